From an optimization exercise on the open Yosys and OpenROAD flow, aimed at small area, a short achievable clock period and few clock cycles per item; shortcuts taken in it are not production practice.
In this exercise RTL edits were held to simulation tests only and were not proved equivalent to the original.
Order is by start time. A run may have started before the one above it ended, and the first run may already hold edits.
The series may have gaps, and a smaller design here may also do less where the tests do not look.

==> design/flow/design.v <==
package BasicTypes;
parameter BYTE_WIDTH = 8;
typedef logic signed [7:0]  int8_t;
typedef logic signed [15:0] int16_t;
typedef logic signed [31:0] int32_t;
typedef logic signed [63:0] int64_t;
typedef logic [7:0]  uint8_t;
typedef logic [15:0] uint16_t;
typedef logic [31:0] uint32_t;
typedef logic [63:0] uint64_t;
typedef struct packed {
    logic sign;
    logic [7:0] exponent;
    logic [22:0] fraction;
} fp32_t;
endpackage
package RvTypes;
parameter REG_ADDR_WIDTH = 5;
parameter CSR_ADDR_WIDTH = 12;
parameter FRM_RNE = 3'b000;  
parameter FRM_RTZ = 3'b001;  
parameter FRM_RDN = 3'b010;  
parameter FRM_RUP = 3'b011;  
parameter FRM_RMM = 3'b100;  
parameter FRM_DYN = 3'b111;  
parameter EXCEPTION_CODE_INSN_ADDR_MISALIGNED  = 4'h0;
parameter EXCEPTION_CODE_INSN_ACCESS_FAULT     = 4'h1;
parameter EXCEPTION_CODE_ILLEGAL_INSN          = 4'h2;
parameter EXCEPTION_CODE_BREAKPOINT            = 4'h3;
parameter EXCEPTION_CODE_LOAD_ADDR_MISALIGNED  = 4'h4;
parameter EXCEPTION_CODE_LOAD_ACCESS_FAULT     = 4'h5;
parameter EXCEPTION_CODE_STORE_ADDR_MISALIGNED = 4'h6;
parameter EXCEPTION_CODE_STORE_ACCESS_FAULT    = 4'h7;
parameter EXCEPTION_CODE_ECALL_FROM_U          = 4'h8;
parameter EXCEPTION_CODE_ECALL_FROM_S          = 4'h9;
parameter EXCEPTION_CODE_ECALL_FROM_M          = 4'hb;
parameter EXCEPTION_CODE_INSN_PAGE_FAULT       = 4'hc;
parameter EXCEPTION_CODE_LOAD_PAGE_FAULT       = 4'hd;
parameter EXCEPTION_CODE_STORE_PAGE_FAULT      = 4'hf;
parameter INTERRUPT_CODE_U_SOFTWARE = 4'h0;
parameter INTERRUPT_CODE_S_SOFTWARE = 4'h1;
parameter INTERRUPT_CODE_M_SOFTWARE = 4'h3;
parameter INTERRUPT_CODE_U_TIMER    = 4'h4;
parameter INTERRUPT_CODE_S_TIMER    = 4'h5;
parameter INTERRUPT_CODE_M_TIMER    = 4'h7;
parameter INTERRUPT_CODE_U_EXTERNAL = 4'h8;
parameter INTERRUPT_CODE_S_EXTERNAL = 4'h9;
parameter INTERRUPT_CODE_M_EXTERNAL = 4'hb;
typedef enum logic [1:0]
{
    MemoryAccessType_Instruction  = 2'h0,
    MemoryAccessType_Load         = 2'h2,
    MemoryAccessType_Store        = 2'h3
} MemoryAccessType;
typedef enum logic [1:0]
{
    Priv_User         = 2'b00,
    Priv_Supervisor   = 2'b01,
    Priv_Machine      = 2'b11
} Priv;
typedef logic [REG_ADDR_WIDTH-1:0] reg_addr_t;
typedef logic [CSR_ADDR_WIDTH-1:0] csr_addr_t;
typedef struct packed {
    logic NV;    
    logic DZ;    
    logic OF;    
    logic UF;    
    logic NX;    
} fflags_t;
endpackage
package Rv32Types;
parameter XLEN = 32;
parameter XLEN_LOG2 = 5;
parameter WORD_WIDTH = XLEN;
parameter WORD_SIZE = WORD_WIDTH / 8;
parameter VADDR_WIDTH = 32;
parameter PADDR_WIDTH = 34;
parameter PAGE_OFFSET_WIDTH = 12;
parameter VIRTUAL_PAGE_NUMBER_WIDTH = VADDR_WIDTH - PAGE_OFFSET_WIDTH;
parameter PHYSICAL_PAGE_NUMBER_WIDTH = PADDR_WIDTH - PAGE_OFFSET_WIDTH;
parameter PAGE_TABLE_ENTRY_SIZE = 4;
parameter PAGE_TABLE_ENTRY_WIDTH = PAGE_TABLE_ENTRY_SIZE * 8;
typedef logic signed    [XLEN-1:0] word_t;
typedef logic [VADDR_WIDTH-1:0] vaddr_t;
typedef logic [PADDR_WIDTH-1:0] paddr_t;
typedef struct packed
{
    logic [ 9:0] VPN1;
    logic [ 9:0] VPN0;
} virtual_page_number_t;
typedef struct packed
{
    logic [11:0] PPN1;
    logic [ 9:0] PPN0;
} physical_page_number_t;
typedef struct packed
{
    logic [ 9:0] VPN1;
    logic [ 9:0] VPN0;
    logic [11:0] OFFSET;
} vaddr_sv32_t;
typedef struct packed
{
    logic [11:0] PPN1;
    logic [ 9:0] PPN0;
    logic [11:0] OFFSET;
} paddr_sv32_t;
typedef struct packed
{
    logic [11:0] PPN1;
    logic [ 9:0] PPN0;
    logic [ 1:0] RESERVED;
    logic D;  
    logic A;  
    logic G;  
    logic U;  
    logic X;  
    logic W;  
    logic R;  
    logic V;  
} PageTableEntry;
typedef enum logic
{
    AddressTranslationMode_Bare = 1'h0,
    AddressTranslationMode_Sv32 = 1'h1
} AddressTranslationMode;
typedef enum logic [1:0]
{
    TrapVectorMode_Direct   = 2'b00,
    TrapVectorMode_Vectored = 2'b01
} TrapVectorMode;
parameter CSR_ADDR_USTATUS  = 12'h000;
parameter CSR_ADDR_UIE      = 12'h004;
parameter CSR_ADDR_UTVEC    = 12'h005;
parameter CSR_ADDR_FFLAGS   = 12'h001;
parameter CSR_ADDR_FRM      = 12'h002;
parameter CSR_ADDR_FCSR     = 12'h003;
parameter CSR_ADDR_USCRATCH = 12'h040;
parameter CSR_ADDR_UEPC     = 12'h041;
parameter CSR_ADDR_UCAUSE   = 12'h042;
parameter CSR_ADDR_UTVAL    = 12'h043;
parameter CSR_ADDR_UIP      = 12'h044;
parameter CSR_ADDR_SSTATUS      = 12'h100;
parameter CSR_ADDR_SEDELEG      = 12'h102;
parameter CSR_ADDR_SIDELEG      = 12'h103;
parameter CSR_ADDR_SIE          = 12'h104;
parameter CSR_ADDR_STVEC        = 12'h105;
parameter CSR_ADDR_SCOUNTEREN   = 12'h106;  
parameter CSR_ADDR_SSCRATCH = 12'h140;
parameter CSR_ADDR_SEPC     = 12'h141;
parameter CSR_ADDR_SCAUSE   = 12'h142;
parameter CSR_ADDR_STVAL    = 12'h143;
parameter CSR_ADDR_SIP      = 12'h144;
parameter CSR_ADDR_SATP     = 12'h180;
parameter CSR_ADDR_MSTATUS      = 12'h300;
parameter CSR_ADDR_MISA         = 12'h301;
parameter CSR_ADDR_MEDELEG      = 12'h302;
parameter CSR_ADDR_MIDELEG      = 12'h303;
parameter CSR_ADDR_MIE          = 12'h304;
parameter CSR_ADDR_MTVEC        = 12'h305;
parameter CSR_ADDR_MCOUNTEREN   = 12'h306;  
parameter CSR_ADDR_MSCRATCH = 12'h340;
parameter CSR_ADDR_MEPC     = 12'h341;
parameter CSR_ADDR_MCAUSE   = 12'h342;
parameter CSR_ADDR_MTVAL    = 12'h343;
parameter CSR_ADDR_MIP      = 12'h344;
parameter CSR_ADDR_CYCLE    = 12'hc00;
parameter CSR_ADDR_TIME     = 12'hc01;
parameter CSR_ADDR_INSTRET  = 12'hc02;
parameter CSR_ADDR_CYCLEH   = 12'hc80;
parameter CSR_ADDR_TIMEH    = 12'hc81;
parameter CSR_ADDR_INSTRETH = 12'hc82;
parameter CSR_ADDR_MVENDORID    = 12'hf11;
parameter CSR_ADDR_MARCHID      = 12'hf12;
parameter CSR_ADDR_MIMPID       = 12'hf13;
parameter CSR_ADDR_MHARTID      = 12'hf14;
typedef struct packed {
    logic SD;
    logic [7:0] RESERVED1;
    logic TSR;
    logic TW;
    logic TVM;
    logic MXR;
    logic SUM;
    logic MPRV;
    logic [1:0] XS;
    logic [1:0] FS;
    logic [1:0] MPP;
    logic [1:0] RESERVED2;
    logic SPP;
    logic MPIE;
    logic RESERVED3;
    logic SPIE;
    logic UPIE;
    logic MIE;
    logic RESERVED4;
    logic SIE;
    logic UIE;
} csr_xstatus_t;
typedef struct packed {
    logic [XLEN-1:2] BASE;
    TrapVectorMode MODE;
} csr_xtvec_t;
typedef struct packed {
    logic MEIP;
    logic RESERVED0;
    logic SEIP;
    logic UEIP;
    logic MTIP;
    logic RESERVED1;
    logic STIP;
    logic UTIP;
    logic MSIP;
    logic RESERVED2;
    logic SSIP;
    logic USIP;
} csr_xip_t;
typedef struct packed {
    logic MEIE;
    logic RESERVED0;
    logic SEIE;
    logic UEIE;
    logic MTIE;
    logic RESERVED1;
    logic STIE;
    logic UTIE;
    logic MSIE;
    logic RESERVED2;
    logic SSIE;
    logic USIE;
} csr_xie_t;
typedef struct packed {
    AddressTranslationMode MODE;
    logic [8:0] ASID;
    logic [21:0] PPN;
} csr_satp_t;
endpackage
package OpTypes;
typedef enum logic [3:0]
{
    AluCommand_Add      = 4'b0000,
    AluCommand_Sub      = 4'b1000,
    AluCommand_Sll      = 4'b0001,
    AluCommand_Slt      = 4'b0010,
    AluCommand_Sltu     = 4'b0011,
    AluCommand_Xor      = 4'b0100,
    AluCommand_Srl      = 4'b0101,
    AluCommand_Sra      = 4'b1101,
    AluCommand_Or       = 4'b0110,
    AluCommand_And      = 4'b0111,
    AluCommand_Clear1   = 4'b1001,  
    AluCommand_Clear2   = 4'b1010   
} AluCommand;
typedef enum logic [1:0]
{
    AluSrcType1_Zero    = 2'h0,
    AluSrcType1_Reg     = 2'h1,
    AluSrcType1_Pc      = 2'h2,
    AluSrcType1_Csr     = 2'h3
} AluSrcType1;
typedef enum logic [1:0]
{
    AluSrcType2_Zero    = 2'h0,
    AluSrcType2_Reg     = 2'h1,
    AluSrcType2_Imm     = 2'h2,
    AluSrcType2_Csr     = 2'h3
} AluSrcType2;
typedef enum logic [3:0]
{
    BranchType_Equal                = 4'b0000,
    BranchType_NotEqual             = 4'b0001,
    BranchType_LessThan             = 4'b0100,
    BranchType_GreaterEqual         = 4'b0101,
    BranchType_UnsignedLessThan     = 4'b0110,
    BranchType_UnsignedGreaterEqual = 4'b0111,
    BranchType_Always               = 4'b1111
} BranchType;
typedef enum logic [1:0]
{
    FenceType_None   = 2'b00,
    FenceType_Normal = 2'b01,  
    FenceType_I      = 2'b10,  
    FenceType_Vma    = 2'b11   
} FenceType;
typedef enum logic [2:0]
{
    ExecuteUnitType_None         = 3'h0,
    ExecuteUnitType_FpConverter  = 3'h1,
    ExecuteUnitType_Fp32         = 3'h2,
    ExecuteUnitType_Fp64         = 3'h3,
    ExecuteUnitType_LoadStore    = 3'h4,
    ExecuteUnitType_MulDiv       = 3'h5,
    ExecuteUnitType_Branch       = 3'h6
} ExecuteUnitType;
typedef enum logic [2:0]
{
    FpSubUnitType_Move         = 3'h0,
    FpSubUnitType_Classifier   = 3'h1,
    FpSubUnitType_Sign         = 3'h2,
    FpSubUnitType_Comparator   = 3'h3,
    FpSubUnitType_Converter    = 3'h4,
    FpSubUnitType_MulAdd       = 3'h5,
    FpSubUnitType_Div          = 3'h6,
    FpSubUnitType_Sqrt         = 3'h7
} FpSubUnitType;
typedef enum logic [3:0]
{
    FpComparatorCommand_Eq    = 4'h1,
    FpComparatorCommand_Lt    = 4'h2,
    FpComparatorCommand_Le    = 4'h3,
    FpComparatorCommand_Min   = 4'h4,
    FpComparatorCommand_Max   = 4'h5
} FpComparatorCommand;
typedef enum logic [3:0]
{
    FpSignUnitCommand_Sgnj  = 4'h1,
    FpSignUnitCommand_Sgnjn = 4'h2,
    FpSignUnitCommand_Sgnjx = 4'h3
} FpSignUnitCommand;
typedef enum logic [4:0]
{
    FpConverterCommand_W_S  = 5'h00,
    FpConverterCommand_WU_S = 5'h01,
    FpConverterCommand_L_S  = 5'h02,
    FpConverterCommand_LU_S = 5'h03,
    FpConverterCommand_W_D  = 5'h04,
    FpConverterCommand_WU_D = 5'h05,
    FpConverterCommand_L_D  = 5'h06,
    FpConverterCommand_LU_D = 5'h07,
    FpConverterCommand_S_W  = 5'h08,
    FpConverterCommand_S_WU = 5'h09,
    FpConverterCommand_S_L  = 5'h0a,
    FpConverterCommand_S_LU = 5'h0b,
    FpConverterCommand_D_W  = 5'h0c,
    FpConverterCommand_D_WU = 5'h0d,
    FpConverterCommand_D_L  = 5'h0e,
    FpConverterCommand_D_LU = 5'h0f,
    FpConverterCommand_S_D  = 5'h10,
    FpConverterCommand_D_S  = 5'h11
} FpConverterCommand;
typedef enum logic [3:0]
{
    FpMulAddCommand_FMADD   = 4'h0,
    FpMulAddCommand_FMSUB   = 4'h1,
    FpMulAddCommand_FNMSUB  = 4'h2,
    FpMulAddCommand_FNMADD  = 4'h3,
    FpMulAddCommand_FADD    = 4'h4,
    FpMulAddCommand_FSUB    = 4'h5,
    FpMulAddCommand_FMUL    = 4'h6
} FpMulAddCommand;
typedef union packed
{
    FpComparatorCommand cmp;
    FpSignUnitCommand sign;
    FpMulAddCommand mulAdd;
} FpCommandUnion;
typedef struct packed
{
    FpSubUnitType unit;
    FpCommandUnion command;
} FpCommand;
endpackage
import BasicTypes::*;
import RvTypes::*;
import Rv32Types::*;
module FpRounder #(
    parameter EXPONENT_WIDTH = 8,
    parameter FRACTION_WIDTH = 23,
    parameter WIDTH = 1 + EXPONENT_WIDTH + FRACTION_WIDTH
)(
    output logic [EXPONENT_WIDTH-1:0] roundedExponent,
    output logic [FRACTION_WIDTH-1:0] roundedFraction,
    output logic inexact,
    input logic [2:0] roundingMode,
    input logic sign,
    input logic [EXPONENT_WIDTH-1:0] exponent,
    input logic [FRACTION_WIDTH-1:0] fraction,
    input logic g,
    input logic r,
    input logic s
);
    logic [FRACTION_WIDTH:0] extendedFraction;
    logic ulp;
    always_comb begin
        extendedFraction = {1'b1, fraction};
        ulp = fraction[0];
    end
    logic increment;
    always_comb begin
        unique case (roundingMode)
        FRM_RNE: begin
            if ({g, r, s} == 3'b100) begin
                increment = ulp ? 1 : 0;
            end
            else if (({g, r, s} == 3'b101 || {g, r, s} == 3'b110 || {g, r, s} == 3'b111)) begin
                increment = 1;
            end
            else begin
                increment = 0;
            end
        end
        FRM_RTZ: increment = (sign == '1 && {g, r, s} != 3'b000) ? 1 : 0;
        FRM_RDN: increment = 0;
        FRM_RUP: increment = {g, r, s} != 3'b000 ? 1 : 0;
        FRM_RMM: increment = ({g, r, s} == 3'b100 || {g, r, s} == 3'b101 || {g, r, s} == 3'b110 || {g, r, s} == 3'b111) ? 1 : 0;
        default: increment = '0;
        endcase
    end
    logic [FRACTION_WIDTH:0] incrementdFraction;
    always_comb begin
        incrementdFraction = extendedFraction + 1;
    end
    always_comb begin
        if (increment && !incrementdFraction[FRACTION_WIDTH]) begin
            roundedExponent = exponent + 1;
            roundedFraction = incrementdFraction[FRACTION_WIDTH:1];
        end
        else if (increment && incrementdFraction[FRACTION_WIDTH]) begin
            roundedExponent = exponent;
            roundedFraction = incrementdFraction[FRACTION_WIDTH-1:0];
        end
        else begin
            roundedExponent = exponent;
            roundedFraction = fraction;
        end
        inexact = g | r | s;
    end
endmodule
import BasicTypes::*;
import RvTypes::*;
import Rv32Types::*;
import OpTypes::*;
module FpClassifier #(
    parameter EXPONENT_WIDTH = 8,
    parameter FRACTION_WIDTH = 23,
    parameter WIDTH = 1 + EXPONENT_WIDTH + FRACTION_WIDTH
)(
    output Rv32Types::word_t intResult,
    input logic [WIDTH-1:0] fpSrc,
    input logic clk,
    input logic rst
);
    localparam FP_CLASS_NEG_INF          = 32'h0001;
    localparam FP_CLASS_NEG_NORMAL       = 32'h0002;
    localparam FP_CLASS_NEG_SUBNORMAL    = 32'h0004;
    localparam FP_CLASS_NEG_ZERO         = 32'h0008;
    localparam FP_CLASS_POS_ZERO         = 32'h0010;
    localparam FP_CLASS_POS_SUBNORMAL    = 32'h0020;
    localparam FP_CLASS_POS_NORMAL       = 32'h0040;
    localparam FP_CLASS_POS_INF          = 32'h0080;
    localparam FP_CLASS_SIGNALING_NAN    = 32'h0100;
    localparam FP_CLASS_QUIET_NAN        = 32'h0200;
    localparam EXPONENT_MAX = (1 << EXPONENT_WIDTH) - 2;
    logic sign;
    logic [EXPONENT_WIDTH-1:0] exponent;
    logic [FRACTION_WIDTH-1:0] fraction;
    always_comb begin
        sign = fpSrc[WIDTH-1];
        exponent = fpSrc[WIDTH-2:FRACTION_WIDTH];
        fraction = fpSrc[FRACTION_WIDTH-1:0];
    end
    always_comb begin
        if (sign == 1 && exponent == '1 && fraction == '0) begin
            intResult =  FP_CLASS_NEG_INF;
        end
        else if (sign == 1 && 1 <= exponent && exponent <= EXPONENT_MAX) begin
            intResult =  FP_CLASS_NEG_NORMAL;
        end
        else if (sign == 1 && exponent == '0 && fraction != '0) begin
            intResult =  FP_CLASS_NEG_SUBNORMAL;
        end
        else if (sign == 1 && exponent == '0 && fraction == '0) begin
            intResult =  FP_CLASS_NEG_ZERO;
        end
        else if (sign == 0 && exponent == '0 && fraction == '0) begin
            intResult =  FP_CLASS_POS_ZERO;
        end
        else if (sign == 0 && exponent == '0 && fraction != '0) begin
            intResult =  FP_CLASS_POS_SUBNORMAL;
        end
        else if (sign == 0 && 1 <= exponent && exponent <= EXPONENT_MAX) begin
            intResult =  FP_CLASS_POS_NORMAL;
        end
        else if (sign == 0 && exponent == '1 && fraction == '0) begin        
            intResult =  FP_CLASS_POS_INF;
        end
        else if (exponent == '1 && fraction != '0 && fraction[FRACTION_WIDTH-1] == 0) begin
            intResult =  FP_CLASS_SIGNALING_NAN;
        end
        else if (exponent == '1 && fraction != '0 && fraction[FRACTION_WIDTH-1] == 1) begin
            intResult =  FP_CLASS_QUIET_NAN;
        end
        else begin
            intResult =  '0;
        end
    end
endmodule
import BasicTypes::*;
import RvTypes::*;
import Rv32Types::*;
import OpTypes::*;
module FpSignUnit #(
    parameter WIDTH = 32
)(
    output logic [WIDTH-1:0] fpResult,
    input OpTypes::FpSignUnitCommand command,
    input logic [WIDTH-1:0] fpSrc1,
    input logic [WIDTH-1:0] fpSrc2,
    input logic clk,
    input logic rst
);
    always_comb begin
        unique case (command)
        FpSignUnitCommand_Sgnj:     fpResult = {fpSrc2[WIDTH-1], fpSrc1[WIDTH-2:0]};
        FpSignUnitCommand_Sgnjn:    fpResult = {~fpSrc2[WIDTH-1], fpSrc1[WIDTH-2:0]};
        FpSignUnitCommand_Sgnjx:    fpResult = {fpSrc1[WIDTH-1] ^ fpSrc2[WIDTH-1], fpSrc1[WIDTH-2:0]};
        default:                    fpResult = '0;
        endcase
    end
endmodule
import BasicTypes::*;
import RvTypes::*;
import Rv32Types::*;
import OpTypes::*;
module FpComparator #(
    parameter EXPONENT_WIDTH = 8,
    parameter FRACTION_WIDTH = 23,
    parameter WIDTH = 1 + EXPONENT_WIDTH + FRACTION_WIDTH
)(
    output Rv32Types::word_t intResult,
    output logic unsigned [WIDTH-1:0] fpResult,
    output RvTypes::fflags_t flags,
    input OpTypes::FpComparatorCommand command,
    input logic unsigned [WIDTH-1:0] fpSrc1,
    input logic unsigned [WIDTH-1:0] fpSrc2,
    input logic clk,
    input logic rst
);
    typedef enum logic [1:0]
    {
        FpResultType_Src1           = 2'h0,
        FpResultType_Src2           = 2'h1,
        FpResultType_QuietNan       = 2'h2,
        FpResultType_SignalingNan   = 2'h3
    } FpResultType;
    typedef logic unsigned [EXPONENT_WIDTH-1:0] exponent_t;
    typedef logic unsigned [FRACTION_WIDTH-1:0] fraction_t;
    function automatic logic unsigned [WIDTH-1:0] GetCanonicalQuietNan();
        logic unsigned [WIDTH-1:0] value;
        value[WIDTH-1] = '0;
        value[WIDTH-2:FRACTION_WIDTH-1] = '1;
        value[FRACTION_WIDTH-2:0] = '0;
        GetCanonicalQuietNan = value;
    endfunction
    function automatic logic unsigned [WIDTH-1:0] GetCanonicalSignalingNan();
        logic unsigned [WIDTH-1:0] value;
        value[WIDTH-1] = '0;
        value[WIDTH-2:FRACTION_WIDTH] = '1;
        value[FRACTION_WIDTH-1:1] = '0;
        value[0] = '1;
        GetCanonicalSignalingNan = value;
    endfunction
    logic sign1;
    logic sign2;
    exponent_t exponent1;
    exponent_t exponent2;
    fraction_t fraction1;
    fraction_t fraction2;
    always_comb begin
        sign1 = fpSrc1[WIDTH-1];
        sign2 = fpSrc2[WIDTH-1];
        exponent1 = fpSrc1[WIDTH-2:FRACTION_WIDTH];
        exponent2 = fpSrc2[WIDTH-2:FRACTION_WIDTH];
        fraction1 = fpSrc1[FRACTION_WIDTH-1:0];
        fraction2 = fpSrc2[FRACTION_WIDTH-1:0];
    end
    logic is_zero1;
    logic is_zero2;
    logic is_nan1;
    logic is_nan2;
    logic is_signaling_nan1;
    logic is_signaling_nan2;
    always_comb begin
        is_zero1 = exponent1 == '0 && fraction1 != '0;
        is_zero2 = exponent2 == '0 && fraction2 != '0;
        is_nan1 = exponent1 == '1 && fraction1 != '0;
        is_nan2 = exponent2 == '1 && fraction2 != '0;
        is_signaling_nan1 = is_nan1 && fraction1[FRACTION_WIDTH-1] == '0;
        is_signaling_nan2 = is_nan2 && fraction2[FRACTION_WIDTH-1] == '0;
    end
    logic sign_eq;
    logic sign_lt;
    logic sign_le;
    always_comb begin
        sign_eq = sign1 == sign2;
        sign_lt = sign1 == 1 && sign2 == 0;
        sign_le = sign_eq && sign_lt;
    end
    logic exponent_eq;
    logic exponent_lt;
    logic exponent_le;
    always_comb begin
        exponent_eq = exponent1 == exponent2;
        exponent_lt = exponent1 < exponent2;
        exponent_le = exponent1 <= exponent2;
    end
    logic fraction_eq;
    logic fraction_lt;
    logic fraction_le;
    always_comb begin
        fraction_eq = fraction1 == fraction2;
        fraction_lt = fraction1 < fraction2;
        fraction_le = fraction1 <= fraction2;
    end
    logic eq;
    logic lt;
    logic le;
    always_comb begin
        eq = (sign_eq & exponent_eq & fraction_eq) | (is_zero1 & is_zero2);
        lt = sign_lt |
            (sign_eq & !sign1 & exponent_lt) |
            (sign_eq & sign1 & !exponent_le) |
            (sign_eq & exponent_eq & !sign1 & fraction_lt) |
            (sign_eq & exponent_eq & sign1 & !fraction_le);
        le = eq | lt;
    end
    FpResultType fp_result_type;
    always_comb begin
        if (is_zero1 && is_zero2) begin
            fp_result_type = (!sign1 && sign2) ? FpResultType_Src1 : FpResultType_Src2;
        end
        else if (is_nan1 && is_nan2) begin
            fp_result_type = (is_signaling_nan1 || is_signaling_nan2) ? FpResultType_SignalingNan : FpResultType_QuietNan;
        end
        else if (!is_nan1 && is_nan2) begin
            fp_result_type = FpResultType_Src1;
        end
        else if (is_nan1 && !is_nan2) begin
            fp_result_type = FpResultType_Src2;
        end
        else begin
            unique case (command)
            FpComparatorCommand_Max: fp_result_type = lt ? FpResultType_Src2 : FpResultType_Src1;
            FpComparatorCommand_Min: fp_result_type = lt ? FpResultType_Src1 : FpResultType_Src2;
            default:                 fp_result_type = FpResultType_Src1;
            endcase
        end
    end
    always_comb begin
        if (is_nan1 || is_nan2) begin
            intResult = 0;
        end
        else begin
            unique case (command)
            FpComparatorCommand_Eq: intResult = eq ? 1 : 0;
            FpComparatorCommand_Lt: intResult = lt ? 1 : 0;
            FpComparatorCommand_Le: intResult = le ? 1 : 0;
            default:                intResult = 0;
            endcase
        end
        unique case (fp_result_type)
        FpResultType_Src1:          fpResult = fpSrc1;
        FpResultType_Src2:          fpResult = fpSrc2;
        FpResultType_QuietNan:      fpResult = GetCanonicalQuietNan();
        FpResultType_SignalingNan:  fpResult = GetCanonicalSignalingNan();
        default:                    fpResult = '0;
        endcase
        if ((command == FpComparatorCommand_Lt || command == FpComparatorCommand_Le)) begin
            flags.NV = is_nan1 || is_nan2;
            flags.DZ = 0;
            flags.OF = 0;
            flags.UF = 0;
            flags.NX = 0;
        end
        else begin
            flags.NV = is_signaling_nan1 || is_signaling_nan2;
            flags.DZ = 0;
            flags.OF = 0;
            flags.UF = 0;
            flags.NX = 0;
        end
    end
endmodule
import BasicTypes::*;
import RvTypes::*;
import Rv32Types::*;
import OpTypes::*;
module FpMul #(
    parameter EXPONENT_WIDTH = 8,
    parameter FRACTION_WIDTH = 23,
    parameter WIDTH = 1 + EXPONENT_WIDTH + FRACTION_WIDTH
)(
    output logic [WIDTH-1:0] result,
    output RvTypes::fflags_t flags,
    input logic [2:0] roundingMode,
    input logic [WIDTH-1:0] src1,
    input logic [WIDTH-1:0] src2
);
    localparam EXPONENT_MAX = (1 << EXPONENT_WIDTH) - 2;
    typedef enum logic [1:0]
    {
        ResultType_Production = 2'h0,
        ResultType_Zero       = 2'h1,
        ResultType_Inf        = 2'h2,
        ResultType_Nan        = 2'h3
    } ResultType;
    logic sign1;
    logic sign2;
    logic [EXPONENT_WIDTH-1:0] exponent1;
    logic [EXPONENT_WIDTH-1:0] exponent2;
    logic [FRACTION_WIDTH-1:0] fraction1;
    logic [FRACTION_WIDTH-1:0] fraction2;
    always_comb begin
        sign1 = src1[WIDTH-1];
        sign2 = src2[WIDTH-1];
        exponent1 = src1[WIDTH-2:FRACTION_WIDTH];
        exponent2 = src2[WIDTH-2:FRACTION_WIDTH];
        fraction1 = src1[FRACTION_WIDTH-1:0];
        fraction2 = src2[FRACTION_WIDTH-1:0];
    end
    logic is_zero1;
    logic is_zero2;
    logic is_inf1;
    logic is_inf2;
    logic is_nan1;
    logic is_nan2;
    always_comb begin
        is_zero1 = exponent1 == '0;
        is_zero2 = exponent2 == '0;
        is_nan1 = exponent1 == '1 && fraction1 != '0;
        is_nan2 = exponent2 == '1 && fraction2 != '0;
        is_inf1 = exponent1 == '1 && fraction1 == '0;
        is_inf2 = exponent2 == '1 && fraction2 == '0;
    end
    logic signed [EXPONENT_WIDTH+1:0] exponent1_extended;
    logic signed [EXPONENT_WIDTH+1:0] exponent2_extended;
    logic [FRACTION_WIDTH:0] fraction1_extended;
    logic [FRACTION_WIDTH:0] fraction2_extended;
    always_comb begin
        exponent1_extended = {2'h0, exponent1};
        exponent2_extended = {2'h0, exponent2};
        fraction1_extended = {1'h1, fraction1};
        fraction2_extended = {1'h1, fraction2};
    end
    logic sign;
    logic signed [EXPONENT_WIDTH+1:0] exponent_sum;
    logic [FRACTION_WIDTH*2+1:0] fraction_prod;
    always_comb begin
        sign = sign1 ^ sign2;
        exponent_sum = exponent1_extended + exponent2_extended - EXPONENT_MAX / 2;
        fraction_prod = fraction1_extended * fraction2_extended;
    end
    logic signed [EXPONENT_WIDTH+1:0] exponent_normalized;
    logic [FRACTION_WIDTH*2:0] fraction_normalized;
    always_comb begin
        if (fraction_prod[FRACTION_WIDTH*2+1]) begin
            exponent_normalized = exponent_sum + 1;
            fraction_normalized = fraction_prod[FRACTION_WIDTH*2+1:1];
        end
        else begin
            exponent_normalized = exponent_sum;
            fraction_normalized = fraction_prod[FRACTION_WIDTH*2:0];
        end
    end
    logic inexact;
    logic signed [EXPONENT_WIDTH+1:0] exponent_rounded;
    logic [FRACTION_WIDTH-1:0] fraction_rounded;
    FpRounder #(
        .EXPONENT_WIDTH(EXPONENT_WIDTH + 2),
        .FRACTION_WIDTH(FRACTION_WIDTH)
    ) rounder (
        .inexact(inexact),
        .roundedExponent(exponent_rounded),
        .roundedFraction(fraction_rounded),
        .roundingMode(roundingMode),
        .sign(sign),
        .exponent(exponent_normalized),
        .fraction(fraction_normalized[FRACTION_WIDTH*2-1:FRACTION_WIDTH]),
        .g(fraction_normalized[FRACTION_WIDTH-1]),
        .r(fraction_normalized[FRACTION_WIDTH-2]),
        .s(|fraction_normalized[FRACTION_WIDTH-3:0]));
    logic overflow;
    logic underflow;
    always_comb begin
        overflow = exponent_rounded > EXPONENT_MAX;
        underflow = exponent_rounded <= 0;
    end
    ResultType result_type;
    always_comb begin
        if (is_nan1 || is_nan2 || (is_zero1 && is_inf2) || (is_zero2 && is_inf1)) begin
            result_type = ResultType_Nan;
        end
        else if (is_inf1 || is_inf2) begin
            result_type = ResultType_Inf;
        end
        else if (is_zero1 || is_zero2) begin
            result_type = ResultType_Zero;
        end
        else begin
            result_type = ResultType_Production;
        end
    end
    always_comb begin
        unique case (result_type)
        ResultType_Production: begin
            result[WIDTH-1] = sign;
            result[WIDTH-2:FRACTION_WIDTH] = exponent_rounded[EXPONENT_WIDTH-1:0];
            result[FRACTION_WIDTH-1:0] = fraction_rounded;
        end
        ResultType_Zero: begin
            result[WIDTH-1] = sign;
            result[WIDTH-2:0] = '0;
        end
        ResultType_Inf: begin
            result[WIDTH-1] = sign;
            result[WIDTH-2:FRACTION_WIDTH] = '1;
            result[FRACTION_WIDTH-1:0] = '0;
        end
        ResultType_Nan: begin
            result[WIDTH-1] = '0;
            result[WIDTH-2:FRACTION_WIDTH] = '1;
            result[FRACTION_WIDTH-1:1] = '0;
            result[0] = '1;
        end
        default: begin
            result = '0;
        end
        endcase
        flags.NV = result_type == ResultType_Nan;
        flags.DZ = 0;
        flags.OF = overflow;
        flags.UF = underflow;
        flags.NX = inexact;
    end
endmodule
module FpAdd #(
    parameter EXPONENT_WIDTH = 8,
    parameter FRACTION_WIDTH = 23,
    parameter WIDTH = 1 + EXPONENT_WIDTH + FRACTION_WIDTH
)(
    output logic [WIDTH-1:0] result,
    output RvTypes::fflags_t flags,
    input logic [2:0] roundingMode,
    input logic minus1,
    input logic minus2,
    input logic [WIDTH-1:0] src1,
    input logic [WIDTH-1:0] src2
);
    localparam EXPONENT_MAX = (1 << EXPONENT_WIDTH) - 2;
    typedef enum logic [1:0]
    {
        ResultType_Sum  = 2'h0,
        ResultType_Zero = 2'h1,
        ResultType_Inf  = 2'h2,
        ResultType_Nan  = 2'h3
    } ResultType;
    logic sign1;
    logic sign2;
    logic [EXPONENT_WIDTH-1:0] exponent1;
    logic [EXPONENT_WIDTH-1:0] exponent2;
    logic [FRACTION_WIDTH-1:0] fraction1;
    logic [FRACTION_WIDTH-1:0] fraction2;
    always_comb begin
        sign1 = src1[WIDTH-1] ^ minus1;
        sign2 = src2[WIDTH-1] ^ minus2;
        exponent1 = src1[WIDTH-2:FRACTION_WIDTH];
        exponent2 = src2[WIDTH-2:FRACTION_WIDTH];
        fraction1 = src1[FRACTION_WIDTH-1:0];
        fraction2 = src2[FRACTION_WIDTH-1:0];
    end
    logic is_zero1;
    logic is_zero2;
    logic is_inf1;
    logic is_inf2;
    logic is_nan1;
    logic is_nan2;
    always_comb begin
        is_zero1 = exponent1 == '0;
        is_zero2 = exponent2 == '0;
        is_nan1 = exponent1 == '1 && fraction1 != '0;
        is_nan2 = exponent2 == '1 && fraction2 != '0;
        is_inf1 = exponent1 == '1 && fraction1 == '0;
        is_inf2 = exponent2 == '1 && fraction2 == '0;
    end
    logic ge;  
    logic sign_large;
    logic sign_small;
    logic [EXPONENT_WIDTH-1:0] exponent_large;
    logic [EXPONENT_WIDTH-1:0] exponent_small;
    logic [FRACTION_WIDTH-1:0] fraction_large;
    logic [FRACTION_WIDTH-1:0] fraction_small;
    always_comb begin
        ge = (exponent1 > exponent2) ||
            (exponent1 == exponent2 && fraction1 >= fraction2);
        sign_large = ge ? sign1 : sign2;
        sign_small = ge ? sign2 : sign1;
        exponent_large = ge ? exponent1 : exponent2;
        exponent_small = ge ? exponent2 : exponent1;
        fraction_large = ge ? fraction1 : fraction2;
        fraction_small = ge ? fraction2 : fraction1;
    end
    logic [FRACTION_WIDTH*2+3:0] fraction_large_extended;
    logic [FRACTION_WIDTH*2+3:0] fraction_small_extended;
    always_comb begin
        fraction_large_extended[FRACTION_WIDTH*2+3] = 1'b0;
        fraction_large_extended[FRACTION_WIDTH*2+2] = 1'b1;
        fraction_large_extended[FRACTION_WIDTH*2+1:FRACTION_WIDTH+2] = fraction_large;
        fraction_large_extended[FRACTION_WIDTH+1:0] = '0;
        fraction_small_extended[FRACTION_WIDTH*2+3] = 1'b0;
        fraction_small_extended[FRACTION_WIDTH*2+2] = 1'b1;
        fraction_small_extended[FRACTION_WIDTH*2+1:FRACTION_WIDTH+2] = fraction_small;
        fraction_small_extended[FRACTION_WIDTH+1:0] = '0;
    end
    logic [EXPONENT_WIDTH-1:0] shamt;
    logic [FRACTION_WIDTH*2+3:0] fraction_small_shifted;
    always_comb begin
        shamt = exponent_large - exponent_small;
        fraction_small_shifted = fraction_small_extended >> shamt;
    end
    logic minus;
    logic [FRACTION_WIDTH*2+3:0] fraction_added;
    always_comb begin
        minus = sign_large != sign_small;
        fraction_added = fraction_large_extended +
            (minus ? -fraction_small_shifted : fraction_small_shifted);
    end
    function automatic logic [EXPONENT_WIDTH+1:0] GetNumberOfLeadingZero(logic [FRACTION_WIDTH*2+3:0] value);
        GetNumberOfLeadingZero = '0;
        for (int i = 0; i <= FRACTION_WIDTH*2+3; i++) begin
            if (value[i] == 1'b1) begin
                /*verilator lint_off WIDTH*/
                GetNumberOfLeadingZero = FRACTION_WIDTH*2+3 - i;
            end
        end
    endfunction
    logic [EXPONENT_WIDTH+1:0] shamt_normalize;
    logic signed [EXPONENT_WIDTH+1:0] exponent_normalized;
    logic [FRACTION_WIDTH*2+3:0] fraction_normalized;
    always_comb begin
        shamt_normalize = GetNumberOfLeadingZero(fraction_added);
        exponent_normalized = {2'h0, exponent_large} + 1 - shamt_normalize;
        fraction_normalized = fraction_added << shamt_normalize;
    end
    logic inexact;
    logic [EXPONENT_WIDTH+1:0] exponent_rounded;
    logic [FRACTION_WIDTH-1:0] fraction_rounded;
    FpRounder #(
        .EXPONENT_WIDTH(EXPONENT_WIDTH),
        .FRACTION_WIDTH(FRACTION_WIDTH)
    ) rounder (
        .inexact(inexact),
        .roundedExponent(exponent_rounded),
        .roundedFraction(fraction_rounded),
        .roundingMode(roundingMode),
        .sign(sign_large),
        .exponent(exponent_normalized[EXPONENT_WIDTH-1:0]),
        .fraction(fraction_normalized[FRACTION_WIDTH*2+2:FRACTION_WIDTH+3]),
        .g(fraction_normalized[FRACTION_WIDTH+2]),
        .r(fraction_normalized[FRACTION_WIDTH+1]),
        .s(|fraction_normalized[FRACTION_WIDTH:0]));
    logic overflow;
    logic underflow;
    always_comb begin
        overflow = exponent_rounded > EXPONENT_MAX;
        underflow = exponent_rounded <= 0;
    end
    ResultType result_type;
    always_comb begin
        if (is_nan1 || is_nan2) begin
            result_type = ResultType_Nan;
        end
        else if (is_inf1 && is_inf2 && sign1 != sign2) begin
            result_type = ResultType_Nan;
        end
        else if (is_inf1 || is_inf2) begin
            result_type = ResultType_Inf;
        end
        else if (is_zero1 && is_zero2) begin
            result_type = ResultType_Zero;
        end
        else begin
            result_type = ResultType_Sum;
        end
    end
    always_comb begin
        unique case (result_type)
        ResultType_Sum: begin
            result[WIDTH-1] = sign_large;
            result[WIDTH-2:FRACTION_WIDTH] = exponent_rounded[EXPONENT_WIDTH-1:0];
            result[FRACTION_WIDTH-1:0] = fraction_rounded;
        end
        ResultType_Zero: begin
            result = '0;
        end
        ResultType_Inf: begin
            result[WIDTH-1] = sign_large;
            result[WIDTH-2:FRACTION_WIDTH] = '1;
            result[FRACTION_WIDTH-1:0] = '0;
        end
        ResultType_Nan: begin
            result[WIDTH-1] = '0;
            result[WIDTH-2:FRACTION_WIDTH-1] = '1;
            result[FRACTION_WIDTH-2:0] = '0;
        end
        default: begin
            result = '0;
        end
        endcase
        flags.NV = result_type == ResultType_Nan;
        flags.DZ = 0;
        flags.OF = (result_type != ResultType_Nan) && overflow;
        flags.UF = (result_type != ResultType_Nan) && underflow;
        flags.NX = (result_type != ResultType_Nan) && inexact;
    end
endmodule
module FpMulAdd #(
    parameter EXPONENT_WIDTH = 8,
    parameter FRACTION_WIDTH = 23,
    parameter WIDTH = 1 + EXPONENT_WIDTH + FRACTION_WIDTH
)(
    output logic [WIDTH-1:0] fpResult,
    output RvTypes::fflags_t flags,
    input logic [2:0] roundingMode,
    input OpTypes::FpMulAddCommand command,
    input logic [WIDTH-1:0] fpSrc1,
    input logic [WIDTH-1:0] fpSrc2,
    input logic [WIDTH-1:0] fpSrc3,
    input logic clk,
    input logic rst
);
    logic [WIDTH-1:0] resultMul;
    RvTypes::fflags_t flagsMul;
    FpMul #(
        .EXPONENT_WIDTH(EXPONENT_WIDTH),
        .FRACTION_WIDTH(FRACTION_WIDTH)
    ) fpMul (
        .result(resultMul),
        .flags(flagsMul),
        .roundingMode(roundingMode),
        .src1(fpSrc1),
        .src2(fpSrc2));
    logic [WIDTH-1:0] resultAdd;
    RvTypes::fflags_t flagsAdd;
    logic useSrc3;
    logic minus1;
    logic minus2;
    FpAdd #(
        .EXPONENT_WIDTH(EXPONENT_WIDTH),
        .FRACTION_WIDTH(FRACTION_WIDTH)
    ) fpAdd (
        .result(resultAdd),
        .flags(flagsAdd),
        .roundingMode(roundingMode),
        .minus1(minus1),
        .minus2(minus2),
        .src1(useSrc3 ? resultMul : fpSrc1),
        .src2(useSrc3 ? fpSrc3 : fpSrc2));
    always_comb begin
        fpResult = (command == FpMulAddCommand_FMUL) ? resultMul : resultAdd;
        flags    = (command == FpMulAddCommand_FMUL) ? flagsMul : flagsAdd;
        useSrc3  = (command == FpMulAddCommand_FMADD || command == FpMulAddCommand_FMSUB || command == FpMulAddCommand_FNMADD || command == FpMulAddCommand_FNMSUB);
        minus1   = (command == FpMulAddCommand_FNMADD || command == FpMulAddCommand_FNMSUB);
        minus2   = (command == FpMulAddCommand_FSUB || command == FpMulAddCommand_FMSUB || command == FpMulAddCommand_FNMADD);
    end
endmodule
import BasicTypes::*;
import RvTypes::*;
import Rv32Types::*;
module FpDivUnit #(
    parameter EXPONENT_WIDTH = 8,
    parameter FRACTION_WIDTH = 23,
    parameter WIDTH = 1 + EXPONENT_WIDTH + FRACTION_WIDTH
)(
    output logic [WIDTH-1:0] fpResult,
    output RvTypes::fflags_t flags,
    input logic [2:0] roundingMode,
    input logic [WIDTH-1:0] fpSrc1,
    input logic [WIDTH-1:0] fpSrc2,
    input logic clk,
    input logic rst
);
    localparam EXPONENT_MAX = (1 << EXPONENT_WIDTH) - 2;
    typedef enum logic [1:0]
    {
        ResultType_Quotient = 2'h0,
        ResultType_Zero     = 2'h1,
        ResultType_Inf      = 2'h2,
        ResultType_Nan      = 2'h3
    } ResultType;
    logic sign1;
    logic sign2;
    logic [EXPONENT_WIDTH-1:0] exponent1;
    logic [EXPONENT_WIDTH-1:0] exponent2;
    logic [FRACTION_WIDTH-1:0] fraction1;
    logic [FRACTION_WIDTH-1:0] fraction2;
    always_comb begin
        sign1 = fpSrc1[WIDTH-1];
        sign2 = fpSrc2[WIDTH-1];
        exponent1 = fpSrc1[WIDTH-2:FRACTION_WIDTH];
        exponent2 = fpSrc2[WIDTH-2:FRACTION_WIDTH];
        fraction1 = fpSrc1[FRACTION_WIDTH-1:0];
        fraction2 = fpSrc2[FRACTION_WIDTH-1:0];
    end
    logic is_zero1;
    logic is_zero2;
    logic is_inf1;
    logic is_inf2;
    logic is_nan1;
    logic is_nan2;
    always_comb begin
        is_zero1 = exponent1 == '0;
        is_zero2 = exponent2 == '0;
        is_nan1 = exponent1 == '1 && fraction1 != '0;
        is_nan2 = exponent2 == '1 && fraction2 != '0;
        is_inf1 = exponent1 == '1 && fraction1 == '0;
        is_inf2 = exponent2 == '1 && fraction2 == '0;
    end
    logic signed [EXPONENT_WIDTH+1:0] exponent1_extended;
    logic signed [EXPONENT_WIDTH+1:0] exponent2_extended;
    logic [FRACTION_WIDTH*2+3:0] fraction1_extended;
    logic [FRACTION_WIDTH*2+3:0] fraction2_extended;
    always_comb begin
        exponent1_extended = {2'h0, exponent1};
        exponent2_extended = {2'h0, exponent2};
        fraction1_extended[FRACTION_WIDTH*2+3] = 1'b0;
        fraction1_extended[FRACTION_WIDTH*2+2] = 1'b1;
        fraction1_extended[FRACTION_WIDTH*2+1:FRACTION_WIDTH+2] = fraction1;
        fraction1_extended[FRACTION_WIDTH+1:0] = '0;
        fraction2_extended[FRACTION_WIDTH*2+3:FRACTION_WIDTH+1] = '0;
        fraction2_extended[FRACTION_WIDTH] = 1'b1;
        fraction2_extended[FRACTION_WIDTH-1:0] = fraction2;
    end
    logic sign;
    logic signed [EXPONENT_WIDTH+1:0] exponent_sum;
    logic [FRACTION_WIDTH*2+3:0] fraction_quotient;
    logic [FRACTION_WIDTH*2+3:0] fraction_remnant;
    always_comb begin
        sign = sign1 ^ sign2;
        exponent_sum = exponent1_extended - exponent2_extended + (EXPONENT_MAX / 2);
        fraction_quotient = fraction1_extended / fraction2_extended;
        fraction_remnant = fraction1_extended % fraction2_extended;
    end
    logic signed [EXPONENT_WIDTH+1:0] exponent_normalized;
    logic [FRACTION_WIDTH+3:0] fraction_normalized;
    always_comb begin
        if (~fraction_quotient[FRACTION_WIDTH+2]) begin
            exponent_normalized = exponent_sum - 1;
            fraction_normalized = {fraction_quotient[FRACTION_WIDTH+1:0], fraction_remnant == '0 ? 2'b00 : 2'b11};
        end
        else begin
            exponent_normalized = exponent_sum;
            fraction_normalized = {fraction_quotient[FRACTION_WIDTH+2:0], fraction_remnant == '0 ? 1'b0 : 1'b1};
        end
    end
    logic inexact;
    logic signed [EXPONENT_WIDTH+1:0] exponent_rounded;
    logic [FRACTION_WIDTH-1:0] fraction_rounded;
    FpRounder #(
        .EXPONENT_WIDTH(EXPONENT_WIDTH + 2),
        .FRACTION_WIDTH(FRACTION_WIDTH)
    ) rounder (
        .inexact(inexact),
        .roundedExponent(exponent_rounded),
        .roundedFraction(fraction_rounded),
        .roundingMode(roundingMode),
        .sign(sign),
        .exponent(exponent_normalized),
        .fraction(fraction_normalized[FRACTION_WIDTH+2:3]),
        .g(fraction_normalized[2]),
        .r(fraction_normalized[1]),
        .s(fraction_normalized[0]));
    logic overflow;
    logic underflow;
    always_comb begin
        overflow = exponent_rounded > EXPONENT_MAX;
        underflow = exponent_rounded <= 0;
    end
    ResultType result_type;
    always_comb begin
        if (is_nan1 || is_nan2 || (is_zero1 && is_zero2) || (is_inf1 && is_inf2)) begin
            result_type = ResultType_Nan;
        end
        else if (is_inf1 || is_zero2) begin
            result_type = ResultType_Inf;
        end
        else if (is_zero1 || is_inf2) begin
            result_type = ResultType_Zero;
        end
        else begin
            result_type = ResultType_Quotient;
        end
    end
    always_comb begin
        unique case (result_type)
        ResultType_Quotient: begin
            fpResult[WIDTH-1] = sign;
            fpResult[WIDTH-2:FRACTION_WIDTH] = exponent_rounded[EXPONENT_WIDTH-1:0];
            fpResult[FRACTION_WIDTH-1:0] = fraction_rounded;
        end
        ResultType_Zero: begin
            fpResult[WIDTH-1] = sign;
            fpResult[WIDTH-2:0] = '0;
        end
        ResultType_Inf: begin
            fpResult[WIDTH-1] = sign;
            fpResult[WIDTH-2:FRACTION_WIDTH] = '1;
            fpResult[FRACTION_WIDTH-1:0] = '0;
        end
        ResultType_Nan: begin
            fpResult[WIDTH-1] = '0;
            fpResult[WIDTH-2:FRACTION_WIDTH-1] = '1;
            fpResult[FRACTION_WIDTH-2:0] = '0;
        end
        default: begin
            fpResult = '0;
        end
        endcase
        flags.NV = result_type == ResultType_Nan;
        flags.DZ = 0;
        flags.OF = overflow;
        flags.UF = underflow;
        flags.NX = inexact;
    end
endmodule
import BasicTypes::*;
import RvTypes::*;
import Rv32Types::*;
module SqrtUnit #(
    parameter WIDTH = 16
)(
    output logic [WIDTH-1:0] sqrt,
    output logic [WIDTH-1:0] remnant,
    output logic done,
    input logic enable,
    input logic [WIDTH*2-1:0] src,
    input logic flush,
    input logic clk,
    input logic rst
);
    typedef logic [$clog2(WIDTH):0] _counter_t;
    _counter_t reg_counter;
    logic [WIDTH*2-1:0] reg_shifted_src;
    logic [WIDTH-1:0] reg_sqrt;
    logic [WIDTH-1:0] reg_remnant;
    logic [WIDTH+1:0] sub_src1;
    logic [WIDTH+1:0] sub_src2;
    logic [WIDTH+1:0] sub_result;
    logic sub_result_sign;
    always_comb begin
        sub_src1 = {reg_remnant, (reg_counter == _counter_t'(WIDTH)) ? src[WIDTH*2-1:WIDTH*2-2] : reg_shifted_src[WIDTH*2-1:WIDTH*2-2]};
        sub_src2 = {reg_sqrt, 2'b01};
        sub_result = sub_src1 - sub_src2;
        sub_result_sign = sub_result[WIDTH+1];
    end
    _counter_t next_counter;
    logic [WIDTH*2-1:0] next_shifted_src;
    logic [WIDTH-1:0] next_sqrt;
    logic [WIDTH-1:0] next_remnant;
    always_comb begin
        if (!enable || flush || reg_counter == '0) begin
            next_counter = _counter_t'(WIDTH);
            next_shifted_src = '0;
            next_sqrt = '0;
            next_remnant = '0;
        end
        else begin
            next_counter = reg_counter - 1;
            next_shifted_src = (reg_counter == _counter_t'(WIDTH)) ? src << 2 : reg_shifted_src << 2;
            next_sqrt = {reg_sqrt[WIDTH-2:0], ~sub_result_sign};
            next_remnant = sub_result_sign ? sub_src1[WIDTH-1:0] : sub_result[WIDTH-1:0];
        end
    end
    always_comb begin
        sqrt = reg_sqrt;
        remnant = reg_remnant;
        done = reg_counter == '0;
    end
    always_ff @(posedge clk) begin
        if (rst) begin
            reg_counter <= _counter_t'(WIDTH);
            reg_shifted_src <= '0;
            reg_sqrt <= '0;
            reg_remnant <= '0;
        end
        else begin
            reg_counter <= next_counter;
            reg_shifted_src <= next_shifted_src;
            reg_sqrt <= next_sqrt;
            reg_remnant <= next_remnant;
        end
    end
endmodule
import BasicTypes::*;
import RvTypes::*;
import Rv32Types::*;
module FpSqrtUnit #(
    parameter EXPONENT_WIDTH = 8,
    parameter FRACTION_WIDTH = 23,
    parameter WIDTH = 1 + EXPONENT_WIDTH + FRACTION_WIDTH
)(
    output logic [WIDTH-1:0] fpResult,
    output RvTypes::fflags_t flags,
    output logic done,
    input logic enable,
    input logic flush,
    input logic [2:0] roundingMode,
    input logic [WIDTH-1:0] fpSrc,
    input logic clk,
    input logic rst
);
    localparam EXPONENT_MAX = (1 << EXPONENT_WIDTH) - 2;
    typedef enum logic [1:0]
    {
        ResultType_Sqrt = 2'h0,
        ResultType_Zero = 2'h1,
        ResultType_Inf  = 2'h2,
        ResultType_Nan  = 2'h3
    } ResultType;
    logic sign;
    logic [EXPONENT_WIDTH-1:0] exponent;
    logic [FRACTION_WIDTH-1:0] fraction;
    always_comb begin
        sign = fpSrc[WIDTH-1];
        exponent = fpSrc[WIDTH-2:FRACTION_WIDTH];
        fraction = fpSrc[FRACTION_WIDTH-1:0];
    end
    logic is_zero;
    logic is_inf;
    logic is_nan;
    always_comb begin
        is_zero = exponent == '0;
        is_nan = exponent == '1 && fraction != '0;
        is_inf = exponent == '1 && fraction == '0;
    end
    logic [EXPONENT_WIDTH:0] exponent_unbiased;
    logic [EXPONENT_WIDTH:0] exponent_normalized;
    logic [FRACTION_WIDTH*2+5:0] fraction_normalized;
    always_comb begin
        exponent_unbiased = {1'b0, exponent} - EXPONENT_MAX / 2;
        exponent_normalized[EXPONENT_WIDTH:1] = exponent_unbiased[EXPONENT_WIDTH:1];
        exponent_normalized[0] = 1'b0;
        if (exponent_unbiased[0]) begin
            fraction_normalized[FRACTION_WIDTH*2+5] = 1'b1;
            fraction_normalized[FRACTION_WIDTH*2+4:FRACTION_WIDTH+5] = fraction;
            fraction_normalized[FRACTION_WIDTH  +4:0] = '0;
        end
        else begin
            fraction_normalized[FRACTION_WIDTH*2+5] = 1'b0;
            fraction_normalized[FRACTION_WIDTH*2+4] = 1'b1;
            fraction_normalized[FRACTION_WIDTH*2+3:FRACTION_WIDTH+4] = fraction;
            fraction_normalized[FRACTION_WIDTH  +3:0] = '0;
        end
    end
    logic [EXPONENT_WIDTH-1:0] exponent_sqrt;
    logic [FRACTION_WIDTH+2:0] fraction_sqrt;
    logic [FRACTION_WIDTH+2:0] remnant;
    SqrtUnit #(
        .WIDTH(FRACTION_WIDTH+3)
    ) sqrtUnit (
        .sqrt(fraction_sqrt),
        .remnant(remnant),
        .done(done),
        .enable(enable),
        .flush(flush),
        .src(fraction_normalized),
        .clk(clk),
        .rst(rst));
    always_comb begin
        exponent_sqrt = exponent_normalized[EXPONENT_WIDTH:1] + EXPONENT_MAX / 2;
    end
    logic inexact;
    logic [EXPONENT_WIDTH-1:0] exponent_rounded;
    logic [FRACTION_WIDTH-1:0] fraction_rounded;
    FpRounder #(
        .EXPONENT_WIDTH(EXPONENT_WIDTH),
        .FRACTION_WIDTH(FRACTION_WIDTH)
    ) rounder (
        .inexact(inexact),
        .roundedExponent(exponent_rounded),
        .roundedFraction(fraction_rounded),
        .roundingMode(roundingMode),
        .sign(sign),
        .exponent(exponent_sqrt),
        .fraction(fraction_sqrt[FRACTION_WIDTH+1:2]),
        .g(fraction_sqrt[1]),
        .r(fraction_sqrt[0]),
        .s(|remnant));
    ResultType result_type;
    always_comb begin
        if (is_nan || sign) begin
            result_type = ResultType_Nan;
        end
        else if (is_inf) begin
            result_type = ResultType_Inf;
        end
        else if (is_zero) begin
            result_type = ResultType_Zero;
        end
        else begin
            result_type = ResultType_Sqrt;
        end
    end
    always_comb begin
        unique case (result_type)
        ResultType_Sqrt: begin
            fpResult[WIDTH-1] = 0;
            fpResult[WIDTH-2:FRACTION_WIDTH] = exponent_rounded;
            fpResult[FRACTION_WIDTH-1:0] = fraction_rounded;
        end
        ResultType_Zero: begin
            fpResult = '0;
        end
        ResultType_Inf: begin
            fpResult[WIDTH-1] = 0;
            fpResult[WIDTH-2:FRACTION_WIDTH] = '1;
            fpResult[FRACTION_WIDTH-1:0] = '0;
        end
        ResultType_Nan: begin
            fpResult[WIDTH-1] = '0;
            fpResult[WIDTH-2:FRACTION_WIDTH-1] = '1;
            fpResult[FRACTION_WIDTH-2:0] = '0;
        end
        default: begin
            fpResult = '0;
        end
        endcase
        flags.NV = result_type == ResultType_Nan;
        flags.DZ = 0;
        flags.OF = 0;
        flags.UF = 0;
        flags.NX = result_type == ResultType_Sqrt && inexact;
    end
endmodule
import BasicTypes::*;
import RvTypes::*;
import Rv32Types::*;
import OpTypes::*;
module FpUnit #(
    parameter EXPONENT_WIDTH = 8,
    parameter FRACTION_WIDTH = 23,
    parameter FP_WIDTH = 1 + EXPONENT_WIDTH + FRACTION_WIDTH
)(
    output Rv32Types::word_t intResult,
    output logic [FP_WIDTH-1:0] fpResult,
    output logic writeFlags,
    output RvTypes::fflags_t writeFlagsValue,
    output logic done,
    input logic enable,
    input logic flush,
    input OpTypes::FpSubUnitType unit,
    input OpTypes::FpCommandUnion command,
    input logic [2:0] roundingMode,
    input Rv32Types::word_t intSrc1,
    input Rv32Types::word_t intSrc2,
    input logic [FP_WIDTH-1:0] fpSrc1,
    input logic [FP_WIDTH-1:0] fpSrc2,
    input logic [FP_WIDTH-1:0] fpSrc3,
    input logic clk,
    input logic rst
);
    BasicTypes::uint32_t fpResultClass;
    FpClassifier #(
        .EXPONENT_WIDTH(EXPONENT_WIDTH),
        .FRACTION_WIDTH(FRACTION_WIDTH)
    ) fpClassifier(
        .intResult(fpResultClass),
        .fpSrc(fpSrc1),
        .clk(clk),
        .rst(rst));
    logic [FP_WIDTH-1:0] fpResultSign;
    FpSignUnit #(
        .WIDTH(FP_WIDTH)
    ) fpSignUnit (
        .fpResult(fpResultSign),
        .command(command.sign),
        .fpSrc1(fpSrc1),
        .fpSrc2(fpSrc2),
        .clk(clk),
        .rst(rst));
    BasicTypes::uint32_t intResultCmp;
    logic [FP_WIDTH-1:0] fpResultCmp;
    RvTypes::fflags_t flagsCmp;
    FpComparator #(
        .EXPONENT_WIDTH(EXPONENT_WIDTH),
        .FRACTION_WIDTH(FRACTION_WIDTH)
    ) fpComparator (
        .intResult(intResultCmp),
        .fpResult(fpResultCmp),
        .flags(flagsCmp),
        .command(command.cmp),
        .fpSrc1(fpSrc1),
        .fpSrc2(fpSrc2),
        .clk(clk),
        .rst(rst));
    logic [FP_WIDTH-1:0] fpResultMulAdd;
    RvTypes::fflags_t flagsMulAdd;
    FpMulAdd #(
        .EXPONENT_WIDTH(EXPONENT_WIDTH),
        .FRACTION_WIDTH(FRACTION_WIDTH)
    ) fpMulAdd (
        .fpResult(fpResultMulAdd),
        .flags(flagsMulAdd),
        .command(command.mulAdd),
        .roundingMode(roundingMode),
        .fpSrc1(fpSrc1),
        .fpSrc2(fpSrc2),
        .fpSrc3(fpSrc3),
        .clk(clk),
        .rst(rst));
    logic [FP_WIDTH-1:0] fpResultDiv;
    RvTypes::fflags_t flagsDiv;
    FpDivUnit #(
        .EXPONENT_WIDTH(EXPONENT_WIDTH),
        .FRACTION_WIDTH(FRACTION_WIDTH)
    ) fpDivUnit (
        .fpResult(fpResultDiv),
        .flags(flagsDiv),
        .roundingMode(roundingMode),
        .fpSrc1(fpSrc1),
        .fpSrc2(fpSrc2),
        .clk(clk),
        .rst(rst));
    logic [FP_WIDTH-1:0] fpResultSqrt;
    RvTypes::fflags_t flagsSqrt;
    logic doneSqrt;
    FpSqrtUnit #(
        .EXPONENT_WIDTH(EXPONENT_WIDTH),
        .FRACTION_WIDTH(FRACTION_WIDTH)
    ) fpSqrtUnit (
        .fpResult(fpResultSqrt),
        .flags(flagsSqrt),
        .done(doneSqrt),
        .enable(enable && unit == FpSubUnitType_Sqrt),
        .flush(flush),
        .roundingMode(roundingMode),
        .fpSrc(fpSrc1),
        .clk(clk),
        .rst(rst));
    always_comb begin
        unique case (unit)
        FpSubUnitType_Move: begin
            intResult = fpSrc1[31:0];  
            fpResult = '0;
            fpResult[31:0] = intSrc1;  
            done = '1;
            writeFlags = '0;
            writeFlagsValue = '0;
        end
        FpSubUnitType_Classifier: begin
            intResult = fpResultClass;
            fpResult = '0;
            done = '1;
            writeFlags = '0;
            writeFlagsValue = '0;
        end
        FpSubUnitType_Sign: begin
            intResult = '0;
            fpResult = fpResultSign;
            done = '1;
            writeFlags = '0;
            writeFlagsValue = '0;
        end
        FpSubUnitType_Comparator: begin
            intResult = intResultCmp;
            fpResult = fpResultCmp;
            done = '1;
            writeFlags = '1;
            writeFlagsValue = flagsCmp;
        end
        FpSubUnitType_MulAdd: begin
            intResult = '0;
            fpResult = fpResultMulAdd;
            done = '1;
            writeFlags = '1;
            writeFlagsValue = flagsMulAdd;
        end
        FpSubUnitType_Div: begin
            intResult = '0;
            fpResult = fpResultDiv;
            done = '1;
            writeFlags = '1;
            writeFlagsValue = flagsDiv;
        end
        FpSubUnitType_Sqrt: begin
            intResult = '0;
            fpResult = fpResultSqrt;
            done = doneSqrt;
            writeFlags = '1;
            writeFlagsValue = flagsSqrt;
        end
        default: begin
            intResult = '0;
            fpResult = '0;
            done = '0;
            writeFlags = '0;
            writeFlagsValue = '0;
        end
        endcase
    end
endmodule
import BasicTypes::*;
import RvTypes::*;
import Rv32Types::*;
import OpTypes::*;
module Fp32Unit (
    output logic [31:0] intResult,
    output logic [31:0] fpResult,
    output logic writeFlags,
    output logic [4:0] writeFlagsValue,
    output logic done,
    input logic enable,
    input logic flush,
    input logic [2:0] unit,
    input logic [3:0] command,
    input logic [2:0] roundingMode,
    input logic [31:0] intSrc1,
    input logic [31:0] intSrc2,
    input logic [31:0] fpSrc1,
    input logic [31:0] fpSrc2,
    input logic [31:0] fpSrc3,
    input logic clk,
    input logic rst
);
    FpUnit #(
        .EXPONENT_WIDTH(8),
        .FRACTION_WIDTH(23)
    ) body (
        .intResult(intResult),
        .fpResult(fpResult),
        .writeFlags(writeFlags),
        .writeFlagsValue(writeFlagsValue),
        .done(done),
        .enable(enable),
        .flush(flush),
        .unit(OpTypes::FpSubUnitType'(unit)),
        .command(OpTypes::FpCommandUnion'(command)),
        .roundingMode(roundingMode),
        .intSrc1(intSrc1),
        .intSrc2(intSrc2),
        .fpSrc1(fpSrc1),
        .fpSrc2(fpSrc2),
        .fpSrc3(fpSrc3),
        .clk(clk),
        .rst(rst));
endmodule
==> design/flow/run.sh <==
#!/bin/bash
# synth_recipe.tcl (not shown) runs the flow's synth.tcl, then flattens the netlist and writes it again
# the make line also repeats each setting of config.mk as NAME=value (left out here)
make -C /OpenROAD-flow-scripts/flow DESIGN_CONFIG=/design/flow/config.mk WORK_HOME=/design/flow/orfs CLKGATE_MAP_FILE= SYNTH_SCRIPT=/design/flow/synth_recipe.tcl finish
==> design/flow/config.mk <==
export PLATFORM = sky130hd
export DESIGN_NAME = Fp32Unit
export DESIGN_NICKNAME = Fp32Unit
export VERILOG_FILES = /design/flow/design.v
export SDC_FILE = /design/flow/constraint.sdc
export NUM_CORES = 4
export LEC_CHECK = 0
export ABC_CLOCK_PERIOD_IN_PS = 80000
export CAP_MARGIN = 20
export CORE_MARGIN = 2
export CORE_UTILIZATION = 40
export SETUP_SLACK_MARGIN = 5
export SLEW_MARGIN = 20
==> design/flow/constraint.sdc <==
create_clock -name core_clock -period 240.0 [get_ports {clk}]
set_input_delay 48.0000 -clock core_clock [delete_from_list [all_inputs] [get_ports {clk}]]
set_output_delay 48.0000 -clock core_clock [all_outputs]
set_load 0.01 [all_outputs]
==> flow_metrics.env, run 1 <==
export IMPL_status="no timing/DRC/antenna violations"
export IMPL_tritoncts_num_buffers=9
export IMPL_port_buffers=211
export IMPL_synth_net_count=14771
export IMPL_worstReg2RegStart="body.fpSqrtUnit.sqrtUnit.reg_counter[0]$_SDFF_PP0_"
export IMPL_worst_path_dominant_cell_family="compound AO/OA/AOI/OAI gates"
export IMPL_worst_r2r_cell_count=36
export IMPL_grt_pass1_vias=92396
export IMPL_regToRegSetupSlack_ps=232560
export IMPL_synth_seq_cells=81
export IMPL_yosys_cell_types_count=171
export IMPL_seqCellArea_um2=1622
export IMPL_critical_path_cell_count=688
export IMPL_start_kind="primary input"
export IMPL_min_delay_start="body.fpSqrtUnit.sqrtUnit.reg_counter[0]$_SDFF_PP0_"
export IMPL_synth_adder_area_share_pct=22.63
export IMPL_pre_cts_ws_ps=1727
export IMPL_critPathArrivalTime_ps=178580
export IMPL_setup_viol=0
export IMPL_h_tree_depth=3
export IMPL_cts_tree="yes"
export IMPL_regToRegEndpoint="body.fpSqrtUnit.sqrtUnit.reg_remnant[16]$_SDFF_PP0_"
export IMPL_layout_min_cycle_time_ps=226580
export IMPL_synth_compound_gate_area_share_pct=29.09
export IMPL_post_synth_top_area_cell="ha_1"
export IMPL_initial_core_util_pct=40.11
export IMPL_drv_max_cap_violation_count=0
export IMPL_hold_depth=1
export IMPL_route_detailed_drc=0
export IMPL_n_fill_cell=24253
export IMPL_ys_warn_count=13
export IMPL_critical_path_buf_inv_count=36
export IMPL_antenna_found_initial=17
export IMPL_finalMaxSlewViolations=0
export IMPL_total_routed_length_um=368000
export IMPL_boundaryPins=245
export IMPL_yosys_top_cells_area="ha_1 12%, fa_1 10%, a21oi_1 6.2%"
export IMPL_synth_edf_count=0
export IMPL_multiInputGateArea_um2=85950
export IMPL_synthFlopType="dfxtp_1"
export IMPL_cts_num_sinks=81
export IMPL_ctsRootBufferMaster="clkbuf_16"
export IMPL_post_synth_mux_area_share_pct=4.439
export IMPL_yosys_area_share_xor_xnor_pct=8.902
export IMPL_clockBufferDepth=2
export IMPL_synthesis_area_per_instance_um2=7.042
export IMPL_hold_end="body.fpSqrtUnit.sqrtUnit.reg_counter[0]$_SDFF_PP0_"
export IMPL_tightest_slew_ps=1254
export IMPL_route_antenna_remaining_nets=0
export IMPL_crit_path_frequent_cell="o21a_1"
export IMPL_core_rowCount=177
export IMPL_grt_remaining_overflow=0
export IMPL_die_w_um=486.2
export IMPL_crit_slowest_cell="o21ai_1"
export IMPL_tns_ps=0
export IMPL_gr_usage_all_layers_pct=29.60
export IMPL_criticalPathCategory="in -> out"
export IMPL_route_detailed_vias_per_inst=6.182
export IMPL_final_layout_size_suffix_gt1_share_pct=7.293
export IMPL_synth_simple_gate_area_share_pct=26.35
export IMPL_drtIter0Drc=10012
export IMPL_setup_crit_start="fpSrc2[17]"
export IMPL_max_slew_margin_rel_pct=15.32
export IMPL_synth_largest_type_area_fraction_pct=12.13
export IMPL_final_critical_path_setup_slack_ps=13420
export IMPL_number_of_vias_after_detailed_routing=99959
export IMPL_grt_pass1_wl_um=558300
export IMPL_cts_hold_fix_buffers=0
export IMPL_yosysSeqAreaShare_pct=1.743
export IMPL_syn_instance_count=13208
export IMPL_rsz0062_at_grt="false"
export IMPL_synth_async_reset_ratio_pct=0
export IMPL_cts_reportedPaths_clkPinSlew_ps=60
export IMPL_place_detailed_hpwl_um=280100
export IMPL_netlist_area_um2=93010
export IMPL_num_nets_final=14681
export IMPL_endpoint_kind="output pin"
export IMPL_final_hold_violation_count=0
export IMPL_critPathRequiredTime_ps=192000
export IMPL_drt_wirelength_per_cell_um=22.76
export IMPL_combinational_family_with_the_most_area_after_synthesis="compound AO/OA/AOI/OAI gates"
export IMPL_cpPeakStageDelay_ps=720
export IMPL_floorplan_die_height_um=486.2
export IMPL_core_region_area_um2=231900
export IMPL_skew_pair_late_insertion_delay_ps=340
export IMPL_timing_critical_path_fanout_max=49
export IMPL_hold_path_class="reg -> reg"
export IMPL_grt_start_max_net_pins=65
export IMPL_die_area_um2=236400
export IMPL_finalWeightedCongestion=1.011
export IMPL_crit_end="fpResult[2]"
export IMPL_timing_fmax_mhz=4.413
export IMPL_synthToLayoutAreaGrowth_pct=6.850
export IMPL_drt_pass1_iterations=9
export IMPL_worst_clock_skew_ps=8.148
export IMPL_final_min_period_over_clock_period_pct=94.41
[final cells by class]
cell class | count | share of cell area (%)
antenna | 4 | 0.01007
clock buffer | 9 | 0.2266
clock inverter | 7 | 0.1020
inverter | 879 | 3.326
multi-input combinational | 11640 | 86.49
sequential | 81 | 1.632
tap | 3043 | 3.831
timing repair buffer | 507 | 4.383
[metrics by stage]
step                      hold slack, ps  util (%)  instance area [um2]  instances
after CTS                          441.1     42.33                98150      16098
after global placement             428.0     42.10                97610      16071
final                              439.6     42.86                99380      16170
after detailed placement           429.7     42.10                97620      16072
after floorplan                    412.8         -                93010      13208
after global routing               481.4     42.86                99370      16167
[placed cells by master, fill, tap and decap left out, types with 120 or more instances in the layout]
master / synthesis / layout
or2_2: 131 / 131
nand2_1: 1150 / 1144
clkdlybuf4s50_1: 0 / 182
a21o_1: 503 / 502
a31oi_1: 121 / 120
xor2_1: 292 / 290
buf_4: 78 / 274
ha_1: 902 / 898
o21ai_0: 613 / 594
xnor2_1: 619 / 613
nor3_1: 379 / 372
and3_1: 123 / 120
mux2i_1: 273 / 271
nand2b_1: 201 / 200
fa_1: 487 / 487
nand3_1: 324 / 323
inv_1: 873 / 849
o21bai_1: 130 / 130
nand4_1: 176 / 176
nor2_1: 1390 / 1376
a21oi_1: 1156 / 1140
and2_1: 323 / 323
o21a_1: 236 / 234
[metal layers]
metal  up-vias  share of wire [%]  track usage, %
met1     47391                 44           41.02
met2      4145                 43           46.32
met5         -              0.025               0
met3       734                8.6           4.361
met4        14                4.3           10.77
li1      47675                  -               -
[synthesized netlist by cell type (all sizes together), types with 38 or more instances]
library cell,count
a221oi,51
buf,227
nand2b,201
o22ai,61
a31oi,122
or2,154
xnor2,625
nor3,400
fa,487
a21o,506
a211o,42
and4,53
a2111oi,47
o31ai,91
clkbuf,383
and3,125
o221ai,38
o21bai,131
o21ai,714
a41oi,45
nand2,1162
mux2,96
nor2b,97
o21a,238
dfxtp,81
or4,52
nor2,1401
nand4,182
ha,902
nand3,331
a21oi,1170
or3,109
nor4,127
inv,876
and2,330
o211ai,96
a211oi,121
a21boi,48
a311oi,40
nand3b,41
xor2,296
mux2i,276
[flip-flops by register name (all words and copies together), names as in the netlist]
name / flops
body.fpSqrtUnit.sqrtUnit.reg_remnant: 26
body.fpSqrtUnit.sqrtUnit.reg_sqrt: 26
body.fpSqrtUnit.sqrtUnit.reg_counter: 6
body.fpSqrtUnit.sqrtUnit.reg_shifted_src: 23
[cell families after synthesis]
logic type / Yosys count
AO/OA/AOI/OAI: 4019
XOR/XNOR: 927
adder cells (fa/ha/maj): 1390
buffers and inverters: 1494
flip-flops: 81
multiplexers: 384
other: 1
AND/OR/NAND/NOR: 4912
[what timing repair did]
action                                  in CTS  in global routing
endpoints found under the hold margin        0                  0
buffers inserted                             9                 62
endpoints found under the setup margin      34                 34
resized for setup                           25                171
pin swaps                                    5                 27
gates cloned                                 1                  6
Testbench counts, summed over its fixed seeds: cycles 27,678, ops 12,000.
Power of run 1 is not shown: the default activity estimate is doubtful for this run.
==> inputs of run 2 (changes only) <==
--- a/design/flow/design.v
+++ b/design/flow/design.v
@@ -363,6 +363,43 @@
 import BasicTypes::*;
 import RvTypes::*;
 import Rv32Types::*;
+module RcAdd #(
+    parameter W = 8
+)(
+    output logic [W-1:0] s,
+    output logic co,
+    input logic [W-1:0] a,
+    input logic [W-1:0] b,
+    input logic ci
+);
+    logic [W:0] c;
+    always_comb begin
+        c[0] = ci;
+        for (int i = 0; i < W; i++) begin
+            s[i] = a[i] ^ b[i] ^ c[i];
+            c[i+1] = (a[i] & b[i]) | (a[i] & c[i]) | (b[i] & c[i]);
+        end
+        co = c[W];
+    end
+endmodule
+module RcInc #(
+    parameter W = 8
+)(
+    output logic [W-1:0] s,
+    output logic co,
+    input logic [W-1:0] a,
+    input logic ci
+);
+    logic [W:0] c;
+    always_comb begin
+        c[0] = ci;
+        for (int i = 0; i < W; i++) begin
+            s[i] = a[i] ^ c[i];
+            c[i+1] = a[i] & c[i];
+        end
+        co = c[W];
+    end
+endmodule
 module FpRounder #(
     parameter EXPONENT_WIDTH = 8,
     parameter FRACTION_WIDTH = 23,
@@ -379,51 +416,33 @@
     input logic r,
     input logic s
 );
-    logic [FRACTION_WIDTH:0] extendedFraction;
-    logic ulp;
-    always_comb begin
-        extendedFraction = {1'b1, fraction};
-        ulp = fraction[0];
-    end
     logic increment;
     always_comb begin
         unique case (roundingMode)
-        FRM_RNE: begin
-            if ({g, r, s} == 3'b100) begin
-                increment = ulp ? 1 : 0;
-            end
-            else if (({g, r, s} == 3'b101 || {g, r, s} == 3'b110 || {g, r, s} == 3'b111)) begin
-                increment = 1;
-            end
-            else begin
-                increment = 0;
-            end
-        end
-        FRM_RTZ: increment = (sign == '1 && {g, r, s} != 3'b000) ? 1 : 0;
-        FRM_RDN: increment = 0;
-        FRM_RUP: increment = {g, r, s} != 3'b000 ? 1 : 0;
-        FRM_RMM: increment = ({g, r, s} == 3'b100 || {g, r, s} == 3'b101 || {g, r, s} == 3'b110 || {g, r, s} == 3'b111) ? 1 : 0;
-        default: increment = '0;
+        FRM_RNE: increment = g & (r | s | fraction[0]);
+        FRM_RTZ: increment = sign & (g | r | s);
+        FRM_RDN: increment = 1'b0;
+        FRM_RUP: increment = g | r | s;
+        FRM_RMM: increment = g;
+        default: increment = 1'b0;
         endcase
+        inexact = g | r | s;
     end
-    logic [FRACTION_WIDTH:0] incrementdFraction;
-    always_comb begin
-        incrementdFraction = extendedFraction + 1;
-    end
+    logic [FRACTION_WIDTH-1:0] fractionPlusOne;
+    logic fractionCarry;
+    RcInc #(.W(FRACTION_WIDTH)) fractionInc (
+        .s(fractionPlusOne),
+        .co(fractionCarry),
+        .a(fraction),
+        .ci(1'b1));
+    logic exponentCarry;
+    RcInc #(.W(EXPONENT_WIDTH)) exponentInc (
+        .s(roundedExponent),
+        .co(exponentCarry),
+        .a(exponent),
+        .ci(increment & fractionCarry));
     always_comb begin
-        if (increment && !incrementdFraction[FRACTION_WIDTH]) begin
-            roundedExponent = exponent + 1;
-            roundedFraction = incrementdFraction[FRACTION_WIDTH:1];
-        end
-        else if (increment && incrementdFraction[FRACTION_WIDTH]) begin
-            roundedExponent = exponent;
-            roundedFraction = incrementdFraction[FRACTION_WIDTH-1:0];
-        end
-        else begin
-            roundedExponent = exponent;
-            roundedFraction = fraction;
-        end
-        inexact = g | r | s;
+        roundedFraction = increment ? fractionPlusOne : fraction;
     end
 endmodule
 import BasicTypes::*;
@@ -685,46 +704,57 @@
 import RvTypes::*;
 import Rv32Types::*;
 import OpTypes::*;
-module FpMul #(
-    parameter EXPONENT_WIDTH = 8,
-    parameter FRACTION_WIDTH = 23,
-    parameter WIDTH = 1 + EXPONENT_WIDTH + FRACTION_WIDTH
-)(
-    output logic [WIDTH-1:0] result,
+module MulArray24 (
+    output logic [47:0] p,
+    input logic [23:0] a,
+    input logic [23:0] b
+);
+    logic [23:0] s [0:23];
+    logic [23:0] c [0:23];
+    logic [23:0] cc;
+    always_comb begin
+        for (int j = 0; j < 24; j++) begin
+            s[0][j] = a[j] & b[0];
+            c[0][j] = 1'b0;
+        end
+        p[0] = s[0][0];
+        for (int i = 1; i < 24; i++) begin
+            for (int j = 0; j < 24; j++) begin
+                logic x, y, z;
+                x = a[j] & b[i];
+                y = (j == 23) ? 1'b0 : s[i-1][j+1];
+                z = c[i-1][j];
+                s[i][j] = x ^ y ^ z;
+                c[i][j] = (x & y) | (x & z) | (y & z);
+            end
+            p[i] = s[i][0];
+        end
+        cc[0] = 1'b0;
+        for (int j = 0; j < 23; j++) begin
+            p[24+j] = s[23][j+1] ^ c[23][j] ^ cc[j];
+            cc[j+1] = (s[23][j+1] & c[23][j]) | (s[23][j+1] & cc[j]) | (c[23][j] & cc[j]);
+        end
+        p[47] = c[23][23] ^ cc[23];
+    end
+endmodule
+module FpMul (
+    output logic [31:0] result,
     output RvTypes::fflags_t flags,
     input logic [2:0] roundingMode,
-    input logic [WIDTH-1:0] src1,
-    input logic [WIDTH-1:0] src2
+    input logic [31:0] src1,
+    input logic [31:0] src2
 );
-    localparam EXPONENT_MAX = (1 << EXPONENT_WIDTH) - 2;
-    typedef enum logic [1:0]
-    {
-        ResultType_Production = 2'h0,
-        ResultType_Zero       = 2'h1,
-        ResultType_Inf        = 2'h2,
-        ResultType_Nan        = 2'h3
-    } ResultType;
-    logic sign1;
-    logic sign2;
-    logic [EXPONENT_WIDTH-1:0] exponent1;
-    logic [EXPONENT_WIDTH-1:0] exponent2;
-    logic [FRACTION_WIDTH-1:0] fraction1;
-    logic [FRACTION_WIDTH-1:0] fraction2;
-    always_comb begin
-        sign1 = src1[WIDTH-1];
-        sign2 = src2[WIDTH-1];
-        exponent1 = src1[WIDTH-2:FRACTION_WIDTH];
-        exponent2 = src2[WIDTH-2:FRACTION_WIDTH];
-        fraction1 = src1[FRACTION_WIDTH-1:0];
-        fraction2 = src2[FRACTION_WIDTH-1:0];
-    end
-    logic is_zero1;
-    logic is_zero2;
-    logic is_inf1;
-    logic is_inf2;
-    logic is_nan1;
-    logic is_nan2;
-    always_comb begin
+    logic sign1, sign2;
+    logic [7:0] exponent1, exponent2;
+    logic [22:0] fraction1, fraction2;
+    logic is_zero1, is_zero2, is_inf1, is_inf2, is_nan1, is_nan2;
+    always_comb begin
+        sign1 = src1[31];
+        sign2 = src2[31];
+        exponent1 = src1[30:23];
+        exponent2 = src2[30:23];
+        fraction1 = src1[22:0];
+        fraction2 = src2[22:0];
         is_zero1 = exponent1 == '0;
         is_zero2 = exponent2 == '0;
         is_nan1 = exponent1 == '1 && fraction1 != '0;
@@ -732,149 +762,101 @@
         is_inf1 = exponent1 == '1 && fraction1 == '0;
         is_inf2 = exponent2 == '1 && fraction2 == '0;
     end
-    logic signed [EXPONENT_WIDTH+1:0] exponent1_extended;
-    logic signed [EXPONENT_WIDTH+1:0] exponent2_extended;
-    logic [FRACTION_WIDTH:0] fraction1_extended;
-    logic [FRACTION_WIDTH:0] fraction2_extended;
-    always_comb begin
-        exponent1_extended = {2'h0, exponent1};
-        exponent2_extended = {2'h0, exponent2};
-        fraction1_extended = {1'h1, fraction1};
-        fraction2_extended = {1'h1, fraction2};
-    end
-    logic sign;
-    logic signed [EXPONENT_WIDTH+1:0] exponent_sum;
-    logic [FRACTION_WIDTH*2+1:0] fraction_prod;
-    always_comb begin
-        sign = sign1 ^ sign2;
-        exponent_sum = exponent1_extended + exponent2_extended - EXPONENT_MAX / 2;
-        fraction_prod = fraction1_extended * fraction2_extended;
-    end
-    logic signed [EXPONENT_WIDTH+1:0] exponent_normalized;
-    logic [FRACTION_WIDTH*2:0] fraction_normalized;
-    always_comb begin
-        if (fraction_prod[FRACTION_WIDTH*2+1]) begin
-            exponent_normalized = exponent_sum + 1;
-            fraction_normalized = fraction_prod[FRACTION_WIDTH*2+1:1];
+    logic [47:0] prod;
+    MulArray24 mulArray (
+        .p(prod),
+        .a({1'b1, fraction1}),
+        .b({1'b1, fraction2}));
+    logic [8:0] exponentPair;
+    logic [9:0] exponentNormalized;
+    logic unusedCarry1, unusedCarry2;
+    RcAdd #(.W(8)) exponentAdd (
+        .s(exponentPair[7:0]),
+        .co(exponentPair[8]),
+        .a(exponent1),
+        .b(exponent2),
+        .ci(1'b0));
+    RcAdd #(.W(10)) exponentBias (
+        .s(exponentNormalized),
+        .co(unusedCarry1),
+        .a({1'b0, exponentPair}),
+        .b(10'h381),
+        .ci(prod[47]));
+    logic [22:0] fraction;
+    logic g, r, s;
+    always_comb begin
+        if (prod[47]) begin
+            fraction = prod[46:24];
+            g = prod[23];
+            r = prod[22];
+            s = |prod[21:1];
         end
         else begin
-            exponent_normalized = exponent_sum;
-            fraction_normalized = fraction_prod[FRACTION_WIDTH*2:0];
+            fraction = prod[45:23];
+            g = prod[22];
+            r = prod[21];
+            s = |prod[20:0];
         end
     end
     logic inexact;
-    logic signed [EXPONENT_WIDTH+1:0] exponent_rounded;
-    logic [FRACTION_WIDTH-1:0] fraction_rounded;
+    logic [9:0] exponentRounded;
+    logic [22:0] fractionRounded;
     FpRounder #(
-        .EXPONENT_WIDTH(EXPONENT_WIDTH + 2),
-        .FRACTION_WIDTH(FRACTION_WIDTH)
+        .EXPONENT_WIDTH(10),
+        .FRACTION_WIDTH(23)
     ) rounder (
         .inexact(inexact),
-        .roundedExponent(exponent_rounded),
-        .roundedFraction(fraction_rounded),
+        .roundedExponent(exponentRounded),
+        .roundedFraction(fractionRounded),
         .roundingMode(roundingMode),
-        .sign(sign),
-        .exponent(exponent_normalized),
-        .fraction(fraction_normalized[FRACTION_WIDTH*2-1:FRACTION_WIDTH]),
-        .g(fraction_normalized[FRACTION_WIDTH-1]),
-        .r(fraction_normalized[FRACTION_WIDTH-2]),
-        .s(|fraction_normalized[FRACTION_WIDTH-3:0]));
-    logic overflow;
-    logic underflow;
-    always_comb begin
-        overflow = exponent_rounded > EXPONENT_MAX;
-        underflow = exponent_rounded <= 0;
-    end
-    ResultType result_type;
-    always_comb begin
-        if (is_nan1 || is_nan2 || (is_zero1 && is_inf2) || (is_zero2 && is_inf1)) begin
-            result_type = ResultType_Nan;
+        .sign(sign1 ^ sign2),
+        .exponent(exponentNormalized),
+        .fraction(fraction),
+        .g(g),
+        .r(r),
+        .s(s));
+    logic overflow, underflow, isNan;
+    always_comb begin
+        overflow = !exponentRounded[9] && (exponentRounded[8] || exponentRounded[7:0] == 8'hff);
+        underflow = exponentRounded[9] || exponentRounded == '0;
+        isNan = is_nan1 || is_nan2 || (is_zero1 && is_inf2) || (is_zero2 && is_inf1);
+        if (isNan) begin
+            result = 32'h7f800001;
         end
         else if (is_inf1 || is_inf2) begin
-            result_type = ResultType_Inf;
+            result = {sign1 ^ sign2, 8'hff, 23'h0};
         end
         else if (is_zero1 || is_zero2) begin
-            result_type = ResultType_Zero;
+            result = {sign1 ^ sign2, 31'h0};
         end
         else begin
-            result_type = ResultType_Production;
-        end
-    end
-    always_comb begin
-        unique case (result_type)
-        ResultType_Production: begin
-            result[WIDTH-1] = sign;
-            result[WIDTH-2:FRACTION_WIDTH] = exponent_rounded[EXPONENT_WIDTH-1:0];
-            result[FRACTION_WIDTH-1:0] = fraction_rounded;
-        end
-        ResultType_Zero: begin
-            result[WIDTH-1] = sign;
-            result[WIDTH-2:0] = '0;
-        end
-        ResultType_Inf: begin
-            result[WIDTH-1] = sign;
-            result[WIDTH-2:FRACTION_WIDTH] = '1;
-            result[FRACTION_WIDTH-1:0] = '0;
-        end
-        ResultType_Nan: begin
-            result[WIDTH-1] = '0;
-            result[WIDTH-2:FRACTION_WIDTH] = '1;
-            result[FRACTION_WIDTH-1:1] = '0;
-            result[0] = '1;
+            result = {sign1 ^ sign2, exponentRounded[7:0], fractionRounded};
         end
-        default: begin
-            result = '0;
-        end
-        endcase
-        flags.NV = result_type == ResultType_Nan;
-        flags.DZ = 0;
+        flags.NV = isNan;
+        flags.DZ = 1'b0;
         flags.OF = overflow;
         flags.UF = underflow;
         flags.NX = inexact;
     end
 endmodule
-module FpAdd #(
-    parameter EXPONENT_WIDTH = 8,
-    parameter FRACTION_WIDTH = 23,
-    parameter WIDTH = 1 + EXPONENT_WIDTH + FRACTION_WIDTH
-)(
-    output logic [WIDTH-1:0] result,
+module FpAdd (
+    output logic [31:0] result,
     output RvTypes::fflags_t flags,
     input logic [2:0] roundingMode,
-    input logic minus1,
-    input logic minus2,
-    input logic [WIDTH-1:0] src1,
-    input logic [WIDTH-1:0] src2
+    input logic [31:0] src1,
+    input logic [31:0] src2
 );
-    localparam EXPONENT_MAX = (1 << EXPONENT_WIDTH) - 2;
-    typedef enum logic [1:0]
-    {
-        ResultType_Sum  = 2'h0,
-        ResultType_Zero = 2'h1,
-        ResultType_Inf  = 2'h2,
-        ResultType_Nan  = 2'h3
-    } ResultType;
-    logic sign1;
-    logic sign2;
-    logic [EXPONENT_WIDTH-1:0] exponent1;
-    logic [EXPONENT_WIDTH-1:0] exponent2;
-    logic [FRACTION_WIDTH-1:0] fraction1;
-    logic [FRACTION_WIDTH-1:0] fraction2;
-    always_comb begin
-        sign1 = src1[WIDTH-1] ^ minus1;
-        sign2 = src2[WIDTH-1] ^ minus2;
-        exponent1 = src1[WIDTH-2:FRACTION_WIDTH];
-        exponent2 = src2[WIDTH-2:FRACTION_WIDTH];
-        fraction1 = src1[FRACTION_WIDTH-1:0];
-        fraction2 = src2[FRACTION_WIDTH-1:0];
-    end
-    logic is_zero1;
-    logic is_zero2;
-    logic is_inf1;
-    logic is_inf2;
-    logic is_nan1;
-    logic is_nan2;
-    always_comb begin
+    logic sign1, sign2;
+    logic [7:0] exponent1, exponent2;
+    logic [22:0] fraction1, fraction2;
+    logic is_zero1, is_zero2, is_inf1, is_inf2, is_nan1, is_nan2;
+    always_comb begin
+        sign1 = src1[31];
+        sign2 = src2[31];
+        exponent1 = src1[30:23];
+        exponent2 = src2[30:23];
+        fraction1 = src1[22:0];
+        fraction2 = src2[22:0];
         is_zero1 = exponent1 == '0;
         is_zero2 = exponent2 == '0;
         is_nan1 = exponent1 == '1 && fraction1 != '0;
@@ -882,16 +864,18 @@
         is_inf1 = exponent1 == '1 && fraction1 == '0;
         is_inf2 = exponent2 == '1 && fraction2 == '0;
     end
-    logic ge;  
-    logic sign_large;
-    logic sign_small;
-    logic [EXPONENT_WIDTH-1:0] exponent_large;
-    logic [EXPONENT_WIDTH-1:0] exponent_small;
-    logic [FRACTION_WIDTH-1:0] fraction_large;
-    logic [FRACTION_WIDTH-1:0] fraction_small;
+    logic ge;
+    logic [30:0] unusedDiff;
+    RcAdd #(.W(31)) magnitudeCompare (
+        .s(unusedDiff),
+        .co(ge),
+        .a(src1[30:0]),
+        .b(~src2[30:0]),
+        .ci(1'b1));
+    logic sign_large, sign_small;
+    logic [7:0] exponent_large, exponent_small;
+    logic [22:0] fraction_large, fraction_small;
     always_comb begin
-        ge = (exponent1 > exponent2) ||
-            (exponent1 == exponent2 && fraction1 >= fraction2);
         sign_large = ge ? sign1 : sign2;
         sign_small = ge ? sign2 : sign1;
         exponent_large = ge ? exponent1 : exponent2;
@@ -899,118 +883,105 @@
         fraction_large = ge ? fraction1 : fraction2;
         fraction_small = ge ? fraction2 : fraction1;
     end
-    logic [FRACTION_WIDTH*2+3:0] fraction_large_extended;
-    logic [FRACTION_WIDTH*2+3:0] fraction_small_extended;
-    always_comb begin
-        fraction_large_extended[FRACTION_WIDTH*2+3] = 1'b0;
-        fraction_large_extended[FRACTION_WIDTH*2+2] = 1'b1;
-        fraction_large_extended[FRACTION_WIDTH*2+1:FRACTION_WIDTH+2] = fraction_large;
-        fraction_large_extended[FRACTION_WIDTH+1:0] = '0;
-        fraction_small_extended[FRACTION_WIDTH*2+3] = 1'b0;
-        fraction_small_extended[FRACTION_WIDTH*2+2] = 1'b1;
-        fraction_small_extended[FRACTION_WIDTH*2+1:FRACTION_WIDTH+2] = fraction_small;
-        fraction_small_extended[FRACTION_WIDTH+1:0] = '0;
-    end
-    logic [EXPONENT_WIDTH-1:0] shamt;
-    logic [FRACTION_WIDTH*2+3:0] fraction_small_shifted;
-    always_comb begin
-        shamt = exponent_large - exponent_small;
-        fraction_small_shifted = fraction_small_extended >> shamt;
-    end
+    logic [7:0] shamt;
+    logic unusedCarry1;
+    RcAdd #(.W(8)) shamtSub (
+        .s(shamt),
+        .co(unusedCarry1),
+        .a(exponent_large),
+        .b(~exponent_small),
+        .ci(1'b1));
+    logic [23:0] mantissa_small;
+    logic [27:0] shifted_small;
+    logic sticky_small;
+    logic [28:0] window_large;
+    logic [28:0] window_small;
     logic minus;
-    logic [FRACTION_WIDTH*2+3:0] fraction_added;
     always_comb begin
-        minus = sign_large != sign_small;
-        fraction_added = fraction_large_extended +
-            (minus ? -fraction_small_shifted : fraction_small_shifted);
-    end
-    function automatic logic [EXPONENT_WIDTH+1:0] GetNumberOfLeadingZero(logic [FRACTION_WIDTH*2+3:0] value);
-        GetNumberOfLeadingZero = '0;
-        for (int i = 0; i <= FRACTION_WIDTH*2+3; i++) begin
-            if (value[i] == 1'b1) begin
-                /*verilator lint_off WIDTH*/
-                GetNumberOfLeadingZero = FRACTION_WIDTH*2+3 - i;
-            end
+        mantissa_small = {1'b1, fraction_small};
+        shifted_small = (|shamt[7:5]) ? 28'h0 : ({1'b0, mantissa_small, 3'b000} >> shamt[4:0]);
+        sticky_small = 1'b0;
+        for (int i = 0; i < 24; i++) begin
+            sticky_small = sticky_small | (mantissa_small[i] && shamt >= i + 4 && shamt <= i + 25);
         end
-    endfunction
-    logic [EXPONENT_WIDTH+1:0] shamt_normalize;
-    logic signed [EXPONENT_WIDTH+1:0] exponent_normalized;
-    logic [FRACTION_WIDTH*2+3:0] fraction_normalized;
-    always_comb begin
-        shamt_normalize = GetNumberOfLeadingZero(fraction_added);
-        exponent_normalized = {2'h0, exponent_large} + 1 - shamt_normalize;
-        fraction_normalized = fraction_added << shamt_normalize;
+        window_large = {2'b01, fraction_large, 4'b0000};
+        window_small = {shifted_small, sticky_small};
+        minus = sign_large != sign_small;
     end
+    logic [28:0] sum;
+    logic unusedCarry2;
+    RcAdd #(.W(29)) fractionAdd (
+        .s(sum),
+        .co(unusedCarry2),
+        .a(window_large),
+        .b(window_small ^ {29{minus}}),
+        .ci(minus));
+    logic [28:0] v1, v2, v3, v4, normalized;
+    logic [4:0] lzc;
+    logic isZeroSum;
+    always_comb begin
+        lzc[4] = ~|sum[28:13];
+        v1 = lzc[4] ? {sum[12:0], 16'h0} : sum;
+        lzc[3] = ~|v1[28:21];
+        v2 = lzc[3] ? {v1[20:0], 8'h0} : v1;
+        lzc[2] = ~|v2[28:25];
+        v3 = lzc[2] ? {v2[24:0], 4'h0} : v2;
+        lzc[1] = ~|v3[28:27];
+        v4 = lzc[1] ? {v3[26:0], 2'h0} : v3;
+        lzc[0] = ~v4[28];
+        normalized = lzc[0] ? {v4[27:0], 1'b0} : v4;
+        isZeroSum = ~normalized[28];
+    end
+    logic [7:0] exponentPlusOne, exponentNormalized;
+    logic unusedCarry3, unusedCarry4;
+    RcInc #(.W(8)) exponentInc (
+        .s(exponentPlusOne),
+        .co(unusedCarry3),
+        .a(exponent_large),
+        .ci(1'b1));
+    RcAdd #(.W(8)) exponentSub (
+        .s(exponentNormalized),
+        .co(unusedCarry4),
+        .a(exponentPlusOne),
+        .b(~{3'b000, isZeroSum ? 5'h0 : lzc}),
+        .ci(1'b1));
     logic inexact;
-    logic [EXPONENT_WIDTH+1:0] exponent_rounded;
-    logic [FRACTION_WIDTH-1:0] fraction_rounded;
+    logic [7:0] exponentRounded;
+    logic [22:0] fractionRounded;
     FpRounder #(
-        .EXPONENT_WIDTH(EXPONENT_WIDTH),
-        .FRACTION_WIDTH(FRACTION_WIDTH)
+        .EXPONENT_WIDTH(8),
+        .FRACTION_WIDTH(23)
     ) rounder (
         .inexact(inexact),
-        .roundedExponent(exponent_rounded),
-        .roundedFraction(fraction_rounded),
+        .roundedExponent(exponentRounded),
+        .roundedFraction(fractionRounded),
         .roundingMode(roundingMode),
         .sign(sign_large),
-        .exponent(exponent_normalized[EXPONENT_WIDTH-1:0]),
-        .fraction(fraction_normalized[FRACTION_WIDTH*2+2:FRACTION_WIDTH+3]),
-        .g(fraction_normalized[FRACTION_WIDTH+2]),
-        .r(fraction_normalized[FRACTION_WIDTH+1]),
-        .s(|fraction_normalized[FRACTION_WIDTH:0]));
-    logic overflow;
-    logic underflow;
-    always_comb begin
-        overflow = exponent_rounded > EXPONENT_MAX;
-        underflow = exponent_rounded <= 0;
-    end
-    ResultType result_type;
-    always_comb begin
-        if (is_nan1 || is_nan2) begin
-            result_type = ResultType_Nan;
-        end
-        else if (is_inf1 && is_inf2 && sign1 != sign2) begin
-            result_type = ResultType_Nan;
+        .exponent(exponentNormalized),
+        .fraction(normalized[27:5]),
+        .g(normalized[4]),
+        .r(normalized[3]),
+        .s(|normalized[2:0]));
+    logic isNan;
+    always_comb begin
+        isNan = is_nan1 || is_nan2 || (is_inf1 && is_inf2 && sign1 != sign2);
+        if (isNan) begin
+            result = 32'h7fc00000;
         end
         else if (is_inf1 || is_inf2) begin
-            result_type = ResultType_Inf;
+            result = {sign_large, 8'hff, 23'h0};
         end
         else if (is_zero1 && is_zero2) begin
-            result_type = ResultType_Zero;
-        end
-        else begin
-            result_type = ResultType_Sum;
-        end
-    end
-    always_comb begin
-        unique case (result_type)
-        ResultType_Sum: begin
-            result[WIDTH-1] = sign_large;
-            result[WIDTH-2:FRACTION_WIDTH] = exponent_rounded[EXPONENT_WIDTH-1:0];
-            result[FRACTION_WIDTH-1:0] = fraction_rounded;
-        end
-        ResultType_Zero: begin
             result = '0;
         end
-        ResultType_Inf: begin
-            result[WIDTH-1] = sign_large;
-            result[WIDTH-2:FRACTION_WIDTH] = '1;
-            result[FRACTION_WIDTH-1:0] = '0;
-        end
-        ResultType_Nan: begin
-            result[WIDTH-1] = '0;
-            result[WIDTH-2:FRACTION_WIDTH-1] = '1;
-            result[FRACTION_WIDTH-2:0] = '0;
-        end
-        default: begin
-            result = '0;
+        else begin
+            result = {sign_large, exponentRounded, fractionRounded};
         end
-        endcase
-        flags.NV = result_type == ResultType_Nan;
-        flags.DZ = 0;
-        flags.OF = (result_type != ResultType_Nan) && overflow;
-        flags.UF = (result_type != ResultType_Nan) && underflow;
-        flags.NX = (result_type != ResultType_Nan) && inexact;
+        flags.NV = isNan;
+        flags.DZ = 1'b0;
+        flags.OF = !isNan && exponentRounded == 8'hff;
+        flags.UF = !isNan && exponentRounded == 8'h00;
+        flags.NX = !isNan && inexact;
     end
 endmodule
 module FpMulAdd #(
@@ -1028,58 +999,84 @@
     input logic clk,
     input logic rst
 );
-    logic [WIDTH-1:0] resultMul;
+    logic [31:0] resultMul;
     RvTypes::fflags_t flagsMul;
-    FpMul #(
-        .EXPONENT_WIDTH(EXPONENT_WIDTH),
-        .FRACTION_WIDTH(FRACTION_WIDTH)
-    ) fpMul (
+    FpMul fpMul (
         .result(resultMul),
         .flags(flagsMul),
         .roundingMode(roundingMode),
         .src1(fpSrc1),
         .src2(fpSrc2));
-    logic [WIDTH-1:0] resultAdd;
-    RvTypes::fflags_t flagsAdd;
-    logic useSrc3;
-    logic minus1;
-    logic minus2;
-    FpAdd #(
-        .EXPONENT_WIDTH(EXPONENT_WIDTH),
-        .FRACTION_WIDTH(FRACTION_WIDTH)
-    ) fpAdd (
-        .result(resultAdd),
-        .flags(flagsAdd),
-        .roundingMode(roundingMode),
-        .minus1(minus1),
-        .minus2(minus2),
-        .src1(useSrc3 ? resultMul : fpSrc1),
-        .src2(useSrc3 ? fpSrc3 : fpSrc2));
+    logic isMul, useSrc3, minus1, minus2;
     always_comb begin
-        fpResult = (command == FpMulAddCommand_FMUL) ? resultMul : resultAdd;
-        flags    = (command == FpMulAddCommand_FMUL) ? flagsMul : flagsAdd;
+        isMul    = (command == FpMulAddCommand_FMUL);
         useSrc3  = (command == FpMulAddCommand_FMADD || command == FpMulAddCommand_FMSUB || command == FpMulAddCommand_FNMADD || command == FpMulAddCommand_FNMSUB);
         minus1   = (command == FpMulAddCommand_FNMADD || command == FpMulAddCommand_FNMSUB);
         minus2   = (command == FpMulAddCommand_FSUB || command == FpMulAddCommand_FMSUB || command == FpMulAddCommand_FNMADD);
     end
+    logic [31:0] regSrc1, regSrc2;
+    RvTypes::fflags_t regFlagsMul;
+    logic regIsMul;
+    logic [2:0] regRoundingMode;
+    always_ff @(posedge clk) begin
+        regSrc1 <= (useSrc3 || isMul) ? {resultMul[31] ^ minus1, resultMul[30:0]} : fpSrc1;
+        regSrc2 <= useSrc3 ? {fpSrc3[31] ^ minus2, fpSrc3[30:0]} : {fpSrc2[31] ^ minus2, fpSrc2[30:0]};
+        regFlagsMul <= flagsMul;
+        regIsMul <= isMul;
+        regRoundingMode <= roundingMode;
+    end
+    logic [31:0] resultAdd;
+    RvTypes::fflags_t flagsAdd;
+    FpAdd fpAdd (
+        .result(resultAdd),
+        .flags(flagsAdd),
+        .roundingMode(regRoundingMode),
+        .src1(regSrc1),
+        .src2(regSrc2));
+    always_comb begin
+        fpResult = regIsMul ? regSrc1 : resultAdd;
+        flags    = regIsMul ? regFlagsMul : flagsAdd;
+    end
 endmodule
 import BasicTypes::*;
 import RvTypes::*;
 import Rv32Types::*;
+module DivStep (
+    output logic [23:0] remainderNext,
+    output logic quotientBit,
+    input logic [23:0] remainder,
+    input logic dividendBit,
+    input logic [23:0] divisor
+);
+    logic [24:0] diff;
+    logic noBorrow;
+    RcAdd #(.W(25)) sub (
+        .s(diff),
+        .co(noBorrow),
+        .a({remainder, dividendBit}),
+        .b({1'b1, ~divisor}),
+        .ci(1'b1));
+    always_comb begin
+        quotientBit = noBorrow;
+        remainderNext = noBorrow ? diff[23:0] : {remainder[22:0], dividendBit};
+    end
+endmodule
 module FpDivUnit #(
     parameter EXPONENT_WIDTH = 8,
     parameter FRACTION_WIDTH = 23,
-    parameter WIDTH = 1 + EXPONENT_WIDTH + FRACTION_WIDTH
+    parameter WIDTH = 1 + EXPONENT_WIDTH + FRACTION_WIDTH,
+    parameter STEPS = 8,
+    parameter LAST_STEPS = 2
 )(
     output logic [WIDTH-1:0] fpResult,
     output RvTypes::fflags_t flags,
+    input logic first,
     input logic [2:0] roundingMode,
     input logic [WIDTH-1:0] fpSrc1,
     input logic [WIDTH-1:0] fpSrc2,
     input logic clk,
     input logic rst
 );
-    localparam EXPONENT_MAX = (1 << EXPONENT_WIDTH) - 2;
     typedef enum logic [1:0]
     {
         ResultType_Quotient = 2'h0,
@@ -1087,27 +1084,17 @@
         ResultType_Inf      = 2'h2,
         ResultType_Nan      = 2'h3
     } ResultType;
-    logic sign1;
-    logic sign2;
-    logic [EXPONENT_WIDTH-1:0] exponent1;
-    logic [EXPONENT_WIDTH-1:0] exponent2;
-    logic [FRACTION_WIDTH-1:0] fraction1;
-    logic [FRACTION_WIDTH-1:0] fraction2;
-    always_comb begin
-        sign1 = fpSrc1[WIDTH-1];
-        sign2 = fpSrc2[WIDTH-1];
-        exponent1 = fpSrc1[WIDTH-2:FRACTION_WIDTH];
-        exponent2 = fpSrc2[WIDTH-2:FRACTION_WIDTH];
-        fraction1 = fpSrc1[FRACTION_WIDTH-1:0];
-        fraction2 = fpSrc2[FRACTION_WIDTH-1:0];
-    end
-    logic is_zero1;
-    logic is_zero2;
-    logic is_inf1;
-    logic is_inf2;
-    logic is_nan1;
-    logic is_nan2;
-    always_comb begin
+    logic sign1, sign2;
+    logic [7:0] exponent1, exponent2;
+    logic [22:0] fraction1, fraction2;
+    logic is_zero1, is_zero2, is_inf1, is_inf2, is_nan1, is_nan2;
+    always_comb begin
+        sign1 = fpSrc1[31];
+        sign2 = fpSrc2[31];
+        exponent1 = fpSrc1[30:23];
+        exponent2 = fpSrc2[30:23];
+        fraction1 = fpSrc1[22:0];
+        fraction2 = fpSrc2[22:0];
         is_zero1 = exponent1 == '0;
         is_zero2 = exponent2 == '0;
         is_nan1 = exponent1 == '1 && fraction1 != '0;
@@ -1115,66 +1102,6 @@
         is_inf1 = exponent1 == '1 && fraction1 == '0;
         is_inf2 = exponent2 == '1 && fraction2 == '0;
     end
-    logic signed [EXPONENT_WIDTH+1:0] exponent1_extended;
-    logic signed [EXPONENT_WIDTH+1:0] exponent2_extended;
-    logic [FRACTION_WIDTH*2+3:0] fraction1_extended;
-    logic [FRACTION_WIDTH*2+3:0] fraction2_extended;
-    always_comb begin
-        exponent1_extended = {2'h0, exponent1};
-        exponent2_extended = {2'h0, exponent2};
-        fraction1_extended[FRACTION_WIDTH*2+3] = 1'b0;
-        fraction1_extended[FRACTION_WIDTH*2+2] = 1'b1;
-        fraction1_extended[FRACTION_WIDTH*2+1:FRACTION_WIDTH+2] = fraction1;
-        fraction1_extended[FRACTION_WIDTH+1:0] = '0;
-        fraction2_extended[FRACTION_WIDTH*2+3:FRACTION_WIDTH+1] = '0;
-        fraction2_extended[FRACTION_WIDTH] = 1'b1;
-        fraction2_extended[FRACTION_WIDTH-1:0] = fraction2;
-    end
-    logic sign;
-    logic signed [EXPONENT_WIDTH+1:0] exponent_sum;
-    logic [FRACTION_WIDTH*2+3:0] fraction_quotient;
-    logic [FRACTION_WIDTH*2+3:0] fraction_remnant;
-    always_comb begin
-        sign = sign1 ^ sign2;
-        exponent_sum = exponent1_extended - exponent2_extended + (EXPONENT_MAX / 2);
-        fraction_quotient = fraction1_extended / fraction2_extended;
-        fraction_remnant = fraction1_extended % fraction2_extended;
-    end
-    logic signed [EXPONENT_WIDTH+1:0] exponent_normalized;
-    logic [FRACTION_WIDTH+3:0] fraction_normalized;
-    always_comb begin
-        if (~fraction_quotient[FRACTION_WIDTH+2]) begin
-            exponent_normalized = exponent_sum - 1;
-            fraction_normalized = {fraction_quotient[FRACTION_WIDTH+1:0], fraction_remnant == '0 ? 2'b00 : 2'b11};
-        end
-        else begin
-            exponent_normalized = exponent_sum;
-            fraction_normalized = {fraction_quotient[FRACTION_WIDTH+2:0], fraction_remnant == '0 ? 1'b0 : 1'b1};
-        end
-    end
-    logic inexact;
-    logic signed [EXPONENT_WIDTH+1:0] exponent_rounded;
-    logic [FRACTION_WIDTH-1:0] fraction_rounded;
-    FpRounder #(
-        .EXPONENT_WIDTH(EXPONENT_WIDTH + 2),
-        .FRACTION_WIDTH(FRACTION_WIDTH)
-    ) rounder (
-        .inexact(inexact),
-        .roundedExponent(exponent_rounded),
-        .roundedFraction(fraction_rounded),
-        .roundingMode(roundingMode),
-        .sign(sign),
-        .exponent(exponent_normalized),
-        .fraction(fraction_normalized[FRACTION_WIDTH+2:3]),
-        .g(fraction_normalized[2]),
-        .r(fraction_normalized[1]),
-        .s(fraction_normalized[0]));
-    logic overflow;
-    logic underflow;
-    always_comb begin
-        overflow = exponent_rounded > EXPONENT_MAX;
-        underflow = exponent_rounded <= 0;
-    end
     ResultType result_type;
     always_comb begin
         if (is_nan1 || is_nan2 || (is_zero1 && is_zero2) || (is_inf1 && is_inf2)) begin
@@ -1190,105 +1117,106 @@
             result_type = ResultType_Quotient;
         end
     end
-    always_comb begin
-        unique case (result_type)
-        ResultType_Quotient: begin
-            fpResult[WIDTH-1] = sign;
-            fpResult[WIDTH-2:FRACTION_WIDTH] = exponent_rounded[EXPONENT_WIDTH-1:0];
-            fpResult[FRACTION_WIDTH-1:0] = fraction_rounded;
-        end
-        ResultType_Zero: begin
-            fpResult[WIDTH-1] = sign;
-            fpResult[WIDTH-2:0] = '0;
-        end
-        ResultType_Inf: begin
-            fpResult[WIDTH-1] = sign;
-            fpResult[WIDTH-2:FRACTION_WIDTH] = '1;
-            fpResult[FRACTION_WIDTH-1:0] = '0;
-        end
-        ResultType_Nan: begin
-            fpResult[WIDTH-1] = '0;
-            fpResult[WIDTH-2:FRACTION_WIDTH-1] = '1;
-            fpResult[FRACTION_WIDTH-2:0] = '0;
-        end
-        default: begin
-            fpResult = '0;
-        end
-        endcase
-        flags.NV = result_type == ResultType_Nan;
-        flags.DZ = 0;
-        flags.OF = overflow;
-        flags.UF = underflow;
-        flags.NX = inexact;
-    end
-endmodule
-import BasicTypes::*;
-import RvTypes::*;
-import Rv32Types::*;
-module SqrtUnit #(
-    parameter WIDTH = 16
-)(
-    output logic [WIDTH-1:0] sqrt,
-    output logic [WIDTH-1:0] remnant,
-    output logic done,
-    input logic enable,
-    input logic [WIDTH*2-1:0] src,
-    input logic flush,
-    input logic clk,
-    input logic rst
-);
-    typedef logic [$clog2(WIDTH):0] _counter_t;
-    _counter_t reg_counter;
-    logic [WIDTH*2-1:0] reg_shifted_src;
-    logic [WIDTH-1:0] reg_sqrt;
-    logic [WIDTH-1:0] reg_remnant;
-    logic [WIDTH+1:0] sub_src1;
-    logic [WIDTH+1:0] sub_src2;
-    logic [WIDTH+1:0] sub_result;
-    logic sub_result_sign;
-    always_comb begin
-        sub_src1 = {reg_remnant, (reg_counter == _counter_t'(WIDTH)) ? src[WIDTH*2-1:WIDTH*2-2] : reg_shifted_src[WIDTH*2-1:WIDTH*2-2]};
-        sub_src2 = {reg_sqrt, 2'b01};
-        sub_result = sub_src1 - sub_src2;
-        sub_result_sign = sub_result[WIDTH+1];
-    end
-    _counter_t next_counter;
-    logic [WIDTH*2-1:0] next_shifted_src;
-    logic [WIDTH-1:0] next_sqrt;
-    logic [WIDTH-1:0] next_remnant;
-    always_comb begin
-        if (!enable || flush || reg_counter == '0) begin
-            next_counter = _counter_t'(WIDTH);
-            next_shifted_src = '0;
-            next_sqrt = '0;
-            next_remnant = '0;
-        end
-        else begin
-            next_counter = reg_counter - 1;
-            next_shifted_src = (reg_counter == _counter_t'(WIDTH)) ? src << 2 : reg_shifted_src << 2;
-            next_sqrt = {reg_sqrt[WIDTH-2:0], ~sub_result_sign};
-            next_remnant = sub_result_sign ? sub_src1[WIDTH-1:0] : sub_result[WIDTH-1:0];
+    logic [9:0] exponentSum;
+    logic unusedCarry1;
+    RcAdd #(.W(10)) exponentSub (
+        .s(exponentSum),
+        .co(unusedCarry1),
+        .a({2'b00, exponent1}),
+        .b(~{2'b00, exponent2}),
+        .ci(1'b1));
+    ResultType regType;
+    logic regSign;
+    logic [9:0] regExponent;
+    logic [2:0] regRoundingMode;
+    logic [23:0] regDivisor;
+    logic [23:0] regRemainder;
+    logic [25:0] regQuotient;
+    logic regDividendBit;
+    logic [23:0] stepRemainder [0:STEPS];
+    logic [25:0] stepQuotient [0:STEPS];
+    always_comb begin
+        stepRemainder[0] = regRemainder;
+        stepQuotient[0] = regQuotient;
+    end
+    for (genvar i = 0; i < STEPS; i++) begin : step
+        logic quotientBit;
+        DivStep divStep (
+            .remainderNext(stepRemainder[i+1]),
+            .quotientBit(quotientBit),
+            .remainder(stepRemainder[i]),
+            .dividendBit((i == 0) ? regDividendBit : 1'b0),
+            .divisor(regDivisor));
+        always_comb begin
+            stepQuotient[i+1] = {stepQuotient[i][24:0], quotientBit};
         end
     end
-    always_comb begin
-        sqrt = reg_sqrt;
-        remnant = reg_remnant;
-        done = reg_counter == '0;
-    end
     always_ff @(posedge clk) begin
-        if (rst) begin
-            reg_counter <= _counter_t'(WIDTH);
-            reg_shifted_src <= '0;
-            reg_sqrt <= '0;
-            reg_remnant <= '0;
+        regType <= result_type;
+        regSign <= sign1 ^ sign2;
+        regExponent <= exponentSum + 10'd127;
+        regRoundingMode <= roundingMode;
+        regDivisor <= {1'b1, fraction2};
+        regDividendBit <= first ? fraction1[0] : 1'b0;
+        regRemainder <= first ? {2'b01, fraction1[22:1]} : stepRemainder[STEPS];
+        regQuotient <= stepQuotient[STEPS];
+    end
+    logic [25:0] quotient;
+    logic sticky;
+    logic [9:0] exponentMinusOne;
+    logic [9:0] exponentNormalized;
+    logic [22:0] fraction;
+    logic g, r, s;
+    always_comb begin
+        quotient = stepQuotient[LAST_STEPS];
+        sticky = |stepRemainder[LAST_STEPS];
+        exponentMinusOne = regExponent - 10'd1;
+        if (quotient[25]) begin
+            exponentNormalized = regExponent;
+            fraction = quotient[24:2];
+            g = quotient[1];
+            r = quotient[0];
+            s = sticky;
         end
         else begin
-            reg_counter <= next_counter;
-            reg_shifted_src <= next_shifted_src;
-            reg_sqrt <= next_sqrt;
-            reg_remnant <= next_remnant;
+            exponentNormalized = exponentMinusOne;
+            fraction = quotient[23:1];
+            g = quotient[0];
+            r = sticky;
+            s = sticky;
         end
     end
+    logic inexact;
+    logic [9:0] exponentRounded;
+    logic [22:0] fractionRounded;
+    FpRounder #(
+        .EXPONENT_WIDTH(10),
+        .FRACTION_WIDTH(23)
+    ) rounder (
+        .inexact(inexact),
+        .roundedExponent(exponentRounded),
+        .roundedFraction(fractionRounded),
+        .roundingMode(regRoundingMode),
+        .sign(regSign),
+        .exponent(exponentNormalized),
+        .fraction(fraction),
+        .g(g),
+        .r(r),
+        .s(s));
+    always_comb begin
+        unique case (regType)
+        ResultType_Quotient: fpResult = {regSign, exponentRounded[7:0], fractionRounded};
+        ResultType_Zero:     fpResult = {regSign, 31'h0};
+        ResultType_Inf:      fpResult = {regSign, 8'hff, 23'h0};
+        ResultType_Nan:      fpResult = 32'h7fc00000;
+        default:             fpResult = '0;
+        endcase
+        flags.NV = regType == ResultType_Nan;
+        flags.DZ = 1'b0;
+        flags.OF = !exponentRounded[9] && (exponentRounded[8] || exponentRounded[7:0] == 8'hff);
+        flags.UF = exponentRounded[9] || exponentRounded == '0;
+        flags.NX = inexact;
+    end
 endmodule
 import BasicTypes::*;
 import RvTypes::*;
@@ -1296,19 +1224,18 @@
 module FpSqrtUnit #(
     parameter EXPONENT_WIDTH = 8,
     parameter FRACTION_WIDTH = 23,
-    parameter WIDTH = 1 + EXPONENT_WIDTH + FRACTION_WIDTH
+    parameter WIDTH = 1 + EXPONENT_WIDTH + FRACTION_WIDTH,
+    parameter STEPS = 8,
+    parameter LAST_STEPS = 2
 )(
     output logic [WIDTH-1:0] fpResult,
     output RvTypes::fflags_t flags,
-    output logic done,
-    input logic enable,
-    input logic flush,
+    input logic first,
     input logic [2:0] roundingMode,
     input logic [WIDTH-1:0] fpSrc,
     input logic clk,
     input logic rst
 );
-    localparam EXPONENT_MAX = (1 << EXPONENT_WIDTH) - 2;
     typedef enum logic [1:0]
     {
         ResultType_Sqrt = 2'h0,
@@ -1317,74 +1244,17 @@
         ResultType_Nan  = 2'h3
     } ResultType;
     logic sign;
-    logic [EXPONENT_WIDTH-1:0] exponent;
-    logic [FRACTION_WIDTH-1:0] fraction;
-    always_comb begin
-        sign = fpSrc[WIDTH-1];
-        exponent = fpSrc[WIDTH-2:FRACTION_WIDTH];
-        fraction = fpSrc[FRACTION_WIDTH-1:0];
-    end
-    logic is_zero;
-    logic is_inf;
-    logic is_nan;
-    always_comb begin
+    logic [7:0] exponent;
+    logic [22:0] fraction;
+    logic is_zero, is_inf, is_nan;
+    always_comb begin
+        sign = fpSrc[31];
+        exponent = fpSrc[30:23];
+        fraction = fpSrc[22:0];
         is_zero = exponent == '0;
         is_nan = exponent == '1 && fraction != '0;
         is_inf = exponent == '1 && fraction == '0;
     end
-    logic [EXPONENT_WIDTH:0] exponent_unbiased;
-    logic [EXPONENT_WIDTH:0] exponent_normalized;
-    logic [FRACTION_WIDTH*2+5:0] fraction_normalized;
-    always_comb begin
-        exponent_unbiased = {1'b0, exponent} - EXPONENT_MAX / 2;
-        exponent_normalized[EXPONENT_WIDTH:1] = exponent_unbiased[EXPONENT_WIDTH:1];
-        exponent_normalized[0] = 1'b0;
-        if (exponent_unbiased[0]) begin
-            fraction_normalized[FRACTION_WIDTH*2+5] = 1'b1;
-            fraction_normalized[FRACTION_WIDTH*2+4:FRACTION_WIDTH+5] = fraction;
-            fraction_normalized[FRACTION_WIDTH  +4:0] = '0;
-        end
-        else begin
-            fraction_normalized[FRACTION_WIDTH*2+5] = 1'b0;
-            fraction_normalized[FRACTION_WIDTH*2+4] = 1'b1;
-            fraction_normalized[FRACTION_WIDTH*2+3:FRACTION_WIDTH+4] = fraction;
-            fraction_normalized[FRACTION_WIDTH  +3:0] = '0;
-        end
-    end
-    logic [EXPONENT_WIDTH-1:0] exponent_sqrt;
-    logic [FRACTION_WIDTH+2:0] fraction_sqrt;
-    logic [FRACTION_WIDTH+2:0] remnant;
-    SqrtUnit #(
-        .WIDTH(FRACTION_WIDTH+3)
-    ) sqrtUnit (
-        .sqrt(fraction_sqrt),
-        .remnant(remnant),
-        .done(done),
-        .enable(enable),
-        .flush(flush),
-        .src(fraction_normalized),
-        .clk(clk),
-        .rst(rst));
-    always_comb begin
-        exponent_sqrt = exponent_normalized[EXPONENT_WIDTH:1] + EXPONENT_MAX / 2;
-    end
-    logic inexact;
-    logic [EXPONENT_WIDTH-1:0] exponent_rounded;
-    logic [FRACTION_WIDTH-1:0] fraction_rounded;
-    FpRounder #(
-        .EXPONENT_WIDTH(EXPONENT_WIDTH),
-        .FRACTION_WIDTH(FRACTION_WIDTH)
-    ) rounder (
-        .inexact(inexact),
-        .roundedExponent(exponent_rounded),
-        .roundedFraction(fraction_rounded),
-        .roundingMode(roundingMode),
-        .sign(sign),
-        .exponent(exponent_sqrt),
-        .fraction(fraction_sqrt[FRACTION_WIDTH+1:2]),
-        .g(fraction_sqrt[1]),
-        .r(fraction_sqrt[0]),
-        .s(|remnant));
     ResultType result_type;
     always_comb begin
         if (is_nan || sign) begin
@@ -1400,35 +1270,98 @@
             result_type = ResultType_Sqrt;
         end
     end
-    always_comb begin
-        unique case (result_type)
-        ResultType_Sqrt: begin
-            fpResult[WIDTH-1] = 0;
-            fpResult[WIDTH-2:FRACTION_WIDTH] = exponent_rounded;
-            fpResult[FRACTION_WIDTH-1:0] = fraction_rounded;
+    logic [8:0] exponentUnbiased;
+    logic [7:0] exponentSqrt;
+    logic [25:0] radicandTop;
+    always_comb begin
+        exponentUnbiased = {1'b0, exponent} - 9'd127;
+        exponentSqrt = exponentUnbiased[8:1] + 8'd127;
+        if (exponentUnbiased[0]) begin
+            radicandTop = {1'b1, fraction, 2'b00};
         end
-        ResultType_Zero: begin
-            fpResult = '0;
+        else begin
+            radicandTop = {2'b01, fraction, 1'b0};
         end
-        ResultType_Inf: begin
-            fpResult[WIDTH-1] = 0;
-            fpResult[WIDTH-2:FRACTION_WIDTH] = '1;
-            fpResult[FRACTION_WIDTH-1:0] = '0;
-        end
-        ResultType_Nan: begin
-            fpResult[WIDTH-1] = '0;
-            fpResult[WIDTH-2:FRACTION_WIDTH-1] = '1;
-            fpResult[FRACTION_WIDTH-2:0] = '0;
+    end
+    ResultType regType;
+    logic [7:0] regExponent;
+    logic [2:0] regRoundingMode;
+    logic [25:0] regRadicand;
+    logic [25:0] regRoot;
+    logic [25:0] regRemainder;
+    logic [25:0] stepRoot [0:STEPS];
+    logic [25:0] stepRemainder [0:STEPS];
+    always_comb begin
+        stepRoot[0] = regRoot;
+        stepRemainder[0] = regRemainder;
+    end
+    for (genvar i = 0; i < STEPS; i++) begin : step
+        logic [27:0] subSrc1;
+        logic [27:0] subResult;
+        logic unusedCarry;
+        always_comb begin
+            subSrc1 = {stepRemainder[i], (2 * i + 1 <= 25) ? regRadicand[25 - 2 * i -: 2] : 2'b00};
+        end
+        RcAdd #(.W(28)) sub (
+            .s(subResult),
+            .co(unusedCarry),
+            .a(subSrc1),
+            .b(~{stepRoot[i], 2'b01}),
+            .ci(1'b1));
+        always_comb begin
+            stepRoot[i+1] = {stepRoot[i][24:0], ~subResult[27]};
+            stepRemainder[i+1] = subResult[27] ? subSrc1[25:0] : subResult[25:0];
         end
-        default: begin
-            fpResult = '0;
+    end
+    always_ff @(posedge clk) begin
+        regType <= result_type;
+        regExponent <= exponentSqrt;
+        regRoundingMode <= roundingMode;
+        if (first) begin
+            regRadicand <= radicandTop;
+            regRoot <= '0;
+            regRemainder <= '0;
+        end
+        else begin
+            regRadicand <= regRadicand << (2 * STEPS);
+            regRoot <= stepRoot[STEPS];
+            regRemainder <= stepRemainder[STEPS];
         end
+    end
+    logic [25:0] root;
+    logic inexact;
+    logic [7:0] exponentRounded;
+    logic [22:0] fractionRounded;
+    always_comb begin
+        root = stepRoot[LAST_STEPS];
+    end
+    FpRounder #(
+        .EXPONENT_WIDTH(8),
+        .FRACTION_WIDTH(23)
+    ) rounder (
+        .inexact(inexact),
+        .roundedExponent(exponentRounded),
+        .roundedFraction(fractionRounded),
+        .roundingMode(regRoundingMode),
+        .sign(1'b0),
+        .exponent(regExponent),
+        .fraction(root[24:2]),
+        .g(root[1]),
+        .r(root[0]),
+        .s(|stepRemainder[LAST_STEPS]));
+    always_comb begin
+        unique case (regType)
+        ResultType_Sqrt: fpResult = {1'b0, exponentRounded, fractionRounded};
+        ResultType_Zero: fpResult = '0;
+        ResultType_Inf:  fpResult = {1'b0, 8'hff, 23'h0};
+        ResultType_Nan:  fpResult = 32'h7fc00000;
+        default:         fpResult = '0;
         endcase
-        flags.NV = result_type == ResultType_Nan;
-        flags.DZ = 0;
-        flags.OF = 0;
-        flags.UF = 0;
-        flags.NX = result_type == ResultType_Sqrt && inexact;
+        flags.NV = regType == ResultType_Nan;
+        flags.DZ = 1'b0;
+        flags.OF = 1'b0;
+        flags.UF = 1'b0;
+        flags.NX = regType == ResultType_Sqrt && inexact;
     end
 endmodule
 import BasicTypes::*;
@@ -1458,6 +1391,17 @@
     input logic clk,
     input logic rst
 );
+    localparam DIV_STEPS = 8;
+    localparam DIV_LAST_STEPS = 2;
+    localparam DIV_LAST_PHASE = 1 + (26 - DIV_LAST_STEPS) / DIV_STEPS;
+    localparam SQRT_STEPS = 8;
+    localparam SQRT_LAST_STEPS = 2;
+    localparam SQRT_LAST_PHASE = 1 + (26 - SQRT_LAST_STEPS) / SQRT_STEPS;
+    logic [2:0] phase;
+    logic first;
+    always_comb begin
+        first = phase == '0;
+    end
     BasicTypes::uint32_t fpResultClass;
     FpClassifier #(
         .EXPONENT_WIDTH(EXPONENT_WIDTH),
@@ -1511,10 +1455,13 @@
     RvTypes::fflags_t flagsDiv;
     FpDivUnit #(
         .EXPONENT_WIDTH(EXPONENT_WIDTH),
-        .FRACTION_WIDTH(FRACTION_WIDTH)
+        .FRACTION_WIDTH(FRACTION_WIDTH),
+        .STEPS(DIV_STEPS),
+        .LAST_STEPS(DIV_LAST_STEPS)
     ) fpDivUnit (
         .fpResult(fpResultDiv),
         .flags(flagsDiv),
+        .first(first),
         .roundingMode(roundingMode),
         .fpSrc1(fpSrc1),
         .fpSrc2(fpSrc2),
@@ -1522,16 +1469,15 @@
         .rst(rst));
     logic [FP_WIDTH-1:0] fpResultSqrt;
     RvTypes::fflags_t flagsSqrt;
-    logic doneSqrt;
     FpSqrtUnit #(
         .EXPONENT_WIDTH(EXPONENT_WIDTH),
-        .FRACTION_WIDTH(FRACTION_WIDTH)
+        .FRACTION_WIDTH(FRACTION_WIDTH),
+        .STEPS(SQRT_STEPS),
+        .LAST_STEPS(SQRT_LAST_STEPS)
     ) fpSqrtUnit (
         .fpResult(fpResultSqrt),
         .flags(flagsSqrt),
-        .done(doneSqrt),
-        .enable(enable && unit == FpSubUnitType_Sqrt),
-        .flush(flush),
+        .first(first),
         .roundingMode(roundingMode),
         .fpSrc(fpSrc1),
         .clk(clk),
@@ -1570,21 +1516,21 @@
         FpSubUnitType_MulAdd: begin
             intResult = '0;
             fpResult = fpResultMulAdd;
-            done = '1;
+            done = phase == 3'd1;
             writeFlags = '1;
             writeFlagsValue = flagsMulAdd;
         end
         FpSubUnitType_Div: begin
             intResult = '0;
             fpResult = fpResultDiv;
-            done = '1;
+            done = phase == 3'(DIV_LAST_PHASE);
             writeFlags = '1;
             writeFlagsValue = flagsDiv;
         end
         FpSubUnitType_Sqrt: begin
             intResult = '0;
             fpResult = fpResultSqrt;
-            done = doneSqrt;
+            done = phase == 3'(SQRT_LAST_PHASE);
             writeFlags = '1;
             writeFlagsValue = flagsSqrt;
         end
@@ -1597,6 +1543,14 @@
         end
         endcase
     end
+    always_ff @(posedge clk) begin
+        if (rst || !enable || flush || done) begin
+            phase <= '0;
+        end
+        else begin
+            phase <= phase + 3'd1;
+        end
+    end
 endmodule
 import BasicTypes::*;
 import RvTypes::*;
==> flow_metrics.env, run 2 <==
export IMPL_cts_repair_timing_setup_buffer_count=0
export IMPL_port_buffers=211
export IMPL_cts_num_sinks=247
export IMPL_ys_warn_count=38
export IMPL_num_nets_final=6645
export IMPL_clockBufferDepth=3
export IMPL_synthFlopType="dfxtp_1"
export IMPL_post_synth_top_area_cell="fa_1"
export IMPL_cpPeakStageDelay_ps=740
export IMPL_most_common_library_cell_in_the_layout_ignoring_fill_and_taps="fa_1"
export IMPL_hold_depth=0
export IMPL_antenna_found_initial=19
export IMPL_grt_start_max_net_pins=97
export IMPL_die_w_um=350.5
export IMPL_h_tree_depth=2
export IMPL_number_of_vias_after_detailed_routing=38917
export IMPL_ctsRootBufferMaster="clkbuf_16"
export IMPL_cts_tree="yes"
export IMPL_hold_end="body.fpDivUnit.regQuotient[15]$_DFF_P_"
export IMPL_tightest_slew_ps=1342
export IMPL_grt_pass1_wl_um=245800
export IMPL_place_detailed_hpwl_um=129400
export IMPL_crit_slowest_cell="o21ai_0"
export IMPL_final_hold_violation_count=0
export IMPL_layout_common_cells="907 x fa_1, 761 x nor2_1, 543 x inv_1, 356 x nand2_1, 337 x mux2i_1"
export IMPL_n_fill_cell=11815
export IMPL_start_kind="primary input"
export IMPL_boundaryPins=245
export IMPL_tritoncts_num_buffers=36
export IMPL_post_synth_top_count_cell="fa_1"
export IMPL_final_layout_size_suffix_gt1_share_pct=8.574
export IMPL_critical_path_buf_inv_count=6
export IMPL_cts_hold_fix_buffers=0
export IMPL_endpoint_kind="output pin"
export IMPL_worst_r2r_cell_count=230
export IMPL_route_antenna_remaining_nets=0
export IMPL_finalMaxSlewViolations=0
export IMPL_timing_critical_path_fanout_max=64
export IMPL_skew_pair_late_insertion_delay_ps=580
export IMPL_grt_remaining_overflow=0
export IMPL_die_area_um2=122900
export IMPL_hold_path_class="reg -> reg"
export IMPL_synth_largest_type_area_fraction_pct=37.80
export IMPL_synth_top_cells_by_count="907 x fa_1, 767 x nor2_1, 543 x inv_1"
export IMPL_core_rowCount=127
export IMPL_cts_repair_resized=0
export IMPL_syn_instance_count=5247
export IMPL_timing_fmax_mhz=9.730
export IMPL_final_min_period_over_clock_period_pct=42.82
export IMPL_netlist_area_um2=48030
export IMPL_min_delay_start="body.fpDivUnit.regQuotient[7]$_DFF_P_"
export IMPL_yosys_cell_types_count=89
export IMPL_crit_path_frequent_cell="o21ai_0"
export IMPL_criticalPathCategory="in -> out"
export IMPL_synth_seq_cells=247
export IMPL_worst_path_dominant_cell_family="buffers and inverters"
export IMPL_synth_edf_count=0
export IMPL_drv_max_cap_violation_count=0
export IMPL_drt_pass1_iterations=8
export IMPL_gr_usage_all_layers_pct=26.55
export IMPL_core_region_area_um2=119500
export IMPL_critPathArrivalTime_ps=54770
export IMPL_tns_ps=0
export IMPL_grt_pass1_vias=39847
export IMPL_synth_net_count=6590
export IMPL_status="no timing/DRC/antenna violations"
export IMPL_route_detailed_drc=0
export IMPL_route_detailed_vias_per_inst=5.602
export IMPL_finalWeightedCongestion=0.9665
export IMPL_synthToLayoutAreaGrowth_pct=11.03
export IMPL_drtIter0Drc=3600
export IMPL_drt_wirelength_per_cell_um=23.10
export IMPL_rsz0062_at_grt="false"
export IMPL_regToRegEndpoint="body.fpSqrtUnit.regRemainder[2]$_SDFF_PP0_"
export IMPL_yosys_top_cells_area="fa_1 38%, dfxtp_1 10%, mux2i_1 7.0%"
export IMPL_synth_async_reset_ratio_pct=0
export IMPL_layout_min_cycle_time_ps=102770
export IMPL_synthesis_area_per_instance_um2=9.154
export IMPL_critPathRequiredTime_ps=192000
export IMPL_yosysSeqAreaShare_pct=10.29
export IMPL_worst_clock_skew_ps=24.34
export IMPL_worstReg2RegStart="body.fpSqrtUnit.regRoot[1]$_SDFF_PP0_"
export IMPL_floorplan_die_height_um=350.5
export IMPL_cts_reportedPaths_clkPinSlew_ps=60
export IMPL_setup_viol=0
export IMPL_top_regs="body.fpMulAdd.regSrc1 x32, body.fpMulAdd.regSrc2 x32"
export IMPL_max_slew_margin_rel_pct=9.366
export IMPL_regToRegSetupSlack_ps=153360
export IMPL_initial_core_util_pct=40.20
export IMPL_total_routed_length_um=160500
[run 2: area by class of cell]
type | instances | area (um2) | area share [%]
clock buffer | 41 | 970.9 | 1.821
sequential | 247 | 4945 | 9.272
inverter | 545 | 2046 | 3.836
clock inverter | 25 | 265.3 | 0.4974
antenna | 5 | 12.51 | 0.02346
timing repair buffer | 342 | 3075 | 5.767
tap | 1612 | 2017 | 3.782
multi-input combinational | 4130 | 40000 | 75.00
[run 2: worst reg2reg max path, delay by kind of cell, from the launching register on]
kind | cells | cell delay, ps
adder cells (fa/ha/maj) | 182 | 74940
flip-flops | 1 | 810
AND/OR/NAND/NOR | 8 | 980
multiplexers | 3 | 1000
AO/OA/AOI/OAI | 15 | 3320
XOR/XNOR | 9 | 1490
buffers and inverters | 13 | 3950
[run 2: worst max path at each step]
| stage | from | cells after the start | endpoint | slack (ps) |
|---|---|---|---|---|
| 4_1_cts | fpSrc2[8] | 28 | fpResult[31] | 137380 |
| 3_5_place_dp | fpSrc2[8] | 28 | fpResult[31] | 137390 |
| 2_1_floorplan | fpSrc2[1] | 25 | fpResult[31] | 140150 |
| 3_3_place_gp | fpSrc2[8] | 28 | fpResult[31] | 137540 |
| 6_report | fpSrc2[9] | 27 | fpResult[31] | 137230 |
| 5_1_grt | fpSrc2[8] | 28 | fpResult[8] | 136880 |
[run 2: kinds of logic (layout without fill, tap and decap cells)]
kind of cell	Yosys count	after routing	share of synthesized area, %
buffers and inverters	870	953	6.838
flip-flops	247	247	10.29
other	1	6	0.007807
adder cells (fa/ha/maj)	1194	1194	45.16
AO/OA/AOI/OAI	813	813	10.67
XOR/XNOR	134	134	2.725
AND/OR/NAND/NOR	1484	1484	13.32
multiplexers	504	504	10.98
[run 2: through the flow]
stage	hold WS [ps]	cells	area (um2)	setup slack [ps]	utilization, %
floorplan	342.2	5247	48030	140150	-
global placement	360.3	6876	52060	137540	43.57
detailed placement	358.0	6876	52070	137390	43.58
CTS	363.2	6942	53310	137380	44.61
global route	378.5	6942	53320	136880	44.62
finish	353.9	6947	53330	137230	44.63
[run 2: layer usage]
| metal | share of wire [%] | routed length [um] | up-vias | GRT usage [%] |
|---|---|---|---|---|
| met4 | 3.2 | 5196 | 8 | 7.909 |
| li1 | - | - | 17459 | - |
| met3 | 8.8 | 14190 | 247 | 4.724 |
| met1 | 43 | 69200 | 19755 | 37.20 |
| met2 | 45 | 71860 | 1448 | 41.86 |
| met5 | 0.032 | 52 | - | 0 |
Testbench counts for the RTL of run 2, summed over its fixed seeds: cycles 23,936, ops 12,000.
Power of run 2 is not shown: default switching activity piles up to over one toggle a cycle in this logic, so the estimate is an artifact.
==> inputs of run 3 (changes only) <==
--- a/design/flow/design.v
+++ b/design/flow/design.v
@@ -897,12 +897,24 @@
     logic [28:0] window_large;
     logic [28:0] window_small;
     logic minus;
+    logic [27:0] alignStage [0:5];
+    logic [4:0] shiftedOut;
+    logic stickyAllOut;
     always_comb begin
         mantissa_small = {1'b1, fraction_small};
-        shifted_small = (|shamt[7:5]) ? 28'h0 : ({1'b0, mantissa_small, 3'b000} >> shamt[4:0]);
-        sticky_small = 1'b0;
-        for (int i = 0; i < 24; i++) begin
-            sticky_small = sticky_small | (mantissa_small[i] && shamt >= i + 4 && shamt <= i + 25);
+        alignStage[0] = {1'b0, mantissa_small, 3'b000};
+        for (int k = 0; k < 5; k++) begin
+            shiftedOut[k] = shamt[k] && (|(alignStage[k] & ((28'h1 << (1 << k)) - 28'h1)));
+            alignStage[k+1] = shamt[k] ? (alignStage[k] >> (1 << k)) : alignStage[k];
+        end
+        stickyAllOut = |shiftedOut;
+        if (shamt[7:5] == 3'b000) begin
+            shifted_small = alignStage[5];
+            sticky_small = stickyAllOut && !(shamt[4:0] == 5'd26 && fraction_small[22:1] == '0);
+        end
+        else begin
+            shifted_small = 28'h0;
+            sticky_small = shamt[7:5] == 3'b001 && shamt[4:0] <= 5'd16;
         end
         window_large = {2'b01, fraction_large, 4'b0000};
         window_small = {shifted_small, sticky_small};
==> flow_metrics.env, run 3 <==
export IMPL_status="no timing/DRC/antenna violations"
export IMPL_cts_num_sinks=247
export IMPL_core_region_area_um2=118200
export IMPL_global_route_peak_usage_layer="met2"
export IMPL_grt_pass1_vias=37931
export IMPL_total_routed_length_um=162900
export IMPL_ys_warn_count=39
export IMPL_yosys_cell_types_count=81
export IMPL_cts_tree="yes"
export IMPL_final_min_period_over_clock_period_pct=42.55
export IMPL_synthToLayoutAreaGrowth_pct=10.70
export IMPL_synth_top_cells_by_count="907 x fa_1, 779 x nor2_1, 531 x inv_1"
export IMPL_cpPeakStageDelay_ps=570
export IMPL_antenna_found_initial=9
export IMPL_layout_common_cells="907 x fa_1, 777 x nor2_1, 531 x inv_1, 377 x mux2i_1, 354 x nand2_1"
export IMPL_finalWeightedCongestion=1.017
export IMPL_rsz0062_at_grt="false"
export IMPL_drv_max_cap_violation_count=0
export IMPL_n_fill_cell=11573
export IMPL_initial_core_util_pct=40.41
export IMPL_setup_viol=0
export IMPL_crit_slowest_cell="clkdlybuf4s50_1"
export IMPL_route_antenna_remaining_nets=0
export IMPL_post_synth_top_count_cell="fa_1"
export IMPL_yosysSeqAreaShare_pct=10.35
export IMPL_start_kind="primary input"
export IMPL_tightest_slew_ps=1053
export IMPL_die_area_um2=122200
export IMPL_place_detailed_hpwl_um=132500
export IMPL_timing_fmax_mhz=9.792
export IMPL_final_layout_size_suffix_gt1_share_pct=7.942
export IMPL_worst_path_dominant_cell_family="compound AO/OA/AOI/OAI gates"
export IMPL_drt_wirelength_per_cell_um=23.91
export IMPL_synth_net_count=6529
export IMPL_clockBufferDepth=3
export IMPL_hold_path_class="reg -> reg"
export IMPL_tritoncts_num_buffers=35
export IMPL_final_hold_violation_count=0
export IMPL_crit_path_frequent_cell="o21ai_0"
export IMPL_synth_edf_count=0
export IMPL_cts_reportedPaths_clkPinSlew_ps=60
export IMPL_timing_critical_path_fanout_max=37
export IMPL_h_tree_depth=2
export IMPL_ctsRootBufferMaster="clkbuf_16"
export IMPL_syn_instance_count=5186
export IMPL_skew_pair_late_insertion_delay_ps=590
export IMPL_critical_path_buf_inv_count=6
export IMPL_die_w_um=349.6
export IMPL_critPathArrivalTime_ps=54120
export IMPL_post_synth_top_area_cell="fa_1"
export IMPL_port_buffers=211
export IMPL_route_detailed_vias_per_inst=5.667
export IMPL_worst_clock_skew_ps=30.40
export IMPL_yosys_top_cells_area="fa_1 38%, dfxtp_1 10%, mux2i_1 7.9%"
export IMPL_most_common_library_cell_in_the_layout_ignoring_fill_and_taps="fa_1"
export IMPL_core_rowCount=126
export IMPL_cts_hold_fix_buffers=0
export IMPL_floorplan_die_height_um=349.6
export IMPL_route_detailed_drc=0
export IMPL_finalMaxSlewViolations=0
export IMPL_boundaryPins=245
export IMPL_drtIter0Drc=3815
export IMPL_criticalPathCategory="in -> out"
export IMPL_tns_ps=0
export IMPL_cts_repair_timing_setup_buffer_count=0
export IMPL_grt_remaining_overflow=0
export IMPL_cts_repair_resized=0
export IMPL_synth_seq_cells=247
export IMPL_top_regs="body.fpMulAdd.regSrc1 x32, body.fpMulAdd.regSrc2 x32"
export IMPL_synthFlopType="dfxtp_1"
export IMPL_gr_usage_all_layers_pct=26.89
export IMPL_grtUsageMet3_pct=4.449
export IMPL_layout_min_cycle_time_ps=102120
export IMPL_grt_pass1_wl_um=245900
export IMPL_num_nets_final=6596
export IMPL_synthesis_area_per_instance_um2=9.213
export IMPL_synth_largest_type_area_fraction_pct=38.00
export IMPL_critPathRequiredTime_ps=192000
export IMPL_endpoint_kind="output pin"
export IMPL_global_route_track_usage_on_met1_pct=39.12
export IMPL_drt_pass1_iterations=9
export IMPL_grt_start_max_net_pins=82
export IMPL_number_of_vias_after_detailed_routing=38624
export IMPL_grt_use_met2_pct=41.81
export IMPL_synth_async_reset_ratio_pct=0
export IMPL_netlist_area_um2=47780
export IMPL_max_slew_margin_rel_pct=29.62
[run 3: cell families (layout without fill, tap and decap cells)]
logic type	Yosys count	count (layout)	synth area share (%)
and+or+nand+nor	1492	1492	13.53
adders and majority gates	1198	1198	45.49
buffers and inverters	848	938	6.764
AOI/OAI and AO/OA	727	727	9.566
muxes	534	534	11.59
DFF	247	247	10.35
xor gates and xnor gates	139	139	2.705
other	1	4	0.007849
[run 3: worst paths after layout]
path	from	to	slack (ps)	cells past startpoint
setup reg to reg	body.fpSqrtUnit.regRoot[0]$_SDFF_PP0_	body.fpSqrtUnit.regRemainder[2]$_SDFF_PP0_	153360	231
setup / recovery	fpSrc2[1]	fpResult[16]	137880	29
hold reg to reg	body.fpDivUnit.regQuotient[12]$_DFF_P_	body.fpDivUnit.regQuotient[20]$_DFF_P_	370	0
hold / removal	body.fpDivUnit.regQuotient[12]$_DFF_P_	body.fpDivUnit.regQuotient[20]$_DFF_P_	370	0
[run 3: cell type report]
class	count	area [um2]	area share [%]
diodes	3	7.507	0.01419
multi-input cells	4091	39840	75.33
clock inverters	9	56.30	0.1065
inverters	536	2012	3.804
flip-flops and latches	247	4945	9.349
repair buffers	342	3080	5.824
clock buffers	51	1026	1.940
well taps	1536	1922	3.634
[run 3: per-layer routing]
layer,share of wire (%),vias to the layer above
li1,-,17228
met1,45,19774
met2,44,1399
met3,8.2,217
met4,2.6,6
met5,0.025,-
[run 3: per-stage QoR]
stage          utilization (%)  worst slack, ps  hold WS, ps  cell area [um2]  cells
6_report                 44.73           137880        366.9            52890   6815
5_1_grt                  44.73           137580        376.3            52880   6812
4_1_cts                  44.73           137980        364.9            52880   6812
3_5_place_dp             43.81           138020        363.8            51800   6752
3_3_place_gp             43.81           138030        353.8            51800   6752
2_1_floorplan                -           139660        342.2            47780   5186
Testbench counts for the RTL of run 3, summed over its fixed seeds: cycles 23,936, ops 12,000.
Power of run 3 is left out for the same reason.
==> inputs of run 4 (changes only) <==
--- a/design/flow/design.v
+++ b/design/flow/design.v
@@ -372,15 +372,18 @@
     input logic [W-1:0] b,
     input logic ci
 );
-    logic [W:0] c;
-    always_comb begin
-        c[0] = ci;
-        for (int i = 0; i < W; i++) begin
-            s[i] = a[i] ^ b[i] ^ c[i];
-            c[i+1] = (a[i] & b[i]) | (a[i] & c[i]) | (b[i] & c[i]);
+    localparam N = (W + 1) / 2;
+    logic [N:0] c;
+    assign c[0] = ci;
+    for (genvar k = 0; k < N; k++) begin : chunk
+        if (2 * k + 1 < W) begin : two
+            assign {c[k+1], s[2*k+1:2*k]} = {1'b0, a[2*k+1:2*k]} + {1'b0, b[2*k+1:2*k]} + {2'b00, c[k]};
+        end
+        else begin : one
+            assign {c[k+1], s[2*k]} = {1'b0, a[2*k]} + {1'b0, b[2*k]} + {1'b0, c[k]};
         end
-        co = c[W];
     end
+    assign co = c[N];
 endmodule
 module RcInc #(
     parameter W = 8
@@ -1008,6 +1011,9 @@
     input logic [WIDTH-1:0] fpSrc1,
     input logic [WIDTH-1:0] fpSrc2,
     input logic [WIDTH-1:0] fpSrc3,
+    input logic active,
+    output logic [31:0] heldSrc1,
+    output logic [31:0] heldSrc2,
     input logic clk,
     input logic rst
 );
@@ -1021,8 +1027,8 @@
         .src2(fpSrc2));
     logic isMul, useSrc3, minus1, minus2;
     always_comb begin
-        isMul    = (command == FpMulAddCommand_FMUL);
-        useSrc3  = (command == FpMulAddCommand_FMADD || command == FpMulAddCommand_FMSUB || command == FpMulAddCommand_FNMADD || command == FpMulAddCommand_FNMSUB);
+        isMul    = active && (command == FpMulAddCommand_FMUL);
+        useSrc3  = active && (command == FpMulAddCommand_FMADD || command == FpMulAddCommand_FMSUB || command == FpMulAddCommand_FNMADD || command == FpMulAddCommand_FNMSUB);
         minus1   = (command == FpMulAddCommand_FNMADD || command == FpMulAddCommand_FNMSUB);
         minus2   = (command == FpMulAddCommand_FSUB || command == FpMulAddCommand_FMSUB || command == FpMulAddCommand_FNMADD);
     end
@@ -1046,6 +1052,8 @@
         .src1(regSrc1),
         .src2(regSrc2));
     always_comb begin
+        heldSrc1 = regSrc1;
+        heldSrc2 = regSrc2;
         fpResult = regIsMul ? regSrc1 : resultAdd;
         flags    = regIsMul ? regFlagsMul : flagsAdd;
     end
@@ -1053,54 +1061,39 @@
 import BasicTypes::*;
 import RvTypes::*;
 import Rv32Types::*;
-module DivStep (
-    output logic [23:0] remainderNext,
-    output logic quotientBit,
-    input logic [23:0] remainder,
-    input logic dividendBit,
-    input logic [23:0] divisor
-);
-    logic [24:0] diff;
-    logic noBorrow;
-    RcAdd #(.W(25)) sub (
-        .s(diff),
-        .co(noBorrow),
-        .a({remainder, dividendBit}),
-        .b({1'b1, ~divisor}),
-        .ci(1'b1));
-    always_comb begin
-        quotientBit = noBorrow;
-        remainderNext = noBorrow ? diff[23:0] : {remainder[22:0], dividendBit};
-    end
-endmodule
-module FpDivUnit #(
-    parameter EXPONENT_WIDTH = 8,
-    parameter FRACTION_WIDTH = 23,
-    parameter WIDTH = 1 + EXPONENT_WIDTH + FRACTION_WIDTH,
+module FpDivSqrtUnit #(
     parameter STEPS = 8,
     parameter LAST_STEPS = 2
 )(
-    output logic [WIDTH-1:0] fpResult,
-    output RvTypes::fflags_t flags,
-    input logic first,
+    output logic [31:0] fpResultDiv,
+    output RvTypes::fflags_t flagsDiv,
+    output logic [31:0] fpResultSqrt,
+    output RvTypes::fflags_t flagsSqrt,
+    input logic [2:0] phase,
+    input logic isDiv,
     input logic [2:0] roundingMode,
-    input logic [WIDTH-1:0] fpSrc1,
-    input logic [WIDTH-1:0] fpSrc2,
+    input logic [31:0] fpSrc1,
+    input logic [31:0] fpSrc2,
+    input logic [31:0] heldSrc1,
+    input logic [31:0] heldSrc2,
     input logic clk,
     input logic rst
 );
+    localparam ITERATIONS = (26 - LAST_STEPS) / STEPS;
     typedef enum logic [1:0]
     {
-        ResultType_Quotient = 2'h0,
-        ResultType_Zero     = 2'h1,
-        ResultType_Inf      = 2'h2,
-        ResultType_Nan      = 2'h3
+        ResultType_Value = 2'h0,
+        ResultType_Zero  = 2'h1,
+        ResultType_Inf   = 2'h2,
+        ResultType_Nan   = 2'h3
     } ResultType;
+    logic first;
     logic sign1, sign2;
     logic [7:0] exponent1, exponent2;
     logic [22:0] fraction1, fraction2;
     logic is_zero1, is_zero2, is_inf1, is_inf2, is_nan1, is_nan2;
     always_comb begin
+        first = phase == '0;
         sign1 = fpSrc1[31];
         sign2 = fpSrc2[31];
         exponent1 = fpSrc1[30:23];
@@ -1114,64 +1107,110 @@
         is_inf1 = exponent1 == '1 && fraction1 == '0;
         is_inf2 = exponent2 == '1 && fraction2 == '0;
     end
-    ResultType result_type;
+    ResultType divType, sqrtType;
     always_comb begin
         if (is_nan1 || is_nan2 || (is_zero1 && is_zero2) || (is_inf1 && is_inf2)) begin
-            result_type = ResultType_Nan;
+            divType = ResultType_Nan;
         end
         else if (is_inf1 || is_zero2) begin
-            result_type = ResultType_Inf;
+            divType = ResultType_Inf;
         end
         else if (is_zero1 || is_inf2) begin
-            result_type = ResultType_Zero;
+            divType = ResultType_Zero;
+        end
+        else begin
+            divType = ResultType_Value;
+        end
+        if (is_nan1 || sign1) begin
+            sqrtType = ResultType_Nan;
+        end
+        else if (is_inf1) begin
+            sqrtType = ResultType_Inf;
+        end
+        else if (is_zero1) begin
+            sqrtType = ResultType_Zero;
         end
         else begin
-            result_type = ResultType_Quotient;
+            sqrtType = ResultType_Value;
         end
     end
-    logic [9:0] exponentSum;
+    logic [9:0] exponentDifference;
     logic unusedCarry1;
     RcAdd #(.W(10)) exponentSub (
-        .s(exponentSum),
+        .s(exponentDifference),
         .co(unusedCarry1),
         .a({2'b00, exponent1}),
         .b(~{2'b00, exponent2}),
         .ci(1'b1));
-    ResultType regType;
+    logic [8:0] exponentUnbiased;
+    logic [7:0] exponentSqrt;
+    always_comb begin
+        exponentUnbiased = {1'b0, exponent1} - 9'd127;
+        exponentSqrt = exponentUnbiased[8:1] + 8'd127;
+    end
+    ResultType regDivType, regSqrtType;
     logic regSign;
-    logic [9:0] regExponent;
+    logic [9:0] regDivExponent;
+    logic [7:0] regSqrtExponent;
     logic [2:0] regRoundingMode;
-    logic [23:0] regDivisor;
-    logic [23:0] regRemainder;
+    logic [25:0] regRemainder;
     logic [25:0] regQuotient;
     logic regDividendBit;
-    logic [23:0] stepRemainder [0:STEPS];
+    logic regIsDiv;
+    logic [23:0] divisor;
+    logic [25:0] radicandTop;
+    always_comb begin
+        divisor = {1'b1, heldSrc2[22:0]};
+        if (!heldSrc1[23]) begin
+            radicandTop = {1'b1, heldSrc1[22:0], 2'b00};
+        end
+        else begin
+            radicandTop = {2'b01, heldSrc1[22:0], 1'b0};
+        end
+    end
+    logic [25:0] stepRemainder [0:STEPS];
     logic [25:0] stepQuotient [0:STEPS];
     always_comb begin
         stepRemainder[0] = regRemainder;
         stepQuotient[0] = regQuotient;
     end
     for (genvar i = 0; i < STEPS; i++) begin : step
-        logic quotientBit;
-        DivStep divStep (
+        logic [1:0] radicandBits;
+        always_comb begin
+            radicandBits = 2'b00;
+            for (int p = 1; p <= ITERATIONS; p++) begin
+                if ((p - 1) * STEPS + i <= 12 && phase == 3'(p)) begin
+                    radicandBits = radicandTop[25 - 2 * ((p - 1) * STEPS + i) -: 2];
+                end
+            end
+        end
+        DivSqrtStep step (
             .remainderNext(stepRemainder[i+1]),
-            .quotientBit(quotientBit),
+            .rootNext(stepQuotient[i+1]),
+            .isDiv(regIsDiv),
             .remainder(stepRemainder[i]),
+            .root(stepQuotient[i]),
             .dividendBit((i == 0) ? regDividendBit : 1'b0),
-            .divisor(regDivisor));
-        always_comb begin
-            stepQuotient[i+1] = {stepQuotient[i][24:0], quotientBit};
-        end
+            .radicandBits(radicandBits),
+            .divisor(divisor));
     end
     always_ff @(posedge clk) begin
-        regType <= result_type;
+        regDivType <= divType;
+        regSqrtType <= sqrtType;
         regSign <= sign1 ^ sign2;
-        regExponent <= exponentSum + 10'd127;
+        regDivExponent <= exponentDifference + 10'd127;
+        regSqrtExponent <= exponentSqrt;
         regRoundingMode <= roundingMode;
-        regDivisor <= {1'b1, fraction2};
-        regDividendBit <= first ? fraction1[0] : 1'b0;
-        regRemainder <= first ? {2'b01, fraction1[22:1]} : stepRemainder[STEPS];
-        regQuotient <= stepQuotient[STEPS];
+        regDividendBit <= first && fraction1[0];
+        regIsDiv <= isDiv;
+        if (first) begin
+            regRemainder <= isDiv ? {3'b001, fraction1[22:1]} : '0;
+            regQuotient <= '0;
+        end
+        else begin
+            regRemainder <= stepRemainder[STEPS];
+            regQuotient <= stepQuotient[STEPS];
+        end
     end
     logic [25:0] quotient;
     logic sticky;
@@ -1182,9 +1221,9 @@
     always_comb begin
         quotient = stepQuotient[LAST_STEPS];
         sticky = |stepRemainder[LAST_STEPS];
-        exponentMinusOne = regExponent - 10'd1;
+        exponentMinusOne = regDivExponent - 10'd1;
         if (quotient[25]) begin
-            exponentNormalized = regExponent;
+            exponentNormalized = regDivExponent;
             fraction = quotient[24:2];
             g = quotient[1];
             r = quotient[0];
@@ -1198,16 +1237,16 @@
             s = sticky;
         end
     end
-    logic inexact;
-    logic [9:0] exponentRounded;
-    logic [22:0] fractionRounded;
+    logic divInexact;
+    logic [9:0] divExponentRounded;
+    logic [22:0] divFractionRounded;
     FpRounder #(
         .EXPONENT_WIDTH(10),
         .FRACTION_WIDTH(23)
-    ) rounder (
-        .inexact(inexact),
-        .roundedExponent(exponentRounded),
-        .roundedFraction(fractionRounded),
+    ) divRounder (
+        .inexact(divInexact),
+        .roundedExponent(divExponentRounded),
+        .roundedFraction(divFractionRounded),
         .roundingMode(regRoundingMode),
         .sign(regSign),
         .exponent(exponentNormalized),
@@ -1216,164 +1255,91 @@
         .r(r),
         .s(s));
     always_comb begin
-        unique case (regType)
-        ResultType_Quotient: fpResult = {regSign, exponentRounded[7:0], fractionRounded};
-        ResultType_Zero:     fpResult = {regSign, 31'h0};
-        ResultType_Inf:      fpResult = {regSign, 8'hff, 23'h0};
-        ResultType_Nan:      fpResult = 32'h7fc00000;
-        default:             fpResult = '0;
+        unique case (regDivType)
+        ResultType_Value: fpResultDiv = {regSign, divExponentRounded[7:0], divFractionRounded};
+        ResultType_Zero:  fpResultDiv = {regSign, 31'h0};
+        ResultType_Inf:   fpResultDiv = {regSign, 8'hff, 23'h0};
+        ResultType_Nan:   fpResultDiv = 32'h7fc00000;
+        default:          fpResultDiv = '0;
         endcase
-        flags.NV = regType == ResultType_Nan;
-        flags.DZ = 1'b0;
-        flags.OF = !exponentRounded[9] && (exponentRounded[8] || exponentRounded[7:0] == 8'hff);
-        flags.UF = exponentRounded[9] || exponentRounded == '0;
-        flags.NX = inexact;
-    end
-endmodule
-import BasicTypes::*;
-import RvTypes::*;
-import Rv32Types::*;
-module FpSqrtUnit #(
-    parameter EXPONENT_WIDTH = 8,
-    parameter FRACTION_WIDTH = 23,
-    parameter WIDTH = 1 + EXPONENT_WIDTH + FRACTION_WIDTH,
-    parameter STEPS = 8,
-    parameter LAST_STEPS = 2
-)(
-    output logic [WIDTH-1:0] fpResult,
-    output RvTypes::fflags_t flags,
-    input logic first,
-    input logic [2:0] roundingMode,
-    input logic [WIDTH-1:0] fpSrc,
-    input logic clk,
-    input logic rst
-);
-    typedef enum logic [1:0]
-    {
-        ResultType_Sqrt = 2'h0,
-        ResultType_Zero = 2'h1,
-        ResultType_Inf  = 2'h2,
-        ResultType_Nan  = 2'h3
-    } ResultType;
-    logic sign;
-    logic [7:0] exponent;
-    logic [22:0] fraction;
-    logic is_zero, is_inf, is_nan;
-    always_comb begin
-        sign = fpSrc[31];
-        exponent = fpSrc[30:23];
-        fraction = fpSrc[22:0];
-        is_zero = exponent == '0;
-        is_nan = exponent == '1 && fraction != '0;
-        is_inf = exponent == '1 && fraction == '0;
-    end
-    ResultType result_type;
-    always_comb begin
-        if (is_nan || sign) begin
-            result_type = ResultType_Nan;
-        end
-        else if (is_inf) begin
-            result_type = ResultType_Inf;
-        end
-        else if (is_zero) begin
-            result_type = ResultType_Zero;
-        end
-        else begin
-            result_type = ResultType_Sqrt;
-        end
-    end
-    logic [8:0] exponentUnbiased;
-    logic [7:0] exponentSqrt;
-    logic [25:0] radicandTop;
-    always_comb begin
-        exponentUnbiased = {1'b0, exponent} - 9'd127;
-        exponentSqrt = exponentUnbiased[8:1] + 8'd127;
-        if (exponentUnbiased[0]) begin
-            radicandTop = {1'b1, fraction, 2'b00};
-        end
-        else begin
-            radicandTop = {2'b01, fraction, 1'b0};
-        end
-    end
-    ResultType regType;
-    logic [7:0] regExponent;
-    logic [2:0] regRoundingMode;
-    logic [25:0] regRadicand;
-    logic [25:0] regRoot;
-    logic [25:0] regRemainder;
-    logic [25:0] stepRoot [0:STEPS];
-    logic [25:0] stepRemainder [0:STEPS];
-    always_comb begin
-        stepRoot[0] = regRoot;
-        stepRemainder[0] = regRemainder;
-    end
-    for (genvar i = 0; i < STEPS; i++) begin : step
-        logic [27:0] subSrc1;
-        logic [27:0] subResult;
-        logic unusedCarry;
-        always_comb begin
-            subSrc1 = {stepRemainder[i], (2 * i + 1 <= 25) ? regRadicand[25 - 2 * i -: 2] : 2'b00};
-        end
-        RcAdd #(.W(28)) sub (
-            .s(subResult),
-            .co(unusedCarry),
-            .a(subSrc1),
-            .b(~{stepRoot[i], 2'b01}),
-            .ci(1'b1));
-        always_comb begin
-            stepRoot[i+1] = {stepRoot[i][24:0], ~subResult[27]};
-            stepRemainder[i+1] = subResult[27] ? subSrc1[25:0] : subResult[25:0];
-        end
-    end
-    always_ff @(posedge clk) begin
-        regType <= result_type;
-        regExponent <= exponentSqrt;
-        regRoundingMode <= roundingMode;
-        if (first) begin
-            regRadicand <= radicandTop;
-            regRoot <= '0;
-            regRemainder <= '0;
-        end
-        else begin
-            regRadicand <= regRadicand << (2 * STEPS);
-            regRoot <= stepRoot[STEPS];
-            regRemainder <= stepRemainder[STEPS];
-        end
+        flagsDiv.NV = regDivType == ResultType_Nan;
+        flagsDiv.DZ = 1'b0;
+        flagsDiv.OF = !divExponentRounded[9] && (divExponentRounded[8] || divExponentRounded[7:0] == 8'hff);
+        flagsDiv.UF = divExponentRounded[9] || divExponentRounded == '0;
+        flagsDiv.NX = divInexact;
     end
     logic [25:0] root;
-    logic inexact;
-    logic [7:0] exponentRounded;
-    logic [22:0] fractionRounded;
+    logic sqrtInexact;
+    logic [7:0] sqrtExponentRounded;
+    logic [22:0] sqrtFractionRounded;
     always_comb begin
-        root = stepRoot[LAST_STEPS];
+        root = stepQuotient[LAST_STEPS];
     end
     FpRounder #(
         .EXPONENT_WIDTH(8),
         .FRACTION_WIDTH(23)
-    ) rounder (
-        .inexact(inexact),
-        .roundedExponent(exponentRounded),
-        .roundedFraction(fractionRounded),
+    ) sqrtRounder (
+        .inexact(sqrtInexact),
+        .roundedExponent(sqrtExponentRounded),
+        .roundedFraction(sqrtFractionRounded),
         .roundingMode(regRoundingMode),
         .sign(1'b0),
-        .exponent(regExponent),
+        .exponent(regSqrtExponent),
         .fraction(root[24:2]),
         .g(root[1]),
         .r(root[0]),
         .s(|stepRemainder[LAST_STEPS]));
     always_comb begin
-        unique case (regType)
-        ResultType_Sqrt: fpResult = {1'b0, exponentRounded, fractionRounded};
-        ResultType_Zero: fpResult = '0;
-        ResultType_Inf:  fpResult = {1'b0, 8'hff, 23'h0};
-        ResultType_Nan:  fpResult = 32'h7fc00000;
-        default:         fpResult = '0;
+        unique case (regSqrtType)
+        ResultType_Value: fpResultSqrt = {1'b0, sqrtExponentRounded, sqrtFractionRounded};
+        ResultType_Zero:  fpResultSqrt = '0;
+        ResultType_Inf:   fpResultSqrt = {1'b0, 8'hff, 23'h0};
+        ResultType_Nan:   fpResultSqrt = 32'h7fc00000;
+        default:          fpResultSqrt = '0;
         endcase
-        flags.NV = regType == ResultType_Nan;
-        flags.DZ = 1'b0;
-        flags.OF = 1'b0;
-        flags.UF = 1'b0;
-        flags.NX = regType == ResultType_Sqrt && inexact;
+        flagsSqrt.NV = regSqrtType == ResultType_Nan;
+        flagsSqrt.DZ = 1'b0;
+        flagsSqrt.OF = 1'b0;
+        flagsSqrt.UF = 1'b0;
+        flagsSqrt.NX = regSqrtType == ResultType_Value && sqrtInexact;
+    end
+endmodule
+import BasicTypes::*;
+import RvTypes::*;
+import Rv32Types::*;
+module DivSqrtStep (
+    output logic [25:0] remainderNext,
+    output logic [25:0] rootNext,
+    input logic isDiv,
+    input logic [25:0] remainder,
+    input logic [25:0] root,
+    input logic dividendBit,
+    input logic [1:0] radicandBits,
+    input logic [23:0] divisor
+);
+    logic [27:0] subSrc1;
+    logic [27:0] subSrc2;
+    logic [27:0] subResult;
+    logic unusedCarry;
+    always_comb begin
+        if (isDiv) begin
+            subSrc1 = {3'b000, remainder[23:0], dividendBit};
+            subSrc2 = {4'b0000, divisor};
+        end
+        else begin
+            subSrc1 = {remainder, radicandBits};
+            subSrc2 = {root, 2'b01};
+        end
+    end
+    RcAdd #(.W(28)) sub (
+        .s(subResult),
+        .co(unusedCarry),
+        .a(subSrc1),
+        .b(~subSrc2),
+        .ci(1'b1));
+    always_comb begin
+        rootNext = {root[24:0], ~subResult[27]};
+        remainderNext = subResult[27] ? subSrc1[25:0] : subResult[25:0];
     end
 endmodule
 import BasicTypes::*;
@@ -1406,8 +1372,8 @@
     localparam DIV_STEPS = 8;
     localparam DIV_LAST_STEPS = 2;
     localparam DIV_LAST_PHASE = 1 + (26 - DIV_LAST_STEPS) / DIV_STEPS;
-    localparam SQRT_STEPS = 8;
-    localparam SQRT_LAST_STEPS = 2;
+    localparam SQRT_STEPS = DIV_STEPS;
+    localparam SQRT_LAST_STEPS = DIV_LAST_STEPS;
     localparam SQRT_LAST_PHASE = 1 + (26 - SQRT_LAST_STEPS) / SQRT_STEPS;
     logic [2:0] phase;
     logic first;
@@ -1449,6 +1415,7 @@
         .clk(clk),
         .rst(rst));
     logic [FP_WIDTH-1:0] fpResultMulAdd;
+    logic [31:0] heldSrc1, heldSrc2;
     RvTypes::fflags_t flagsMulAdd;
     FpMulAdd #(
         .EXPONENT_WIDTH(EXPONENT_WIDTH),
@@ -1461,37 +1428,30 @@
         .fpSrc1(fpSrc1),
         .fpSrc2(fpSrc2),
         .fpSrc3(fpSrc3),
+        .active(unit == FpSubUnitType_MulAdd),
+        .heldSrc1(heldSrc1),
+        .heldSrc2(heldSrc2),
         .clk(clk),
         .rst(rst));
     logic [FP_WIDTH-1:0] fpResultDiv;
     RvTypes::fflags_t flagsDiv;
-    FpDivUnit #(
-        .EXPONENT_WIDTH(EXPONENT_WIDTH),
-        .FRACTION_WIDTH(FRACTION_WIDTH),
+    logic [FP_WIDTH-1:0] fpResultSqrt;
+    RvTypes::fflags_t flagsSqrt;
+    FpDivSqrtUnit #(
         .STEPS(DIV_STEPS),
         .LAST_STEPS(DIV_LAST_STEPS)
-    ) fpDivUnit (
-        .fpResult(fpResultDiv),
-        .flags(flagsDiv),
-        .first(first),
+    ) fpDivSqrtUnit (
+        .fpResultDiv(fpResultDiv),
+        .flagsDiv(flagsDiv),
+        .fpResultSqrt(fpResultSqrt),
+        .flagsSqrt(flagsSqrt),
+        .phase(phase),
+        .isDiv(unit == FpSubUnitType_Div),
         .roundingMode(roundingMode),
         .fpSrc1(fpSrc1),
         .fpSrc2(fpSrc2),
-        .clk(clk),
-        .rst(rst));
-    logic [FP_WIDTH-1:0] fpResultSqrt;
-    RvTypes::fflags_t flagsSqrt;
-    FpSqrtUnit #(
-        .EXPONENT_WIDTH(EXPONENT_WIDTH),
-        .FRACTION_WIDTH(FRACTION_WIDTH),
-        .STEPS(SQRT_STEPS),
-        .LAST_STEPS(SQRT_LAST_STEPS)
-    ) fpSqrtUnit (
-        .fpResult(fpResultSqrt),
-        .flags(flagsSqrt),
-        .first(first),
-        .roundingMode(roundingMode),
-        .fpSrc(fpSrc1),
+        .heldSrc1(heldSrc1),
+        .heldSrc2(heldSrc2),
         .clk(clk),
         .rst(rst));
     always_comb begin
==> flow_metrics.env, run 4 <==
export IMPL_status="no timing/DRC/antenna violations"
export IMPL_grt_start_max_net_pins=85
export IMPL_synth_edf_count=0
export IMPL_cts_repair_timing_setup_buffer_count=0
export IMPL_synth_seq_cells=152
export IMPL_yosys_area_share_xor_xnor_pct=1.791
export IMPL_place_detailed_hpwl_um=129800
export IMPL_drtIter0Drc=3940
export IMPL_tns_ps=0
export IMPL_criticalPathCategory="in -> out"
export IMPL_rsz0062_at_grt="false"
export IMPL_cts_num_sinks=152
export IMPL_setup_viol=0
export IMPL_critPathRequiredTime_ps=192000
export IMPL_finalWeightedCongestion=1.018
export IMPL_worst_clock_skew_ps=11.59
export IMPL_worstReg2RegStart="body.fpDivSqrtUnit.regIsDiv$_DFF_P_"
export IMPL_synth_compound_gate_area_share_pct=10.58
export IMPL_final_layout_size_suffix_gt1_share_pct=9.035
export IMPL_synthesis_area_per_instance_um2=8.842
export IMPL_drv_max_cap_violation_count=0
export IMPL_post_synth_mux_area_share_pct=14.72
export IMPL_boundaryPins=245
export IMPL_num_nets_final=6279
export IMPL_core_rowCount=121
export IMPL_cts_reportedPaths_clkPinSlew_ps=70
export IMPL_final_min_period_over_clock_period_pct=43.01
export IMPL_hold_path_class="reg -> reg"
export IMPL_cts_hold_fix_buffers=0
export IMPL_n_fill_cell=11024
export IMPL_ys_warn_count=60
export IMPL_regToRegSetupSlack_ps=148660
export IMPL_number_of_vias_after_detailed_routing=38531
export IMPL_regToRegEndpoint="body.fpDivSqrtUnit.regRemainder[7]$_DFF_P_"
export IMPL_total_routed_length_um=161000
export IMPL_synth_net_count=6224
export IMPL_worst_r2r_cell_count=265
export IMPL_top_regs="body.fpMulAdd.regSrc1 x32, body.fpMulAdd.regSrc2 x32"
export IMPL_core_region_area_um2=109300
export IMPL_setup_crit_start="fpSrc2[1]"
export IMPL_layout_min_cycle_time_ps=103220
export IMPL_synth_top_cells_by_count="865 x nor2_1, 768 x fa_1, 420 x inv_1"
export IMPL_yosys_top_cells_area="fa_1 35%, mux2i_1 9.0%, ha_1 8.0%"
export IMPL_layout_common_cells="864 x nor2_1, 768 x fa_1, 420 x inv_1, 396 x mux2i_1, 322 x nand2_1"
export IMPL_antenna_found_initial=19
export IMPL_synth_largest_type_area_fraction_pct=34.77
export IMPL_timing_critical_path_fanout_max=36
export IMPL_critPathArrivalTime_ps=55220
export IMPL_tritoncts_num_buffers=17
export IMPL_route_detailed_vias_per_inst=5.883
export IMPL_post_synth_top_area_cell="fa_1"
export IMPL_die_area_um2=113200
export IMPL_route_antenna_remaining_nets=0
export IMPL_start_kind="primary input"
export IMPL_synth_simple_gate_area_share_pct=16.78
export IMPL_clockBufferDepth=2
export IMPL_synth_adder_area_share_pct=42.72
export IMPL_crit_end="fpResult[0]"
export IMPL_floorplan_die_height_um=336.5
export IMPL_synthFlopType="dfxtp_1"
export IMPL_min_delay_start="body.phase[0]$_SDFF_PP0_"
export IMPL_timing_fmax_mhz=9.688
export IMPL_grt_remaining_overflow=0
export IMPL_skew_pair_late_insertion_delay_ps=480
export IMPL_max_slew_margin_rel_pct=24.55
export IMPL_final_hold_violation_count=0
export IMPL_gr_usage_all_layers_pct=28.43
export IMPL_ctsRootBufferMaster="clkbuf_16"
export IMPL_cts_repair_resized=0
export IMPL_grt_pass1_wl_um=242500
export IMPL_syn_instance_count=5001
export IMPL_port_buffers=211
export IMPL_drt_pass1_iterations=9
export IMPL_cts_tree="yes"
export IMPL_post_synth_top_count_cell="nor2_1"
export IMPL_yosys_cell_types_count=98
export IMPL_synthToLayoutAreaGrowth_pct=10.29
export IMPL_drt_wirelength_per_cell_um=24.58
export IMPL_netlist_area_um2=44220
export IMPL_initial_core_util_pct=40.45
export IMPL_yosysSeqAreaShare_pct=6.882
export IMPL_tightest_slew_ps=1129
export IMPL_route_detailed_drc=0
export IMPL_die_w_um=336.5
export IMPL_h_tree_depth=4
export IMPL_most_common_library_cell_in_the_layout_ignoring_fill_and_taps="nor2_1"
export IMPL_grt_pass1_vias=38081
export IMPL_synth_async_reset_ratio_pct=0
export IMPL_endpoint_kind="output pin"
export IMPL_combinational_family_with_the_most_area_after_synthesis="adder cells"
export IMPL_finalMaxSlewViolations=0
run 4: how the worst min path moves through the flow:
stage                                     endpoint  slack (ps)  cells after the start
final                     body.phase[0]$_SDFF_PP0_         470                      1
after global routing      body.phase[0]$_SDFF_PP0_         490                      1
after CTS                 body.phase[0]$_SDFF_PP0_         470                      1
after detailed placement  body.phase[0]$_SDFF_PP0_         460                      1
after global placement    body.phase[0]$_SDFF_PP0_         450                      1
after floorplan           body.phase[0]$_SDFF_PP0_         430                      1
run 4: logic make-up (layout without fill, tap and decap cells):
group / Yosys count / after routing
AND/OR/NAND/NOR: 1661 / 1661
adder cells (fa/ha/maj): 1049 / 1049
buffers and inverters: 753 / 821
AO/OA/AOI/OAI: 713 / 713
multiplexers: 590 / 590
flip-flops: 152 / 152
XOR/XNOR: 82 / 82
other: 1 / 6
run 4: area by class of cell:
type	count	area, um2	area share [%]
Antenna cell	5	12.51	0.02566
Inverter	421	1583	3.246
Timing Repair Buffer	368	3286	6.737
Clock buffer	20	467.9	0.9596
Sequential cell	152	3048	6.250
Multi-Input combinational cell	4096	38410	78.76
Tap cell	1476	1847	3.787
Clock inverter	12	115.1	0.2360
run 4: per-stage QoR:
step	hold WS (ps)	area, um2	instances	util [%]	setup WS (ps)
after floorplan	433.2	44220	5001	-	139530
after global placement	449.7	48170	6513	44.07	137100
after detailed placement	459.1	48170	6513	44.07	137020
after CTS	473.3	48750	6545	44.60	136990
after global routing	494.2	48750	6545	44.60	136610
final	474.7	48770	6550	44.61	136780
run 4: per-layer routing:
layer	vias up	GRT usage, %	share of wire [%]
li1	16958	-	-
met1	19647	40.70	43
met2	1638	44.26	44
met3	280	4.567	9.0
met4	8	8.302	3.1
met5	-	0	0.035
run 4: critical path, stage by stage:
cell	delay, ps
clkdlybuf4s50_1	400
buf_4	200
inv_1	650
ha_1	390
a21o_1	170
a21oi_1	130
o21ai_0	90
a21oi_1	140
o21ai_0	140
a221o_1	400
a221o_1	330
a21o_1	180
a21oi_1	200
mux2_2	370
a211oi_1	540
xnor2_1	120
o21ai_0	220
o31ai_1	140
mux2i_4	170
buf_4	560
o31ai_1	190
a211oi_1	510
o21ai_0	360
clkdlybuf4s50_1	590
Testbench counts for the RTL of run 4, summed over its fixed seeds: cycles 23,936, ops 12,000.
Power of run 4 is left out for the same reason.
==> inputs of run 5 (changes only) <==
==> design/flow/flow/run.sh (new file) <==
#!/bin/bash
# The standard layout, with timing repair aimed at a setup slack of 138 ns
# instead of 5 ns: the clock period and constraints stay the design's, but
# repair then also works on the paths from inputs to outputs, which set the
# period the layout achieves.
set -euo pipefail
bash standard.sh SETUP_SLACK_MARGIN=138 finish > standard_flow.log 2>&1
==> design/flow/standard.sh (new file) <==
#!/bin/bash
# synth_recipe.tcl (not shown) runs the flow's synth.tcl, then flattens the netlist and writes it again
# the make line also repeats each setting of config.mk as NAME=value (left out here)
make -C /OpenROAD-flow-scripts/flow DESIGN_CONFIG=/design/flow/config.mk WORK_HOME=/design/flow/orfs CLKGATE_MAP_FILE= SYNTH_SCRIPT=/design/flow/synth_recipe.tcl "${@:-finish}"
--- a/design/flow/config.mk
+++ b/design/flow/config.mk
@@ -9,5 +9,4 @@
 export CAP_MARGIN = 20
 export CORE_MARGIN = 2
 export CORE_UTILIZATION = 40
-export SETUP_SLACK_MARGIN = 5
 export SLEW_MARGIN = 20
removed: design/flow/run.sh
==> flow_metrics.env, run 5 <==
export IMPL_grt_remaining_overflow=0
export IMPL_die_area_um2=113200
export IMPL_ctsRootBufferMaster="clkbuf_16"
export IMPL_grt_pass1_wl_um=242800
export IMPL_syn_instance_count=5001
export IMPL_tns_ps=0
export IMPL_layout_common_cells="864 x nor2_1, 768 x fa_1, 419 x inv_1, 391 x mux2i_1, 322 x nand2_1"
export IMPL_floorplan_die_height_um=336.5
export IMPL_yosysSeqAreaShare_pct=6.882
export IMPL_drtIter0Drc=4022
export IMPL_drt_wirelength_per_cell_um=24.67
export IMPL_antenna_found_initial=18
export IMPL_skew_pair_late_insertion_delay_ps=470
export IMPL_criticalPathCategory="in -> out"
export IMPL_synthToLayoutAreaGrowth_pct=10.63
export IMPL_yosys_cell_types_count=98
export IMPL_most_common_library_cell_in_the_layout_ignoring_fill_and_taps="nor2_1"
export IMPL_critPathRequiredTime_ps=192000
export IMPL_synth_async_reset_ratio_pct=0
export IMPL_postLayoutCoreUtil_pct=44.75
export IMPL_max_slew_margin_rel_pct=22.17
export IMPL_final_critical_path_setup_slack_ps=138090
export IMPL_clockBufferDepth=2
export IMPL_h_tree_depth=4
export IMPL_synth_largest_type_area_fraction_pct=34.77
export IMPL_synth_seq_cells=152
export IMPL_final_hold_violation_count=0
export IMPL_top_regs="body.fpMulAdd.regSrc1 x32, body.fpMulAdd.regSrc2 x32"
export IMPL_synthesis_area_per_instance_um2=8.842
export IMPL_gr_usage_all_layers_pct=28.46
export IMPL_rsz0062_at_grt="true"
export IMPL_core_region_area_um2=109300
export IMPL_post_synth_top_area_cell="fa_1"
export IMPL_endpoint_kind="output pin"
export IMPL_place_detailed_hpwl_um=129800
export IMPL_drt_pass1_iterations=9
export IMPL_cts_tree="yes"
export IMPL_boundaryPins=245
export IMPL_tritoncts_num_buffers=17
export IMPL_grt_start_max_net_pins=85
export IMPL_core_rowCount=121
export IMPL_status="no timing/DRC/antenna violations"
export IMPL_setup_viol=0
export IMPL_synth_top_cells_by_count="865 x nor2_1, 768 x fa_1, 420 x inv_1"
export IMPL_route_detailed_drc=0
export IMPL_hold_path_class="reg -> reg"
export IMPL_yosys_top_cells_area="fa_1 35%, mux2i_1 9.0%, ha_1 8.0%"
export IMPL_tightest_slew_ps=1164
export IMPL_timing_critical_path_fanout_max=21
export IMPL_total_routed_length_um=161600
export IMPL_grt_pass1_vias=38083
export IMPL_netlist_area_um2=44220
export IMPL_timing_fmax_mhz=9.812
export IMPL_cts_num_sinks=152
export IMPL_start_kind="primary input"
export IMPL_drv_max_cap_violation_count=0
export IMPL_final_layout_size_suffix_gt1_share_pct=9.363
export IMPL_synth_net_count=6224
export IMPL_worst_clock_skew_ps=9.800
export IMPL_final_min_period_over_clock_period_pct=42.46
export IMPL_cts_reportedPaths_clkPinSlew_ps=60
export IMPL_number_of_vias_after_detailed_routing=38600
export IMPL_num_nets_final=6283
export IMPL_pre_cts_ws_ps=137020
export IMPL_synth_edf_count=0
export IMPL_regToRegSetupSlack_ps=148660
export IMPL_route_antenna_remaining_nets=0
export IMPL_finalWeightedCongestion=1.018
export IMPL_finalMaxSlewViolations=0
export IMPL_route_detailed_vias_per_inst=5.891
export IMPL_n_fill_cell=11012
export IMPL_initial_core_util_pct=40.45
export IMPL_ys_warn_count=60
export IMPL_critPathArrivalTime_ps=53910
export IMPL_port_buffers=211
export IMPL_layout_min_cycle_time_ps=101910
export IMPL_die_w_um=336.5
export IMPL_synthFlopType="dfxtp_1"
export IMPL_post_synth_top_count_cell="nor2_1"
-- run 5: changes by cell type in the layout (fill, tap and decap cells not counted), moves of 2 or more --
| cell | before | now |
|---|---|---|
| clkdlybuf4s50_1 | 210 | 201 |
| dlymetal6s2s_1 | 0 | 9 |
| mux2i_1 | 396 | 391 |
| mux2i_2 | 0 | 4 |
| a211oi_1 | 27 | 25 |
| diode_2 | 5 | 3 |
| o21ai_0 | 199 | 197 |
| o21ai_2 | 5 | 7 |
-- run 5: through the flow --
stage	area, um2	cells	hold slack (ps)
after floorplan	44220	5001	433.2
after global placement	48170	6513	449.7
after detailed placement	48170	6513	459.1
after CTS	48810	6547	473.3
after global routing	48910	6549	494.2
final	48920	6552	471.5
-- run 5: repair_timing --
action                                  in CTS  in global routing
hold buffers                                 0                  0
gates resized for setup                     12                 18
cloned                                       1                  1
pin swaps                                    0                  0
endpoints found under the setup margin      32                 21
buffers inserted                             1                  1
-- run 5: cell type report --
class,count,area (um2),share of cell area [%]
multi-input combinational,4096,38480,78.66
sequential,152,3048,6.230
tap,1476,1847,3.775
antenna,3,7.507,0.01535
timing repair buffer,371,3364,6.878
inverter,421,1587,3.243
clock inverter,12,115.1,0.2353
timing repair inverter,1,5.005,0.01023
clock buffer,20,467.9,0.9566
-- run 5: worst paths after layout --
| path | to | cells after the start | start |
|---|---|---|---|
| worst max register to register | body.fpDivSqrtUnit.regRemainder[7]$_DFF_P_ | 265 | body.fpDivSqrtUnit.regIsDiv$_DFF_P_ |
| worst min-delay path | body.phase[0]$_SDFF_PP0_ | 1 | body.phase[0]$_SDFF_PP0_ |
| worst min register to register | body.phase[0]$_SDFF_PP0_ | 1 | body.phase[0]$_SDFF_PP0_ |
| worst max-delay path | fpResult[5] | 23 | fpSrc2[8] |
-- run 5: cells by family after synthesis --
kind of cell | Yosys count | synth area share (%)
buffers and inverters | 753 | 6.522
XOR/XNOR | 82 | 1.791
multiplexers | 590 | 14.72
other | 1 | 0.008481
AND/OR/NAND/NOR | 1661 | 16.78
AO/OA/AOI/OAI | 713 | 10.58
adder cells (fa/ha/maj) | 1049 | 42.72
flip-flops | 152 | 6.882
-- run 5: layer usage --
metal  global-route usage [%]  wire (um)  vias up
met5                        0         43        -
met4                    8.121       4698        8
met3                    4.365      14600      270
met2                    44.36      72040     1668
met1                    40.90      70230    19679
li1                         -          -    16975
-- run 5: worst max-delay path, stage by stage --
cell and delay, ps:
clkdlybuf4s50_1 450, buf_4 250, inv_1 60, buf_4 220, ha_1 330, a21o_1 170
a21o_1 170, a21oi_1 120, o21ai_0 140, a221o_1 400, a221o_1 330, a21o_1 180
a21oi_1 210, mux2_2 390, a211oi_4 300, xnor2_1 90, o21ai_0 200, o31ai_1 130
mux2i_4 220, buf_12 230, mux2i_2 430, o221ai_1 250, clkdlybuf4s50_1 590
Power of run 5 is left out for the same reason.
==> inputs of run 6 (changes only) <==
--- a/design/flow/design.v
+++ b/design/flow/design.v
@@ -612,38 +612,31 @@
     end
     logic sign_eq;
     logic sign_lt;
-    logic sign_le;
+    logic [3:0] part_lt;
+    logic [3:0] part_eq;
+    logic [31:0] magnitude1, magnitude2;
+    logic magnitude_eq;
+    logic magnitude_lt;
+    logic magnitude_gt;
     always_comb begin
         sign_eq = sign1 == sign2;
         sign_lt = sign1 == 1 && sign2 == 0;
-        sign_le = sign_eq && sign_lt;
-    end
-    logic exponent_eq;
-    logic exponent_lt;
-    logic exponent_le;
-    always_comb begin
-        exponent_eq = exponent1 == exponent2;
-        exponent_lt = exponent1 < exponent2;
-        exponent_le = exponent1 <= exponent2;
-    end
-    logic fraction_eq;
-    logic fraction_lt;
-    logic fraction_le;
-    always_comb begin
-        fraction_eq = fraction1 == fraction2;
-        fraction_lt = fraction1 < fraction2;
-        fraction_le = fraction1 <= fraction2;
+        magnitude1 = {1'b0, fpSrc1[WIDTH-2:0]};
+        magnitude2 = {1'b0, fpSrc2[WIDTH-2:0]};
+        for (int k = 0; k < 4; k++) begin
+            part_lt[k] = magnitude1[8*k +: 8] < magnitude2[8*k +: 8];
+            part_eq[k] = magnitude1[8*k +: 8] == magnitude2[8*k +: 8];
+        end
+        magnitude_eq = &part_eq;
+        magnitude_lt = part_lt[3] | (part_eq[3] & (part_lt[2] | (part_eq[2] & (part_lt[1] | (part_eq[1] & part_lt[0])))));
+        magnitude_gt = !magnitude_lt && !magnitude_eq;
     end
     logic eq;
     logic lt;
     logic le;
     always_comb begin
-        eq = (sign_eq & exponent_eq & fraction_eq) | (is_zero1 & is_zero2);
-        lt = sign_lt |
-            (sign_eq & !sign1 & exponent_lt) |
-            (sign_eq & sign1 & !exponent_le) |
-            (sign_eq & exponent_eq & !sign1 & fraction_lt) |
-            (sign_eq & exponent_eq & sign1 & !fraction_le);
+        eq = (sign_eq & magnitude_eq) | (is_zero1 & is_zero2);
+        lt = sign_lt | (sign_eq & (sign1 ? magnitude_gt : magnitude_lt));
         le = eq | lt;
     end
     FpResultType fp_result_type;
@@ -1065,10 +1058,8 @@
     parameter STEPS = 8,
     parameter LAST_STEPS = 2
 )(
-    output logic [31:0] fpResultDiv,
-    output RvTypes::fflags_t flagsDiv,
-    output logic [31:0] fpResultSqrt,
-    output RvTypes::fflags_t flagsSqrt,
+    output logic [31:0] fpResult,
+    output RvTypes::fflags_t flags,
     input logic [2:0] phase,
     input logic isDiv,
     input logic [2:0] roundingMode,
@@ -1148,10 +1139,9 @@
         exponentUnbiased = {1'b0, exponent1} - 9'd127;
         exponentSqrt = exponentUnbiased[8:1] + 8'd127;
     end
-    ResultType regDivType, regSqrtType;
+    ResultType regType;
     logic regSign;
-    logic [9:0] regDivExponent;
-    logic [7:0] regSqrtExponent;
+    logic [9:0] regExponent;
     logic [2:0] regRoundingMode;
     logic [25:0] regRemainder;
     logic [25:0] regQuotient;
@@ -1195,11 +1185,9 @@
             .divisor(divisor));
     end
     always_ff @(posedge clk) begin
-        regDivType <= divType;
-        regSqrtType <= sqrtType;
-        regSign <= sign1 ^ sign2;
-        regDivExponent <= exponentDifference + 10'd127;
-        regSqrtExponent <= exponentSqrt;
+        regType <= isDiv ? divType : sqrtType;
+        regSign <= isDiv && (sign1 ^ sign2);
+        regExponent <= isDiv ? exponentDifference + 10'd127 : {2'b00, exponentSqrt};
         regRoundingMode <= roundingMode;
         regDividendBit <= first && fraction1[0];
         regIsDiv <= isDiv;
@@ -1214,6 +1202,7 @@
     end
     logic [25:0] quotient;
     logic sticky;
+    logic leadingOne;
     logic [9:0] exponentMinusOne;
     logic [9:0] exponentNormalized;
     logic [22:0] fraction;
@@ -1221,9 +1210,10 @@
     always_comb begin
         quotient = stepQuotient[LAST_STEPS];
         sticky = |stepRemainder[LAST_STEPS];
-        exponentMinusOne = regDivExponent - 10'd1;
-        if (quotient[25]) begin
-            exponentNormalized = regDivExponent;
+        leadingOne = quotient[25] || !regIsDiv;
+        exponentMinusOne = regExponent - 10'd1;
+        if (leadingOne) begin
+            exponentNormalized = regExponent;
             fraction = quotient[24:2];
             g = quotient[1];
             r = quotient[0];
@@ -1237,16 +1227,16 @@
             s = sticky;
         end
     end
-    logic divInexact;
-    logic [9:0] divExponentRounded;
-    logic [22:0] divFractionRounded;
+    logic inexact;
+    logic [9:0] exponentRounded;
+    logic [22:0] fractionRounded;
     FpRounder #(
         .EXPONENT_WIDTH(10),
         .FRACTION_WIDTH(23)
-    ) divRounder (
-        .inexact(divInexact),
-        .roundedExponent(divExponentRounded),
-        .roundedFraction(divFractionRounded),
+    ) rounder (
+        .inexact(inexact),
+        .roundedExponent(exponentRounded),
+        .roundedFraction(fractionRounded),
         .roundingMode(regRoundingMode),
         .sign(regSign),
         .exponent(exponentNormalized),
@@ -1255,53 +1245,25 @@
         .r(r),
         .s(s));
     always_comb begin
-        unique case (regDivType)
-        ResultType_Value: fpResultDiv = {regSign, divExponentRounded[7:0], divFractionRounded};
-        ResultType_Zero:  fpResultDiv = {regSign, 31'h0};
-        ResultType_Inf:   fpResultDiv = {regSign, 8'hff, 23'h0};
-        ResultType_Nan:   fpResultDiv = 32'h7fc00000;
-        default:          fpResultDiv = '0;
-        endcase
-        flagsDiv.NV = regDivType == ResultType_Nan;
-        flagsDiv.DZ = 1'b0;
-        flagsDiv.OF = !divExponentRounded[9] && (divExponentRounded[8] || divExponentRounded[7:0] == 8'hff);
-        flagsDiv.UF = divExponentRounded[9] || divExponentRounded == '0;
-        flagsDiv.NX = divInexact;
-    end
-    logic [25:0] root;
-    logic sqrtInexact;
-    logic [7:0] sqrtExponentRounded;
-    logic [22:0] sqrtFractionRounded;
-    always_comb begin
-        root = stepQuotient[LAST_STEPS];
-    end
-    FpRounder #(
-        .EXPONENT_WIDTH(8),
-        .FRACTION_WIDTH(23)
-    ) sqrtRounder (
-        .inexact(sqrtInexact),
-        .roundedExponent(sqrtExponentRounded),
-        .roundedFraction(sqrtFractionRounded),
-        .roundingMode(regRoundingMode),
-        .sign(1'b0),
-        .exponent(regSqrtExponent),
-        .fraction(root[24:2]),
-        .g(root[1]),
-        .r(root[0]),
-        .s(|stepRemainder[LAST_STEPS]));
-    always_comb begin
-        unique case (regSqrtType)
-        ResultType_Value: fpResultSqrt = {1'b0, sqrtExponentRounded, sqrtFractionRounded};
-        ResultType_Zero:  fpResultSqrt = '0;
-        ResultType_Inf:   fpResultSqrt = {1'b0, 8'hff, 23'h0};
-        ResultType_Nan:   fpResultSqrt = 32'h7fc00000;
-        default:          fpResultSqrt = '0;
+        unique case (regType)
+        ResultType_Value: fpResult = {regSign, exponentRounded[7:0], fractionRounded};
+        ResultType_Zero:  fpResult = {regSign, 31'h0};
+        ResultType_Inf:   fpResult = {regSign, 8'hff, 23'h0};
+        ResultType_Nan:   fpResult = 32'h7fc00000;
+        default:          fpResult = '0;
         endcase
-        flagsSqrt.NV = regSqrtType == ResultType_Nan;
-        flagsSqrt.DZ = 1'b0;
-        flagsSqrt.OF = 1'b0;
-        flagsSqrt.UF = 1'b0;
-        flagsSqrt.NX = regSqrtType == ResultType_Value && sqrtInexact;
+        flags.NV = regType == ResultType_Nan;
+        flags.DZ = 1'b0;
+        if (regIsDiv) begin
+            flags.OF = !exponentRounded[9] && (exponentRounded[8] || exponentRounded[7:0] == 8'hff);
+            flags.UF = exponentRounded[9] || exponentRounded == '0;
+            flags.NX = inexact;
+        end
+        else begin
+            flags.OF = 1'b0;
+            flags.UF = 1'b0;
+            flags.NX = regType == ResultType_Value && inexact;
+        end
     end
 endmodule
 import BasicTypes::*;
@@ -1435,16 +1397,12 @@
         .rst(rst));
     logic [FP_WIDTH-1:0] fpResultDiv;
     RvTypes::fflags_t flagsDiv;
-    logic [FP_WIDTH-1:0] fpResultSqrt;
-    RvTypes::fflags_t flagsSqrt;
     FpDivSqrtUnit #(
         .STEPS(DIV_STEPS),
         .LAST_STEPS(DIV_LAST_STEPS)
     ) fpDivSqrtUnit (
-        .fpResultDiv(fpResultDiv),
-        .flagsDiv(flagsDiv),
-        .fpResultSqrt(fpResultSqrt),
-        .flagsSqrt(flagsSqrt),
+        .fpResult(fpResultDiv),
+        .flags(flagsDiv),
         .phase(phase),
         .isDiv(unit == FpSubUnitType_Div),
         .roundingMode(roundingMode),
@@ -1501,10 +1459,10 @@
         end
         FpSubUnitType_Sqrt: begin
             intResult = '0;
-            fpResult = fpResultSqrt;
+            fpResult = fpResultDiv;
             done = phase == 3'(SQRT_LAST_PHASE);
             writeFlags = '1;
-            writeFlagsValue = flagsSqrt;
+            writeFlagsValue = flagsDiv;
         end
         default: begin
             intResult = '0;
==> design/flow/flow/run.sh (replaced) <==
#!/bin/bash
# The standard layout with two changes to how it is optimised; the clock
# period and all constraints stay the design's:
#  - timing repair aims at a setup slack of 141 ns instead of 5 ns, so it
#    also works on the paths from inputs to outputs, which set the period
#    the layout achieves;
#  - every port still gets its buffer, but a plain buf_2 (repair resizes it
#    where timing needs) instead of the default delay buffer.
set -euo pipefail
bash standard.sh SETUP_SLACK_MARGIN=141 \
    "BUFFER_PORTS_ARGS=-buffer_cell sky130_fd_sc_hd__buf_2" \
    finish > standard_flow.log 2>&1
--- a/design/flow/config.mk
+++ b/design/flow/config.mk
@@ -9,4 +9,5 @@
 export CAP_MARGIN = 20
 export CORE_MARGIN = 2
 export CORE_UTILIZATION = 40
+export CTS_BUF_LIST = sky130_fd_sc_hd__clkbuf_4 sky130_fd_sc_hd__clkbuf_8
 export SLEW_MARGIN = 20
==> flow_metrics.env, run 6 <==
export IMPL_status="no timing/DRC/antenna violations"
export IMPL_core_region_area_um2=108900
export IMPL_yosysSeqAreaShare_pct=6.471
export IMPL_cpPeakStageDelay_ps=400
export IMPL_synth_top_cells_by_count="886 x nor2_1, 768 x fa_1, 444 x nand2_1"
export IMPL_synth_compound_gate_area_share_pct=11.98
export IMPL_start_kind="primary input"
export IMPL_num_nets_final=6423
export IMPL_synthToLayoutAreaGrowth_pct=9.666
export IMPL_grt_start_max_net_pins=125
export IMPL_layout_common_cells="883 x nor2_1, 768 x fa_1, 443 x nand2_1, 408 x inv_1, 312 x mux2i_1"
export IMPL_synth_seq_cells=142
export IMPL_grt_remaining_overflow=0
export IMPL_synthFlopType="dfxtp_1"
export IMPL_criticalPathCategory="in -> out"
export IMPL_synth_adder_area_share_pct=42.17
export IMPL_most_common_library_cell_in_the_layout_ignoring_fill_and_taps="nor2_1"
export IMPL_timing_fmax_mhz=9.989
export IMPL_endpoint_kind="output pin"
export IMPL_critPathArrivalTime_ps=52110
export IMPL_grt_pass1_wl_um=259200
export IMPL_drtIter0Drc=4290
export IMPL_final_hold_violation_count=0
export IMPL_synth_largest_type_area_fraction_pct=35.00
export IMPL_synth_async_reset_ratio_pct=0
export IMPL_synth_edf_count=0
export IMPL_layout_min_cycle_time_ps=100110
export IMPL_drt_wirelength_per_cell_um=26.26
export IMPL_syn_instance_count=5162
export IMPL_ys_warn_count=60
export IMPL_drt_pass1_iterations=14
export IMPL_route_detailed_vias_per_inst=6.041
export IMPL_post_synth_top_count_cell="nor2_1"
export IMPL_post_synth_mux_area_share_pct=12.01
export IMPL_die_w_um=335.4
export IMPL_gr_usage_all_layers_pct=31.02
export IMPL_boundaryPins=245
export IMPL_port_buffers=211
export IMPL_total_routed_length_um=174900
export IMPL_crit_slowest_cell="buf_2"
export IMPL_synth_simple_gate_area_share_pct=19.00
export IMPL_synth_net_count=6355
export IMPL_max_slew_margin_rel_pct=22.61
export IMPL_combinational_family_with_the_most_area_after_synthesis="adder cells"
export IMPL_top_regs="body.fpMulAdd.regSrc1 x32, body.fpMulAdd.regSrc2 x32"
export IMPL_cts_tree="yes"
export IMPL_route_antenna_remaining_nets=0
export IMPL_core_rowCount=121
export IMPL_tightest_slew_ps=1161
export IMPL_floorplan_die_height_um=335.4
export IMPL_place_detailed_hpwl_um=136800
export IMPL_finalWeightedCongestion=1.008
export IMPL_cts_hold_fix_buffers=0
export IMPL_yosys_area_share_xor_xnor_pct=1.666
export IMPL_cts_num_sinks=142
export IMPL_ctsRootBufferMaster="clkbuf_8"
export IMPL_timing_critical_path_cells="buf_2 -> clkinvlp_4 -> ha_1 -> nand4_1 -> nor2_1 -> nand4_1 -> o21ai_0 -> mux2i_1 -> a21oi_2 -> xor2_1 -> nand4_1 -> a21oi_2 -> a21oi_4 -> buf_6 -> buf_12 -> mux2i_1 -> a31oi_2 -> o21ai_1 -> buf_2"
export IMPL_netlist_area_um2=43930
export IMPL_h_tree_depth=4
export IMPL_synthesis_area_per_instance_um2=8.511
export IMPL_setup_viol=0
export IMPL_tns_ps=0
export IMPL_timing_critical_path_fanout_max=11
export IMPL_initial_core_util_pct=40.36
export IMPL_post_synth_top_area_cell="fa_1"
export IMPL_clockBufferDepth=2
export IMPL_critPathRequiredTime_ps=192000
export IMPL_hold_path_class="reg -> reg"
export IMPL_yosys_cell_types_count=105
export IMPL_yosys_top_cells_area="fa_1 35%, nor2_1 7.6%, mux2i_1 7.3%"
export IMPL_final_min_period_over_clock_period_pct=41.71
export IMPL_rsz0062_at_grt="true"
export IMPL_number_of_vias_after_detailed_routing=40236
export IMPL_antenna_found_initial=23
export IMPL_die_area_um2=112500
export IMPL_finalMaxSlewViolations=0
export IMPL_cts_reportedPaths_clkPinSlew_ps=90
export IMPL_tritoncts_num_buffers=17
export IMPL_final_layout_size_suffix_gt1_share_pct=13.85
export IMPL_grt_pass1_vias=39769
export IMPL_worst_clock_skew_ps=21.24
export IMPL_drv_max_cap_violation_count=0
export IMPL_route_detailed_drc=0
export IMPL_crit_path_frequent_cell="nand4_1"
export IMPL_skew_pair_late_insertion_delay_ps=580
[run 6: cells by family after synthesis]
family | after synthesis
AO/OA/AOI/OAI | 810
XOR/XNOR | 81
adder cells (fa/ha/maj) | 1020
buffers and inverters | 764
flip-flops | 142
multiplexers | 471
other | 1
AND/OR/NAND/NOR | 1873
[run 6: cell type report]
type | instances | area [um2]
repair inverters | 6 | 33.78
clock inverters | 12 | 160.2
fillers | 10935 | 60670
inverters | 423 | 1642
repair buffers | 384 | 2781
diodes | 4 | 10.01
flip-flops and latches | 142 | 2846
well taps | 1414 | 1769
multi-input cells | 4256 | 38680
clock buffers | 19 | 255.2
[run 6: routing by layer]
layer  vias to the layer above  global-route usage (%)  wire length (um)
met4                        12                   11.56              7167
met5                         -                       0               184
li1                      17505                       -                 -
met1                     20377                   42.30             72430
met3                       389                   6.826             17450
met2                      1953                   48.12             77630
[run 6: through the flow]
stage	hold slack (ps)	instances	worst slack, ps	cell area, um2	utilization [%]
floorplan	433.2	5162	140800	44080	-
CTS	505.8	6646	139950	47990	44.09
global placement	447.9	6584	138330	46670	42.87
finish	503.7	6660	139890	48180	44.26
global route	531.6	6658	139740	48170	44.26
detailed placement	474.1	6584	138310	46670	42.88
[run 6: worst max-delay path: cells and delay by family]
family / cells / cell delay [ps]
compound gates: 6 / 1310
xor+xnor: 1 / 150
fa+ha+maj: 1 / 340
buf+inv: 5 / 1110
mux: 2 / 250
simple gates: 4 / 920
[run 6: final timing paths]
kind	slack, ps	cells after the start	start	endpoint
hold reg to reg	500	1	body.phase[0]$_SDFF_PP0_	body.phase[0]$_SDFF_PP0_
setup / recovery	139890	19	fpSrc2[22]	fpResult[3]
hold / removal	500	1	body.phase[0]$_SDFF_PP0_	body.phase[0]$_SDFF_PP0_
setup reg to reg	147940	270	body.phase[0]$_SDFF_PP0_	body.fpDivSqrtUnit.regRemainder[20]$_DFF_P_
[run 6: what timing repair did]
| action | 4_1_cts | 5_1_grt |
|---|---|---|
| pin swaps | 11 | 2 |
| gates resized for setup | 118 | 19 |
| endpoints found under the setup margin | 33 | 33 |
| gates cloned | 10 | 1 |
| setup buffers | 21 | 9 |
Testbench counts for the RTL of run 6, summed over its fixed seeds: cycles 23,936, ops 12,000.
Power of run 6 is left out for the same reason.
==> inputs of run 7 (changes only) <==
==> design/flow/run.sh (new file) <==
#!/bin/bash
# synth_recipe.tcl (not shown) runs the flow's synth.tcl, then flattens the netlist and writes it again
# the make line also repeats each setting of config.mk as NAME=value (left out here)
make -C /OpenROAD-flow-scripts/flow DESIGN_CONFIG=/design/flow/config.mk WORK_HOME=/design/flow/orfs CLKGATE_MAP_FILE= SYNTH_SCRIPT=/design/flow/synth_recipe.tcl finish
--- a/design/flow/config.mk
+++ b/design/flow/config.mk
@@ -9,5 +9,5 @@
 export CAP_MARGIN = 20
 export CORE_MARGIN = 2
 export CORE_UTILIZATION = 40
-export CTS_BUF_LIST = sky130_fd_sc_hd__clkbuf_4 sky130_fd_sc_hd__clkbuf_8
+export SETUP_SLACK_MARGIN = 5
 export SLEW_MARGIN = 20
removed: design/flow/flow/run.sh
removed: design/flow/standard.sh
==> flow_metrics.env, run 7 <==
export IMPL_initial_core_util_pct=40.36
export IMPL_final_layout_size_suffix_gt1_share_pct=8.539
export IMPL_timing_fmax_mhz=9.726
export IMPL_cts_repair_resized=0
export IMPL_cts_num_sinks=142
export IMPL_layout_common_cells="883 x nor2_1, 768 x fa_1, 443 x nand2_1, 417 x inv_1, 322 x mux2i_1"
export IMPL_finalWeightedCongestion=1.003
export IMPL_route_detailed_drc=0
export IMPL_syn_instance_count=5162
export IMPL_tightest_slew_ps=1121
export IMPL_num_nets_final=6415
export IMPL_cts_hold_fix_buffers=0
export IMPL_h_tree_depth=4
export IMPL_most_common_library_cell_in_the_layout_ignoring_fill_and_taps="nor2_1"
export IMPL_synthFlopType="dfxtp_1"
export IMPL_hold_path_class="reg -> reg"
export IMPL_ctsRootBufferMaster="clkbuf_16"
export IMPL_final_hold_violation_count=0
export IMPL_final_min_period_over_clock_period_pct=42.84
export IMPL_timing_critical_path_fanout_max=23
export IMPL_place_detailed_hpwl_um=135600
export IMPL_port_buffers=211
export IMPL_total_routed_length_um=170500
export IMPL_tritoncts_num_buffers=17
export IMPL_antenna_found_initial=12
export IMPL_synth_net_count=6355
export IMPL_worstReg2RegStart="body.phase[0]$_SDFF_PP0_"
export IMPL_grt_pass1_vias=40252
export IMPL_floorplan_die_height_um=335.4
export IMPL_synthToLayoutAreaGrowth_pct=10.36
export IMPL_core_region_area_um2=108900
export IMPL_cts_tree="yes"
export IMPL_ys_warn_count=60
export IMPL_min_delay_start="body.phase[0]$_SDFF_PP0_"
export IMPL_synth_async_reset_ratio_pct=0
export IMPL_grt_remaining_overflow=0
export IMPL_layout_cells_non_filler=6661
export IMPL_core_rowCount=121
export IMPL_grt_pass1_wl_um=257100
export IMPL_grt_start_max_net_pins=91
export IMPL_route_antenna_remaining_nets=0
export IMPL_yosys_cell_types_count=105
export IMPL_finalMaxSlewViolations=0
export IMPL_endpoint_kind="output pin"
export IMPL_synth_seq_cells=142
export IMPL_synth_top_cells_by_count="886 x nor2_1, 768 x fa_1, 444 x nand2_1"
export IMPL_clockBufferDepth=2
export IMPL_skew_pair_late_insertion_delay_ps=490
export IMPL_post_synth_top_count_cell="nor2_1"
export IMPL_drv_max_cap_violation_count=0
export IMPL_critPathRequiredTime_ps=192000
export IMPL_die_area_um2=112500
export IMPL_n_fill_cell=10857
export IMPL_status="no timing/DRC/antenna violations"
export IMPL_synth_largest_type_area_fraction_pct=35.00
export IMPL_criticalPathCategory="in -> out"
export IMPL_setup_viol=0
export IMPL_cpPeakStageDelay_ps=700
export IMPL_worst_r2r_cell_count=270
export IMPL_cts_reportedPaths_clkPinSlew_ps=70
export IMPL_rsz0062_at_grt="false"
export IMPL_pre_cts_ws_ps=137510
export IMPL_top_regs="body.fpMulAdd.regSrc1 x32, body.fpMulAdd.regSrc2 x32"
export IMPL_number_of_vias_after_detailed_routing=39996
export IMPL_netlist_area_um2=43930
export IMPL_layout_min_cycle_time_ps=102820
export IMPL_worst_clock_skew_ps=9.133
export IMPL_final_critical_path_setup_slack_ps=137180
export IMPL_synthesis_area_per_instance_um2=8.511
export IMPL_synth_edf_count=0
export IMPL_crit_slowest_cell="a31oi_1"
export IMPL_cts_repair_timing_setup_buffer_count=0
export IMPL_yosys_top_cells_area="fa_1 35%, nor2_1 7.6%, mux2i_1 7.3%"
export IMPL_hold_depth=1
export IMPL_critical_path_cell_count=25
export IMPL_yosysSeqAreaShare_pct=6.471
export IMPL_drt_wirelength_per_cell_um=25.59
export IMPL_gr_usage_all_layers_pct=30.52
export IMPL_critPathArrivalTime_ps=54820
export IMPL_regToRegEndpoint="body.fpDivSqrtUnit.regRemainder[22]$_DFF_P_"
export IMPL_critical_path_buf_inv_count=5
export IMPL_route_detailed_vias_per_inst=6.005
export IMPL_die_w_um=335.4
export IMPL_numPlacedInstances=6617
export IMPL_drt_pass1_iterations=8
export IMPL_boundaryPins=245
export IMPL_worst_path_dominant_cell_family="compound AO/OA/AOI/OAI gates"
export IMPL_start_kind="primary input"
export IMPL_post_synth_top_area_cell="fa_1"
export IMPL_hold_end="body.phase[0]$_SDFF_PP0_"
export IMPL_max_slew_margin_rel_pct=25.00
export IMPL_regToRegSetupSlack_ps=148410
export IMPL_tns_ps=0
export IMPL_drtIter0Drc=4075
-- run 7: kinds of logic after synthesis --
| family | Yosys count | synth area share (%) |
|---|---|---|
| xor gates and xnor gates | 81 | 1.666 |
| AOI/OAI and AO/OA | 810 | 11.98 |
| adders and majority gates | 1020 | 42.17 |
| and+or+nand+nor | 1873 | 19.00 |
| DFF | 142 | 6.471 |
| buffers and inverters | 764 | 6.696 |
| muxes | 471 | 12.01 |
| other | 1 | 0.008536 |
-- run 7: final cells by class --
cell class,count,area (um2),share of cell area (%)
antenna,12,30.03,0.06194
clock buffer,19,442.9,0.9136
clock inverter,13,105.1,0.2168
inverter,423,1590,3.280
multi-input combinational,4256,38280,78.96
sequential,142,2846,5.871
tap,1414,1769,3.649
timing repair buffer,382,3416,7.046
-- run 7: worst max path at each step --
stage,start,to
after floorplan,fpSrc2[9],fpResult[11]
after global placement,fpSrc2[9],fpResult[4]
after detailed placement,fpSrc2[9],fpResult[5]
after CTS,fpSrc2[17],fpResult[5]
after global routing,fpSrc2[17],fpResult[3]
final,fpSrc2[17],fpResult[6]
-- run 7: per-stage QoR --
stage	util (%)	area, um2	hold slack (ps)
6_report	44.54	48480	488.3
4_1_cts	44.51	48450	489.1
2_1_floorplan	-	43930	433.2
5_1_grt	44.51	48450	523.2
3_3_place_gp	44.00	47900	446.8
3_5_place_dp	44.00	47900	475.6
-- run 7: metal layers --
metal | part of all wire (%) | track usage (%)
met1 | 43 | 42.10
met2 | 43 | 45.77
met3 | 9.2 | 6.485
met4 | 4.8 | 13.93
met5 | 0.028 | 0
-- run 7: worst register-to-register path, delay by kind of cell (launching register included) --
kind,cells,cell delay [ps]
and+or+nand+nor,12,3000
AOI/OAI and AO/OA,21,6730
buffers and inverters,31,3290
muxes,4,1170
DFF,1,350
xor gates and xnor gates,7,1990
adders and majority gates,195,74940
Power of run 7 is left out for the same reason.
==> inputs of run 8 (changes only) <==
==> design/flow/flow/run.sh (new file) <==
#!/bin/bash
# The standard layout with two changes to how it is optimised; the clock
# period and all constraints stay the design's:
#  - timing repair aims at a setup slack of 141 ns instead of 5 ns, so it
#    also works on the paths from inputs to outputs, which set the period
#    the layout achieves;
#  - every port still gets its buffer, but a plain buf_1 (repair resizes it
#    where timing needs) instead of the default delay buffer.
set -euo pipefail
bash standard.sh SETUP_SLACK_MARGIN=141 \
    "BUFFER_PORTS_ARGS=-buffer_cell sky130_fd_sc_hd__buf_1" \
    finish > standard_flow.log 2>&1
==> design/flow/standard.sh (new file) <==
#!/bin/bash
# synth_recipe.tcl (not shown) runs the flow's synth.tcl, then flattens the netlist and writes it again
# the make line also repeats each setting of config.mk as NAME=value (left out here)
make -C /OpenROAD-flow-scripts/flow DESIGN_CONFIG=/design/flow/config.mk WORK_HOME=/design/flow/orfs CLKGATE_MAP_FILE= SYNTH_SCRIPT=/design/flow/synth_recipe.tcl "${@:-finish}"
--- a/design/flow/config.mk
+++ b/design/flow/config.mk
@@ -8,6 +8,7 @@
 export ABC_CLOCK_PERIOD_IN_PS = 80000
 export CAP_MARGIN = 20
 export CORE_MARGIN = 2
-export CORE_UTILIZATION = 40
-export SETUP_SLACK_MARGIN = 5
+export CORE_UTILIZATION = 55
+export CTS_BUF_LIST = sky130_fd_sc_hd__clkbuf_4 sky130_fd_sc_hd__clkbuf_8
+export PLACE_DENSITY = 0.7
 export SLEW_MARGIN = 20
removed: design/flow/run.sh
==> flow_metrics.env, run 8 <==
export IMPL_synth_edf_count=0
export IMPL_synth_largest_type_area_fraction_pct=35.00
export IMPL_finalMaxSlewViolations=0
export IMPL_floorplan_die_height_um=286.6
export IMPL_pre_cts_ws_ps=138780
export IMPL_synth_net_count=6355
export IMPL_h_tree_depth=4
export IMPL_setup_viol=0
export IMPL_number_of_vias_after_detailed_routing=40726
export IMPL_yosys_cell_types_count=105
export IMPL_place_detailed_hpwl_um=127600
export IMPL_worst_clock_skew_ps=28.83
export IMPL_route_detailed_drc=0
export IMPL_timing_fmax_mhz=9.983
export IMPL_drt_pass1_iterations=10
export IMPL_initial_core_util_pct=55.61
export IMPL_synth_top_cells_by_count="886 x nor2_1, 768 x fa_1, 444 x nand2_1"
export IMPL_final_hold_violation_count=0
export IMPL_status="no timing/DRC/antenna violations"
export IMPL_min_delay_start="body.phase[0]$_SDFF_PP0_"
export IMPL_synthFlopType="dfxtp_1"
export IMPL_critPathRequiredTime_ps=192000
export IMPL_layout_common_cells="880 x nor2_1, 768 x fa_1, 443 x nand2_1, 407 x inv_1, 312 x mux2i_1"
export IMPL_clockBufferDepth=2
export IMPL_layout_min_cycle_time_ps=100170
export IMPL_num_nets_final=6436
export IMPL_worst_r2r_cell_count=268
export IMPL_cts_tree="yes"
export IMPL_grt_start_max_net_pins=77
export IMPL_cts_reportedPaths_clkPinSlew_ps=90
export IMPL_grt_pass1_wl_um=247800
export IMPL_endpoint_kind="output pin"
export IMPL_core_rowCount=103
export IMPL_most_common_library_cell_in_the_layout_ignoring_fill_and_taps="nor2_1"
export IMPL_drv_max_cap_violation_count=0
export IMPL_finalWeightedCongestion=1.019
export IMPL_die_area_um2=82150
export IMPL_regToRegEndpoint="body.fpDivSqrtUnit.regRemainder[12]$_DFF_P_"
export IMPL_gr_usage_all_layers_pct=40.32
export IMPL_drt_wirelength_per_cell_um=26.01
export IMPL_grt_remaining_overflow=0
export IMPL_final_min_period_over_clock_period_pct=41.74
export IMPL_yosys_top_cells_area="fa_1 35%, nor2_1 7.6%, mux2i_1 7.3%"
export IMPL_grt_pass1_vias=39692
export IMPL_top_regs="body.fpMulAdd.regSrc1 x32, body.fpMulAdd.regSrc2 x32"
export IMPL_post_synth_mux_area_share_pct=12.01
export IMPL_worstReg2RegStart="body.phase[0]$_SDFF_PP0_"
export IMPL_synth_compound_gate_area_share_pct=11.98
export IMPL_tns_ps=0
export IMPL_post_synth_top_area_cell="fa_1"
export IMPL_netlist_area_um2=43930
export IMPL_synth_async_reset_ratio_pct=0
export IMPL_postLayoutCoreUtil_pct=60.09
export IMPL_cts_num_sinks=142
export IMPL_ctsRootBufferMaster="clkbuf_8"
export IMPL_combinational_family_with_the_most_area_after_synthesis="adder cells"
export IMPL_final_critical_path_setup_slack_ps=139830
export IMPL_criticalPathCategory="in -> out"
export IMPL_synthesis_area_per_instance_um2=8.511
export IMPL_synth_simple_gate_area_share_pct=19.00
export IMPL_hold_path_class="reg -> reg"
export IMPL_synth_seq_cells=142
export IMPL_start_kind="primary input"
export IMPL_ys_warn_count=60
export IMPL_synth_adder_area_share_pct=42.17
export IMPL_yosys_area_share_xor_xnor_pct=1.666
export IMPL_core_region_area_um2=79000
export IMPL_skew_pair_late_insertion_delay_ps=560
export IMPL_antenna_found_initial=13
export IMPL_tightest_slew_ps=1137
export IMPL_critPathArrivalTime_ps=52170
export IMPL_boundaryPins=245
export IMPL_port_buffers=211
export IMPL_yosysSeqAreaShare_pct=6.471
export IMPL_post_synth_top_count_cell="nor2_1"
export IMPL_total_routed_length_um=164300
export IMPL_hold_end="body.phase[0]$_SDFF_PP0_"
export IMPL_route_detailed_vias_per_inst=6.445
export IMPL_tritoncts_num_buffers=17
export IMPL_syn_instance_count=5162
export IMPL_max_slew_margin_rel_pct=24.09
export IMPL_synthToLayoutAreaGrowth_pct=8.054
export IMPL_regToRegSetupSlack_ps=149190
export IMPL_hold_depth=1
export IMPL_rsz0062_at_grt="true"
export IMPL_die_w_um=286.6
export IMPL_drtIter0Drc=4750
export IMPL_final_layout_size_suffix_gt1_share_pct=10.73
export IMPL_timing_critical_path_fanout_max=5
export IMPL_route_antenna_remaining_nets=0
==> run 8: how the worst max path moves through the flow <==
| stage | start | end | cells past startpoint |
|---|---|---|---|
| floorplan | fpSrc2[9] | fpResult[11] | 23 |
| global placement | fpSrc2[17] | fpResult[23] | 25 |
| detailed placement | fpSrc2[17] | fpResult[23] | 25 |
| CTS | fpSrc2[9] | fpResult[22] | 27 |
| global route | fpSrc2[1] | fpResult[3] | 25 |
| finish | fpSrc1[9] | fpResult[3] | 24 |
==> run 8: critical path, stage by stage <==
cell and delay (ps):
clkbuf_2 100, buf_12 140, ha_4 240, nor2b_4 120, o21a_1 160, o21a_1 160
o21a_1 160, o21a_1 160, o21a_1 170, o21a_1 180, o21ai_2 160, a21oi_2 100
o22ai_2 180, mux2i_1 260, a21oi_2 100, xor2_1 160, nand4_1 130, a21oi_4 90
a21oi_4 320, buf_4 200, mux2i_1 270, a31oi_2 200, o21ai_1 210, buf_1 180
==> run 8: metal layers <==
| metal | part of all wire, % | global-route usage, % | vias up |
|---|---|---|---|
| met5 | 0.013 | 0 | - |
| met4 | 7.3 | 24.79 | 4 |
| met3 | 11 | 9.014 | 547 |
| met2 | 43 | 59.70 | 2298 |
| met1 | 39 | 53.93 | 20336 |
| li1 | - | - | 17541 |
==> run 8: timing repair <==
action | CTS | global route
buffers inserted | 24 | 2
endpoints found under the hold margin | 0 | 0
endpoints found under the setup margin | 33 | 33
resized for setup | 109 | 32
hold buffers | 0 | 0
cloned | 12 | 1
pin swaps | 18 | 10
==> run 8: metrics by stage <==
| stage | cells | instance area [um2] | hold slack (ps) |
|---|---|---|---|
| floorplan | 5162 | 44080 | 433.2 |
| global placement | 6235 | 46040 | 447.8 |
| detailed placement | 6235 | 46040 | 463.1 |
| CTS | 6303 | 47290 | 483.8 |
| global route | 6313 | 47460 | 499.5 |
| finish | 6319 | 47470 | 481.3 |
==> run 8: area by class of cell <==
cell class	instances	area, um2
Tap cell	1050	1314
Clock buffer	17	234.0
Clock inverter	15	171.4
Timing Repair Buffer	394	2444
Sequential cell	142	2846
Antenna cell	13	32.53
Multi-Input combinational cell	4257	38740
Inverter	423	1640
Fill cell	7225	31530
Timing Repair inverter	8	43.79
==> run 8: cells by family after synthesis <==
group | after synthesis
other | 1
and+or+nand+nor | 1873
DFF | 142
muxes | 471
xor gates and xnor gates | 81
buffers and inverters | 764
AOI/OAI and AO/OA | 810
adders and majority gates | 1020
Power of run 8 is left out for the same reason.
==> inputs of run 9 (changes only) <==
==> design/flow/flow/run.sh (replaced) <==
#!/bin/bash
# The standard layout with two changes to how it is optimised; the clock
# period and all constraints stay the design's:
#  - timing repair aims at a setup slack of 140 ns instead of 5 ns, so it
#    also works on the paths from inputs to outputs, which set the period
#    the layout achieves;
#  - every port still gets its buffer, but a plain buf_2 (repair resizes it
#    where timing needs) instead of the default delay buffer.
set -euo pipefail
bash standard.sh SETUP_SLACK_MARGIN=140 \
    "BUFFER_PORTS_ARGS=-buffer_cell sky130_fd_sc_hd__buf_2" \
    finish > standard_flow.log 2>&1
==> design/flow/config.mk (replaced) <==
export PLATFORM = sky130hd
export DESIGN_NAME = Fp32Unit
export DESIGN_NICKNAME = Fp32Unit
export VERILOG_FILES = /design/flow/design.v
export SDC_FILE = /design/flow/constraint.sdc
export NUM_CORES = 4
export LEC_CHECK = 0
export ABC_CLOCK_PERIOD_IN_PS = 80000
export CAP_MARGIN = 10
export CORE_MARGIN = 2
export CORE_UTILIZATION = 40
export CTS_BUF_LIST = sky130_fd_sc_hd__clkbuf_4 sky130_fd_sc_hd__clkbuf_8
export SLEW_MARGIN = 10
==> flow_metrics.env, run 9 <==
export IMPL_gr_usage_all_layers_pct=30.32
export IMPL_yosysSeqAreaShare_pct=6.471
export IMPL_hold_path_class="reg -> reg"
export IMPL_critical_path_cell_count=19
export IMPL_netlist_area_um2=43930
export IMPL_grt_pass1_wl_um=255000
export IMPL_max_slew_margin_rel_pct=18.18
export IMPL_synthesis_area_per_instance_um2=8.511
export IMPL_drt_pass1_iterations=8
export IMPL_hold_depth=1
export IMPL_synth_async_reset_ratio_pct=0
export IMPL_floorplan_die_height_um=335.4
export IMPL_yosys_cell_types_count=105
export IMPL_timing_fmax_mhz=9.960
export IMPL_core_region_area_um2=108900
export IMPL_crit_path_frequent_cell="nand4_1"
export IMPL_synthFlopType="dfxtp_1"
export IMPL_synth_net_count=6355
export IMPL_core_rowCount=121
export IMPL_drtIter0Drc=4231
export IMPL_post_synth_top_count_cell="nor2_1"
export IMPL_post_dp_cell_area_um2=46610
export IMPL_synth_top_cells_by_count="886 x nor2_1, 768 x fa_1, 444 x nand2_1"
export IMPL_grt_pass1_vias=39382
export IMPL_cts_reportedPaths_clkPinSlew_ps=100
export IMPL_criticalPathCategory="in -> out"
export IMPL_route_antenna_remaining_nets=0
export IMPL_final_min_period_over_clock_period_pct=41.84
export IMPL_layout_common_cells="877 x nor2_1, 768 x fa_1, 443 x nand2_1, 408 x inv_1, 311 x mux2i_1"
export IMPL_grt_start_max_net_pins=67
export IMPL_number_of_vias_after_detailed_routing=40008
export IMPL_endpoint_kind="output pin"
export IMPL_ys_warn_count=60
export IMPL_layout_cell_area_non_filler_um2=48130
export IMPL_port_buffers=211
export IMPL_skew_pair_late_insertion_delay_ps=570
export IMPL_worst_path_dominant_cell_family="compound AO/OA/AOI/OAI gates"
export IMPL_ctsRootBufferMaster="clkbuf_8"
export IMPL_num_nets_final=6426
export IMPL_cts_num_sinks=142
export IMPL_multiInputGateArea_um2=38710
export IMPL_h_tree_depth=4
export IMPL_yosys_top_cells_area="fa_1 35%, nor2_1 7.6%, mux2i_1 7.3%"
export IMPL_synthToLayoutAreaGrowth_pct=9.555
export IMPL_post_synth_top_area_cell="fa_1"
export IMPL_place_detailed_hpwl_um=133900
export IMPL_worst_r2r_cell_count=270
export IMPL_tightest_slew_ps=1223
export IMPL_initial_core_util_pct=40.36
export IMPL_tns_ps=0
export IMPL_final_hold_violation_count=0
export IMPL_finalMaxSlewViolations=0
export IMPL_cts_tree="yes"
export IMPL_drv_max_cap_violation_count=0
export IMPL_total_routed_length_um=171000
export IMPL_route_detailed_drc=0
export IMPL_synth_edf_count=0
export IMPL_layout_min_cycle_time_ps=100410
export IMPL_timing_critical_path_fanout_max=11
export IMPL_crit_slowest_cell="buf_2"
export IMPL_start_kind="primary input"
export IMPL_boundaryPins=245
export IMPL_synth_largest_type_area_fraction_pct=35.00
export IMPL_status="no timing/DRC/antenna violations"
export IMPL_seqCellArea_um2=2846
export IMPL_synth_seq_cells=142
export IMPL_critical_path_buf_inv_count=5
export IMPL_drt_wirelength_per_cell_um=25.62
export IMPL_most_common_library_cell_in_the_layout_ignoring_fill_and_taps="nor2_1"
export IMPL_die_w_um=335.4
export IMPL_setup_viol=0
export IMPL_rsz0062_at_grt="true"
export IMPL_timing_critical_path_cells="buf_2 -> clkinvlp_4 -> ha_1 -> nand4_1 -> nor2_1 -> nand4_1 -> o21ai_0 -> mux2i_2 -> a21oi_2 -> xor2_1 -> nand4_1 -> a21oi_2 -> a21oi_4 -> buf_12 -> clkbuf_16 -> mux2i_1 -> o221a_2 -> o21ai_1 -> buf_2"
export IMPL_clockBufferDepth=2
export IMPL_critPathRequiredTime_ps=192000
export IMPL_route_detailed_vias_per_inst=5.994
export IMPL_die_area_um2=112500
export IMPL_top_regs="body.fpMulAdd.regSrc1 x32, body.fpMulAdd.regSrc2 x32"
export IMPL_final_layout_size_suffix_gt1_share_pct=13.92
export IMPL_finalWeightedCongestion=1.006
export IMPL_cpPeakStageDelay_ps=420
export IMPL_grt_remaining_overflow=0
export IMPL_antenna_found_initial=29
export IMPL_syn_instance_count=5162
export IMPL_n_fill_cell=10837
export IMPL_worst_clock_skew_ps=19.84
export IMPL_tritoncts_num_buffers=17
export IMPL_critPathArrivalTime_ps=52410
==> run 9: cell count changes in the layout (fill, tap and decap cells not counted), sizes merged, moves of 2 or more <==
cell / before / now
buf: 386 / 381
inv: 422 / 417
clkinv: 3 / 5
diode: 13 / 15
==> run 9: repair_timing <==
item                                    4_1_cts  5_1_grt
gates cloned                                 11        2
hold buffers                                  0        0
endpoints found under the setup margin       33       32
resized for setup                            91       50
setup buffers                                16       11
pin swaps                                    16       14
==> run 9: logic make-up after synthesis <==
kind of cell,synth area share [%]
compound gates,11.98
xor+xnor,1.666
fa+ha+maj,42.17
buf+inv,6.696
flops,6.471
mux,12.01
other cells,0.008536
simple gates,19.00
==> run 9: worst register-to-register path: cells and delay by family, from the launching register on <==
family / cells / cell delay, ps
mux: 2 / 640
simple gates: 12 / 2700
xor+xnor: 6 / 970
compound gates: 18 / 7100
flops: 1 / 700
buf+inv: 37 / 5550
fa+ha+maj: 195 / 74680
==> run 9: final timing paths <==
kind | start | endpoint | slack (ps)
worst max-delay path | fpSrc2[22] | fpResult[14] | 139590
worst min-delay path | body.phase[0]$_SDFF_PP0_ | body.phase[0]$_SDFF_PP0_ | 490
worst max register to register | body.fpDivSqrtUnit.regIsDiv$_DFF_P_ | body.fpDivSqrtUnit.regRemainder[3]$_DFF_P_ | 147470
worst min register to register | body.phase[0]$_SDFF_PP0_ | body.phase[0]$_SDFF_PP0_ | 490
==> run 9: routing by layer <==
layer,routed length (um),global-route usage (%)
met1,72420,42.18
met2,74370,45.89
met3,17520,6.999
met4,6580,11.04
met5,140,0
==> run 9: layout make-up <==
cell class	count	share of cell area, %
clock inverters	13	0.3691
repair inverters	8	0.08319
diodes	15	0.07799
flip-flops and latches	142	5.914
clock buffers	19	0.5303
repair buffers	385	5.548
well taps	1414	3.676
multi-input cells	4256	80.42
inverters	423	3.382
==> run 9: stage by stage <==
stage               hold WS [ps]  worst slack, ps  cells  util (%)
detailed placement         462.2           138210   6588     42.82
floorplan                  433.2           140030   5162         -
global placement           446.9           138240   6588     42.82
global route               497.0           139470   6666     44.19
CTS                        484.6           139690   6647     43.84
finish                     485.3           139590   6675     44.22
Power of run 9 is left out for the same reason.
==> inputs of run 10 (changes only) <==
--- a/design/flow/design.v
+++ b/design/flow/design.v
@@ -1022,8 +1022,8 @@
     always_comb begin
         isMul    = active && (command == FpMulAddCommand_FMUL);
         useSrc3  = active && (command == FpMulAddCommand_FMADD || command == FpMulAddCommand_FMSUB || command == FpMulAddCommand_FNMADD || command == FpMulAddCommand_FNMSUB);
-        minus1   = (command == FpMulAddCommand_FNMADD || command == FpMulAddCommand_FNMSUB);
-        minus2   = (command == FpMulAddCommand_FSUB || command == FpMulAddCommand_FMSUB || command == FpMulAddCommand_FNMADD);
+        minus1   = active && (command == FpMulAddCommand_FNMADD || command == FpMulAddCommand_FNMSUB);
+        minus2   = active && (command == FpMulAddCommand_FSUB || command == FpMulAddCommand_FMSUB || command == FpMulAddCommand_FNMADD);
     end
     logic [31:0] regSrc1, regSrc2;
     RvTypes::fflags_t regFlagsMul;
@@ -1085,12 +1085,12 @@
     logic is_zero1, is_zero2, is_inf1, is_inf2, is_nan1, is_nan2;
     always_comb begin
         first = phase == '0;
-        sign1 = fpSrc1[31];
-        sign2 = fpSrc2[31];
-        exponent1 = fpSrc1[30:23];
-        exponent2 = fpSrc2[30:23];
-        fraction1 = fpSrc1[22:0];
-        fraction2 = fpSrc2[22:0];
+        sign1 = heldSrc1[31];
+        sign2 = heldSrc2[31];
+        exponent1 = heldSrc1[30:23];
+        exponent2 = heldSrc2[30:23];
+        fraction1 = heldSrc1[22:0];
+        fraction2 = heldSrc2[22:0];
         is_zero1 = exponent1 == '0;
         is_zero2 = exponent2 == '0;
         is_nan1 = exponent1 == '1 && fraction1 != '0;
@@ -1139,9 +1139,14 @@
         exponentUnbiased = {1'b0, exponent1} - 9'd127;
         exponentSqrt = exponentUnbiased[8:1] + 8'd127;
     end
-    ResultType regType;
-    logic regSign;
-    logic [9:0] regExponent;
+    ResultType resultType;
+    logic resultSign;
+    logic [9:0] resultExponent;
+    always_comb begin
+        resultType = regIsDiv ? divType : sqrtType;
+        resultSign = regIsDiv && (sign1 ^ sign2);
+        resultExponent = regIsDiv ? exponentDifference + 10'd127 : {2'b00, exponentSqrt};
+    end
     logic [2:0] regRoundingMode;
     logic [25:0] regRemainder;
     logic [25:0] regQuotient;
@@ -1185,14 +1190,11 @@
             .divisor(divisor));
     end
     always_ff @(posedge clk) begin
-        regType <= isDiv ? divType : sqrtType;
-        regSign <= isDiv && (sign1 ^ sign2);
-        regExponent <= isDiv ? exponentDifference + 10'd127 : {2'b00, exponentSqrt};
         regRoundingMode <= roundingMode;
-        regDividendBit <= first && fraction1[0];
+        regDividendBit <= first && fpSrc1[0];
         regIsDiv <= isDiv;
         if (first) begin
-            regRemainder <= isDiv ? {3'b001, fraction1[22:1]} : '0;
+            regRemainder <= isDiv ? {3'b001, fpSrc1[22:1]} : '0;
             regQuotient <= '0;
         end
         else begin
@@ -1211,9 +1213,9 @@
         quotient = stepQuotient[LAST_STEPS];
         sticky = |stepRemainder[LAST_STEPS];
         leadingOne = quotient[25] || !regIsDiv;
-        exponentMinusOne = regExponent - 10'd1;
+        exponentMinusOne = resultExponent - 10'd1;
         if (leadingOne) begin
-            exponentNormalized = regExponent;
+            exponentNormalized = resultExponent;
             fraction = quotient[24:2];
             g = quotient[1];
             r = quotient[0];
@@ -1238,21 +1240,21 @@
         .roundedExponent(exponentRounded),
         .roundedFraction(fractionRounded),
         .roundingMode(regRoundingMode),
-        .sign(regSign),
+        .sign(resultSign),
         .exponent(exponentNormalized),
         .fraction(fraction),
         .g(g),
         .r(r),
         .s(s));
     always_comb begin
-        unique case (regType)
-        ResultType_Value: fpResult = {regSign, exponentRounded[7:0], fractionRounded};
-        ResultType_Zero:  fpResult = {regSign, 31'h0};
-        ResultType_Inf:   fpResult = {regSign, 8'hff, 23'h0};
+        unique case (resultType)
+        ResultType_Value: fpResult = {resultSign, exponentRounded[7:0], fractionRounded};
+        ResultType_Zero:  fpResult = {resultSign, 31'h0};
+        ResultType_Inf:   fpResult = {resultSign, 8'hff, 23'h0};
         ResultType_Nan:   fpResult = 32'h7fc00000;
         default:          fpResult = '0;
         endcase
-        flags.NV = regType == ResultType_Nan;
+        flags.NV = resultType == ResultType_Nan;
         flags.DZ = 1'b0;
         if (regIsDiv) begin
             flags.OF = !exponentRounded[9] && (exponentRounded[8] || exponentRounded[7:0] == 8'hff);
@@ -1262,7 +1264,7 @@
         else begin
             flags.OF = 1'b0;
             flags.UF = 1'b0;
-            flags.NX = regType == ResultType_Value && inexact;
+            flags.NX = resultType == ResultType_Value && inexact;
         end
     end
 endmodule
==> design/flow/flow/run.sh (replaced) <==
#!/bin/bash
# The standard layout with two changes to how it is optimised; the clock
# period and all constraints stay the design's:
#  - timing repair aims at a setup slack of 141 ns instead of 5 ns, so it
#    also works on the paths from inputs to outputs, which set the period
#    the layout achieves;
#  - every port still gets its buffer, but a plain buf_1 (repair resizes it
#    where timing needs) instead of the default delay buffer.
set -euo pipefail
bash standard.sh SETUP_SLACK_MARGIN=141 \
    "BUFFER_PORTS_ARGS=-buffer_cell sky130_fd_sc_hd__buf_1" \
    finish > standard_flow.log 2>&1
--- a/design/flow/config.mk
+++ b/design/flow/config.mk
@@ -6,8 +6,9 @@
 export NUM_CORES = 4
 export LEC_CHECK = 0
 export ABC_CLOCK_PERIOD_IN_PS = 80000
-export CAP_MARGIN = 10
+export CAP_MARGIN = 20
 export CORE_MARGIN = 2
-export CORE_UTILIZATION = 40
+export CORE_UTILIZATION = 55
 export CTS_BUF_LIST = sky130_fd_sc_hd__clkbuf_4 sky130_fd_sc_hd__clkbuf_8
-export SLEW_MARGIN = 10
+export PLACE_DENSITY = 0.7
+export SLEW_MARGIN = 20
==> flow_metrics.env, run 10 <==
export IMPL_die_area_um2=80850
export IMPL_regToRegSetupSlack_ps=148700
export IMPL_synthFlopType="dfxtp_1"
export IMPL_worst_r2r_cell_count=264
export IMPL_grt_remaining_overflow=0
export IMPL_finalWeightedCongestion=1.020
export IMPL_critPathArrivalTime_ps=51980
export IMPL_yosys_cell_types_count=94
export IMPL_yosys_top_cells_area="fa_1 36%, mux2i_1 8.2%, ha_1 7.3%"
export IMPL_start_kind="primary input"
export IMPL_regToRegEndpoint="body.fpDivSqrtUnit.regRemainder[6]$_DFF_P_"
export IMPL_grt_pass1_wl_um=242500
export IMPL_rsz0062_at_grt="true"
export IMPL_h_tree_depth=4
export IMPL_most_common_library_cell_in_the_layout_ignoring_fill_and_taps="nor2_1"
export IMPL_synth_net_count=6223
export IMPL_finalMaxSlewViolations=0
export IMPL_total_routed_length_um=160700
export IMPL_top_regs="body.fpMulAdd.regSrc1 x32, body.fpMulAdd.regSrc2 x32"
export IMPL_synth_largest_type_area_fraction_pct=35.57
export IMPL_synth_edf_count=0
export IMPL_worst_clock_skew_ps=24.06
export IMPL_drt_pass1_iterations=12
export IMPL_synth_top_cells_by_count="829 x nor2_1, 768 x fa_1, 427 x nand2_1"
export IMPL_skew_pair_late_insertion_delay_ps=560
export IMPL_synth_async_reset_ratio_pct=0
export IMPL_critPathRequiredTime_ps=192000
export IMPL_syn_instance_count=5030
export IMPL_status="no timing/DRC/antenna violations"
export IMPL_n_fill_cell=7182
export IMPL_grt_start_max_net_pins=65
export IMPL_cts_tree="yes"
export IMPL_criticalPathCategory="in -> out"
export IMPL_antenna_found_initial=5
export IMPL_hold_depth=1
export IMPL_synthToLayoutAreaGrowth_pct=7.977
export IMPL_floorplan_die_height_um=284.3
export IMPL_grt_pass1_vias=38976
export IMPL_final_layout_size_suffix_gt1_share_pct=10.46
export IMPL_final_hold_violation_count=0
export IMPL_cts_hold_fix_buffers=0
export IMPL_route_detailed_vias_per_inst=6.436
export IMPL_number_of_vias_after_detailed_routing=39655
export IMPL_yosysSeqAreaShare_pct=5.974
export IMPL_timing_fmax_mhz=10.00
export IMPL_post_synth_top_area_cell="fa_1"
export IMPL_cts_reportedPaths_clkPinSlew_ps=80
export IMPL_tightest_slew_ps=1055
export IMPL_cts_num_sinks=129
export IMPL_tritoncts_num_buffers=17
export IMPL_max_slew_margin_rel_pct=29.64
export IMPL_drv_max_cap_violation_count=0
export IMPL_post_synth_top_count_cell="nor2_1"
export IMPL_die_w_um=284.3
export IMPL_drtIter0Drc=5037
export IMPL_initial_core_util_pct=55.71
export IMPL_route_detailed_drc=0
export IMPL_route_antenna_remaining_nets=0
export IMPL_worstReg2RegStart="body.fpDivSqrtUnit.regIsDiv$_DFF_P_"
export IMPL_boundaryPins=245
export IMPL_ctsRootBufferMaster="clkbuf_8"
export IMPL_place_detailed_hpwl_um=126800
export IMPL_core_region_area_um2=77590
export IMPL_drt_wirelength_per_cell_um=26.09
export IMPL_layout_cell_area_non_filler_um2=46670
export IMPL_endpoint_kind="output pin"
export IMPL_hold_path_class="reg -> reg"
export IMPL_timing_critical_path_fanout_max=22
export IMPL_layout_min_cycle_time_ps=99980
export IMPL_synthesis_area_per_instance_um2=8.594
export IMPL_post_dp_cell_area_um2=45540
export IMPL_hold_end="body.phase[0]$_SDFF_PP0_"
export IMPL_clockBufferDepth=2
export IMPL_tns_ps=0
export IMPL_netlist_area_um2=43230
export IMPL_core_rowCount=102
export IMPL_layout_common_cells="824 x nor2_1, 768 x fa_1, 426 x nand2_1, 410 x inv_1, 333 x mux2i_1"
export IMPL_synth_seq_cells=129
export IMPL_ys_warn_count=60
export IMPL_final_min_period_over_clock_period_pct=41.66
export IMPL_setup_viol=0
export IMPL_port_buffers=211
export IMPL_gr_usage_all_layers_pct=39.93
export IMPL_num_nets_final=6294
export IMPL_min_delay_start="body.phase[0]$_SDFF_PP0_"
==> run 10: cell count changes after synthesis, sizes merged, moves of 12 or more <==
cell    before  now
a21oi      224  185
mux2i      323  354
a31oi       41   24
buf         79   60
xnor2       54   42
o221ai      20   33
clkbuf     262  283
o221a       15    1
dfxtp      142  129
nor2       889  830
nand2      445  427
or3         37   22
a211oi      24   36
==> run 10: critical path: stages <==
cell and delay (ps):
buf_1 60, buf_4 220, inv_1 60, buf_4 220, ha_1 330, nand4_1 150
nor2_4 150, o21ai_0 120, nor3_2 320, o21ai_2 100, o21ai_2 100, a21oi_2 80
mux2i_1 140, a21oi_2 180, xor2_1 160, nand3_1 140, a31oi_4 240, buf_12 180
nand2_8 110, mux2i_2 460, o221ai_2 200, buf_2 190
==> run 10: worst max-delay path by stage <==
| stage | start | slack (ps) | endpoint | depth (start not counted) |
|---|---|---|---|---|
| finish | fpSrc2[14] | 140020 | fpResult[13] | 22 |
| global route | fpSrc2[14] | 139950 | fpResult[0] | 22 |
| CTS | fpSrc2[1] | 140080 | fpResult[0] | 25 |
| detailed placement | fpSrc2[10] | 138830 | fpResult[0] | 20 |
| global placement | fpSrc2[10] | 138800 | fpResult[0] | 20 |
| floorplan | fpSrc2[1] | 141000 | fpResult[1] | 22 |
==> run 10: routing by layer <==
layer  part of all wire (%)  wire length (um)  up-vias  GRT usage, %
li1                       -                 -    17089             -
met3                     13             21250      436         11.38
met1                     39             62560    19724         55.31
met5                  0.072               116        -             0
met2                     43             68500     2404         58.36
met4                    5.2              8300        2         17.39
==> run 10: area by class of cell <==
cell class,count,area [um2],area share (%)
clock buffers,19,249.0,0.5335
well taps,1040,1301,2.788
flip-flops and latches,129,2586,5.541
clock inverters,13,128.9,0.2761
repair buffers,388,2311,4.951
diodes,7,17.52,0.03753
repair inverters,4,27.53,0.05897
inverters,418,1609,3.447
multi-input cells,4143,38440,82.37
==> run 10: stage by stage <==
step | setup slack, ps | instances | hold slack [ps] | util (%)
5_1_grt | 139950 | 6155 | 491.5 | 60.13
2_1_floorplan | 141000 | 5030 | 433.2 | -
3_5_place_dp | 138830 | 6100 | 461.0 | 58.69
4_1_cts | 140080 | 6149 | 480.4 | 59.80
6_report | 140020 | 6161 | 479.6 | 60.15
3_3_place_gp | 138800 | 6100 | 450.2 | 58.69
==> run 10: what timing repair did <==
item,4_1_cts,5_1_grt
resized for setup,86,48
pin swaps,14,19
endpoints found under the setup margin,33,33
setup buffers,11,3
cloned,6,2
==> run 10: cell families (layout without fill, tap and decap cells) <==
group	after synthesis	count (layout)	share of synthesized area, %
and+or+nand+nor	1770	1773	18.26
muxes	494	494	12.78
adders and majority gates	1019	1019	42.83
AOI/OAI and AO/OA	782	782	11.88
other	1	8	0.008675
xor gates and xnor gates	74	74	1.551
buffers and inverters	761	842	6.712
DFF	129	129	5.974
Testbench counts for the RTL of run 10, summed over its fixed seeds: cycles 23,936, ops 12,000.
Power of run 10 is left out for the same reason.
==> inputs of run 11 (changes only) <==
--- a/design/flow/config.mk
+++ b/design/flow/config.mk
@@ -8,7 +8,7 @@
 export ABC_CLOCK_PERIOD_IN_PS = 80000
 export CAP_MARGIN = 20
 export CORE_MARGIN = 2
-export CORE_UTILIZATION = 55
+export CORE_UTILIZATION = 60
 export CTS_BUF_LIST = sky130_fd_sc_hd__clkbuf_4 sky130_fd_sc_hd__clkbuf_8
-export PLACE_DENSITY = 0.7
+export PLACE_DENSITY = 0.74
 export SLEW_MARGIN = 20
==> flow_metrics.env, run 11 <==
export IMPL_status="no timing/DRC/antenna violations"
export IMPL_clockBufferDepth=2
export IMPL_worst_clock_skew_ps=15.71
export IMPL_setup_viol=0
export IMPL_timing_fmax_mhz=9.996
export IMPL_endpoint_kind="output pin"
export IMPL_rsz0062_at_grt="true"
export IMPL_total_routed_length_um=167200
export IMPL_cts_num_sinks=129
export IMPL_cts_tree="yes"
export IMPL_synth_async_reset_ratio_pct=0
export IMPL_antenna_found_initial=14
export IMPL_die_area_um2=74210
export IMPL_grt_remaining_overflow=0
export IMPL_cts_reportedPaths_clkPinSlew_ps=80
export IMPL_drtIter0Drc=5283
export IMPL_synthesis_area_per_instance_um2=8.594
export IMPL_yosys_cell_types_count=94
export IMPL_tightest_slew_ps=1098
export IMPL_most_common_library_cell_in_the_layout_ignoring_fill_and_taps="nor2_1"
export IMPL_initial_core_util_pct=60.57
export IMPL_finalWeightedCongestion=1.023
export IMPL_netlist_area_um2=43230
export IMPL_synthFlopType="dfxtp_1"
export IMPL_post_dp_cell_area_um2=45440
export IMPL_timing_critical_path_fanout_max=8
export IMPL_port_buffers=211
export IMPL_place_detailed_hpwl_um=129500
export IMPL_critPathArrivalTime_ps=52040
export IMPL_critical_path_buf_inv_count=5
export IMPL_grt_start_max_net_pins=74
export IMPL_grt_pass1_vias=39517
export IMPL_crit_slowest_cell="mux2i_2"
export IMPL_ctsRootBufferMaster="clkbuf_8"
export IMPL_route_detailed_vias_per_inst=6.641
export IMPL_die_w_um=272.4
export IMPL_post_synth_top_area_cell="fa_1"
export IMPL_cpPeakStageDelay_ps=470
export IMPL_max_slew_margin_rel_pct=26.55
export IMPL_yosysSeqAreaShare_pct=5.974
export IMPL_final_min_period_over_clock_period_pct=41.68
export IMPL_synth_seq_cells=129
export IMPL_layout_cell_area_non_filler_um2=46820
export IMPL_layout_common_cells="824 x nor2_1, 768 x fa_1, 426 x nand2_1, 407 x inv_1, 329 x mux2i_1"
export IMPL_route_antenna_remaining_nets=0
export IMPL_num_nets_final=6310
export IMPL_final_critical_path_setup_slack_ps=139960
export IMPL_synth_edf_count=0
export IMPL_hold_path_class="reg -> reg"
export IMPL_number_of_vias_after_detailed_routing=40395
export IMPL_syn_instance_count=5030
export IMPL_floorplan_die_height_um=272.4
export IMPL_tns_ps=0
export IMPL_synth_net_count=6223
export IMPL_synth_top_cells_by_count="829 x nor2_1, 768 x fa_1, 427 x nand2_1"
export IMPL_core_region_area_um2=71360
export IMPL_final_hold_violation_count=0
export IMPL_tritoncts_num_buffers=17
export IMPL_synth_largest_type_area_fraction_pct=35.57
export IMPL_synthToLayoutAreaGrowth_pct=8.316
export IMPL_final_layout_size_suffix_gt1_share_pct=10.82
export IMPL_worst_path_dominant_cell_family="compound AO/OA/AOI/OAI gates"
export IMPL_finalMaxSlewViolations=0
export IMPL_drv_max_cap_violation_count=0
export IMPL_skew_pair_late_insertion_delay_ps=540
export IMPL_drt_pass1_iterations=7
export IMPL_timing_critical_path_cells="buf_1 -> buf_4 -> clkinvlp_4 -> ha_1 -> o21ai_1 -> nand2b_1 -> a21oi_1 -> nor2b_1 -> o21ai_1 -> nand2b_1 -> a21oi_4 -> o21ai_2 -> o21ai_1 -> a21oi_2 -> mux2i_1 -> a21oi_2 -> xor2_1 -> nand3_2 -> a31oi_4 -> buf_12 -> nand2_8 -> mux2i_2 -> o221ai_2 -> buf_1"
export IMPL_yosys_top_cells_area="fa_1 36%, mux2i_1 8.2%, ha_1 7.3%"
export IMPL_h_tree_depth=4
export IMPL_top_regs="body.fpMulAdd.regSrc1 x32, body.fpMulAdd.regSrc2 x32"
export IMPL_core_rowCount=98
export IMPL_criticalPathCategory="in -> out"
export IMPL_pre_cts_ws_ps=138330
export IMPL_ys_warn_count=60
export IMPL_boundaryPins=245
export IMPL_critPathRequiredTime_ps=192000
export IMPL_grt_pass1_wl_um=248900
export IMPL_gr_usage_all_layers_pct=45.25
export IMPL_start_kind="primary input"
export IMPL_layout_min_cycle_time_ps=100040
export IMPL_route_detailed_drc=0
export IMPL_hold_ws_ps=493.3
export IMPL_drt_wirelength_per_cell_um=27.48
export IMPL_post_synth_top_count_cell="nor2_1"
export IMPL_crit_path_frequent_cell="o21ai_1"
-- run 11: per-stage QoR --
stage | util, % | std cells
2_1_floorplan | - | 5030
3_3_place_gp | 63.67 | 6009
3_5_place_dp | 63.67 | 6009
4_1_cts | 65.35 | 6076
5_1_grt | 65.60 | 6081
6_report | 65.61 | 6083
-- run 11: final timing paths --
kind              slack [ps]                           startpoint  cells after the start                                          end
setup / recovery      139960                           fpSrc2[11]                     24                                  fpResult[1]
hold / removal           490             body.phase[0]$_SDFF_PP0_                      1                     body.phase[0]$_SDFF_PP0_
setup reg to reg      148420  body.fpDivSqrtUnit.regIsDiv$_DFF_P_                    268  body.fpDivSqrtUnit.regRemainder[16]$_DFF_P_
hold reg to reg          490             body.phase[0]$_SDFF_PP0_                      1                     body.phase[0]$_SDFF_PP0_
-- run 11: cells by family (layout without fill, tap and decap cells) --
family,after synthesis,after routing,share of synthesized area [%]
other,1,5,0.008675
multiplexers,494,494,12.78
buffers and inverters,761,858,6.712
adder cells (fa/ha/maj),1019,1019,42.83
AO/OA/AOI/OAI,782,782,11.88
flip-flops,129,129,5.974
XOR/XNOR,74,74,1.551
AND/OR/NAND/NOR,1770,1772,18.26
-- run 11: routing by layer --
layer	global-route usage (%)	vias to the layer above	part of all wire [%]
li1	-	17120	-
met2	66.37	2593	43
met1	62.00	20121	38
met3	12.80	547	13
met4	21.40	14	5.6
met5	0.3851	-	0.069
-- run 11: layout make-up --
| type | instances | area, um2 |
|---|---|---|
| clock inverters | 11 | 85.08 |
| well taps | 950 | 1189 |
| repair buffers | 404 | 2585 |
| fillers | 6131 | 24540 |
| flip-flops and latches | 129 | 2586 |
| inverters | 418 | 1613 |
| multi-input cells | 4142 | 38460 |
| clock buffers | 20 | 269.0 |
| repair inverters | 5 | 28.78 |
| diodes | 4 | 10.01 |
-- run 11: worst register-to-register path: cells and delay by family (launching register included) --
kind / cells / cell delay [ps]
DFF: 1 / 610
AOI/OAI and AO/OA: 14 / 3430
adders and majority gates: 190 / 73530
xor gates and xnor gates: 5 / 710
and+or+nand+nor: 16 / 2810
buffers and inverters: 35 / 7370
muxes: 8 / 2970
-- run 11: what timing repair did --
item                                    CTS  global route
pin swaps                                16            18
setup buffers                            24             3
cloned                                   12             0
endpoints found under the setup margin   33            33
gates resized for setup                 119            38
hold buffers                              0             0
Power of run 11 is left out for the same reason.
==> inputs of run 12 (changes only) <==
==> design/flow/flow/run.sh (replaced) <==
#!/bin/bash
# The standard layout with two changes to how it is optimised; the clock
# period and all constraints stay the design's:
#  - timing repair aims at a setup slack of 142 ns instead of 5 ns, so it
#    also works on the paths from inputs to outputs, which set the period
#    the layout achieves;
#  - every port still gets its buffer, but a plain buf_1 (repair resizes it
#    where timing needs) instead of the default delay buffer.
set -euo pipefail
bash standard.sh SETUP_SLACK_MARGIN=142 \
    "BUFFER_PORTS_ARGS=-buffer_cell sky130_fd_sc_hd__buf_1" \
    finish > standard_flow.log 2>&1
--- a/design/flow/config.mk
+++ b/design/flow/config.mk
@@ -8,7 +8,7 @@
 export ABC_CLOCK_PERIOD_IN_PS = 80000
 export CAP_MARGIN = 20
 export CORE_MARGIN = 2
-export CORE_UTILIZATION = 60
+export CORE_UTILIZATION = 55
 export CTS_BUF_LIST = sky130_fd_sc_hd__clkbuf_4 sky130_fd_sc_hd__clkbuf_8
-export PLACE_DENSITY = 0.74
+export PLACE_DENSITY = 0.7
 export SLEW_MARGIN = 20
==> flow_metrics.env, run 12 <==
export IMPL_status="no timing/DRC/antenna violations"
export IMPL_finalWeightedCongestion=1.048
export IMPL_h_tree_depth=4
export IMPL_syn_instance_count=5030
export IMPL_initial_core_util_pct=55.71
export IMPL_total_routed_length_um=160400
export IMPL_timing_critical_path_fanout_max=8
export IMPL_tritoncts_num_buffers=17
export IMPL_regToRegSetupSlack_ps=148980
export IMPL_clockBufferDepth=2
export IMPL_wirelength_met1_um=62900
export IMPL_critical_path_cell_count=23
export IMPL_critPathArrivalTime_ps=51920
export IMPL_drtIter0Drc=5015
export IMPL_crit_end="fpResult[0]"
export IMPL_place_detailed_hpwl_um=125600
export IMPL_antenna_found_initial=6
export IMPL_port_buffers=211
export IMPL_routed_wl_met3_um=20440
export IMPL_final_layout_size_suffix_gt1_share_pct=11.48
export IMPL_route_detailed_drc=0
export IMPL_yosysSeqAreaShare_pct=5.974
export IMPL_die_area_um2=80850
export IMPL_floorplan_die_height_um=284.3
export IMPL_seqCellArea_um2=2586
export IMPL_core_region_area_um2=77590
export IMPL_netlist_area_um2=43230
export IMPL_ys_warn_count=60
export IMPL_worst_path_dominant_cell_family="compound AO/OA/AOI/OAI gates"
export IMPL_final_min_period_over_clock_period_pct=41.63
export IMPL_cts_tree="yes"
export IMPL_max_slew_margin_rel_pct=29.41
export IMPL_hold_depth=1
export IMPL_route_antenna_remaining_nets=0
export IMPL_post_synth_top_area_cell="fa_1"
export IMPL_grt_pass1_vias=39336
export IMPL_worst_r2r_cell_count=266
export IMPL_critPathRequiredTime_ps=192000
export IMPL_start_kind="primary input"
export IMPL_post_synth_top_count_cell="nor2_1"
export IMPL_dr_max_layer_used="met5"
export IMPL_drt_pass1_iterations=9
export IMPL_die_w_um=284.3
export IMPL_skew_pair_late_insertion_delay_ps=520
export IMPL_gr_usage_all_layers_pct=39.81
export IMPL_grt_pass1_wl_um=243100
export IMPL_setup_crit_start="fpSrc2[2]"
export IMPL_criticalPathCategory="in -> out"
export IMPL_multiInputGateArea_um2=38590
export IMPL_crit_slowest_cell="nor3_2"
export IMPL_grt_start_max_net_pins=74
export IMPL_drv_max_cap_violation_count=0
export IMPL_synth_async_reset_ratio_pct=0
export IMPL_timing_critical_path_cells="buf_4 -> buf_12 -> clkinvlp_4 -> ha_1 -> o21a_1 -> o21ai_1 -> nand2b_1 -> a21oi_2 -> nor2_1 -> nor3_2 -> o21ai_2 -> o21ai_2 -> a21oi_2 -> mux2i_2 -> a21oi_2 -> xor2_1 -> nand3_1 -> a31oi_4 -> buf_12 -> nand2_8 -> o32a_1 -> o221ai_2 -> buf_2"
export IMPL_critical_path_buf_inv_count=5
export IMPL_cts_hold_fix_buffers=0
export IMPL_final_hold_violation_count=0
export IMPL_ctsRootBufferMaster="clkbuf_8"
export IMPL_synthFlopType="dfxtp_1"
export IMPL_top_regs="body.fpMulAdd.regSrc1 x32, body.fpMulAdd.regSrc2 x32"
export IMPL_n_fill_cell=7033
export IMPL_tns_ps=0
export IMPL_synthesis_area_per_instance_um2=8.594
export IMPL_endpoint_kind="output pin"
export IMPL_drt_wirelength_per_cell_um=25.93
export IMPL_yosys_cell_types_count=94
export IMPL_tightest_slew_ps=1057
export IMPL_boundaryPins=245
export IMPL_core_rowCount=102
export IMPL_crit_path_frequent_cell="a21oi_2"
export IMPL_grt_remaining_overflow=0
export IMPL_number_of_vias_after_detailed_routing=39835
export IMPL_worstReg2RegStart="body.fpDivSqrtUnit.regIsDiv$_DFF_P_"
export IMPL_layout_min_cycle_time_ps=99920
export IMPL_synth_net_count=6223
export IMPL_layout_common_cells="824 x nor2_1, 768 x fa_1, 423 x nand2_1, 408 x inv_1, 328 x mux2i_1"
export IMPL_hold_path_class="reg -> reg"
export IMPL_setup_viol=0
export IMPL_finalMaxSlewViolations=0
export IMPL_synth_seq_cells=129
export IMPL_yosys_top_cells_area="fa_1 36%, mux2i_1 8.2%, ha_1 7.3%"
export IMPL_cts_reportedPaths_clkPinSlew_ps=90
export IMPL_num_nets_final=6321
export IMPL_regToRegEndpoint="body.fpDivSqrtUnit.regRemainder[19]$_DFF_P_"
export IMPL_route_detailed_vias_per_inst=6.441
export IMPL_synthToLayoutAreaGrowth_pct=9.257
export IMPL_cpPeakStageDelay_ps=360
export IMPL_cts_num_sinks=129
export IMPL_synth_largest_type_area_fraction_pct=35.57
export IMPL_timing_fmax_mhz=10.01
export IMPL_synth_edf_count=0
export IMPL_synth_top_cells_by_count="829 x nor2_1, 768 x fa_1, 427 x nand2_1"
export IMPL_routed_length_on_met2_um=68130
export IMPL_worst_clock_skew_ps=22.71
export IMPL_most_common_library_cell_in_the_layout_ignoring_fill_and_taps="nor2_1"
export IMPL_rsz0062_at_grt="true"
run 12: cell counts after synthesis:
No cell type changed its count.
run 12: repair_timing:
item                       CTS  global route
gates cloned                 8             0
setup endpoints to repair   38            35
pin swaps                   22            21
buffers inserted            23            21
resized for setup          110            81
run 12: cell type report:
type                       count  area share (%)
timing repair buffer         416           5.662
clock buffer                  19          0.5272
inverter                     418           3.433
multi-input combinational   4142           81.70
clock inverter                13          0.3709
timing repair inverter         4         0.05034
tap                         1040           2.755
sequential                   129           5.476
antenna                        4         0.02119
run 12: logic make-up (layout without fill, tap and decap cells):
kind of cell,after synthesis,after routing,synth area share [%]
and+or+nand+nor,1770,1772,18.26
adders and majority gates,1019,1019,42.83
AOI/OAI and AO/OA,782,782,11.88
buffers and inverters,761,870,6.712
muxes,494,494,12.78
DFF,129,129,5.974
xor gates and xnor gates,74,74,1.551
other,1,5,0.008675
run 12: how the worst min path moves through the flow:
stage | start | to
after floorplan | body.phase[0]$_SDFF_PP0_ | body.phase[0]$_SDFF_PP0_
after global placement | body.phase[0]$_SDFF_PP0_ | body.phase[0]$_SDFF_PP0_
after detailed placement | body.phase[0]$_SDFF_PP0_ | body.phase[0]$_SDFF_PP0_
after CTS | body.phase[0]$_SDFF_PP0_ | body.phase[0]$_SDFF_PP0_
after global routing | body.phase[0]$_SDFF_PP0_ | body.phase[0]$_SDFF_PP0_
final | body.phase[0]$_SDFF_PP0_ | body.phase[0]$_SDFF_PP0_
run 12: metal layers:
metal | GRT usage [%] | up-vias
li1 | - | 17139
met2 | 58.18 | 2326
met1 | 54.38 | 19916
met5 | 0 | -
met3 | 11.61 | 450
met4 | 18.79 | 4
run 12: stage by stage:
step	cells	utilization, %	instance area [um2]	hold slack [ps]	worst slack (ps)
CTS	6160	60.22	46730	475.2	140210
detailed placement	6097	58.75	45580	454.8	138600
global placement	6097	58.75	45580	448.1	138550
global route	6182	60.86	47220	505.5	139990
floorplan	5030	-	43600	433.2	141080
finish	6185	60.86	47230	478.3	140080
run 12: worst reg2reg max path, delay by kind of cell, from the launching register on:
| kind | cells | cell delay [ps] |
|---|---|---|
| buffers and inverters | 34 | 6190 |
| AOI/OAI and AO/OA | 13 | 2710 |
| xor gates and xnor gates | 5 | 810 |
| muxes | 7 | 2900 |
| and+or+nand+nor | 16 | 3540 |
| DFF | 1 | 770 |
| adders and majority gates | 191 | 74020 |
Power of run 12 is left out for the same reason.

==> afterwards: timing with drivers on the ports <==
The results above use ideal ports. As a check the final layouts listed here were re-extracted and re-timed, cells and wires unchanged.
Step 1: set_driving_cell puts a clkbuf_16 on clk and a buf_2 on each other input, an assumption about the parent block.
Step 2 also shifts input and output timing later by t, the mid clock arrival at the registers, as if the neighbouring blocks saw the same clock.
a / b / c = no drivers / after step 1 / after step 2; a / b = the first two.
run	shift t [ns]	setup slack, ns	worst setup path at the end	clock arrival spread, ns	cell pins on the clock port's net
run 1	0.382	13.421 / 13.387 / 13.387	input to output	0.010 / 0.009	1
run 2	0.649	137.227 / 137.200 / 137.200	input to output	0.043 / 0.043	1
run 3	0.627	137.876 / 137.851 / 137.851	input to output	0.055 / 0.054	1
run 4	0.526	136.779 / 136.759 / 136.759	input to output	0.011 / 0.011	1
run 5	0.517	138.085 / 138.060 / 138.060	input to output	0.012 / 0.012	1
run 6	0.619	139.889 / 139.829 / 139.829	input to output	0.023 / 0.023	1
run 7	0.544	137.181 / 137.155 / 137.155	input to output	0.012 / 0.012	1
run 8	0.609	139.828 / 139.796 / 139.796	input to output	0.029 / 0.029	1
run 9	0.617	139.594 / 139.528 / 139.528	input to output	0.020 / 0.020	1
run 10	0.611	140.019 / 139.997 / 139.997	input to output	0.027 / 0.027	1
run 11	0.590	139.963 / 139.940 / 139.940	input to output	0.016 / 0.016	1
run 12	0.572	140.082 / 140.056 / 140.056	input to output	0.023 / 0.023	1
After both steps every run listed still meets setup and hold. The setup slack of run 9, which loses most, moves by -0.066 ns with the drivers and by -0.066 ns with both steps.
